This design comes from an exercise in tuning for small area on the open sky130 flow, not from production work. Where RTL was checked, it was by simulation tests only, not by an equivalence proof against the original. The runs stand in the order in which they began. Some may have run side by side, so a run need not build on the results above it, and the first need not be the original design. The series may have gaps, and a smaller design here may also do less where the tests do not look. For runs 1 to 3, 9 and 21, only the layout was checked, not whether the RTL still works. Power is estimated from default activity; no workload was simulated.

==> design/flow/design.v <==
`timescale 1ns / 1ps
module FourBitCPU(rst, clk, opcode, address, myinput, myoutput, HLT, s_flag, z_flag, c_flag);
parameter n=4;
localparam DEPTH = 2**n;
input rst, clk;
input [3:0] opcode;
input [n-1:0] address;
input [7:0] myinput;
output reg [7:0] myoutput;
output reg HLT, s_flag, z_flag, c_flag;
reg [n-1:0] stackPoint;
reg [7:0] stackReg [0:DEPTH-1];
reg [7:0] mem [0:DEPTH-1];
reg [4:0] progCount;
integer i;
wire [n-1:0] addrNext = address + 1'b1;
wire [n-1:0] spDec    = stackPoint - 1'b1;
wire [7:0] memA   = mem[address];
wire [7:0] memA1  = mem[addrNext];
wire [7:0] mem0   = mem[0];
wire [7:0] stkTop = stackReg[stackPoint];
wire [8:0] sum    = {1'b0, memA} + {1'b0, myinput};
wire       borrow = (memA < myinput);
wire [7:0] andRes = memA & myinput;
wire [7:0] orRes  = memA | myinput;
wire [7:0] xorRes = memA ^ myinput;
always @(posedge clk)
begin
if (rst)
begin
  for (i=0; i<DEPTH; i=i+1)
    begin
      mem[i] <= i;
      stackReg[i] <= i;
    end
  c_flag <= 0;
  z_flag <= 0;
  s_flag <= 0;
  myoutput <= 0;
  HLT <= 0;
  progCount <= 0;
  stackPoint <= 4'b1110;
end
else if (progCount < 16 && !HLT)
begin
progCount <= progCount + 1;
case(opcode)
4'b0000:       
begin
  {c_flag, myoutput} <= sum;
  if (memA == 0) z_flag <= 1;
  s_flag <= 1'b0;
end
4'b0001:       
begin
  s_flag <= borrow;
  c_flag <= borrow;
  z_flag <= (memA == 0);
  myoutput <= memA;
end
4'b0010:       
begin
  mem[address] <= memA1;
  mem[addrNext] <= memA;
  myoutput <= memA1;
end
4'b0011:       
begin
  mem[address] <= mem0;
  if (mem0 == 0) z_flag <= 1;
  myoutput <= mem0;
end
4'b0100:       
begin
  myoutput <= memA >> 1;
end
4'b0101:       
begin
  mem[address] <= myinput;
  myoutput <= myinput;
  z_flag <= (myinput == 0);
end
4'b0110:       
begin
  myoutput <= memA;
  z_flag <= (memA == 0);
end
4'b0111:       
begin
  mem[address] <= andRes;
  myoutput <= andRes;
  if (andRes == 0) z_flag <= 1;
end
4'b1000:       
begin
  c_flag <= 0;
  z_flag <= 0;
  s_flag <= 0;
  myoutput <= memA;
end
4'b1001:       
begin
  mem[address] <= orRes;
  myoutput <= orRes;
  z_flag <= (orRes == 0);
  c_flag <= 1'b0;
  s_flag <= 1'b0;
end
4'b1010:       
begin
  mem[address] <= xorRes;
  myoutput <= xorRes;
  z_flag <= (xorRes == 0);
  c_flag <= 1'b0;
  s_flag <= 1'b0;
end
4'b1011:       
begin
  stackPoint <= spDec;
  stackReg[spDec] <= memA;
  myoutput <= memA;
end
4'b1100:       
begin
  mem[address] <= stkTop;
  stackPoint <= stackPoint + 1'b1;
  myoutput <= stkTop;
end
4'b1101:       
begin
  myoutput <= memA << 1;
  z_flag <= (memA == 0);
end
4'b1110:       
begin
  mem[address] <= ~memA;
  myoutput <= ~memA;
end
4'b1111:       
begin
  HLT <= 1'b1;
end
default: myoutput <= 0;
endcase
end
end
endmodule
==> design/flow/run.sh <==
#!/bin/bash
# synth_recipe.tcl (not shown) runs the flow's synth.tcl, then flattens the netlist and writes it again
# the make line also repeats each setting of config.mk as NAME=value (left out here)
make -C /OpenROAD-flow-scripts/flow DESIGN_CONFIG=/design/flow/config.mk WORK_HOME=/design/flow/orfs CLKGATE_MAP_FILE= SYNTH_SCRIPT=/design/flow/synth_recipe.tcl finish
==> design/flow/config.mk <==
export PLATFORM = sky130hd
export DESIGN_NAME = FourBitCPU
export DESIGN_NICKNAME = FourBitCPU
export VERILOG_FILES = /design/flow/design.v
export SDC_FILE = /design/flow/constraint.sdc
export NUM_CORES = 4
export LEC_CHECK = 0
export CAP_MARGIN = 20
export CORE_MARGIN = 2
export CORE_UTILIZATION = 40
export SLEW_MARGIN = 20
==> design/flow/constraint.sdc <==
create_clock -name core_clock -period 8.0 [get_ports {clk}]
set_input_delay 1.6000 -clock core_clock [delete_from_list [all_inputs] [get_ports {clk}]]
set_output_delay 1.6000 -clock core_clock [all_outputs]
set_load 0.01 [all_outputs]
==> impl_metrics.csv, run 1 <==
group,metric,value,unit
status,status,"finished clean",
clocking,cts_max_level,1,
grt,antenna_found_initial,0,
yosys,yosys-top-cells-count,"edfxtp_1, nor2_1, nand2_1",
grt,overflow,0,
timing,drv_slew,0,
floorplanning,fp.coreArea,40900,µm²
place,dp_cells,1894,
critical_path,crit_start,"address[2]",
worst_hold_path,hold_start,"myoutput[5]",
critical_path,crit_arrival,5.88,ns
floorplanning,io_pins,30,
critical_path,critPathRequiredTime,8.27,ns
power_and_ir_drop,p_int,0.00279,W
drt,dr_total_vias,12920,
clocking,cts_root_buf,"clkbuf_16",
critical_path,reg2reg_to,"mem[11][0]",
final_layout,layout.cells.non_filler,1952,
critical_path,cp-end-kind,"flop",
power_and_ir_drop,seqPwrFrac,43.0,%
drt,wl_per_cell,27.7,µm
clocking,cts_tree,"done",
yosys,ys_seq_elements,281,
yosys,avgSynthCellArea,11.7,µm²
grt,grt_pass1_vias,12526,
place,gp_congestion,1.05,
timing,rsz0062_at_grt,"no",
timing,fin_worst_skew,0.0119,ns
grt,grt_max_degree,41,
yosys,ys.flop_type,"edfxtp_1",
final_layout,antennaDiodeCount,0,
power_and_ir_drop,p_per_area,212,nW/µm²
floorplanning,initial_utilization,40.6,%
clocking,ctsResizeCount,0,
drt,drt-total-wl,54100,µm
timing,period_minus_slack,5.61,ns
power_and_ir_drop,p_leak,6.00,nW
power_and_ir_drop,ir_drop,165,µV
clocking,clkSlewWorstSetupHoldPaths,0.06,ns
run,maxCapViolations,0,
grt,track_usage,24.7,%
clocking,post_cts_buffers,0,
final_layout,drive_above_1_share,15.6,%
clocking,ctsHoldBuffers,0,
clocking,cts_buffers,31,
yosys,yosysSeqAreaShare,49.3,%
drt,viasPerCell,6.62,
yosys,syn_nets,1476,
power_and_ir_drop,power_switching,0.00112,W
timing,setup_ws,2.39,ns
timing,tns,0,ns
drt,drc_errors,0,
yosys,syn-instance-count,1421,
critical_path,critPathKind,"input port to flop",
drt,first_iter_violations,1866,
place,dp_hpwl,36600,µm
drt,ant_nets,0,
critical_path,r2r-start,"mem[0][0]",
power_and_ir_drop,switching_share,28.6,%
critical_path,regToRegSetupSlack,3.68,ns
floorplanning,dieArea,43200,µm²
clocking,clock-sinks,281,
yosys,synth_most_common_cell,"edfxtp_1",
critical_path,crit_fanout,39,
worst_hold_path,whs_endpoint,"myoutput[5]",
timing,final-hold-violation-count,0,
place,io_buffers,29,
yosys,netlist-cell-type-count,71,
power_and_ir_drop,clkPwrFrac,38.9,%
final_layout,syn2layout_area_growth,10.8,%
timing,holdWs,0.460,ns
yosys,yosys_warnings,1,
power_and_ir_drop,finalPower,0.00390,W
drt,drt-pass1-iter-count,6,
clocking,clockBufferDepth,3,
floorplanning,die_w,208,µm
floorplanning,rows,74,
timing,worstMarginPinSlew,1.06,ns
place,pre_cts_slack,1.88,ns
critical_path,rr_worst_depth,9,
timing,setup_viol,0,
yosys,syn_area,16600,µm²
yosys,synth_edf_count,256,
final_layout,nNetsFinal,1450,
yosys,synthArstFlopShare,0,%
worst_hold_path,min_delay_path_depth,2,
yosys,synth_top_area_share,46.3,%
timing,timing.slew.headroom,29.3,%
grt,grt_pass1_wl,81400,µm
yosys,synth.area.top_cells,"edfxtp_1, mux4_2, o22ai_1",
worst_hold_path,holdCritPathClass,"flop to flop",
critical_path,cp-start-kind,"input port",
timing,period_share,70.1,%
timing,max_freq,0.178,GHz
clocking,clk_latency,0.59,ns
power_and_ir_drop,power_frac_comb,18.2,%
yosys,synth_top_cell_by_area,"edfxtp_1",
floorplanning,fp.dieH,208,µm
final_layout,fill_cells,3769,
critical path, stage by stage:
cell             delay (ns)
clkdlybuf4s50_1        0.88
nor2b_2                0.87
a221oi_4               0.12
buf_4                  0.36
ha_1                   0.48
a2bb2oi_1              0.31
a21oi_1                0.16
a221oi_4               0.78
a22oi_1                0.26
worst max-delay path by stage:
stage                       end  cells past startpoint
finish               mem[11][0]                      9
global route          mem[7][5]                     12
CTS                  mem[11][0]                     10
detailed placement   mem[11][0]                     10
global placement     mem[15][0]                     10
floorplan           myoutput[7]                     17
kinds of logic after synthesis:
logic type	after synthesis	synth area share, %
simple gates	464	12.2
fa+ha+maj	37	2.83
xor+xnor	15	0.836
flops	281	49.3
buf+inv	157	4.43
mux	124	15.7
compound gates	343	14.7
power by group through the flow:
| stage | Clock [W] | Sequential (W) | Combinational (W) |
|---|---|---|---|
| after global placement | 0 | 0.00170 | 0.000690 |
| after detailed placement | 0 | 0.00171 | 0.000690 |
| after global routing | 0.00159 | 0.00168 | 0.000743 |
| after floorplan | 0 | 0.00170 | 0.000455 |
| final | 0.00152 | 0.00168 | 0.000709 |
| after CTS | 0.00153 | 0.00168 | 0.000694 |
layout by cell type, fill, tap and decap left out, types with 24 or more instances in the layout:
master           count
o22ai_1            117
buf_4               31
edfxtp_1           256
clkbuf_16           31
nand3_1             33
ha_1                35
inv_1               36
nor3_1              26
nand2_1            133
mux4_2             100
nor2_1             188
clkdlybuf4s50_1     26
o21ai_0             27
a21oi_1             48
a22oi_1             41
dfxtp_1             24
per-stage QoR:
stage	cell area, µm²	utilization (%)
2_1_floorplan	16600	-
3_3_place_gp	17300	42.3
3_5_place_dp	17300	42.4
4_1_cts	18400	45.0
5_1_grt	18400	45.0
6_report	18400	45.0
metal layers:
layer  wire length, µm  track usage [%]
met1             21400             33.9
met2             25100             39.1
met3              5290             4.37
met5                 0                0
met4              2340             9.93
registers in the layout, indices dropped and copies added, names as in the netlist, named ones only:
name        count
stackPoint      4
s_flag          1
c_flag          1
mem           128
z_flag          1
progCount       5
stackReg      128
HLT             1
myoutput        8
layout make-up:
cell class	instances	area [µm²]	share of cell area, %
clock buffers	32	779	4.23
clock inverters	26	298	1.62
inverters	37	139	0.754
multi-input cells	983	7800	42.4
flip-flops and latches	281	8190	44.5
well taps	532	666	3.61
repair buffers	61	543	2.95
==> inputs of run 2 (changes only) <==
==> design/flow/design.v (replaced) <==
`timescale 1ns / 1ps
module FourBitCPU(rst, clk, opcode, address, myinput, myoutput, HLT, s_flag, z_flag, c_flag);
input rst, clk;
input [3:0] opcode;
input [3:0] address;
input [7:0] myinput;
output reg [7:0] myoutput;
output reg HLT, s_flag, z_flag, c_flag;
reg [7:0] memE [0:7];
reg [7:0] memO [0:7];
reg [7:0] stk  [0:7];
reg [3:0] stackPoint;
reg [3:0] stkCnt;
reg [4:0] progCount;
integer i;
wire run = !progCount[4] && !HLT;
wire [2:0] oIdx = address[3:1];
wire [2:0] eIdx = address[3:1] + address[0];
wire [7:0] eVal = memE[eIdx];
wire [7:0] oVal = memO[oIdx];
wire [7:0] memA  = address[0] ? oVal : eVal;
wire [7:0] memA1 = address[0] ? eVal : oVal;
wire [7:0] mem0  = memE[0];
wire [3:0] spDec = stackPoint - 1'b1;
wire       stkEmpty = (stkCnt == 4'd0);
wire [7:0] stkTop = stkEmpty ? {4'b0, stackPoint} : stk[stackPoint[2:0]];
wire [8:0] sum    = {1'b0, memA} + {1'b0, myinput};
wire       borrow = (memA < myinput);
reg [7:0] res;
always @*
  case (opcode)
    4'd0:  res = sum[7:0];
    4'd2:  res = memA1;
    4'd3:  res = mem0;
    4'd4:  res = memA >> 1;
    4'd5:  res = myinput;
    4'd7:  res = memA & myinput;
    4'd9:  res = memA | myinput;
    4'd10: res = memA ^ myinput;
    4'd12: res = stkTop;
    4'd13: res = memA << 1;
    4'd14: res = ~memA;
    default: res = memA;
  endcase
wire resZero = (res == 8'd0);
wire memZero = (memA == 8'd0);
wire isXchg = (opcode == 4'd2);
wire isPush = (opcode == 4'd11);
wire isPop  = (opcode == 4'd12);
wire wrA    = (opcode == 4'd3) || (opcode == 4'd5) || (opcode == 4'd7) || (opcode == 4'd9) ||
              (opcode == 4'd10) || (opcode == 4'd12) || (opcode == 4'd14);
wire weE = run && (isXchg || (wrA && !address[0]));
wire weO = run && (isXchg || (wrA && address[0]));
wire [7:0] dE = isXchg ? oVal : res;
wire [7:0] dO = isXchg ? eVal : res;
always @(posedge clk)
begin
  for (i=0; i<8; i=i+1)
  begin
    if (rst) memE[i] <= 2*i;
    else if (weE && eIdx == i) memE[i] <= dE;
    if (rst) memO[i] <= 2*i+1;
    else if (weO && oIdx == i) memO[i] <= dO;
  end
  if (!rst && run && isPush)
    stk[spDec[2:0]] <= memA;
end
always @(posedge clk)
begin
if (rst)
begin
  c_flag <= 0;
  z_flag <= 0;
  s_flag <= 0;
  myoutput <= 0;
  HLT <= 0;
  progCount <= 0;
  stackPoint <= 4'b1110;
  stkCnt <= 0;
end
else if (run)
begin
  progCount <= progCount + 1'b1;
  if (opcode != 4'd15) myoutput <= res;
  case (opcode)
  4'd0: begin c_flag <= sum[8]; s_flag <= 1'b0; if (memZero) z_flag <= 1'b1; end
  4'd1: begin c_flag <= borrow; s_flag <= borrow; z_flag <= memZero; end
  4'd3, 4'd7: if (resZero) z_flag <= 1'b1;
  4'd5, 4'd6: z_flag <= resZero;
  4'd8: begin c_flag <= 1'b0; s_flag <= 1'b0; z_flag <= 1'b0; end
  4'd9, 4'd10: begin c_flag <= 1'b0; s_flag <= 1'b0; z_flag <= resZero; end
  4'd11: begin stackPoint <= spDec; stkCnt <= stkCnt + 1'b1; end
  4'd12: begin stackPoint <= stackPoint + 1'b1; if (!stkEmpty) stkCnt <= stkCnt - 1'b1; end
  4'd13: z_flag <= memZero;
  4'd15: HLT <= 1'b1;
  default: ;
  endcase
end
end
endmodule
==> impl_metrics.csv, run 2 <==
group,metric,value,unit
clocking,post_cts_buffers,0,
yosys,syn-instance-count,1276,
final_layout,layout_common_cells,"nor2_1, dfxtp_1, a211oi_1",
clocking,clk_latency,0.54,ns
run,maxCapViolations,0,
yosys,synth_edf_count,64,
drt,first_iter_violations,1005,
critical_path,crit_arrival,7.45,ns
place,gp_congestion,0.958,
grt,antenna_found_initial,0,
yosys,synth_most_common_cell,"nor2_1",
critical_path,cp-end-kind,"flop",
critical_path,crit_fanout,12,
clocking,ctsHoldBuffers,0,
drt,top_layer_used,"met4",
critical_path,r2r-start,"memO[3][6]",
yosys,avgSynthCellArea,9.22,µm²
floorplanning,dieArea,30800,µm²
yosys,synth.area.top_cells,"dfxtp_1, edfxtp_1, nor2_1",
floorplanning,fp.dieH,175,µm
power_and_ir_drop,p_leak,4.78,nW
place,dp_hpwl,25100,µm
yosys,synth_top_area_share,26.5,%
yosys,synth_top_cell_by_area,"dfxtp_1",
drt,drt-pass1-iter-count,6,
critical_path,crit_top_cell,"ha_1",
timing,max_freq,0.142,GHz
timing,rsz0062_at_grt,"no",
critical_path,rr_worst_depth,16,
timing,worstMarginPinSlew,1.12,ns
clocking,cts_root_buf,"clkbuf_16",
worst_hold_path,holdCritPathClass,"flop to flop",
yosys,yosys-top-cells-count,"nor2_1, dfxtp_1, a211oi_1",
critical_path,cp-start-kind,"input port",
drt,wl_met3,1950,µm
worst_hold_path,whs_endpoint,"memO[1][1]",
yosys,yosysSeqAreaShare,42.9,%
yosys,netlist-cell-type-count,83,
grt,grt_max_degree,85,
grt,grt_pass1_wl,54700,µm
final_layout,layout.cells.non_filler,1696,
drt,viasPerCell,5.90,
place,dp_cells,1648,
grt,grt_pass1_vias,9260,
worst_hold_path,hold_start,"memO[1][1]",
drt,dr_total_vias,9998,
status,status,"finished clean",
drt,wl_per_cell,20.7,µm
critical_path,path_cells,"clkdlybuf4s50_1, ha_1, ha_1, nor2b_1, a221oi_1, o2bb2ai_1, nor3_1, or2_2, inv_1, ha_1, inv_1, fa_1, xnor2_1, o211a_1, a221oi_1, o211ai_1, a2111o_1, o22ai_1, nand2b_1, or4_1, a221o_1",
grt,track_usage,22.6,%
critical_path,timing.critical_path.buf_inv,3,
timing,final-hold-violation-count,0,
drt,dr_wl_met2,15500,µm
yosys,ys_seq_elements,220,
floorplanning,fp.coreArea,28900,µm²
critical_path,regToRegSetupSlack,3.10,ns
critical_path,critical_path.slowest_cell,"ha_1",
timing,timing.slew.headroom,24.4,%
clocking,ctsResizeCount,0,
timing,period_minus_slack,7.02,ns
critical_path,max_stage_delay,0.52,ns
clocking,cts_max_level,1,
timing,fin_worst_skew,0.0250,ns
timing,period_share,87.7,%
worst_hold_path,min_delay_path_depth,1,
timing,drv_slew,0,
yosys,ys.flop_type,"dfxtp_1",
final_layout,antennaDiodeCount,0,
timing,tns,0,ns
floorplanning,rows,62,
yosys,syn_area,11800,µm²
power_and_ir_drop,ir_drop,143,µV
critical_path,critPathRequiredTime,8.43,ns
drt,m1WireLength,16800,µm
clocking,cts_tree,"done",
timing,setup_ws,0.981,ns
final_layout,mostFrequentLayoutCell,"nor2_1",
grt,overflow,0,
final_layout,drive_above_1_share,10.7,%
yosys,syn_nets,1330,
clocking,clockBufferDepth,3,
yosys,yosys_warnings,3,
clocking,cts_buffers,26,
critical_path,cpLargestDelayFamily,"compound AO/OA/AOI/OAI gates",
clocking,clock-sinks,220,
critical_path,reg2reg_to,"z_flag",
drt,ant_nets,0,
clocking,clkSlewWorstSetupHoldPaths,0.06,ns
critical_path,critPathKind,"input port to flop",
place,io_buffers,29,
final_layout,syn2layout_area_growth,13.3,%
floorplanning,die_w,175,µm
floorplanning,initial_utilization,40.8,%
final_layout,nNetsFinal,1346,
power_and_ir_drop,p_per_area,214,nW/µm²
yosys,synthArstFlopShare,0,%
place,pre_cts_slack,0.457,ns
drt,drc_errors,0,
timing,setup_viol,0,
floorplanning,io_pins,30,
drt,drt-total-wl,35100,µm
[run 2: final cells by class]
class	instances	area [µm²]
Clock buffer	39	772
Clock inverter	9	47.5
Fill cell	2783	15500
Inverter	37	140
Multi-Input combinational cell	933	6220
Sequential cell	220	5040
Tap cell	384	480
Timing Repair Buffer	74	626
[run 2: how the worst max path moves through the flow]
stage	from	cells after the start	slack, ns	end
after floorplan	address[0]	19	1.61	z_flag
after global placement	address[0]	19	0.56	z_flag
after detailed placement	address[0]	21	0.46	z_flag
after CTS	address[0]	21	1.02	z_flag
after global routing	address[0]	21	0.58	z_flag
final	address[0]	21	0.98	z_flag
[run 2: cell families after synthesis]
kind of cell	count (synthesis)	share of synthesized area, %
AOI/OAI and AO/OA	362	22.0
xor gates and xnor gates	18	1.47
adders and majority gates	37	4.04
buffers and inverters	123	4.39
DFF	220	42.9
muxes	58	6.84
and+or+nand+nor	458	18.4
[run 2: power by group]
group          total [W]  internal [W]  switching (W)  leakage, nW
Combinational   0.000526      0.000188       0.000338         2.54
Sequential       0.00121       0.00119      0.0000221         1.85
Clock            0.00112      0.000664       0.000458        0.392
Total            0.00286       0.00204       0.000818         4.78
[run 2: per-layer routing]
metal | global-route usage [%] | vias up
met4 | 5.96 | 0
met3 | 3.70 | 65
met1 | 33.2 | 4848
li1 | - | 4779
met2 | 34.4 | 306
met5 | 0 | -
[run 2: per-stage QoR]
step	power (W)	instance area (µm²)	hold WS [ns]	utilization, %
2_1_floorplan	0.00157	11800	0.426	-
3_3_place_gp	0.00175	12500	0.447	43.3
3_5_place_dp	0.00175	12500	0.452	43.3
4_1_cts	0.00287	13300	0.463	46.2
5_1_grt	0.00298	13300	0.484	46.2
6_report	0.00286	13300	0.461	46.2
[run 2: worst register-to-register path: cells and delay by family (launching register included)]
| kind | cells | cell delay (ns) |
|---|---|---|
| compound gates | 9 | 2.89 |
| flops | 1 | 0.31 |
| buf+inv | 2 | 0.45 |
| simple gates | 3 | 0.65 |
| mux | 1 | 0.26 |
| fa+ha+maj | 1 | 0.23 |
==> inputs of run 3 (changes only) <==
==> design/flow/design.v (replaced) <==
`timescale 1ns / 1ps
module FourBitCPU(rst, clk, opcode, address, myinput, myoutput, HLT, s_flag, z_flag, c_flag);
input rst, clk;
input [3:0] opcode;
input [3:0] address;
input [7:0] myinput;
output reg [7:0] myoutput;
output reg HLT, s_flag, z_flag, c_flag;
reg [7:0] memE [0:7];
reg [7:0] memO [0:7];
reg [7:0] stk  [0:7];
reg [3:0] stackPoint;
reg [3:0] stkCnt;
reg [4:0] progCount;
wire run = !progCount[4] && !HLT;
wire [7:0] oSel = 8'd1 << address[3:1];
wire [7:0] eSel = address[0] ? {oSel[6:0], oSel[7]} : oSel;
wire [2:0] eIdx = address[3:1] + address[0];
wire [7:0] eVal = memE[eIdx];
wire [7:0] oVal = memO[address[3:1]];
wire [7:0] stkRd = stk[stackPoint[2:0]];
integer i;
wire [7:0] memA  = address[0] ? oVal : eVal;
wire [7:0] memA1 = address[0] ? eVal : oVal;
wire [7:0] mem0  = memE[0];
wire [7:0] spSel = 8'd1 << stackPoint[2:0];
wire       stkEmpty = (stkCnt == 4'd0);
wire [7:0] stkTop = stkEmpty ? {4'b0, stackPoint} : stkRd;
wire       isSub = (opcode == 4'd1);
wire [7:0] addB  = myinput ^ {8{isSub}};
reg [8:0] cy;
reg [7:0] sum;
integer k;
always @*
begin
  cy[0] = isSub;
  for (k=0; k<8; k=k+1)
  begin
    sum[k] = memA[k] ^ addB[k] ^ cy[k];
    cy[k+1] = (memA[k] & addB[k]) | (cy[k] & (memA[k] ^ addB[k]));
  end
end
wire borrow = !cy[8];
reg [7:0] res;
always @*
  case (opcode)
    4'd0:  res = sum;
    4'd2:  res = memA1;
    4'd3:  res = mem0;
    4'd4:  res = memA >> 1;
    4'd5:  res = myinput;
    4'd7:  res = memA & myinput;
    4'd9:  res = memA | myinput;
    4'd10: res = memA ^ myinput;
    4'd12: res = stkTop;
    4'd13: res = memA << 1;
    4'd14: res = ~memA;
    default: res = memA;
  endcase
wire resZero = (res == 8'd0);
wire memZero = (memA == 8'd0);
wire isXchg = (opcode == 4'd2);
wire isPush = (opcode == 4'd11);
wire wrA    = (opcode == 4'd3) || (opcode == 4'd5) || (opcode == 4'd7) || (opcode == 4'd9) ||
              (opcode == 4'd10) || (opcode == 4'd12) || (opcode == 4'd14);
wire weE = run && (isXchg || (wrA && !address[0]));
wire weO = run && (isXchg || (wrA && address[0]));
wire [7:0] dE = isXchg ? oVal : res;
wire [7:0] dO = isXchg ? eVal : res;
wire [7:0] dE0 = dE & {8{!rst}};
wire [7:0] dE1 = dE | {8{rst}};
wire [7:0] dO0 = dO & {8{!rst}};
wire [7:0] dO1 = dO | {8{rst}};
wire stkWe = !rst && run && isPush;
genvar g;
generate
  for (g=0; g<8; g=g+1)
  begin : bank
    wire enE = rst || (weE && eSel[g]);
    wire enO = rst || (weO && oSel[g]);
    wire [7:0] nE = {dE0[7:4], g[2] ? dE1[3] : dE0[3], g[1] ? dE1[2] : dE0[2],
                     g[0] ? dE1[1] : dE0[1], dE0[0]};
    wire [7:0] nO = {dO0[7:4], g[2] ? dO1[3] : dO0[3], g[1] ? dO1[2] : dO0[2],
                     g[0] ? dO1[1] : dO0[1], dO1[0]};
    wire enS = stkWe && spSel[(g+1)%8];
    always @(posedge clk)
    begin
      if (enE) memE[g] <= nE;
      if (enO) memO[g] <= nO;
      if (enS) stk[g] <= memA;
    end
  end
endgenerate
always @(posedge clk)
begin
if (rst)
begin
  c_flag <= 0;
  z_flag <= 0;
  s_flag <= 0;
  myoutput <= 0;
  HLT <= 0;
  progCount <= 0;
  stackPoint <= 4'b1110;
  stkCnt <= 0;
end
else if (run)
begin
  progCount <= progCount + 1'b1;
  if (opcode != 4'd15) myoutput <= res;
  case (opcode)
  4'd0: begin c_flag <= cy[8]; s_flag <= 1'b0; if (memZero) z_flag <= 1'b1; end
  4'd1: begin c_flag <= borrow; s_flag <= borrow; z_flag <= memZero; end
  4'd3, 4'd7: if (resZero) z_flag <= 1'b1;
  4'd5, 4'd6: z_flag <= resZero;
  4'd8: begin c_flag <= 1'b0; s_flag <= 1'b0; z_flag <= 1'b0; end
  4'd9, 4'd10: begin c_flag <= 1'b0; s_flag <= 1'b0; z_flag <= resZero; end
  4'd11: begin stackPoint <= stackPoint - 1'b1; stkCnt <= stkCnt + 1'b1; end
  4'd12: begin stackPoint <= stackPoint + 1'b1; if (!stkEmpty) stkCnt <= stkCnt - 1'b1; end
  4'd13: z_flag <= memZero;
  4'd15: HLT <= 1'b1;
  default: ;
  endcase
end
end
endmodule
==> design/flow/flow/run.sh (new file) <==
#!/bin/bash
# Own flow: the standard layout (standard.sh), with the synthesis script
# swapped for flow/synth.tcl (same as synth_recipe.tcl but a different ABC
# mapping script). Every tool's output goes to a log file in this folder.
set -euo pipefail
HERE=$(pwd)
export FLOW_ABC_SCRIPT=$HERE/flow/abc_map.script
# check that synth_recipe.tcl is the script we modified
diff <(grep -v '^proc synth' synth_recipe.tcl) <(grep -v '^#\|^proc\|^  \|^}' flow/synth.tcl) > synth_diff.log 2>&1 || true
sed "s#SYNTH_SCRIPT=[^ ]*#SYNTH_SCRIPT=$HERE/flow/synth.tcl#" standard.sh > my_standard.sh
if [[ -f flow/cts_args ]]; then export CTS_ARGS="$(cat flow/cts_args)"; fi
bash my_standard.sh > flow_run.log 2>&1
==> design/flow/flow/abc_map.script (new file) <==
strash
dch -f
amap
topo
==> design/flow/flow/synth.tcl (new file) <==
# The standard flow's synthesis script (synth_recipe.tcl) with one change: the combinational
# logic is mapped by ABC with flow/abc_map.script (area-oriented amap) instead of
# ORFS's abc_speed/abc_area script. Registers are untouched by ABC.
proc synth {args} { yosys synth -nofsm -noshare {*}$args }
proc abc {args} {
  set i [lsearch -exact $args -script]
  if {$i >= 0} { lset args [expr {$i + 1}] $::env(FLOW_ABC_SCRIPT) }
  yosys abc {*}$args
}
source $::env(SCRIPTS_DIR)/synth.tcl
# left out here: clear keep_hierarchy, flatten, clean up, hide names made inside functions, write 1_2_yosys.v
==> design/flow/standard.sh (new file) <==
#!/bin/bash
# synth_recipe.tcl (not shown) runs the flow's synth.tcl, then flattens the netlist and writes it again
# the make line also repeats each setting of config.mk as NAME=value (left out here)
make -C /OpenROAD-flow-scripts/flow DESIGN_CONFIG=/design/flow/config.mk WORK_HOME=/design/flow/orfs CLKGATE_MAP_FILE= SYNTH_SCRIPT=/design/flow/synth_recipe.tcl "${@:-finish}"
removed: design/flow/run.sh
==> impl_metrics.csv, run 3 <==
group,metric,value,unit
yosys,synth_compound_area_share,18.9,%
timing,fin_worst_skew,0.00914,ns
drt,drc_errors,0,
yosys,synth_simple_gate_area_share,8.56,%
yosys,synth_edf_count,192,
yosys,yosys-top-cells-count,"edfxtp_1, nor2_1, clkinv_1",
floorplanning,fp.coreArea,23500,µm²
clocking,cts_root_buf,"clkbuf_16",
yosys,synth_adder_area_share,4.86,%
timing,timing.slew.headroom,29.3,%
power_and_ir_drop,ir_drop,197,µV
grt,overflow,0,
clocking,clock-sinks,217,
final_layout,nNetsFinal,979,
yosys,synth.area.mux_share,0,%
yosys,synth.area.top_cells,"edfxtp_1, dfxtp_1, nor2_1",
yosys,yosys_warnings,4,
place,gp_congestion,0.967,
clocking,ctsHoldBuffers,0,
drt,dr_wl_met2,12900,µm
yosys,synth_top_cell_by_area,"edfxtp_1",
drt,m1WireLength,11200,µm
clocking,cts_buffers,24,
clocking,clk_latency,0.50,ns
drt,wl_met3,2170,µm
place,io_buffers,29,
yosys,synth_top_area_share,59.8,%
drt,drt-pass1-iter-count,5,
clocking,clockBufferDepth,3,
critical_path,crit_top_cell,"fa_2",
yosys,synthArstFlopShare,0,%
yosys,ys_seq_elements,217,
yosys,ys.flop_type,"edfxtp_1",
final_layout,drive_above_1_share,18.1,%
floorplanning,fp.dieH,159,µm
yosys,syn-instance-count,765,
critical_path,cp-end-kind,"flop",
floorplanning,dieArea,25300,µm²
critical_path,critical_path.slowest_cell,"fa_1",
timing,final-hold-violation-count,0,
status,status,"finished clean",
timing,max_freq,0.130,GHz
grt,grt_pass1_wl,41500,µm
power_and_ir_drop,p_per_area,248,nW/µm²
yosys,netlist-cell-type-count,37,
timing,period_minus_slack,7.71,ns
power_and_ir_drop,finalPower,0.00300,W
critical_path,cp-start-kind,"input port",
drt,drt-total-wl,27000,µm
yosys,syn_nets,815,
critical_path,critPathRequiredTime,8.38,ns
clocking,cts_max_level,1,
timing,period_share,96.3,%
floorplanning,die_w,159,µm
critical_path,crit_fanout,5,
clocking,cts_tree,"done",
drt,top_layer_used,"met4",
run,maxCapViolations,0,
timing,worstMarginPinSlew,1.05,ns
place,dp_hpwl,19600,µm
final_layout,antennaDiodeCount,0,
drt,viasPerCell,5.89,
critical_path,max_stage_delay,0.49,ns
timing,drv_slew,0,
yosys,syn_area,9630,µm²
drt,wl_per_cell,21.4,µm
critical_path,regToRegSetupSlack,1.75,ns
floorplanning,rows,56,
yosys,synth_top_family_by_area,"compound AO/OA/AOI/OAI gates",
yosys,synth_xor_area_share,0,%
critical_path,critPathKind,"input port to flop",
final_layout,syn2layout_area_growth,25.5,%
drt,dr_total_vias,7446,
yosys,synth_most_common_cell,"edfxtp_1",
timing,setup_viol,0,
final_layout,layout_common_cells,"edfxtp_1, buf_4, nor2_1",
critical_path,crit_arrival,8.09,ns
floorplanning,io_pins,30,
grt,grt_max_degree,31,
final_layout,mostFrequentLayoutCell,"edfxtp_1",
drt,ant_nets,0,
timing,holdWs,0.460,ns
worst_hold_path,holdCritPathClass,"flop to flop",
grt,track_usage,21.0,%
yosys,yosysSeqAreaShare,65.0,%
power_and_ir_drop,p_leak,4.23,nW
grt,grt_pass1_vias,7161,
drt,first_iter_violations,657,
yosys,avgSynthCellArea,12.6,µm²
clocking,clkSlewWorstSetupHoldPaths,0.06,ns
grt,antenna_found_initial,0,
floorplanning,initial_utilization,40.9,%
[run 3: cell types whose count changed after synthesis, moves of 21 or more]
cell	delta
a21oi_1	-26
mux2i_1	-32
a211oi_1	-90
edfxtp_1	+128
nand2_1	-32
nand2b_1	-22
clkinv_1	+67
inv_1	-34
dfxtp_1	-131
a222oi_1	+29
nor2_1	-126
o211ai_1	-21
clkbuf_1	-57
a22oi_1	+26
[run 3: per-stage QoR]
stage	instances	util (%)	TNS (ns)	worst slack, ns	area (µm²)
final	1265	51.4	0	0.293	12100
after global routing	1265	51.4	-0.0201	-0.0201	12100
after CTS	1263	51.1	0	0.00871	12000
after detailed placement	1216	47.4	-8.70	-0.842	11200
after global placement	1216	47.4	-5.92	-0.684	11200
after floorplan	765	-	0	0.00428	9690
[run 3: cell families after synthesis]
group / after synthesis
adder cells (fa/ha/maj): 32
flip-flops: 217
AND/OR/NAND/NOR: 189
AO/OA/AOI/OAI: 258
buffers and inverters: 69
[run 3: critical path: cells and delay by family]
kind / cells / cell delay (ns)
AND/OR/NAND/NOR: 8 / 1.39
AO/OA/AOI/OAI: 10 / 2.02
adder cells (fa/ha/maj): 9 / 2.79
buffers and inverters: 4 / 0.29
[run 3: cell type report]
type / count / area, µm²
clock buffer: 29 / 641
inverter: 69 / 268
tap: 319 / 399
timing repair buffer: 138 / 1100
multi-input combinational: 479 / 3250
sequential: 217 / 6270
clock inverter: 14 / 164
fill: 2095 / 11400
[run 3: repair_timing]
item                                    in CTS  in global routing
endpoints found under the setup margin       1                  1
setup buffers                                4                  2
gates resized for setup                     14                 14
pin swaps                                   17                 21
gates cloned                                 0                  0
[run 3: power by group]
group | switching (W) | total, W | internal, W
sequential | 0.0000319 | 0.00139 | 0.00136
combinational | 0.000306 | 0.000490 | 0.000184
clock | 0.000419 | 0.00111 | 0.000695
total | 0.000757 | 0.00300 | 0.00224
[run 3: per-layer routing]
layer  track usage (%)  vias up
met4              5.99        0
li1                  -     3443
met1              28.7     3610
met3              3.44       59
met5                 0        -
met2              34.8      334
[run 3: worst paths after layout]
kind / from / endpoint / cells after the start
max: address[1] / z_flag / 31
min: progCount[3] / progCount[3] / 2
max reg2reg: memO[3][0] / z_flag / 25
min reg2reg: progCount[3] / progCount[3] / 2
==> inputs of run 4 (changes only) <==
--- a/design/flow/design.v
+++ b/design/flow/design.v
@@ -10,7 +10,6 @@
 reg [7:0] memO [0:7];
 reg [7:0] stk  [0:7];
 reg [3:0] stackPoint;
-reg [3:0] stkCnt;
 reg [4:0] progCount;
 wire run = !progCount[4] && !HLT;
 wire [7:0] oSel = 8'd1 << address[3:1];
@@ -18,14 +17,11 @@
 wire [2:0] eIdx = address[3:1] + address[0];
 wire [7:0] eVal = memE[eIdx];
 wire [7:0] oVal = memO[address[3:1]];
-wire [7:0] stkRd = stk[stackPoint[2:0]];
-integer i;
 wire [7:0] memA  = address[0] ? oVal : eVal;
 wire [7:0] memA1 = address[0] ? eVal : oVal;
 wire [7:0] mem0  = memE[0];
-wire [7:0] spSel = 8'd1 << stackPoint[2:0];
-wire       stkEmpty = (stkCnt == 4'd0);
-wire [7:0] stkTop = stkEmpty ? {4'b0, stackPoint} : stkRd;
+wire [7:0] spSel  = 8'd1 << stackPoint[2:0];
+wire [7:0] stkTop = stk[stackPoint[2:0]];
 wire       isSub = (opcode == 4'd1);
 wire [7:0] addB  = myinput ^ {8{isSub}};
 reg [8:0] cy;
@@ -41,26 +37,32 @@
   end
 end
 wire borrow = !cy[8];
+reg [7:0] lres;
+always @*
+  case (opcode)
+    4'd3:  lres = mem0;
+    4'd5:  lres = myinput;
+    4'd7:  lres = memA & myinput;
+    4'd9:  lres = memA | myinput;
+    4'd10: lres = memA ^ myinput;
+    default: lres = memA;
+  endcase
 reg [7:0] res;
 always @*
   case (opcode)
     4'd0:  res = sum;
     4'd2:  res = memA1;
-    4'd3:  res = mem0;
     4'd4:  res = memA >> 1;
-    4'd5:  res = myinput;
-    4'd7:  res = memA & myinput;
-    4'd9:  res = memA | myinput;
-    4'd10: res = memA ^ myinput;
     4'd12: res = stkTop;
     4'd13: res = memA << 1;
     4'd14: res = ~memA;
-    default: res = memA;
+    default: res = lres;
   endcase
-wire resZero = (res == 8'd0);
+wire resZero = (lres == 8'd0);
 wire memZero = (memA == 8'd0);
 wire isXchg = (opcode == 4'd2);
 wire isPush = (opcode == 4'd11);
+wire isPop  = (opcode == 4'd12);
 wire wrA    = (opcode == 4'd3) || (opcode == 4'd5) || (opcode == 4'd7) || (opcode == 4'd9) ||
               (opcode == 4'd10) || (opcode == 4'd12) || (opcode == 4'd14);
 wire weE = run && (isXchg || (wrA && !address[0]));
@@ -71,7 +73,12 @@
 wire [7:0] dE1 = dE | {8{rst}};
 wire [7:0] dO0 = dO & {8{!rst}};
 wire [7:0] dO1 = dO | {8{rst}};
-wire stkWe = !rst && run && isPush;
+wire stkWe = run && (isPush || isPop);
+wire stkK  = rst || isPop;
+wire [7:0] dS0 = memA & {8{!stkK}};
+wire [7:0] dS1 = memA | {8{stkK}};
+wire       dS3a = rst ? 1'b0 : isPop ? !stackPoint[3] : memA[3];
+wire       dS3b = rst ? 1'b1 : isPop ? !stackPoint[3] : memA[3];
 genvar g;
 generate
   for (g=0; g<8; g=g+1)
@@ -82,12 +89,14 @@
                      g[0] ? dE1[1] : dE0[1], dE0[0]};
     wire [7:0] nO = {dO0[7:4], g[2] ? dO1[3] : dO0[3], g[1] ? dO1[2] : dO0[2],
                      g[0] ? dO1[1] : dO0[1], dO1[0]};
-    wire enS = stkWe && spSel[(g+1)%8];
+    wire enS = rst || (stkWe && (isPush ? spSel[(g+1)%8] : spSel[g]));
+    wire [7:0] nS = {dS0[7:4], (g >= 6) ? dS3b : dS3a, g[2] ? dS1[2] : dS0[2],
+                     g[1] ? dS1[1] : dS0[1], g[0] ? dS1[0] : dS0[0]};
     always @(posedge clk)
     begin
       if (enE) memE[g] <= nE;
       if (enO) memO[g] <= nO;
-      if (enS) stk[g] <= memA;
+      if (enS) stk[g] <= nS;
     end
   end
 endgenerate
@@ -102,7 +111,6 @@
   HLT <= 0;
   progCount <= 0;
   stackPoint <= 4'b1110;
-  stkCnt <= 0;
 end
 else if (run)
 begin
@@ -115,8 +123,8 @@
   4'd5, 4'd6: z_flag <= resZero;
   4'd8: begin c_flag <= 1'b0; s_flag <= 1'b0; z_flag <= 1'b0; end
   4'd9, 4'd10: begin c_flag <= 1'b0; s_flag <= 1'b0; z_flag <= resZero; end
-  4'd11: begin stackPoint <= stackPoint - 1'b1; stkCnt <= stkCnt + 1'b1; end
-  4'd12: begin stackPoint <= stackPoint + 1'b1; if (!stkEmpty) stkCnt <= stkCnt - 1'b1; end
+  4'd11: stackPoint <= stackPoint - 1'b1;
+  4'd12: stackPoint <= stackPoint + 1'b1;
   4'd13: z_flag <= memZero;
   4'd15: HLT <= 1'b1;
   default: ;
--- a/design/flow/flow/run.sh
+++ b/design/flow/flow/run.sh
@@ -9,4 +9,5 @@
 diff <(grep -v '^proc synth' synth_recipe.tcl) <(grep -v '^#\|^proc\|^  \|^}' flow/synth.tcl) > synth_diff.log 2>&1 || true
 sed "s#SYNTH_SCRIPT=[^ ]*#SYNTH_SCRIPT=$HERE/flow/synth.tcl#" standard.sh > my_standard.sh
 if [[ -f flow/cts_args ]]; then export CTS_ARGS="$(cat flow/cts_args)"; fi
+if [[ -f flow/buffer_ports_args ]]; then export BUFFER_PORTS_ARGS="$(cat flow/buffer_ports_args)"; fi
 bash my_standard.sh > flow_run.log 2>&1
==> design/flow/flow/abc_map.script (replaced) <==
strash
dch -f
amap
mfs -a
strash
dch -f
amap
topo
==> design/flow/flow/buffer_ports_args (new file) <==
-buffer_cell sky130_fd_sc_hd__buf_1
==> design/flow/flow/cts_args (new file) <==
-sink_clustering_enable -repair_clock_nets -dont_use_dummy_load -buf_list {sky130_fd_sc_hd__clkbuf_8} -sink_clustering_size 16 -sink_clustering_max_diameter 80
--- a/design/flow/flow/synth.tcl
+++ b/design/flow/flow/synth.tcl
@@ -1,5 +1,5 @@
 # The standard flow's synthesis script (synth_recipe.tcl) with one change: the combinational
-# logic is mapped by ABC with flow/abc_map.script (area-oriented amap) instead of
+# logic is mapped by ABC with flow/abc_map.script (area-oriented amap and mfs) instead of
 # ORFS's abc_speed/abc_area script. Registers are untouched by ABC.
 proc synth {args} { yosys synth -nofsm -noshare {*}$args }
 proc abc {args} {
--- a/design/flow/config.mk
+++ b/design/flow/config.mk
@@ -7,5 +7,6 @@
 export LEC_CHECK = 0
 export CAP_MARGIN = 20
 export CORE_MARGIN = 2
-export CORE_UTILIZATION = 40
+export CORE_UTILIZATION = 60
+export GPL_TIMING_DRIVEN = 0
 export SLEW_MARGIN = 20
==> impl_metrics.csv, run 4 <==
group,metric,value,unit
final_layout,syn2layout_area_growth,10.3,%
drt,drt-total-wl,25700,µm
critical_path,crit_top_cell,"fa_1",
critical_path,timing.critical_path.buf_inv,7,
clocking,cts_tree,"done",
critical_path,cp-start-kind,"input port",
place,gp_congestion,0.914,
critical_path,cp-end-kind,"flop",
power_and_ir_drop,p_leak,3.50,nW
final_layout,fill_cells,1187,
grt,grt_max_degree,38,
yosys,synthArstFlopShare,0,%
yosys,synth_edf_count,192,
yosys,syn_nets,798,
grt,antenna_found_initial,0,
grt,track_usage,30.7,%
drt,m1WireLength,10500,µm
floorplanning,rows,46,
yosys,yosys-top-cells-count,"edfxtp_1, clkinv_1, nor2_1",
timing,period_minus_slack,7.72,ns
drt,dr_wl_met2,12100,µm
drt,viasPerCell,6.86,
timing,worstMarginPinSlew,1.07,ns
floorplanning,fp.dieH,130,µm
grt,overflow,0,
yosys,ys.flop_type,"edfxtp_1",
timing,drv_slew,0,
yosys,synth_top_cell_by_area,"edfxtp_1",
yosys,synth_top_area_share,60.4,%
clocking,cts_max_level,1,
power_and_ir_drop,p_per_area,225,nW/µm²
clocking,ctsHoldBuffers,0,
timing,timing.slew.headroom,28.2,%
yosys,ys_seq_elements,213,
drt,top_layer_used,"met4",
floorplanning,fp.coreArea,15700,µm²
final_layout,drive_above_1_share,9.52,%
grt,grt_pass1_vias,6789,
place,io_buffers,29,
timing,fin_worst_skew,0.0378,ns
place,dp_hpwl,18200,µm
timing,final-hold-violation-count,0,
final_layout,nNetsFinal,868,
yosys,syn-instance-count,751,
critical_path,cpLargestDelayFamily,"adder cells",
power_and_ir_drop,ir_drop,162,µV
floorplanning,io_pins,30,
critical_path,critPathRequiredTime,8.22,ns
critical_path,crit_arrival,7.95,ns
floorplanning,dieArea,16900,µm²
clocking,clkSlewWorstSetupHoldPaths,0.08,ns
critical_path,critPathKind,"input port to flop",
drt,first_iter_violations,1146,
drt,ant_nets,0,
yosys,netlist-cell-type-count,40,
status,status,"finished clean",
clocking,clock-sinks,213,
worst_hold_path,holdCritPathClass,"flop to flop",
timing,max_freq,0.130,GHz
clocking,cts_root_buf,"clkbuf_8",
yosys,avgSynthCellArea,12.7,µm²
grt,grt_pass1_wl,38500,µm
drt,wl_per_cell,24.8,µm
yosys,syn_area,9540,µm²
clocking,clockBufferDepth,3,
drt,drt-pass1-iter-count,6,
yosys,yosysSeqAreaShare,64.8,%
yosys,synth.area.top_cells,"edfxtp_1, dfxtp_1, clkinv_1",
final_layout,mostFrequentLayoutCell,"edfxtp_1",
critical_path,critical_path.slowest_cell,"fa_1",
floorplanning,die_w,130,µm
timing,tns,0,ns
final_layout,antennaDiodeCount,0,
clocking,clk_latency,0.51,ns
clocking,cts_buffers,17,
timing,setup_viol,0,
floorplanning,initial_utilization,60.7,%
critical_path,crit_fanout,27,
critical_path,max_stage_delay,0.49,ns
run,maxCapViolations,0,
drt,wl_met3,2330,µm
final_layout,layout_common_cells,"edfxtp_1, nor2_1, clkinv_1",
yosys,yosys_warnings,4,
power_and_ir_drop,finalPower,0.00237,W
drt,dr_total_vias,7098,
drt,drc_errors,0,
yosys,synth_most_common_cell,"edfxtp_1",
timing,period_share,96.5,%
[run 4: cell count changes after synthesis, sizes merged, moves of 7 or more]
cell	delta
nor2	-12
nor4	-8
a211oi	+10
a21oi	-18
o221ai	+7
a22oi	-8
a221oi	+12
[run 4: kinds of logic after synthesis]
logic type / Yosys count / synth area share, %
AND/OR/NAND/NOR: 184 / 8.50
AO/OA/AOI/OAI: 251 / 19.3
flip-flops: 213 / 64.8
adder cells (fa/ha/maj): 29 / 4.43
buffers and inverters: 74 / 2.91
[run 4: where the power goes]
part | switching [W] | internal [W] | leakage [nW]
clock network | 0.000314 | 0.000192 | 0.122
registers | 0.0000441 | 0.00137 | 2.10
logic | 0.000309 | 0.000139 | 1.28
total | 0.000667 | 0.00170 | 3.50
[run 4: stage by stage]
stage          utilization [%]  hold slack [ns]  setup slack, ns  cells  instance area, µm²
6_report                  67.0            0.498            0.280   1035               10500
3_5_place_dp              64.2            0.478            -2.33   1008               10100
2_1_floorplan                -            0.434            0.280    751                9540
4_1_cts                   66.4            0.501          0.00325   1029               10400
5_1_grt                   67.0            0.516          -0.0194   1035               10500
3_3_place_gp              63.1            0.451            -2.10    996                9920
[run 4: worst paths after layout]
kind	from	endpoint	slack, ns	cells after the start
min reg2reg	progCount[3]	progCount[3]	0.50	2
max reg2reg	memE[2][0]	memO[7][7]	2.24	20
min	progCount[3]	progCount[3]	0.50	2
max	address[0]	memO[7][7]	0.28	27
[run 4: cell type report]
class	instances	area [µm²]	share of cell area [%]
repair buffers	51	303	2.88
multi-input cells	464	3250	30.9
flip-flops and latches	213	6190	58.8
inverters	74	279	2.65
clock buffers	17	234	2.22
well taps	216	270	2.57
[run 4: worst register-to-register path, delay by kind of cell, from the launching register on]
kind / cells / cell delay [ns]
AOI/OAI and AO/OA: 7 / 1.73
adders and majority gates: 7 / 2.71
buffers and inverters: 5 / 0.58
DFF: 1 / 0.37
and+or+nand+nor: 1 / 0.10
[run 4: what timing repair did]
item	in CTS	in global routing
resized for setup	18	11
buffers inserted	4	4
setup endpoints to repair	69	49
pin swaps	6	3
[run 4: metal layers]
layer,global-route usage [%],up-vias
met3,5.74,54
met4,9.11,0
met2,48.8,385
met1,43.8,3499
li1,-,3160
met5,0,-
==> inputs of run 5 (changes only) <==
--- a/design/flow/design.v
+++ b/design/flow/design.v
@@ -11,7 +11,8 @@
 reg [7:0] stk  [0:7];
 reg [3:0] stackPoint;
 reg [4:0] progCount;
-wire run = !progCount[4] && !HLT;
+wire pcDone = (progCount[2:0] == 3'b000);
+wire run = !pcDone && !HLT;
 wire [7:0] oSel = 8'd1 << address[3:1];
 wire [7:0] eSel = address[0] ? {oSel[6:0], oSel[7]} : oSel;
 wire [2:0] eIdx = address[3:1] + address[0];
@@ -37,16 +38,22 @@
   end
 end
 wire borrow = !cy[8];
-reg [7:0] lres;
+reg [3:0] lut;    
 always @*
   case (opcode)
-    4'd3:  lres = mem0;
-    4'd5:  lres = myinput;
-    4'd7:  lres = memA & myinput;
-    4'd9:  lres = memA | myinput;
-    4'd10: lres = memA ^ myinput;
-    default: lres = memA;
+    4'd3:  lut = 4'b1100;    
+    4'd5:  lut = 4'b1010;    
+    4'd7:  lut = 4'b1000;    
+    4'd9:  lut = 4'b1110;    
+    4'd10: lut = 4'b0110;    
+    4'd14: lut = 4'b0011;    
+    default: lut = 4'b1100;  
   endcase
+reg [7:0] lres;
+integer j;
+always @*
+  for (j=0; j<8; j=j+1)
+    lres[j] = (opcode == 4'd3) ? mem0[j] : lut[{memA[j], myinput[j]}];
 reg [7:0] res;
 always @*
   case (opcode)
@@ -55,7 +62,6 @@
     4'd4:  res = memA >> 1;
     4'd12: res = stkTop;
     4'd13: res = memA << 1;
-    4'd14: res = ~memA;
     default: res = lres;
   endcase
 wire resZero = (lres == 8'd0);
@@ -109,12 +115,12 @@
   s_flag <= 0;
   myoutput <= 0;
   HLT <= 0;
-  progCount <= 0;
+  progCount <= 5'b00001;
   stackPoint <= 4'b1110;
 end
 else if (run)
 begin
-  progCount <= progCount + 1'b1;
+  progCount <= {progCount[3:0], progCount[4] ^ progCount[2]};
   if (opcode != 4'd15) myoutput <= res;
   case (opcode)
   4'd0: begin c_flag <= cy[8]; s_flag <= 1'b0; if (memZero) z_flag <= 1'b1; end
--- a/design/flow/config.mk
+++ b/design/flow/config.mk
@@ -5,8 +5,8 @@
 export SDC_FILE = /design/flow/constraint.sdc
 export NUM_CORES = 4
 export LEC_CHECK = 0
-export CAP_MARGIN = 20
+export CAP_MARGIN = 0
 export CORE_MARGIN = 2
 export CORE_UTILIZATION = 60
 export GPL_TIMING_DRIVEN = 0
-export SLEW_MARGIN = 20
+export SLEW_MARGIN = 0
==> impl_metrics.csv, run 5 <==
group,metric,value,unit
yosys,syn-instance-count,716,
yosys,synth_top_cell_by_area,"edfxtp_1",
final_layout,antennaDiodeCount,0,
yosys,synth.area.top_cells,"edfxtp_1, dfxtp_1, nor2_1",
timing,period_share,95.2,%
status,status,"failed layout checks",
yosys,ys_seq_elements,213,
floorplanning,rows,45,
critical_path,r2r-start,"memO[4][0]",
timing,fin_worst_skew,0.0495,ns
status,violatedChecks,"max-capacitance violations, max-slew violations",
drt,wl_met3,2170,µm
yosys,synth_edf_count,192,
timing,drv_slew,11,
clocking,clkSlewWorstSetupHoldPaths,0.09,ns
yosys,yosys-top-cells-count,"edfxtp_1, nor2_1, clkinv_1",
clocking,cts_max_level,1,
yosys,syn_nets,746,
clocking,clock-sinks,213,
floorplanning,initial_utilization,61.0,%
drt,dr_wl_met2,11400,µm
power_and_ir_drop,p_leak,3.32,nW
yosys,synth_most_common_cell,"edfxtp_1",
drt,m1WireLength,10000,µm
timing,rsz0062_at_grt,"no",
final_layout,fill_cells,1124,
critical_path,critPathRequiredTime,8.22,ns
grt,overflow,0,
critical_path,crit_start,"address[0]",
timing,setup_viol,0,
clocking,clockBufferDepth,3,
timing,timing.slew.headroom,-2.09,%
grt,track_usage,30.2,%
clocking,cts_root_buf,"clkbuf_8",
timing,holdWs,0.474,ns
place,io_buffers,29,
yosys,syn_area,9250,µm²
timing,max_freq,0.131,GHz
drt,viasPerCell,6.96,
critical_path,crit_arrival,7.83,ns
drt,first_iter_violations,895,
yosys,yosysSeqAreaShare,66.9,%
grt,antenna_found_initial,0,
critical_path,regToRegSetupSlack,2.29,ns
final_layout,drive_above_1_share,8.08,%
critical_path,cp-start-kind,"input port",
grt,grt_pass1_wl,37000,µm
drt,dr_total_vias,6741,
timing,worstMarginPinSlew,1.52,ns
place,dp_cells,939,
drt,top_layer_used,"met4",
yosys,ys.flop_type,"edfxtp_1",
clocking,ctsHoldBuffers,0,
critical_path,cp-end-kind,"flop",
clocking,cts_buffers,17,
place,gp_congestion,1.03,
final_layout,syn2layout_area_growth,9.62,%
critical_path,crit_fanout,27,
yosys,synthArstFlopShare,0,%
yosys,synth_top_area_share,62.4,%
final_layout,layout.cells.non_filler,968,
grt,grt_max_degree,38,
final_layout,nNetsFinal,812,
drt,drt-total-wl,24300,µm
drt,ant_nets,0,
floorplanning,fp.dieH,128,µm
grt,grt_pass1_vias,6275,
run,maxCapViolations,1,
timing,final-hold-violation-count,0,
floorplanning,fp.coreArea,15100,µm²
power_and_ir_drop,finalPower,0.00234,W
clocking,cts_tree,"done",
final_layout,layout_common_cells,"edfxtp_1, nor2_1, clkinv_1",
power_and_ir_drop,p_per_area,231,nW/µm²
timing,period_minus_slack,7.61,ns
worst_hold_path,min_delay_path_depth,2,
worst_hold_path,hold_start,"progCount[4]",
yosys,avgSynthCellArea,12.9,µm²
critical_path,critPathKind,"input port to flop",
yosys,yosys_warnings,4,
floorplanning,io_pins,30,
critical_path,rr_worst_depth,22,
power_and_ir_drop,ir_drop,178,µV
final_layout,mostFrequentLayoutCell,"edfxtp_1",
place,dp_hpwl,16400,µm
yosys,netlist-cell-type-count,37,
drt,drt-pass1-iter-count,7,
drt,drc_errors,0,
floorplanning,dieArea,16400,µm²
worst_hold_path,holdCritPathClass,"flop to flop",
timing,tns,0,ns
floorplanning,die_w,128,µm
drt,wl_per_cell,25.1,µm
clocking,clk_latency,0.52,ns
## run 5: cell types whose count changed after synthesis, sizes merged, moves of 5 or more
cell,delta
a22o,+10
o21a,+6
a221oi,-8
clkinv,-10
ha,-17
nand3,-6
o221ai,+5
nor2,+11
o21ai,-11
## run 5: area by class of cell
cell class | count | area [µm²] | area share [%]
Clock buffer | 17 | 234 | 2.31
Inverter | 64 | 244 | 2.41
Multi-Input combinational cell | 439 | 2990 | 29.5
Sequential cell | 213 | 6190 | 61.0
Tap cell | 188 | 235 | 2.32
Timing Repair Buffer | 47 | 241 | 2.38
## run 5: metal layers
layer,track usage (%),up-vias
met4,10.1,0
met2,47.8,357
met1,43.2,3294
li1,-,3040
met3,5.13,50
met5,0,-
## run 5: critical path, cell delays in order
cell,delay [ns]
buf_4,0.25
ha_2,0.22
ha_1,0.21
nor2_1,0.10
a21oi_4,0.28
buf_4,0.18
nor3_4,0.04
buf_4,0.18
a22o_1,0.23
nor4_1,0.53
o22ai_1,0.26
fa_1,0.45
fa_1,0.43
clkinv_1,0.08
fa_1,0.20
fa_1,0.20
clkinv_1,0.09
fa_1,0.43
clkinv_1,0.08
fa_1,0.19
clkinv_1,0.09
fa_1,0.53
a221oi_4,0.30
o221ai_2,0.18
nor2_1,0.16
nor2_1,0.08
o21a_1,0.23
## run 5: metrics by stage
step / worst slack, ns / utilization [%] / instance area (µm²)
final: 0.388 / 66.9 / 10100
after CTS: 0.0377 / 66.3 / 10000
after detailed placement: -1.86 / 63.7 / 9640
after global placement: -1.88 / 63.3 / 9590
after floorplan: 0.672 / - / 9250
after global routing: 0.0440 / 66.9 / 10100
## run 5: timing repair
action	CTS	global route
endpoints found under the setup margin	69	17
buffers inserted	6	2
cloned	0	0
pin swaps	6	0
gates resized for setup	29	7
## run 5: logic make-up after synthesis
| logic type | Yosys count | synth area share, % |
|---|---|---|
| compound gates | 241 | 19.6 |
| fa+ha+maj | 12 | 2.27 |
| buf+inv | 64 | 2.60 |
| flops | 213 | 66.9 |
| simple gates | 186 | 8.61 |
## run 5: path summary, 6_finish.rpt
kind / end
worst max-delay path: memE[2][7]
worst min-delay path: progCount[4]
worst max register to register: memE[2][7]
worst min register to register: progCount[4]
## run 5: report_power, final
part,internal (W),switching (W)
combinational,0.000125,0.000296
sequential,0.00137,0.0000399
clock,0.000192,0.000318
total,0.00168,0.000654
==> inputs of run 6 (changes only) <==
--- a/design/flow/config.mk
+++ b/design/flow/config.mk
@@ -5,8 +5,8 @@
 export SDC_FILE = /design/flow/constraint.sdc
 export NUM_CORES = 4
 export LEC_CHECK = 0
-export CAP_MARGIN = 0
+export CAP_MARGIN = 20
 export CORE_MARGIN = 2
 export CORE_UTILIZATION = 60
 export GPL_TIMING_DRIVEN = 0
-export SLEW_MARGIN = 0
+export SLEW_MARGIN = 20
==> impl_metrics.csv, run 6 <==
group,metric,value,unit
floorplanning,die_w,128,µm
clocking,cts_root_buf,"clkbuf_8",
floorplanning,initial_utilization,61.0,%
place,dp_cells,943,
final_layout,fin_util,66.8,%
yosys,yosys-top-cells-count,"edfxtp_1, nor2_1, clkinv_1",
final_layout,layout_common_cells,"edfxtp_1, nor2_1, clkinv_1",
grt,grt_pass1_wl,37100,µm
worst_hold_path,holdCritPathClass,"flop to flop",
yosys,synth_top_area_share,62.4,%
yosys,synth_top_cell_by_area,"edfxtp_1",
floorplanning,io_pins,30,
critical_path,max_stage_delay,0.46,ns
place,io_buffers,29,
yosys,ys.flop_type,"edfxtp_1",
timing,tns,0,ns
clocking,cts_tree,"done",
critical_path,critical_path.slowest_cell,"fa_1",
yosys,synth_edf_count,192,
clocking,ctsHoldBuffers,0,
grt,grt_pass1_vias,6426,
drt,drt-total-wl,24300,µm
final_layout,antennaDiodeCount,0,
timing,drv_slew,0,
floorplanning,dieArea,16400,µm²
drt,dr_total_vias,6764,
run,maxCapViolations,0,
clocking,cts_buffers,17,
timing,worstMarginPinSlew,1.07,ns
timing,max_freq,0.129,GHz
final_layout,seq_area,6190,µm²
power_and_ir_drop,p_leak,3.30,nW
power_and_ir_drop,p_per_area,231,nW/µm²
yosys,synth_most_common_cell,"edfxtp_1",
clocking,cts_max_level,1,
floorplanning,fp.coreArea,15100,µm²
timing,timing.slew.headroom,27.8,%
grt,track_usage,30.4,%
grt,antenna_found_initial,0,
power_and_ir_drop,finalPower,0.00234,W
timing,holdWs,0.472,ns
critical_path,cp-start-kind,"input port",
clocking,clock-sinks,213,
final_layout,mostFrequentLayoutCell,"edfxtp_1",
drt,first_iter_violations,929,
place,gp_congestion,1.03,
grt,grt_max_degree,38,
final_layout,multi_input_area,3010,µm²
final_layout,fill_cells,1091,
yosys,ys_seq_elements,213,
power_and_ir_drop,ir_drop,251,µV
yosys,syn_area,9250,µm²
yosys,synthArstFlopShare,0,%
timing,setup_viol,0,
timing,fin_worst_skew,0.0446,ns
clocking,clkSlewWorstSetupHoldPaths,0.09,ns
critical_path,crit_top_cell,"fa_1",
yosys,avgSynthCellArea,12.9,µm²
critical_path,crit_fanout,8,
final_layout,syn2layout_area_growth,9.49,%
floorplanning,fp.dieH,128,µm
critical_path,crit_arrival,7.94,ns
final_layout,drive_above_1_share,8.27,%
yosys,syn-instance-count,716,
drt,viasPerCell,7.03,
place,dp_hpwl,16700,µm
clocking,clk_latency,0.52,ns
yosys,yosys_warnings,4,
drt,wl_per_cell,25.3,µm
final_layout,nNetsFinal,806,
yosys,yosysSeqAreaShare,66.9,%
critical_path,critPathKind,"input port to flop",
final_layout,layout.cells.non_filler,962,
critical_path,cp-end-kind,"flop",
drt,drc_errors,0,
yosys,netlist-cell-type-count,37,
status,status,"finished clean",
timing,period_share,97.2,%
timing,final-hold-violation-count,0,
grt,overflow,0,
critical_path,critPathRequiredTime,8.17,ns
floorplanning,rows,45,
drt,ant_nets,0,
yosys,synth.area.top_cells,"edfxtp_1, dfxtp_1, nor2_1",
drt,drt-pass1-iter-count,6,
clocking,clockBufferDepth,3,
yosys,syn_nets,746,
timing,period_minus_slack,7.77,ns
-- run 6: cell counts after synthesis --
Identical to the previous run, type by type.
-- run 6: path summary, 6_finish.rpt --
kind	from	to	slack (ns)	cells after the start
max	address[1]	memO[6][7]	0.23	30
min	progCount[4]	progCount[4]	0.47	2
max reg2reg	memO[4][0]	memO[6][7]	2.13	22
min reg2reg	progCount[4]	progCount[4]	0.47	2
-- run 6: metrics by stage --
stage | area, µm² | setup slack (ns)
floorplan | 9250 | 0.672
CTS | 10100 | 0.0134
global route | 10100 | -0.0199
detailed placement | 9750 | -1.69
finish | 10100 | 0.228
global placement | 9590 | -1.88
-- run 6: logic make-up (layout without fill, tap and decap cells) --
| kind of cell | Yosys count | in the layout | synth area share, % |
|---|---|---|---|
| flip-flops | 213 | 213 | 66.9 |
| adder cells (fa/ha/maj) | 12 | 12 | 2.27 |
| AO/OA/AOI/OAI | 241 | 241 | 19.6 |
| AND/OR/NAND/NOR | 186 | 186 | 8.61 |
| buffers and inverters | 64 | 122 | 2.60 |
-- run 6: where the power goes --
part | switching (W) | internal, W
logic | 0.000296 | 0.000126
clock network | 0.000323 | 0.000192
registers | 0.0000410 | 0.00137
total | 0.000659 | 0.00168
-- run 6: timing repair --
item                                    4_1_cts  5_1_grt
resized for setup                            24        5
endpoints found under the setup margin       63       17
setup buffers                                 0        2
-- run 6: area by class of cell --
cell class	instances	area share, %
clock buffer	17	2.31
timing repair buffer	41	1.97
inverter	64	2.57
sequential	213	61.1
multi-input combinational	439	29.7
tap	188	2.32
-- run 6: worst max-delay path, delay by kind of cell --
| family | cells | cell delay [ns] |
|---|---|---|
| and+or+nand+nor | 5 | 0.63 |
| buffers and inverters | 8 | 1.25 |
| AOI/OAI and AO/OA | 8 | 1.64 |
| adders and majority gates | 9 | 2.81 |
-- run 6: layer usage --
metal / up-vias / GRT usage (%) / wire length, µm
met3: 58 / 3.92 / 2010
met2: 363 / 48.1 / 11600
met1: 3313 / 43.4 / 9850
met4: 0 / 12.2 / 899
li1: 3030 / - / -
met5: - / 0 / 0
==> inputs of run 7 (changes only) <==
--- a/design/flow/config.mk
+++ b/design/flow/config.mk
@@ -5,8 +5,8 @@
 export SDC_FILE = /design/flow/constraint.sdc
 export NUM_CORES = 4
 export LEC_CHECK = 0
-export CAP_MARGIN = 20
+export CAP_MARGIN = 10
 export CORE_MARGIN = 2
 export CORE_UTILIZATION = 60
 export GPL_TIMING_DRIVEN = 0
-export SLEW_MARGIN = 20
+export SLEW_MARGIN = 10
==> impl_metrics.csv, run 7 <==
group,metric,value,unit
critical_path,reg2reg_to,"memO[6][7]",
yosys,yosysSeqAreaShare,66.9,%
drt,drt-total-wl,24900,µm
critical_path,critPathRequiredTime,8.18,ns
yosys,synthArstFlopShare,0,%
floorplanning,die_w,128,µm
yosys,avgSynthCellArea,12.9,µm²
drt,ant_nets,0,
critical_path,crit_fanout,11,
yosys,synth_top_area_share,62.4,%
yosys,yosys-top-cells-count,"edfxtp_1, nor2_1, clkinv_1",
grt,track_usage,30.5,%
timing,setup_viol,0,
grt,grt_pass1_vias,6526,
worst_hold_path,min_delay_path_depth,2,
clocking,clkSlewWorstSetupHoldPaths,0.09,ns
timing,max_freq,0.129,GHz
yosys,synth_top_cell_by_area,"edfxtp_1",
final_layout,layout_common_cells,"edfxtp_1, nor2_1, clkinv_1",
critical_path,critPathKind,"input port to flop",
worst_hold_path,hold_start,"progCount[4]",
yosys,synth_top_family_by_area,"compound AO/OA/AOI/OAI gates",
clocking,clockBufferDepth,3,
final_layout,seq_area,6190,µm²
final_layout,layout.cells.non_filler,966,
timing,period_share,96.9,%
floorplanning,io_pins,30,
clocking,cts_buffers,17,
grt,antenna_found_initial,0,
critical_path,r2r-start,"memO[4][0]",
drt,drc_errors,0,
grt,grt_pass1_wl,37500,µm
final_layout,fin_util,67.1,%
timing,period_minus_slack,7.75,ns
critical_path,rr_worst_depth,22,
drt,drt-pass1-iter-count,7,
yosys,synth_simple_gate_area_share,8.61,%
status,status,"finished clean",
clocking,clock-sinks,213,
power_and_ir_drop,ir_drop,223,µV
yosys,syn-instance-count,716,
place,dp_hpwl,16500,µm
floorplanning,dieArea,16400,µm²
final_layout,mostFrequentLayoutCell,"edfxtp_1",
place,io_buffers,29,
clocking,clk_latency,0.51,ns
drt,first_iter_violations,909,
yosys,synth_edf_count,192,
floorplanning,fp.coreArea,15100,µm²
critical_path,cp-end-kind,"flop",
timing,worstMarginPinSlew,1.09,ns
drt,dr_total_vias,6845,
worst_hold_path,holdCritPathClass,"flop to flop",
critical_path,crit_arrival,7.93,ns
drt,wl_per_cell,25.7,µm
final_layout,stdcell_area,10200,µm²
clocking,ctsHoldBuffers,0,
grt,use_met2,47.9,%
critical_path,regToRegSetupSlack,2.16,ns
yosys,synth_xor_area_share,0,%
clocking,cts_tree,"done",
yosys,synth.area.mux_share,0,%
yosys,ys.flop_type,"edfxtp_1",
final_layout,multi_input_area,3030,µm²
place,dp_cells,940,
floorplanning,rows,45,
drt,viasPerCell,7.09,
final_layout,fill_cells,1111,
power_and_ir_drop,p_per_area,231,nW/µm²
place,postPlaceCellArea,9710,µm²
final_layout,antennaDiodeCount,0,
timing,timing.slew.headroom,26.6,%
grt,grt_busiest_layer,"met2",
timing,final-hold-violation-count,0,
yosys,yosys_warnings,4,
timing,fin_worst_skew,0.0424,ns
grt,overflow,0,
critical_path,cp-start-kind,"input port",
yosys,synth_compound_area_share,19.6,%
yosys,synth_adder_area_share,2.27,%
clocking,cts_max_level,1,
final_layout,syn2layout_area_growth,9.91,%
yosys,ys_seq_elements,213,
floorplanning,initial_utilization,61.0,%
timing,drv_slew,0,
yosys,netlist-cell-type-count,37,
grt,grt_max_degree,38,
power_and_ir_drop,p_leak,3.31,nW
floorplanning,fp.dieH,128,µm
worst_hold_path,whs_endpoint,"progCount[4]",
yosys,syn_area,9250,µm²
grt,grtUsageMet3,4.01,%
yosys,synth.area.top_cells,"edfxtp_1, dfxtp_1, nor2_1",
final_layout,nNetsFinal,810,
run,maxCapViolations,0,
yosys,synth_most_common_cell,"edfxtp_1",
grt,met1_usage,43.5,%
yosys,syn_nets,746,
clocking,cts_root_buf,"clkbuf_8",
final_layout,drive_above_1_share,8.87,%
place,gp_congestion,1.03,
-- run 7: cell counts after synthesis --
Identical to the previous run, type by type.
-- run 7: stage by stage --
stage	setup TNS, ns	worst slack, ns	hold WS, ns	power (W)
floorplan	0	0.672	0.435	0.00167
global placement	-83.99	-1.88	0.442	0.00181
detailed placement	-88.77	-1.90	0.459	0.00182
CTS	0	0.129	0.473	0.00233
global route	-0.256	-0.0557	0.496	0.00243
finish	0	0.250	0.477	0.00235
-- run 7: cell families after synthesis --
family,Yosys count
adders and majority gates,12
and+or+nand+nor,186
buffers and inverters,64
DFF,213
AOI/OAI and AO/OA,241
-- run 7: cell type report --
type                       instances  share of cell area [%]
multi-input combinational        439                    29.8
timing repair buffer              45                    2.25
clock buffer                      17                    2.30
inverter                          64                    2.40
sequential                       213                    60.9
tap                              188                    2.31
-- run 7: worst max path at each step --
stage / slack (ns) / from / to
2_1_floorplan: 0.67 / address[0] / memE[0][7]
3_3_place_gp: -1.88 / address[0] / memO[6][7]
3_5_place_dp: -1.90 / address[0] / memO[0][7]
4_1_cts: 0.13 / address[1] / memO[5][7]
5_1_grt: -0.06 / address[2] / memO[7][7]
6_report: 0.25 / address[2] / memO[6][7]
-- run 7: timing repair --
action | 4_1_cts | 5_1_grt
resized for setup | 28 | 6
setup buffers | 5 | 2
setup endpoints to repair | 69 | 16
pin swaps | 5 | 1
-- run 7: critical path, cell delays in order --
cell and delay (ns):
buf_1 0.32, clkinv_1 0.35, nor3_2 0.86, a222oi_1 0.20
nand2_1 0.11, nor2_1 0.13, o22ai_2 0.18, clkinv_2 0.22
o22ai_2 0.23, fa_1 0.26, fa_1 0.18, clkinv_1 0.09
fa_1 0.46, fa_1 0.45, clkinv_1 0.08, fa_1 0.18
clkinv_1 0.09, fa_1 0.43, clkinv_1 0.07, fa_1 0.39
a221oi_2 0.30, o221ai_1 0.27, nor2_1 0.15, nor2_1 0.07
o21a_1 0.26
-- run 7: where the power goes --
part           internal (W)  switching (W)  total [W]
sequential          0.00137      0.0000408    0.00141
clock              0.000192       0.000324   0.000516
combinational      0.000125       0.000301   0.000426
-- run 7: routing by layer --
metal / wire [µm] / share of wire [%]
met2: 11500 / 46
met3: 2270 / 9.1
met5: 0 / 0
met4: 1020 / 4.1
met1: 10000 / 40
==> inputs of run 8 (changes only) <==
==> design/flow/flow/cts_args (replaced) <==
-sink_clustering_enable -repair_clock_nets -dont_use_dummy_load -buf_list {sky130_fd_sc_hd__clkbuf_16} -sink_clustering_size 32 -sink_clustering_max_diameter 100
--- a/design/flow/config.mk
+++ b/design/flow/config.mk
@@ -5,8 +5,8 @@
 export SDC_FILE = /design/flow/constraint.sdc
 export NUM_CORES = 4
 export LEC_CHECK = 0
-export CAP_MARGIN = 10
+export CAP_MARGIN = 20
 export CORE_MARGIN = 2
 export CORE_UTILIZATION = 60
 export GPL_TIMING_DRIVEN = 0
-export SLEW_MARGIN = 10
+export SLEW_MARGIN = 20
==> impl_metrics.csv, run 8 <==
group,metric,value,unit
status,status,"finished clean",
yosys,synthArstFlopShare,0,%
critical_path,crit_start,"address[1]",
critical_path,cp-start-kind,"input port",
critical_path,r2r-start,"memO[4][0]",
place,gp_congestion,1.03,
floorplanning,die_w,128,µm
yosys,syn_area,9250,µm²
timing,fin_worst_skew,0.0546,ns
drt,drt-total-wl,24500,µm
yosys,yosysSeqAreaShare,66.9,%
grt,grt_max_degree,38,
critical_path,cp.depth,30,
timing,period_share,97.0,%
yosys,synth_top_cell_by_area,"edfxtp_1",
place,io_buffers,29,
final_layout,multi_input_area,3010,µm²
critical_path,timing.critical_path.buf_inv,8,
final_layout,nNetsFinal,801,
final_layout,layout_common_cells,"edfxtp_1, nor2_1, clkinv_1",
drt,first_iter_violations,833,
timing,holdWs,0.468,ns
drt,dr_total_vias,6717,
place,dp_hpwl,16700,µm
critical_path,cp-end-kind,"flop",
yosys,yosys_warnings,4,
timing,period_minus_slack,7.76,ns
clocking,cts_root_buf,"clkbuf_16",
power_and_ir_drop,finalPower,0.00240,W
yosys,avgSynthCellArea,12.9,µm²
critical_path,cp-endpoint,"memO[4][7]",
final_layout,syn2layout_area_growth,10.0,%
clocking,cts_tree,"done",
yosys,syn-instance-count,716,
drt,viasPerCell,7.02,
critical_path,crit_arrival,7.93,ns
final_layout,seq_area,6190,µm²
drt,drc_errors,0,
drt,ant_nets,0,
yosys,ys.flop_type,"edfxtp_1",
critical_path,crit_fanout,8,
yosys,synth_most_common_cell,"edfxtp_1",
timing,max_freq,0.129,GHz
floorplanning,fp.coreArea,15100,µm²
timing,drv_slew,0,
clocking,clock-sinks,213,
run,maxCapViolations,0,
critical_path,critPathKind,"input port to flop",
critical_path,critical_path.slowest_cell,"fa_1",
yosys,ys_seq_elements,213,
power_and_ir_drop,ir_drop,236,µV
floorplanning,io_pins,30,
power_and_ir_drop,p_leak,3.32,nW
clocking,cts_buffers,11,
critical_path,regToRegSetupSlack,2.24,ns
place,dp_cells,943,
timing,worstMarginPinSlew,1.13,ns
critical_path,reg2reg_to,"memO[4][7]",
clocking,cts_max_level,1,
power_and_ir_drop,p_per_area,236,nW/µm²
final_layout,layout.cells.non_filler,957,
timing,tns,0,ns
yosys,syn_nets,746,
timing,timing.slew.headroom,24.2,%
critical_path,crit_top_cell,"fa_1",
critical_path,rr_worst_depth,22,
worst_hold_path,holdCritPathClass,"flop to flop",
final_layout,mostFrequentLayoutCell,"edfxtp_1",
floorplanning,fp.dieH,128,µm
timing,setup_viol,0,
clocking,clk_latency,0.48,ns
floorplanning,initial_utilization,61.0,%
yosys,yosys-top-cells-count,"edfxtp_1, nor2_1, clkinv_1",
drt,drt-pass1-iter-count,8,
grt,grt_pass1_wl,37100,µm
grt,track_usage,30.2,%
yosys,netlist-cell-type-count,37,
clocking,ctsHoldBuffers,0,
grt,antenna_found_initial,0,
final_layout,fill_cells,1082,
timing,final-hold-violation-count,0,
yosys,synth_edf_count,192,
clocking,clockBufferDepth,3,
drt,wl_per_cell,25.6,µm
critical_path,cpLargestDelayFamily,"adder cells",
final_layout,drive_above_1_share,7.67,%
critical_path,max_stage_delay,0.46,ns
yosys,synth_top_area_share,62.4,%
clocking,clkSlewWorstSetupHoldPaths,0.07,ns
floorplanning,dieArea,16400,µm²
final_layout,antennaDiodeCount,0,
critical_path,critPathRequiredTime,8.17,ns
floorplanning,rows,45,
grt,grt_pass1_vias,6377,
yosys,synth.area.top_cells,"edfxtp_1, dfxtp_1, nor2_1",
grt,overflow,0,
[run 8: cell counts after synthesis]
Identical to the previous run, type by type.
[run 8: final cells by class]
| class | count | share of cell area, % |
|---|---|---|
| inverter | 64 | 2.56 |
| tap | 188 | 2.31 |
| sequential | 213 | 60.8 |
| clock buffer | 11 | 2.71 |
| multi-input combinational | 439 | 29.6 |
| timing repair buffer | 42 | 2.03 |
[run 8: report_power, final]
group | internal (W) | total [W] | switching (W)
Clock | 0.000249 | 0.000570 | 0.000321
Combinational | 0.000126 | 0.000424 | 0.000297
Sequential | 0.00137 | 0.00141 | 0.0000411
Total | 0.00174 | 0.00240 | 0.000659
[run 8: cell families after synthesis]
family	Yosys count	share of synthesized area, %
buffers and inverters	64	2.60
AOI/OAI and AO/OA	241	19.6
DFF	213	66.9
adders and majority gates	12	2.27
and+or+nand+nor	186	8.61
[run 8: per-layer routing]
layer | track usage (%) | vias to the layer above | wire, µm
met4 | 12.4 | 0 | 1020
met2 | 48.2 | 372 | 11500
met3 | 4.47 | 53 | 2130
met1 | 42.2 | 3273 | 9810
met5 | 0 | - | 0
li1 | - | 3019 | -
[run 8: worst min-delay path by stage]
stage / start / endpoint / slack, ns / cells after the start
2_1_floorplan: progCount[4] / progCount[4] / 0.43 / 2
3_3_place_gp: progCount[4] / progCount[4] / 0.44 / 2
3_5_place_dp: progCount[4] / progCount[4] / 0.46 / 2
4_1_cts: progCount[4] / progCount[4] / 0.47 / 2
5_1_grt: progCount[4] / progCount[4] / 0.49 / 2
6_report: progCount[4] / progCount[4] / 0.47 / 2
[run 8: repair_timing]
action	CTS	global route
endpoints found under the setup margin	69	17
gates resized for setup	24	5
setup buffers	0	3
[run 8: per-stage QoR]
stage | cell area [µm²] | worst slack, ns | util [%]
floorplan | 9250 | 0.672 | -
global placement | 9590 | -1.88 | 63.3
detailed placement | 9750 | -1.69 | 64.3
CTS | 10100 | 0.0307 | 66.8
global route | 10200 | -0.0375 | 67.1
finish | 10200 | 0.242 | 67.1
[run 8: worst register-to-register path, cell delays in order (launching register included)]
cell      delay [ns]
edfxtp_1        0.38
a22o_1          0.21
a221o_1         0.26
nor2_1          0.39
o22ai_1         0.17
bufinv_8        0.26
o22ai_2         0.10
fa_1            0.47
fa_1            0.43
clkinv_1        0.08
fa_1            0.20
fa_1            0.20
clkinv_1        0.09
fa_1            0.43
clkinv_1        0.07
fa_1            0.17
clkinv_1        0.09
fa_1            0.48
a221oi_2        0.34
o221ai_2        0.20
nor2_1          0.12
nor2_1          0.07
o21a_2          0.24
==> inputs of run 9 (changes only) <==
--- a/design/flow/design.v
+++ b/design/flow/design.v
@@ -18,8 +18,8 @@
 wire [2:0] eIdx = address[3:1] + address[0];
 wire [7:0] eVal = memE[eIdx];
 wire [7:0] oVal = memO[address[3:1]];
-wire [7:0] memA  = address[0] ? oVal : eVal;
-wire [7:0] memA1 = address[0] ? eVal : oVal;
+wire       isXchg = (opcode == 4'd2);
+wire [7:0] memA  = (address[0] ^ isXchg) ? oVal : eVal;
 wire [7:0] mem0  = memE[0];
 wire [7:0] spSel  = 8'd1 << stackPoint[2:0];
 wire [7:0] stkTop = stk[stackPoint[2:0]];
@@ -58,15 +58,13 @@
 always @*
   case (opcode)
     4'd0:  res = sum;
-    4'd2:  res = memA1;
     4'd4:  res = memA >> 1;
     4'd12: res = stkTop;
     4'd13: res = memA << 1;
     default: res = lres;
   endcase
 wire resZero = (lres == 8'd0);
-wire memZero = (memA == 8'd0);
-wire isXchg = (opcode == 4'd2);
+wire memZero = resZero;
 wire isPush = (opcode == 4'd11);
 wire isPop  = (opcode == 4'd12);
 wire wrA    = (opcode == 4'd3) || (opcode == 4'd5) || (opcode == 4'd7) || (opcode == 4'd9) ||
==> design/flow/flow/cts_args (replaced) <==
-sink_clustering_enable -repair_clock_nets -dont_use_dummy_load -buf_list {sky130_fd_sc_hd__clkbuf_8} -sink_clustering_size 16 -sink_clustering_max_diameter 80
==> impl_metrics.csv, run 9 <==
group,metric,value,unit
status,status,"finished clean",
final_layout,syn2layout_area_growth,9.22,%
run,maxCapViolations,0,
drt,dr_total_vias,6631,
critical_path,max_stage_delay,0.52,ns
clocking,cts_root_buf,"clkbuf_8",
clocking,ctsHoldBuffers,0,
yosys,synth_most_common_cell,"edfxtp_1",
yosys,syn-instance-count,693,
critical_path,cpLargestDelayFamily,"adder cells",
clocking,cts_max_level,1,
grt,antenna_found_initial,0,
clocking,clock-sinks,213,
yosys,ys.flop_type,"edfxtp_1",
final_layout,drive_above_1_share,8.48,%
timing,period_minus_slack,7.82,ns
critical_path,regToRegSetupSlack,2.06,ns
critical_path,critPathKind,"input port to flop",
timing,period_share,97.8,%
grt,use_met2,51.1,%
critical_path,crit_fanout,21,
clocking,clkSlewWorstSetupHoldPaths,0.10,ns
worst_hold_path,hold_start,"progCount[4]",
clocking,cts_buffers,17,
critical_path,path_cells,"buf_1, clkinv_1, nand2_1, nor2_2, clkinv_2, o22ai_4, o22ai_1, clkinv_1, o22ai_1, fa_1, fa_1, clkinv_1, fa_1, clkinv_1, fa_1, fa_1, fa_1, fa_1, a21oi_1, o221ai_1, nor2_1, nor2_1, o21a_2",
grt,grt_busiest_layer,"met2",
timing,fin_worst_skew,0.0526,ns
timing,timing.slew.headroom,25.1,%
floorplanning,io_pins,30,
floorplanning,rows,45,
power_and_ir_drop,p_leak,3.23,nW
timing,tns,0,ns
critical_path,cp-endpoint,"memE[6][7]",
yosys,syn_nets,723,
critical_path,cp-start-kind,"input port",
drt,drt-total-wl,24400,µm
floorplanning,die_w,127,µm
clocking,post_cts_buffers,0,
critical_path,critical_path.slowest_cell,"nor2_2",
timing,worstMarginPinSlew,1.10,ns
grt,grt_max_degree,41,
yosys,yosysSeqAreaShare,67.7,%
place,io_buffers,29,
final_layout,layout_common_cells,"edfxtp_1, nor2_1, clkinv_1",
critical_path,crit_arrival,8.00,ns
worst_hold_path,holdCritPathClass,"flop to flop",
clocking,clk_latency,0.51,ns
drt,drc_errors,0,
yosys,ys_seq_elements,213,
grt,overflow,0,
drt,first_iter_violations,794,
place,dp_hpwl,17200,µm
yosys,syn_area,9130,µm²
place,postPlaceCellArea,9690,µm²
timing,setup_viol,0,
final_layout,mostFrequentLayoutCell,"edfxtp_1",
grt,grt_pass1_wl,37700,µm
power_and_ir_drop,ir_drop,165,µV
yosys,yosys_warnings,4,
drt,drt-pass1-iter-count,6,
drt,viasPerCell,7.03,
grt,grt_pass1_vias,6569,
timing,rsz0062_at_grt,"no",
final_layout,stdcell_area,9970,µm²
place,gp_congestion,0.928,
timing,drv_slew,0,
critical_path,timing.critical_path.buf_inv,6,
timing,final-hold-violation-count,0,
critical_path,cp.depth,23,
yosys,avgSynthCellArea,13.2,µm²
critical_path,cp-end-kind,"flop",
drt,wl_per_cell,25.9,µm
grt,grtUsageMet3,5.40,%
floorplanning,dieArea,16200,µm²
critical_path,reg2reg_to,"memE[6][7]",
critical_path,critPathRequiredTime,8.18,ns
clocking,cts_tree,"done",
floorplanning,fp.coreArea,15000,µm²
yosys,synth.area.top_cells,"edfxtp_1, dfxtp_1, nor2_1",
yosys,synth_edf_count,192,
critical_path,crit_start,"opcode[3]",
yosys,synth_top_cell_by_area,"edfxtp_1",
yosys,yosys-top-cells-count,"edfxtp_1, nor2_1, clkinv_1",
yosys,netlist-cell-type-count,37,
critical_path,crit_top_cell,"fa_1",
timing,max_freq,0.128,GHz
grt,track_usage,30.9,%
critical_path,r2r-start,"memO[3][0]",
final_layout,nNetsFinal,787,
final_layout,antennaDiodeCount,0,
drt,ant_nets,0,
floorplanning,initial_utilization,60.7,%
clocking,clockBufferDepth,3,
critical_path,rr_worst_depth,20,
power_and_ir_drop,p_per_area,234,nW/µm²
yosys,synth_top_area_share,63.1,%
grt,met1_usage,41.7,%
yosys,synthArstFlopShare,0,%
floorplanning,fp.dieH,127,µm
==> run 9: changes by cell type after synthesis, moves of 3 or more <==
cell / before / now
nand2_1: 46 / 37
and3_1: 0 / 3
nor4_1: 3 / 0
o22ai_1: 35 / 28
a22o_1: 18 / 13
o21a_1: 8 / 14
nor2_1: 84 / 72
nor3_1: 26 / 30
==> run 9: how the worst min path moves through the flow <==
stage,endpoint,slack [ns],cells after the start
floorplan,progCount[4],0.43,2
global placement,progCount[4],0.44,2
detailed placement,progCount[4],0.46,2
CTS,progCount[4],0.47,2
global route,progCount[4],0.51,2
finish,progCount[4],0.47,2
==> run 9: what timing repair did <==
item	4_1_cts	5_1_grt
setup endpoints to repair	49	41
pin swaps	0	0
resized for setup	7	5
==> run 9: cell families (layout without fill, tap and decap cells) <==
kind of cell             Yosys count  count (layout)  synth area share [%]
AO/OA/AOI/OAI                    232             232                  19.1
adder cells (fa/ha/maj)           12              12                  2.30
buffers and inverters             65             127                  2.67
flip-flops                       213             213                  67.7
AND/OR/NAND/NOR                  171             171                  8.19
==> run 9: final cells by class <==
cell class | instances | area, µm²
Sequential cell | 213 | 6190
Fill cell | 1106 | 5060
Multi-Input combinational cell | 415 | 2830
Inverter | 65 | 245
Timing Repair Buffer | 45 | 240
Tap cell | 188 | 235
Clock buffer | 17 | 234
==> run 9: worst register-to-register path: stages (launching register included) <==
cell	delay [ns]
edfxtp_1	0.37
a222oi_1	0.32
nand4_1	0.15
a21oi_1	0.22
o22ai_1	0.17
clkinv_1	0.15
o22ai_1	0.12
fa_1	0.48
fa_1	0.45
clkinv_1	0.08
fa_1	0.19
clkinv_1	0.10
fa_1	0.47
fa_1	0.47
fa_1	0.46
fa_1	0.48
a21oi_1	0.19
o221ai_1	0.26
nor2_1	0.18
nor2_1	0.10
o21a_2	0.23
==> run 9: where the power goes <==
group          switching [W]  internal (W)  leakage [nW]  total, W
Clock               0.000317      0.000192         0.122  0.000509
Combinational       0.000283      0.000123          1.02  0.000406
Sequential         0.0000450       0.00137          2.10   0.00142
==> run 9: per-layer routing <==
layer / up-vias / share of wire, %
met1: 3289 / 39
met4: 0 / 3.2
li1: 2929 / -
met5: - / 0
met3: 53 / 8.8
met2: 360 / 49
==> run 9: stage by stage <==
stage / std cells / util [%] / worst slack (ns) / hold WS (ns) / total power [W]
floorplan: 693 / - / 0.751 / 0.435 / 0.00168
global placement: 910 / 63.0 / -1.01 / 0.443 / 0.00181
detailed placement: 926 / 64.5 / -1.11 / 0.458 / 0.00184
CTS: 943 / 66.2 / 0.0854 / 0.472 / 0.00233
global route: 943 / 66.3 / 0.0283 / 0.511 / 0.00243
finish: 943 / 66.3 / 0.179 / 0.471 / 0.00233
==> inputs of run 10 (changes only) <==
--- a/design/flow/design.v
+++ b/design/flow/design.v
@@ -54,14 +54,14 @@
 always @*
   for (j=0; j<8; j=j+1)
     lres[j] = (opcode == 4'd3) ? mem0[j] : lut[{memA[j], myinput[j]}];
+wire [7:0] wres = (opcode == 4'd12) ? stkTop : lres;
 reg [7:0] res;
 always @*
   case (opcode)
     4'd0:  res = sum;
     4'd4:  res = memA >> 1;
-    4'd12: res = stkTop;
     4'd13: res = memA << 1;
-    default: res = lres;
+    default: res = wres;
   endcase
 wire resZero = (lres == 8'd0);
 wire memZero = resZero;
@@ -71,8 +71,8 @@
               (opcode == 4'd10) || (opcode == 4'd12) || (opcode == 4'd14);
 wire weE = run && (isXchg || (wrA && !address[0]));
 wire weO = run && (isXchg || (wrA && address[0]));
-wire [7:0] dE = isXchg ? oVal : res;
-wire [7:0] dO = isXchg ? eVal : res;
+wire [7:0] dE = isXchg ? oVal : wres;
+wire [7:0] dO = isXchg ? eVal : wres;
 wire [7:0] dE0 = dE & {8{!rst}};
 wire [7:0] dE1 = dE | {8{rst}};
 wire [7:0] dO0 = dO & {8{!rst}};
==> impl_metrics.csv, run 10 <==
group,metric,value,unit
place,dp_cells,941,
yosys,synth_simple_gate_area_share,8.81,%
drt,dr_total_vias,6639,
floorplanning,fp.dieH,128,µm
floorplanning,initial_utilization,60.9,%
yosys,synth.area.top_cells,"edfxtp_1, dfxtp_1, a222oi_1",
yosys,ys.flop_type,"edfxtp_1",
power_and_ir_drop,clkPwrFrac,22.0,%
yosys,synth_adder_area_share,2.29,%
grt,overflow,0,
timing,max_freq,0.134,GHz
power_and_ir_drop,power_frac_comb,17.3,%
clocking,post_cts_buffers,0,
clocking,ctsHoldBuffers,0,
drt,first_iter_violations,828,
grt,grt_max_degree,37,
yosys,syn_nets,742,
yosys,ys_seq_elements,213,
final_layout,mostFrequentLayoutCell,"edfxtp_1",
yosys,syn_area,9160,µm²
power_and_ir_drop,seqPwrFrac,60.7,%
power_and_ir_drop,switching_share,27.7,%
grt,track_usage,29.0,%
yosys,synth_edf_count,192,
clocking,clock-sinks,213,
critical_path,cp-end-kind,"flop",
drt,drt-total-wl,23400,µm
clocking,cts_root_buf,"clkbuf_8",
power_and_ir_drop,power_switching,0.000645,W
yosys,synth_compound_area_share,18.5,%
clocking,clockBufferDepth,3,
place,io_buffers,29,
power_and_ir_drop,p_per_area,234,nW/µm²
critical_path,crit_fanout,12,
floorplanning,die_w,128,µm
timing,period_minus_slack,7.48,ns
clocking,clk_latency,0.52,ns
timing,fin_worst_skew,0.0570,ns
drt,drc_errors,0,
drt,drt-pass1-iter-count,6,
status,status,"finished clean",
yosys,syn-instance-count,712,
yosys,avgSynthCellArea,12.9,µm²
yosys,synth_xor_area_share,0,%
timing,setup_viol,0,
yosys,synthArstFlopShare,0,%
final_layout,nNetsFinal,802,
floorplanning,io_pins,30,
yosys,synth_top_area_share,62.9,%
place,gp_congestion,0.948,
yosys,yosysSeqAreaShare,67.5,%
yosys,yosys_warnings,4,
clocking,cts_tree,"done",
final_layout,drive_above_1_share,7.01,%
clocking,ctsResizeCount,0,
timing,timing.slew.headroom,30.1,%
floorplanning,rows,45,
yosys,yosys-top-cells-count,"edfxtp_1, nor2_1, clkinv_1",
floorplanning,fp.coreArea,15000,µm²
grt,antenna_found_initial,0,
final_layout,fill_cells,1133,
timing,final-hold-violation-count,0,
run,maxCapViolations,0,
yosys,synth_most_common_cell,"edfxtp_1",
floorplanning,dieArea,16300,µm²
critical_path,max_stage_delay,0.48,ns
yosys,synth_top_cell_by_area,"edfxtp_1",
clocking,clkSlewWorstSetupHoldPaths,0.10,ns
critical_path,crit_top_cell,"fa_1",
final_layout,stdcell_area,9950,µm²
power_and_ir_drop,p_leak,3.24,nW
grt,grt_pass1_vias,6250,
grt,grt_pass1_wl,35600,µm
yosys,netlist-cell-type-count,39,
timing,period_share,93.5,%
drt,ant_nets,0,
critical_path,crit_arrival,7.92,ns
critical_path,critical_path.slowest_cell,"fa_1",
place,dp_hpwl,16300,µm
final_layout,antennaDiodeCount,0,
yosys,synth.area.mux_share,0,%
worst_hold_path,holdCritPathClass,"flop to flop",
clocking,cts_buffers,17,
final_layout,layout_common_cells,"edfxtp_1, nor2_1, clkinv_1",
power_and_ir_drop,ir_drop,173,µV
timing,rsz0062_at_grt,"no",
clocking,cts_max_level,1,
yosys,synth_top_family_by_area,"compound AO/OA/AOI/OAI gates",
timing,drv_slew,0,
power_and_ir_drop,p_int,0.00168,W
drt,wl_per_cell,24.4,µm
critical_path,critPathRequiredTime,8.44,ns
timing,worstMarginPinSlew,1.04,ns
final_layout,syn2layout_area_growth,8.60,%
final_layout,layout.cells.non_filler,958,
place,postPlaceCellArea,9690,µm²
critical_path,cp-start-kind,"input port",
drt,viasPerCell,6.93,
critical_path,critPathKind,"input port to flop",
==> run 10: changes by cell type after synthesis, moves of 5 or more <==
cell	change
a222oi_1	+5
nand2_1	+5
a221oi_1	-5
a22o_1	-8
a21oi_1	+8
o22ai_1	+10
o21ai_0	+7
==> run 10: power by group through the flow <==
stage | logic, W | registers, W | clock network (W)
floorplan | 0.000246 | 0.00143 | 0
global placement | 0.000374 | 0.00143 | 0
detailed placement | 0.000391 | 0.00144 | 0
CTS | 0.000393 | 0.00141 | 0.000516
global route | 0.000437 | 0.00142 | 0.000555
finish | 0.000403 | 0.00141 | 0.000512
==> run 10: layer usage <==
layer / global-route usage (%) / vias to the layer above / share of wire [%] / wire [µm]
li1: - / 2978 / - / -
met1: 43.3 / 3232 / 43 / 10100
met2: 45.1 / 372 / 46 / 10700
met3: 3.73 / 57 / 8.4 / 1960
met4: 9.18 / 0 / 2.9 / 678
met5: 0 / - / 0 / 0
==> run 10: kinds of logic (layout without fill, tap and decap cells) <==
family,after synthesis,count (layout)
AND/OR/NAND/NOR,183,183
buffers and inverters,69,127
adder cells (fa/ha/maj),12,12
AO/OA/AOI/OAI,235,235
flip-flops,213,213
==> run 10: area by class of cell <==
| type | instances | area (µm²) | area share, % |
|---|---|---|---|
| clock buffers | 17 | 234 | 2.35 |
| flip-flops and latches | 213 | 6190 | 62.2 |
| repair buffers | 41 | 205 | 2.06 |
| well taps | 188 | 235 | 2.36 |
| inverters | 69 | 263 | 2.64 |
| multi-input cells | 430 | 2830 | 28.4 |
==> run 10: final timing paths <==
check	from	end	slack (ns)	depth (start not counted)
worst max-delay path	address[0]	c_flag	0.52	28
worst min-delay path	progCount[4]	progCount[4]	0.47	2
worst max register to register	memE[3][1]	c_flag	2.96	21
worst min register to register	progCount[4]	progCount[4]	0.47	2
==> run 10: stage by stage <==
| step | worst slack, ns | total power [W] | setup TNS, ns | hold WS, ns | utilization, % |
|---|---|---|---|---|---|
| 3_5_place_dp | -0.309 | 0.00183 | -0.592 | 0.466 | 64.4 |
| 6_report | 0.519 | 0.00233 | 0 | 0.474 | 66.2 |
| 2_1_floorplan | 1.19 | 0.00167 | 0 | 0.435 | - |
| 5_1_grt | 0.101 | 0.00241 | 0 | 0.500 | 66.2 |
| 4_1_cts | 0.161 | 0.00232 | 0 | 0.480 | 66.0 |
| 3_3_place_gp | -0.411 | 0.00181 | -1.07 | 0.443 | 63.2 |
==> run 10: worst max-delay path, delay by kind of cell <==
| kind | cells | cell delay [ns] |
|---|---|---|
| AO/OA/AOI/OAI | 8 | 1.98 |
| adder cells (fa/ha/maj) | 9 | 2.71 |
| buffers and inverters | 7 | 0.93 |
| AND/OR/NAND/NOR | 4 | 0.69 |
==> inputs of run 11 (changes only) <==
--- a/design/flow/config.mk
+++ b/design/flow/config.mk
@@ -7,6 +7,6 @@
 export LEC_CHECK = 0
 export CAP_MARGIN = 20
 export CORE_MARGIN = 2
-export CORE_UTILIZATION = 60
+export CORE_UTILIZATION = 70
 export GPL_TIMING_DRIVEN = 0
 export SLEW_MARGIN = 20
==> impl_metrics.csv, run 11 <==
group,metric,value,unit
status,status,"finished clean",
timing,setup_viol,0,
timing,worstMarginPinSlew,1.13,ns
yosys,syn_nets,742,
final_layout,syn2layout_area_growth,7.80,%
yosys,synth_top_cell_by_area,"edfxtp_1",
place,gp_congestion,0.921,
grt,antenna_found_initial,0,
power_and_ir_drop,p_per_area,238,nW/µm²
worst_hold_path,min_delay_path_depth,2,
place,dp_hpwl,16200,µm
critical_path,r2r-start,"memE[3][1]",
final_layout,nNetsFinal,797,
floorplanning,die_w,118,µm
critical_path,crit_start,"opcode[2]",
drt,drc_errors,0,
critical_path,crit_fanout,20,
drt,drt-total-wl,24400,µm
timing,max_freq,0.131,GHz
grt,grt_pass1_wl,37000,µm
yosys,synth_top_area_share,62.9,%
drt,ant_nets,0,
floorplanning,dieArea,14000,µm²
drt,dr_total_vias,6895,
yosys,yosys-top-cells-count,"edfxtp_1, nor2_1, clkinv_1",
yosys,synthArstFlopShare,0,%
yosys,synth.area.top_cells,"edfxtp_1, dfxtp_1, a222oi_1",
yosys,netlist-cell-type-count,39,
yosys,yosysSeqAreaShare,67.5,%
timing,final-hold-violation-count,0,
drt,viasPerCell,7.36,
yosys,avgSynthCellArea,12.9,µm²
clocking,clockBufferDepth,3,
grt,grt_max_degree,37,
timing,period_minus_slack,7.63,ns
critical_path,rr_worst_depth,21,
worst_hold_path,holdCritPathClass,"flop to flop",
timing,fin_worst_skew,0.0605,ns
drt,wl_per_cell,26.0,µm
critical_path,critPathKind,"input port to flop",
clocking,clkSlewWorstSetupHoldPaths,0.09,ns
clocking,cts_max_level,1,
grt,overflow,0,
final_layout,stdcell_area,9880,µm²
yosys,syn_area,9160,µm²
timing,period_share,95.3,%
yosys,ys_seq_elements,213,
final_layout,fill_cells,777,
grt,track_usage,35.0,%
final_layout,drive_above_1_share,6.27,%
timing,drv_slew,0,
power_and_ir_drop,p_leak,3.21,nW
final_layout,layout_common_cells,"edfxtp_1, nor2_1, clkinv_1",
worst_hold_path,hold_start,"progCount[4]",
power_and_ir_drop,ir_drop,242,µV
clocking,cts_buffers,17,
yosys,syn-instance-count,712,
final_layout,antennaDiodeCount,0,
floorplanning,io_pins,30,
floorplanning,rows,41,
critical_path,critPathRequiredTime,8.35,ns
floorplanning,fp.coreArea,12700,µm²
clocking,ctsHoldBuffers,0,
clocking,clk_latency,0.53,ns
final_layout,layout.cells.non_filler,937,
critical_path,cp-start-kind,"input port",
critical_path,crit_arrival,7.98,ns
final_layout,mostFrequentLayoutCell,"edfxtp_1",
run,maxCapViolations,0,
critical_path,cp-end-kind,"flop",
place,io_buffers,29,
yosys,synth_edf_count,192,
yosys,synth_most_common_cell,"edfxtp_1",
timing,timing.slew.headroom,24.0,%
clocking,cts_root_buf,"clkbuf_8",
final_layout,seq_area,6190,µm²
place,postPlaceCellArea,9610,µm²
clocking,cts_tree,"done",
place,dp_cells,920,
clocking,clock-sinks,213,
floorplanning,fp.dieH,118,µm
drt,first_iter_violations,1125,
clocking,post_cts_buffers,0,
timing,rsz0062_at_grt,"no",
floorplanning,initial_utilization,72.0,%
grt,grt_pass1_vias,6462,
final_layout,multi_input_area,2820,µm²
timing,holdWs,0.465,ns
yosys,ys.flop_type,"edfxtp_1",
drt,drt-pass1-iter-count,5,
yosys,yosys_warnings,4,
run 11: area by class of cell:
class                           instances  area share (%)
Tap cell                              172            2.18
Clock buffer                           17            2.37
Multi-Input combinational cell        430            28.5
Inverter                               69            2.66
Timing Repair Buffer                   36            1.63
Sequential cell                       213            62.6
run 11: where the power goes:
part / leakage (nW) / switching [W] / internal (W)
clock network: 0.122 / 0.000327 / 0.000192
registers: 2.10 / 0.0000474 / 0.00137
logic: 0.984 / 0.000289 / 0.000119
total: 3.21 / 0.000664 / 0.00168
run 11: worst max-delay path, cell delays in order:
cell	delay [ns]
buf_1	0.12
clkinv_1	0.11
nand2_1	0.10
nor2_1	0.68
clkinvlp_4	0.60
o22ai_2	0.47
clkinv_1	0.36
o22ai_1	0.38
clkinv_1	0.28
o22ai_1	0.32
fa_1	0.27
fa_1	0.18
clkinv_1	0.08
fa_1	0.45
fa_1	0.43
clkinv_1	0.07
fa_1	0.17
clkinv_1	0.09
fa_1	0.42
clkinv_1	0.08
fa_1	0.39
nand2_1	0.09
o2111a_1	0.18
nor3_1	0.05
run 11: what timing repair did:
action	4_1_cts	5_1_grt
resized for setup	0	5
endpoints found under the hold margin	0	0
setup endpoints to repair	0	4
run 11: layer usage:
metal / track usage, % / wire length (µm)
met3: 5.98 / 3160
met4: 10.4 / 746
met1: 51.3 / 9110
met5: 0 / 0
met2: 55.0 / 11300
run 11: kinds of logic after synthesis:
group / count (synthesis) / synth area share, %
simple gates: 183 / 8.81
buf+inv: 69 / 2.83
flops: 213 / 67.5
fa+ha+maj: 12 / 2.29
compound gates: 235 / 18.5
run 11: final timing paths:
path | end | slack, ns
hold reg to reg | progCount[4] | 0.47
hold / removal | progCount[4] | 0.47
setup reg to reg | c_flag | 2.82
setup / recovery | myoutput[7] | 0.37
run 11: stage by stage:
step	TNS (ns)	utilization, %	worst slack (ns)	power, W
floorplan	0	-	1.19	0.00167
global placement	-0.303	74.6	-0.219	0.00180
detailed placement	-0.982	75.6	-0.389	0.00183
CTS	0	77.4	0.112	0.00232
global route	0	77.6	0.0395	0.00242
finish	0	77.6	0.372	0.00235
==> inputs of run 12 (changes only) <==
==> design/flow/flow/cts_args (replaced) <==
-sink_clustering_enable -repair_clock_nets -dont_use_dummy_load -buf_list {sky130_fd_sc_hd__clkbuf_8} -sink_clustering_size 20 -sink_clustering_max_diameter 50
==> impl_metrics.csv, run 12 <==
group,metric,value,unit
timing,drv_slew,0,
final_layout,layout.cells.non_filler,936,
grt,grt_pass1_vias,6441,
floorplanning,initial_utilization,72.0,%
floorplanning,rows,41,
drt,first_iter_violations,949,
grt,antenna_found_initial,0,
place,gp_congestion,0.921,
floorplanning,dieArea,14000,µm²
final_layout,stdcell_area,9860,µm²
final_layout,mostFrequentLayoutCell,"edfxtp_1",
clocking,cts_max_level,1,
yosys,syn-instance-count,712,
drt,ant_nets,0,
place,dp_hpwl,16200,µm
critical_path,max_stage_delay,0.64,ns
timing,tns,0,ns
place,io_buffers,29,
timing,setup_viol,0,
clocking,clock-sinks,213,
floorplanning,fp.dieH,118,µm
yosys,netlist-cell-type-count,39,
grt,track_usage,33.7,%
timing,period_share,95.0,%
timing,max_freq,0.132,GHz
timing,period_minus_slack,7.60,ns
floorplanning,io_pins,30,
power_and_ir_drop,p_per_area,234,nW/µm²
floorplanning,fp.coreArea,12700,µm²
clocking,cts_buffers,16,
clocking,clk_latency,0.50,ns
timing,fin_worst_skew,0.0495,ns
timing,setup_ws,0.397,ns
clocking,post_cts_buffers,0,
power_and_ir_drop,p_leak,3.20,nW
status,status,"finished clean",
drt,drt-pass1-iter-count,6,
place,postPlaceCellArea,9610,µm²
critical_path,crit_arrival,7.92,ns
yosys,synth_top_cell_by_area,"edfxtp_1",
yosys,synth_most_common_cell,"edfxtp_1",
drt,wl_per_cell,25.1,µm
drt,drc_errors,0,
clocking,cts_root_buf,"clkbuf_8",
grt,grt_pass1_wl,35900,µm
timing,final-hold-violation-count,0,
critical_path,regToRegSetupSlack,2.81,ns
final_layout,nNetsFinal,796,
place,pre_cts_slack,-0.389,ns
yosys,syn_nets,742,
floorplanning,die_w,118,µm
final_layout,fill_cells,775,
yosys,yosys-top-cells-count,"edfxtp_1, nor2_1, clkinv_1",
yosys,synth.area.top_cells,"edfxtp_1, dfxtp_1, a222oi_1",
timing,timing.slew.headroom,24.2,%
final_layout,layout_common_cells,"edfxtp_1, nor2_1, clkinv_1",
grt,overflow,0,
drt,viasPerCell,7.28,
critical_path,cp-end-kind,"flop",
clocking,clockBufferDepth,3,
run,maxCapViolations,0,
critical_path,critical_path.slowest_cell,"nor2_1",
yosys,synth_top_area_share,62.9,%
drt,drt-total-wl,23500,µm
power_and_ir_drop,ir_drop,199,µV
yosys,ys_seq_elements,213,
critical_path,critPathRequiredTime,8.31,ns
drt,dr_total_vias,6812,
critical_path,cp-start-kind,"input port",
final_layout,fin_util,77.5,%
critical_path,critPathKind,"input port to flop",
yosys,synth_edf_count,192,
critical_path,path_cells,"buf_1, clkinv_1, nand2_1, nor2_1, clkinvlp_4, o22ai_2, clkinv_1, o22ai_1, clkinv_1, o22ai_1, fa_1, fa_1, clkinv_1, fa_1, fa_1, clkinv_1, fa_1, clkinv_1, fa_1, clkinv_1, fa_1, nand2_1, o2111a_1, nor3_1",
final_layout,syn2layout_area_growth,7.65,%
clocking,clkSlewWorstSetupHoldPaths,0.07,ns
grt,grt_max_degree,37,
clocking,ctsResizeCount,0,
final_layout,drive_above_1_share,6.15,%
yosys,yosysSeqAreaShare,67.5,%
clocking,cts_tree,"done",
worst_hold_path,holdCritPathClass,"flop to flop",
clocking,ctsHoldBuffers,0,
yosys,ys.flop_type,"edfxtp_1",
timing,worstMarginPinSlew,1.12,ns
critical_path,crit_fanout,20,
place,dp_cells,920,
yosys,synthArstFlopShare,0,%
final_layout,antennaDiodeCount,0,
yosys,syn_area,9160,µm²
yosys,avgSynthCellArea,12.9,µm²
yosys,yosys_warnings,4,
timing,rsz0062_at_grt,"no",
run 12: cell count changes in the layout (fill, tap and decap cells not counted), sizes merged:
cell,previous run,this run
clkbuf,18,17
run 12: final timing paths:
check                from      endpoint  cells after the start
max             opcode[2]   myoutput[7]                     24
min          progCount[4]  progCount[4]                      2
min reg2reg  progCount[4]  progCount[4]                      2
max reg2reg    memE[3][1]        c_flag                     21
run 12: worst max-delay path, delay by kind of cell:
family | cells | cell delay, ns
AO/OA/AOI/OAI | 4 | 1.34
AND/OR/NAND/NOR | 4 | 0.88
adder cells (fa/ha/maj) | 7 | 2.31
buffers and inverters | 9 | 1.74
run 12: cell type report:
class | instances | area (µm²) | area share (%)
multi-input cells | 430 | 2820 | 28.6
flip-flops and latches | 213 | 6190 | 62.7
clock buffers | 16 | 220 | 2.23
repair buffers | 36 | 161 | 1.64
inverters | 69 | 263 | 2.66
well taps | 172 | 215 | 2.18
run 12: power by group:
group | switching, W | leakage [nW] | internal, W
sequential | 0.0000451 | 2.10 | 0.00137
clock | 0.000307 | 0.115 | 0.000181
combinational | 0.000284 | 0.984 | 0.000119
run 12: routing by layer:
layer | part of all wire, % | vias to the layer above | global-route usage (%) | wire length, µm
met5 | 0 | - | 0 | 0
li1 | - | 2966 | - | -
met3 | 11 | 64 | 6.08 | 2670
met4 | 2.6 | 0 | 8.18 | 620
met2 | 47 | 516 | 53.8 | 11000
met1 | 39 | 3266 | 49.3 | 9130
run 12: cells by family (layout without fill, tap and decap cells):
group	Yosys count	count (layout)	share of synthesized area, %
compound gates	235	235	18.5
buf+inv	69	121	2.83
simple gates	183	183	8.81
flops	213	213	67.5
fa+ha+maj	12	12	2.29
run 12: metrics by stage:
stage          hold slack, ns  total power, W
2_1_floorplan           0.435         0.00167
3_3_place_gp            0.441         0.00180
3_5_place_dp            0.455         0.00183
4_1_cts                 0.466         0.00229
5_1_grt                 0.496         0.00239
6_report                0.459         0.00231
==> inputs of run 13 (changes only) <==
==> design/flow/flow/cts_args (replaced) <==
-sink_clustering_enable -repair_clock_nets -dont_use_dummy_load -buf_list {sky130_fd_sc_hd__clkbuf_4} -sink_clustering_size 10 -sink_clustering_max_diameter 40
==> impl_metrics.csv, run 13 <==
group,metric,value,unit
yosys,netlist-cell-type-count,39,
timing,fin_worst_skew,0.0821,ns
floorplanning,rows,41,
final_layout,layout_common_cells,"edfxtp_1, nor2_1, clkinv_1",
yosys,ys_seq_elements,213,
drt,dr_total_vias,6866,
drt,drc_errors,0,
critical_path,crit_fanout,20,
power_and_ir_drop,ir_drop,166,µV
yosys,syn_area,9160,µm²
worst_hold_path,holdCritPathClass,"flop to flop",
critical_path,cp-start-kind,"input port",
place,io_buffers,29,
clocking,cts_tree,"done",
final_layout,nNetsFinal,807,
grt,overflow,0,
clocking,clkSlewWorstSetupHoldPaths,0.10,ns
clocking,cts_buffers,27,
timing,max_freq,0.132,GHz
critical_path,crit_start,"opcode[2]",
final_layout,mostFrequentLayoutCell,"edfxtp_1",
drt,drt-pass1-iter-count,6,
timing,holdWs,0.468,ns
yosys,synth.area.top_cells,"edfxtp_1, dfxtp_1, a222oi_1",
power_and_ir_drop,power_switching,0.000646,W
drt,drt-total-wl,23500,µm
final_layout,fill_cells,785,
timing,period_minus_slack,7.56,ns
clocking,clockBufferDepth,3,
power_and_ir_drop,p_per_area,233,nW/µm²
clocking,post_cts_buffers,0,
final_layout,syn2layout_area_growth,7.37,%
yosys,yosys_warnings,4,
critical_path,critical_path.slowest_cell,"clkinv_1",
yosys,synth_top_area_share,62.9,%
grt,grt_pass1_vias,6458,
yosys,syn_nets,742,
drt,viasPerCell,7.25,
place,dp_hpwl,16200,µm
clocking,clock-sinks,213,
timing,period_share,94.5,%
power_and_ir_drop,switching_share,28.2,%
timing,worstMarginPinSlew,1.15,ns
grt,grt_pass1_wl,36000,µm
yosys,synthArstFlopShare,0,%
timing,setup_viol,0,
clocking,ctsResizeCount,0,
power_and_ir_drop,finalPower,0.00229,W
clocking,cts_root_buf,"clkbuf_4",
critical_path,crit_arrival,7.99,ns
floorplanning,io_pins,30,
yosys,synth_top_cell_by_area,"edfxtp_1",
power_and_ir_drop,power_frac_comb,17.6,%
grt,antenna_found_initial,0,
grt,grt_max_degree,37,
critical_path,cpLargestDelayFamily,"adder cells",
floorplanning,initial_utilization,72.0,%
clocking,clk_latency,0.65,ns
critical_path,max_stage_delay,0.66,ns
timing,timing.slew.headroom,22.4,%
timing,tns,0,ns
yosys,synth_most_common_cell,"edfxtp_1",
power_and_ir_drop,clkPwrFrac,20.6,%
floorplanning,fp.coreArea,12700,µm²
power_and_ir_drop,seqPwrFrac,61.8,%
yosys,yosys-top-cells-count,"edfxtp_1, nor2_1, clkinv_1",
critical_path,r2r-start,"memE[3][1]",
critical_path,path_cells,"buf_1, clkinv_1, nand2_1, nor2_1, clkinv_1, o22ai_2, clkinv_1, o22ai_1, clkinv_1, o22ai_1, fa_1, fa_1, clkinv_1, fa_1, fa_1, clkinv_1, fa_1, clkinv_1, fa_1, clkinv_1, fa_1, nand2_1, o2111a_1, nor3_1",
yosys,ys.flop_type,"edfxtp_1",
clocking,ctsHoldBuffers,0,
grt,track_usage,33.8,%
timing,final-hold-violation-count,0,
run,maxCapViolations,0,
critical_path,timing.critical_path.buf_inv,9,
yosys,yosysSeqAreaShare,67.5,%
place,dp_cells,920,
critical_path,critPathKind,"input port to flop",
final_layout,stdcell_area,9840,µm²
floorplanning,fp.dieH,118,µm
yosys,synth_edf_count,192,
critical_path,critPathRequiredTime,8.42,ns
critical_path,cp-end-kind,"flop",
yosys,syn-instance-count,712,
place,gp_congestion,0.921,
final_layout,layout.cells.non_filler,947,
floorplanning,die_w,118,µm
clocking,cts_max_level,1,
drt,wl_per_cell,24.8,µm
power_and_ir_drop,p_leak,3.21,nW
yosys,avgSynthCellArea,12.9,µm²
final_layout,drive_above_1_share,7.23,%
critical_path,crit_top_cell,"clkinv_1",
worst_hold_path,hold_start,"progCount[4]",
place,postPlaceCellArea,9610,µm²
power_and_ir_drop,p_int,0.00165,W
status,status,"finished clean",
drt,first_iter_violations,970,
drt,ant_nets,0,
timing,drv_slew,0,
floorplanning,dieArea,14000,µm²
final_layout,antennaDiodeCount,0,
==> run 13: path summary, 6_finish.rpt <==
path | to | slack (ns) | depth (start not counted)
worst max-delay path | myoutput[7] | 0.44 | 24
worst min-delay path | progCount[4] | 0.47 | 2
worst max register to register | c_flag | 2.83 | 21
worst min register to register | progCount[4] | 0.47 | 2
==> run 13: final cells by class <==
cell class / count / area, µm² / area share, %
flip-flops and latches: 213 / 6190 / 62.9
multi-input cells: 430 / 2810 / 28.6
inverters: 69 / 259 / 2.63
well taps: 172 / 215 / 2.19
clock buffers: 27 / 203 / 2.06
repair buffers: 36 / 161 / 1.64
==> run 13: power groups by stage <==
stage	sequential (W)	clock (W)	combinational [W]
3_5_place_dp	0.00144	0	0.000388
3_3_place_gp	0.00143	0	0.000370
2_1_floorplan	0.00143	0	0.000246
4_1_cts	0.00142	0.000466	0.000391
5_1_grt	0.00143	0.000513	0.000435
6_report	0.00142	0.000471	0.000404
==> run 13: per-layer routing <==
| metal | vias up | track usage, % | wire [µm] | share of wire, % |
|---|---|---|---|---|
| li1 | 2995 | - | - | - |
| met1 | 3251 | 49.2 | 8980 | 38 |
| met2 | 558 | 52.9 | 10900 | 47 |
| met3 | 62 | 6.81 | 2970 | 13 |
| met4 | 0 | 9.75 | 586 | 2.5 |
| met5 | - | 0 | 0 | 0 |
==> run 13: logic make-up after synthesis <==
| group | synth area share (%) |
|---|---|
| adders and majority gates | 2.29 |
| DFF | 67.5 |
| AOI/OAI and AO/OA | 18.5 |
| and+or+nand+nor | 8.81 |
| buffers and inverters | 2.83 |
==> run 13: per-stage QoR <==
stage               worst slack, ns  utilization [%]
CTS                           0.189             77.1
finish                        0.437             77.3
global placement             -0.219             74.6
global route                -0.0421             77.3
detailed placement           -0.389             75.6
floorplan                      1.19                -
==> run 13: worst min-delay path, cell delays in order, from the launching register on <==
cell      delay (ns)
dfxtp_1         0.33
clkinv_1        0.05
a21oi_1         0.05
==> inputs of run 14 (changes only) <==
--- a/design/flow/config.mk
+++ b/design/flow/config.mk
@@ -7,6 +7,6 @@
 export LEC_CHECK = 0
 export CAP_MARGIN = 20
 export CORE_MARGIN = 2
-export CORE_UTILIZATION = 70
+export CORE_UTILIZATION = 75
 export GPL_TIMING_DRIVEN = 0
 export SLEW_MARGIN = 20
==> impl_metrics.csv, run 14 <==
group,metric,value,unit
status,status,"finished clean",
drt,viasPerCell,7.60,
drt,top_layer_used,"met4",
clocking,clock-sinks,213,
worst_hold_path,min_delay_path_depth,2,
timing,final-hold-violation-count,0,
final_layout,multi_input_area,2820,µm²
power_and_ir_drop,ir_drop,178,µV
clocking,cts_root_buf,"clkbuf_4",
drt,dr_total_vias,6980,
final_layout,seq_area,6190,µm²
final_layout,nNetsFinal,802,
timing,tns,0,ns
drt,ant_nets,0,
yosys,synth_top_area_share,62.9,%
timing,period_share,92.4,%
yosys,syn-instance-count,712,
final_layout,layout_common_cells,"edfxtp_1, nor2_1, clkinv_1",
timing,worstMarginPinSlew,1.13,ns
timing,timing.slew.headroom,23.7,%
floorplanning,initial_utilization,76.6,%
timing,rsz0062_at_grt,"no",
final_layout,layout.cells.non_filler,918,
critical_path,critPathKind,"input port to flop",
place,io_buffers,29,
yosys,yosys_warnings,4,
place,gp_congestion,0.988,
yosys,ys.flop_type,"edfxtp_1",
timing,drv_slew,0,
timing,period_minus_slack,7.39,ns
drt,wl_met3,3160,µm
grt,grt_max_degree,37,
drt,dr_wl_met2,10400,µm
yosys,synth_edf_count,192,
grt,grt_pass1_wl,35100,µm
grt,antenna_found_initial,0,
final_layout,syn2layout_area_growth,6.79,%
timing,max_freq,0.135,GHz
drt,first_iter_violations,1195,
timing,setup_viol,0,
clocking,post_cts_buffers,0,
timing,fin_worst_skew,0.0835,ns
critical_path,cp-start-kind,"input port",
floorplanning,fp.coreArea,12000,µm²
yosys,syn_nets,742,
critical_path,crit_arrival,7.81,ns
worst_hold_path,holdCritPathClass,"flop to flop",
final_layout,fin_util,81.8,%
yosys,netlist-cell-type-count,39,
drt,drc_errors,0,
floorplanning,fp.dieH,115,µm
place,dp_cells,890,
clocking,clk_latency,0.66,ns
power_and_ir_drop,finalPower,0.00229,W
critical_path,rr_worst_depth,20,
floorplanning,die_w,115,µm
clocking,ctsHoldBuffers,0,
yosys,synth_top_cell_by_area,"edfxtp_1",
power_and_ir_drop,p_per_area,234,nW/µm²
critical_path,crit_fanout,12,
drt,drt-total-wl,23100,µm
drt,drt-pass1-iter-count,7,
clocking,clockBufferDepth,3,
power_and_ir_drop,p_leak,3.19,nW
yosys,synth.area.top_cells,"edfxtp_1, dfxtp_1, a222oi_1",
grt,track_usage,35.7,%
clocking,cts_buffers,27,
yosys,syn_area,9160,µm²
yosys,synthArstFlopShare,0,%
drt,m1WireLength,8600,µm
run,maxCapViolations,0,
clocking,cts_tree,"done",
clocking,clkSlewWorstSetupHoldPaths,0.09,ns
critical_path,cp-end-kind,"flop",
yosys,yosysSeqAreaShare,67.5,%
critical_path,critPathRequiredTime,8.42,ns
yosys,ys_seq_elements,213,
place,dp_hpwl,15600,µm
grt,overflow,0,
yosys,avgSynthCellArea,12.9,µm²
final_layout,fill_cells,671,
clocking,cts_max_level,1,
final_layout,drive_above_1_share,7.01,%
grt,grt_pass1_vias,6476,
floorplanning,rows,40,
final_layout,mostFrequentLayoutCell,"edfxtp_1",
floorplanning,io_pins,30,
yosys,synth_most_common_cell,"edfxtp_1",
yosys,yosys-top-cells-count,"edfxtp_1, nor2_1, clkinv_1",
floorplanning,dieArea,13100,µm²
drt,wl_per_cell,25.2,µm
## run 14: per-stage QoR
step | area [µm²] | hold slack, ns | worst slack, ns
6_report | 9780 | 0.482 | 0.608
5_1_grt | 9780 | 0.509 | 0.184
3_3_place_gp | 9450 | 0.442 | -0.332
2_1_floorplan | 9160 | 0.435 | 1.19
3_5_place_dp | 9550 | 0.466 | -0.626
4_1_cts | 9750 | 0.480 | 0.119
## run 14: path summary, 6_finish.rpt
kind,from,end,slack (ns)
setup / recovery,address[0],myoutput[7],0.61
hold / removal,progCount[4],progCount[4],0.48
setup reg to reg,memO[3][0],myoutput[7],2.78
hold reg to reg,progCount[4],progCount[4],0.48
## run 14: worst max-delay path, stage by stage
cell and delay [ns]:
clkbuf_2 0.19, ha_1 0.24, ha_1 0.40, nor3_1 0.87, a222oi_1 0.17, and3_1 0.29, o22ai_1 0.37, clkinv_1 0.35
o22ai_1 0.27, fa_1 0.25, fa_1 0.18, clkinv_1 0.08, fa_1 0.45, fa_1 0.45, clkinv_1 0.08, fa_1 0.17
clkinv_1 0.09, fa_1 0.42, clkinv_1 0.07, fa_1 0.40, nand2_1 0.10, o2111a_1 0.22, nor3_1 0.07
## run 14: timing repair
action / 4_1_cts / 5_1_grt
resized for setup: 1 / 6
endpoints found under the setup margin: 1 / 4
gates cloned: 0 / 0
## run 14: cell type report
cell class	count	area share, %
Sequential cell	213	63.2
Multi-Input combinational cell	430	28.8
Timing Repair Buffer	31	1.29
Antenna cell	1	0.0256
Tap cell	147	1.88
Inverter	69	2.69
Clock buffer	27	2.07
## run 14: power breakdown
group	internal, W	leakage [nW]	switching [W]
Sequential	0.00137	2.10	0.0000447
Combinational	0.000118	0.961	0.000286
Clock	0.000155	0.124	0.000313
Total	0.00164	3.19	0.000644
## run 14: layer usage
| metal | GRT usage (%) | vias to the layer above |
|---|---|---|
| li1 | - | 2997 |
| met1 | 50.8 | 3247 |
| met2 | 55.6 | 632 |
| met3 | 7.46 | 104 |
| met4 | 13.4 | 0 |
| met5 | 0 | - |
## run 14: cell families (layout without fill, tap and decap cells)
logic type               after synthesis  after routing  share of synthesized area [%]
buffers and inverters                 69            127                           2.83
other                                  0              1                              0
AND/OR/NAND/NOR                      183            183                           8.81
flip-flops                           213            213                           67.5
adder cells (fa/ha/maj)               12             12                           2.29
AO/OA/AOI/OAI                        235            235                           18.5
==> inputs of run 15 (changes only) <==
==> design/flow/flow/run.sh (replaced) <==
#!/bin/bash
# Own flow: the standard layout (standard.sh), with the synthesis script
# swapped for flow/synth.tcl (same as synth_recipe.tcl but a different ABC
# mapping script) and no separate adder mapping. Every tool's output goes to a log file in this folder.
set -euo pipefail
HERE=$(pwd)
export FLOW_ABC_SCRIPT=$HERE/flow/abc_map.script
# check that synth_recipe.tcl is the script we modified
diff <(grep -v '^proc synth' synth_recipe.tcl) <(grep -v '^#\|^proc\|^  \|^}' flow/synth.tcl) > synth_diff.log 2>&1 || true
# Also leave ADDER_MAP_FILE empty, so that ORFS skips its extract_fa/adder
# mapping step and ABC maps the adder logic with everything else.
sed "s#SYNTH_SCRIPT=[^ ]*#SYNTH_SCRIPT=$HERE/flow/synth.tcl ADDER_MAP_FILE=#" standard.sh > my_standard.sh
if [[ -f flow/cts_args ]]; then export CTS_ARGS="$(cat flow/cts_args)"; fi
if [[ -f flow/buffer_ports_args ]]; then export BUFFER_PORTS_ARGS="$(cat flow/buffer_ports_args)"; fi
bash my_standard.sh > flow_run.log 2>&1
==> impl_metrics.csv, run 15 <==
group,metric,value,unit
status,status,"finished clean",
yosys,synth_edf_count,192,
yosys,synth_top_area_share,64.0,%
floorplanning,fp.coreArea,11900,µm²
final_layout,drive_above_1_share,5.65,%
final_layout,stdcell_area,9600,µm²
clocking,clock-sinks,213,
yosys,synth.area.top_cells,"edfxtp_1, dfxtp_1, nor2_1",
clocking,ctsHoldBuffers,0,
clocking,cts_buffers,28,
critical_path,critPathKind,"input port to flop",
drt,drc_errors,0,
floorplanning,io_pins,30,
drt,first_iter_violations,1372,
floorplanning,fp.dieH,114,µm
critical_path,crit_start,"opcode[2]",
floorplanning,die_w,114,µm
yosys,yosys-top-cells-count,"edfxtp_1, nor2_1, o21ai_0",
timing,fin_worst_skew,0.114,ns
timing,setup_viol,0,
final_layout,mostFrequentLayoutCell,"edfxtp_1",
timing,worstMarginPinSlew,1.18,ns
final_layout,syn2layout_area_growth,6.57,%
yosys,ys.flop_type,"edfxtp_1",
critical_path,r2r-start,"memO[7][0]",
final_layout,nNetsFinal,799,
drt,ant_nets,0,
yosys,synth_most_common_cell,"edfxtp_1",
place,gp_congestion,1.05,
critical_path,critical_path.slowest_cell,"o22ai_1",
critical_path,regToRegSetupSlack,4.05,ns
place,dp_cells,898,
critical_path,max_stage_delay,0.75,ns
final_layout,antennaDiodeCount,0,
final_layout,layout_common_cells,"edfxtp_1, nor2_1, clkinv_1",
yosys,syn_nets,733,
timing,rsz0062_at_grt,"no",
yosys,synth_top_cell_by_area,"edfxtp_1",
timing,final-hold-violation-count,0,
timing,drv_slew,0,
floorplanning,initial_utilization,75.9,%
critical_path,rr_worst_depth,21,
yosys,syn_area,9010,µm²
grt,antenna_found_initial,0,
clocking,clkSlewWorstSetupHoldPaths,0.10,ns
timing,timing.slew.headroom,21.0,%
worst_hold_path,holdCritPathClass,"flop to flop",
timing,tns,0,ns
critical_path,reg2reg_to,"c_flag",
clocking,ctsResizeCount,0,
critical_path,timing.critical_path.buf_inv,5,
floorplanning,dieArea,12900,µm²
power_and_ir_drop,p_per_area,233,nW/µm²
critical_path,cpLargestDelayFamily,"compound AO/OA/AOI/OAI gates",
drt,viasPerCell,7.47,
power_and_ir_drop,ir_drop,218,µV
drt,wl_per_cell,25.0,µm
power_and_ir_drop,p_leak,3.13,nW
clocking,cts_max_level,1,
grt,grt_max_degree,37,
clocking,cts_root_buf,"clkbuf_4",
yosys,syn-instance-count,715,
grt,track_usage,35.7,%
clocking,clockBufferDepth,3,
yosys,synthArstFlopShare,0,%
place,io_buffers,29,
critical_path,cp.depth,25,
yosys,yosysSeqAreaShare,68.7,%
critical_path,cp-end-kind,"flop",
timing,period_minus_slack,6.89,ns
yosys,ys_seq_elements,213,
timing,max_freq,0.145,GHz
drt,dr_total_vias,6916,
yosys,netlist-cell-type-count,34,
final_layout,layout.cells.non_filler,926,
grt,grt_pass1_vias,6367,
drt,drt-total-wl,23100,µm
critical_path,crit_fanout,18,
critical_path,cp-start-kind,"input port",
yosys,avgSynthCellArea,12.6,µm²
place,dp_hpwl,15600,µm
place,postPlaceCellArea,9380,µm²
yosys,yosys_warnings,4,
drt,drt-pass1-iter-count,7,
run,maxCapViolations,0,
clocking,clk_latency,0.70,ns
clocking,post_cts_buffers,0,
critical_path,cp-endpoint,"c_flag",
floorplanning,rows,40,
critical_path,crit_arrival,7.38,ns
timing,period_share,86.2,%
clocking,cts_tree,"done",
critical_path,crit_top_cell,"nor2_1",
grt,grt_pass1_wl,34600,µm
grt,overflow,0,
critical_path,critPathRequiredTime,8.48,ns
==> run 15: cell count changes after synthesis, moves of 4 or more <==
cell / change
a211oi_1: -5
a21oi_1: +9
a221oi_1: +5
clkinv_1: -13
fa_1: -8
ha_1: -4
nand2_1: -10
nor2_1: +20
nor3_1: +4
o21ai_0: +17
o221ai_1: -7
o22ai_1: -6
==> run 15: layout make-up <==
class	instances	area [µm²]
clock buffer	28	210
inverter	56	210
tap	147	184
timing repair buffer	36	163
sequential	213	6190
multi-input combinational	446	2650
fill	697	2260
==> run 15: worst min path at each step <==
| stage | from | endpoint | cells past startpoint |
|---|---|---|---|
| 2_1_floorplan | progCount[4] | progCount[4] | 2 |
| 3_3_place_gp | progCount[4] | progCount[4] | 2 |
| 3_5_place_dp | progCount[4] | progCount[4] | 2 |
| 4_1_cts | progCount[4] | progCount[4] | 2 |
| 5_1_grt | progCount[4] | progCount[4] | 2 |
| 6_report | progCount[4] | progCount[4] | 2 |
==> run 15: per-layer routing <==
layer	track usage (%)	vias to the layer above	share of wire, %
met5	0	-	0
met4	15.1	0	3.3
met3	7.60	78	14
met2	53.9	618	46
met1	51.8	3208	37
li1	-	3012	-
==> run 15: metrics by stage <==
stage | hold slack [ns] | total power [W] | setup slack [ns] | utilization (%)
after CTS | 0.467 | 0.00222 | 1.36 | 80.8
after global routing | 0.496 | 0.00230 | 0.653 | 80.9
after floorplan | 0.435 | 0.00163 | 2.13 | -
after global placement | 0.445 | 0.00174 | 0.530 | 78.4
after detailed placement | 0.453 | 0.00176 | 0.737 | 79.1
final | 0.471 | 0.00224 | 1.11 | 80.9
==> run 15: cells by family after synthesis <==
kind of cell	after synthesis	synth area share, %
flops	213	68.7
simple gates	201	9.91
compound gates	245	19.1
buf+inv	56	2.33
==> run 15: worst reg2reg max path: stages (launching register included) <==
cell      delay, ns
edfxtp_1       0.37
a22o_1         0.19
a221oi_1       0.23
nand2_1        0.14
a21oi_1        0.19
o22ai_1        0.24
nor2_1         0.22
a21oi_1        0.08
and2_0         0.21
o21a_1         0.21
o21a_1         0.21
o21a_1         0.20
o21a_1         0.20
o21a_1         0.19
nor2_1         0.12
nor2_1         0.09
nor2_1         0.13
a21oi_1        0.07
a22oi_1        0.20
nor2_1         0.06
a21oi_1        0.12
nor2_1         0.05
==> run 15: where the power goes <==
group | internal (W) | switching (W)
sequential | 0.00136 | 0.0000411
clock | 0.000160 | 0.000320
combinational | 0.000103 | 0.000254
total | 0.00162 | 0.000615
==> inputs of run 16 (changes only) <==
--- a/design/flow/config.mk
+++ b/design/flow/config.mk
@@ -7,6 +7,6 @@
 export LEC_CHECK = 0
 export CAP_MARGIN = 20
 export CORE_MARGIN = 2
-export CORE_UTILIZATION = 75
+export CORE_UTILIZATION = 82
 export GPL_TIMING_DRIVEN = 0
 export SLEW_MARGIN = 20
==> impl_metrics.csv, run 16 <==
group,metric,value,unit
floorplanning,rows,38,
clocking,ctsHoldBuffers,0,
yosys,ys.flop_type,"edfxtp_1",
final_layout,nNetsFinal,793,
grt,grt_busiest_layer,"met2",
clocking,cts_root_buf,"clkbuf_4",
yosys,avgSynthCellArea,12.6,µm²
yosys,netlist-cell-type-count,34,
grt,grt_pass1_vias,6901,
timing,holdWs,0.456,ns
timing,rsz0062_at_grt,"no",
critical_path,cp-start-kind,"input port",
grt,grt_max_degree,37,
grt,grtUsageMet3,13.0,%
drt,drt-pass1-iter-count,8,
grt,antenna_found_initial,0,
run,maxCapViolations,0,
yosys,yosys-top-cells-count,"edfxtp_1, nor2_1, o21ai_0",
worst_hold_path,min_delay_path_depth,2,
place,postPlaceCellArea,9340,µm²
drt,drc_errors,0,
clocking,cts_tree,"done",
floorplanning,fp.coreArea,10800,µm²
critical_path,cpLargestDelayFamily,"compound AO/OA/AOI/OAI gates",
place,dp_hpwl,16700,µm
timing,fin_worst_skew,0.122,ns
yosys,syn_nets,733,
floorplanning,io_pins,30,
place,gp_congestion,0.951,
yosys,synth_top_cell_by_area,"edfxtp_1",
critical_path,crit_arrival,7.85,ns
power_and_ir_drop,p_per_area,237,nW/µm²
critical_path,rr_worst_depth,21,
critical_path,timing.critical_path.buf_inv,5,
floorplanning,die_w,109,µm
yosys,yosys_warnings,4,
clocking,clockBufferDepth,3,
worst_hold_path,holdCritPathClass,"flop to flop",
grt,use_met2,69.7,%
yosys,synth_most_common_cell,"edfxtp_1",
drt,first_iter_violations,2153,
timing,tns,0,ns
yosys,ys_seq_elements,213,
final_layout,drive_above_1_share,5.05,%
drt,drt-total-wl,26100,µm
timing,worstMarginPinSlew,1.10,ns
final_layout,stdcell_area,9550,µm²
drt,viasPerCell,8.09,
power_and_ir_drop,ir_drop,225,µV
grt,track_usage,45.3,%
final_layout,mostFrequentLayoutCell,"edfxtp_1",
worst_hold_path,hold_start,"progCount[4]",
final_layout,multi_input_area,2650,µm²
critical_path,max_stage_delay,0.84,ns
drt,ant_nets,0,
clocking,clk_latency,0.71,ns
critical_path,critical_path.slowest_cell,"o22ai_1",
critical_path,crit_top_cell,"nor2_1",
floorplanning,initial_utilization,83.4,%
clocking,clkSlewWorstSetupHoldPaths,0.07,ns
drt,dr_total_vias,7382,
floorplanning,dieArea,11800,µm²
critical_path,regToRegSetupSlack,3.84,ns
timing,drv_slew,0,
critical_path,reg2reg_to,"c_flag",
clocking,clock-sinks,213,
place,io_buffers,29,
grt,grt_pass1_wl,38800,µm
yosys,synth_edf_count,192,
yosys,syn-instance-count,715,
final_layout,antennaDiodeCount,0,
yosys,syn_area,9010,µm²
grt,overflow,0,
power_and_ir_drop,p_leak,3.10,nW
critical_path,critPathRequiredTime,8.45,ns
status,status,"finished clean",
critical_path,crit_fanout,18,
timing,max_freq,0.135,GHz
critical_path,crit_start,"opcode[2]",
timing,period_share,92.5,%
power_and_ir_drop,finalPower,0.00226,W
clocking,ctsResizeCount,0,
critical_path,r2r-start,"memO[1][1]",
clocking,post_cts_buffers,0,
timing,period_minus_slack,7.40,ns
yosys,yosysSeqAreaShare,68.7,%
floorplanning,fp.dieH,109,µm
grt,met1_usage,61.1,%
critical_path,critPathKind,"input port to flop",
yosys,synth_top_area_share,64.0,%
clocking,cts_max_level,1,
drt,wl_per_cell,28.5,µm
clocking,cts_buffers,26,
timing,setup_viol,0,
final_layout,syn2layout_area_growth,6.03,%
final_layout,fill_cells,428,
critical_path,cp-end-kind,"flop",
timing,final-hold-violation-count,0,
final_layout,fin_util,88.5,%
yosys,synthArstFlopShare,0,%
final_layout,layout_common_cells,"edfxtp_1, nor2_1, clkinv_1",
final_layout,seq_area,6190,µm²
worst_hold_path,whs_endpoint,"progCount[4]",
timing,timing.slew.headroom,26.5,%
yosys,synth.area.top_cells,"edfxtp_1, dfxtp_1, nor2_1",
[run 16: cell families (layout without fill, tap and decap cells)]
| kind of cell | after synthesis | in the layout | synth area share [%] |
|---|---|---|---|
| flops | 213 | 213 | 68.7 |
| simple gates | 201 | 201 | 9.91 |
| compound gates | 245 | 245 | 19.1 |
| buf+inv | 56 | 114 | 2.33 |
[run 16: worst max path at each step]
stage	cells past startpoint	slack, ns	to
after global routing	25	0.28	c_flag
final	25	0.60	c_flag
after floorplan	24	2.13	c_flag
after detailed placement	25	0.45	c_flag
after CTS	26	0.85	c_flag
after global placement	26	0.62	c_flag
[run 16: cell type report]
| type | instances | area share, % |
|---|---|---|
| multi-input cells | 446 | 27.8 |
| well taps | 140 | 1.83 |
| flip-flops and latches | 213 | 64.8 |
| clock buffers | 26 | 2.04 |
| repair buffers | 32 | 1.39 |
| inverters | 56 | 2.20 |
[run 16: report_power, final]
part / total (W) / internal, W / switching, W
sequential: 0.00141 / 0.00136 / 0.0000490
combinational: 0.000370 / 0.000101 / 0.000268
clock: 0.000482 / 0.000149 / 0.000333
total: 0.00226 / 0.00161 / 0.000650
[run 16: through the flow]
step / worst slack (ns) / cells
2_1_floorplan: 2.13 / 715
3_3_place_gp: 0.617 / 884
3_5_place_dp: 0.453 / 887
4_1_cts: 0.849 / 913
5_1_grt: 0.276 / 913
6_report: 0.599 / 913
[run 16: worst reg2reg max path, cell delays in order (launching register included)]
cell,delay (ns)
edfxtp_1,0.37
a222oi_1,0.12
nand3_1,0.14
o21ai_0,0.19
o22ai_1,0.36
clkinv_1,0.36
nor2_1,0.27
a21oi_1,0.08
and2_0,0.18
o21a_1,0.21
o21a_1,0.20
o21a_1,0.20
o21a_1,0.20
o21a_1,0.19
nor2_1,0.14
nor2_1,0.09
nor2_1,0.13
a21oi_1,0.05
a22oi_1,0.22
nor2_1,0.06
a21oi_1,0.12
nor2_1,0.05
[run 16: per-layer routing]
layer | routed length (µm) | vias up
met5 | 0 | -
met4 | 1630 | 0
met3 | 4430 | 196
met2 | 11800 | 867
met1 | 8160 | 3306
li1 | - | 3013
==> inputs of run 17 (changes only) <==
--- a/design/flow/config.mk
+++ b/design/flow/config.mk
@@ -7,6 +7,6 @@
 export LEC_CHECK = 0
 export CAP_MARGIN = 20
 export CORE_MARGIN = 2
-export CORE_UTILIZATION = 82
+export CORE_UTILIZATION = 70
 export GPL_TIMING_DRIVEN = 0
 export SLEW_MARGIN = 20
==> impl_metrics.csv, run 17 <==
group,metric,value,unit
drt,ant_nets,0,
worst_hold_path,whs_endpoint,"progCount[4]",
yosys,syn_area,9010,µm²
floorplanning,dieArea,13800,µm²
clocking,clk_latency,0.64,ns
place,dp_hpwl,15800,µm
floorplanning,die_w,117,µm
place,gp_congestion,0.921,
critical_path,max_stage_delay,0.70,ns
yosys,synthArstFlopShare,0,%
yosys,avgSynthCellArea,12.6,µm²
timing,rsz0062_at_grt,"no",
yosys,yosys-top-cells-count,"edfxtp_1, nor2_1, o21ai_0",
timing,timing.slew.headroom,29.7,%
critical_path,regToRegSetupSlack,4.11,ns
timing,drv_slew,0,
timing,final-hold-violation-count,0,
drt,drt-pass1-iter-count,6,
drt,drc_errors,0,
yosys,synth_most_common_cell,"edfxtp_1",
yosys,syn-instance-count,715,
power_and_ir_drop,clkPwrFrac,20.9,%
floorplanning,fp.dieH,117,µm
grt,track_usage,33.4,%
timing,tns,0,ns
final_layout,nNetsFinal,798,
floorplanning,rows,41,
clocking,clock-sinks,213,
clocking,clkSlewWorstSetupHoldPaths,0.11,ns
timing,period_share,84.8,%
run,maxCapViolations,0,
timing,worstMarginPinSlew,1.05,ns
power_and_ir_drop,p_leak,3.13,nW
yosys,netlist-cell-type-count,34,
worst_hold_path,min_delay_path_depth,2,
grt,grt_pass1_vias,6507,
timing,period_minus_slack,6.78,ns
drt,first_iter_violations,1209,
clocking,cts_root_buf,"clkbuf_4",
timing,max_freq,0.147,GHz
power_and_ir_drop,p_per_area,231,nW/µm²
clocking,cts_tree,"done",
yosys,synth_edf_count,192,
critical_path,critPathRequiredTime,8.49,ns
yosys,yosys_warnings,4,
critical_path,crit_top_cell,"nor2_1",
power_and_ir_drop,power_switching,0.000610,W
grt,antenna_found_initial,1,
critical_path,rr_worst_depth,21,
clocking,ctsHoldBuffers,0,
worst_hold_path,hold_start,"progCount[4]",
drt,viasPerCell,7.19,
drt,drt-total-wl,23100,µm
power_and_ir_drop,seqPwrFrac,63.0,%
final_layout,syn2layout_area_growth,6.84,%
yosys,synth.area.top_cells,"edfxtp_1, dfxtp_1, nor2_1",
yosys,yosysSeqAreaShare,68.7,%
yosys,synth_top_area_share,64.0,%
clocking,ctsResizeCount,0,
status,status,"finished clean",
yosys,syn_nets,733,
critical_path,crit_arrival,7.27,ns
clocking,post_cts_buffers,0,
timing,fin_worst_skew,0.0590,ns
yosys,ys.flop_type,"edfxtp_1",
critical_path,timing.critical_path.buf_inv,5,
drt,wl_per_cell,24.3,µm
critical_path,reg2reg_to,"c_flag",
yosys,ys_seq_elements,213,
grt,grt_pass1_wl,35300,µm
critical_path,critPathKind,"input port to flop",
floorplanning,io_pins,30,
clocking,clockBufferDepth,3,
timing,setup_viol,0,
final_layout,drive_above_1_share,5.53,%
yosys,synth_top_cell_by_area,"edfxtp_1",
drt,dr_total_vias,6836,
floorplanning,initial_utilization,71.7,%
power_and_ir_drop,ir_drop,198,µV
grt,overflow,0,
clocking,cts_max_level,1,
power_and_ir_drop,switching_share,27.5,%
critical_path,critical_path.slowest_cell,"o22ai_1",
final_layout,mostFrequentLayoutCell,"edfxtp_1",
critical_path,cp-start-kind,"input port",
critical_path,cpLargestDelayFamily,"compound AO/OA/AOI/OAI gates",
place,io_buffers,29,
power_and_ir_drop,power_frac_comb,16.1,%
floorplanning,fp.coreArea,12600,µm²
grt,grt_max_degree,37,
critical_path,cp-end-kind,"flop",
timing,holdWs,0.468,ns
critical_path,r2r-start,"memE[3][1]",
critical_path,crit_fanout,18,
clocking,cts_buffers,26,
worst_hold_path,holdCritPathClass,"flop to flop",
power_and_ir_drop,p_int,0.00161,W
final_layout,layout_common_cells,"edfxtp_1, nor2_1, clkinv_1",
run 17: cell types whose count changed in the layout (fill, tap and decap cells not counted), sizes merged:
| cell | change |
|---|---|
| buf | +5 |
| diode | +1 |
run 17: metrics by stage:
step	utilization, %	setup WS, ns	cell area (µm²)	total power, W	std cells
2_1_floorplan	-	2.13	9010	0.00163	715
3_3_place_gp	74.2	0.571	9330	0.00174	916
3_5_place_dp	74.9	0.717	9420	0.00177	924
4_1_cts	76.5	1.38	9610	0.00221	950
5_1_grt	76.5	0.706	9620	0.00230	950
6_report	76.6	1.22	9620	0.00222	951
run 17: layout make-up:
type | count | area [µm²]
clock buffer | 26 | 195
timing repair buffer | 37 | 168
antenna | 1 | 2.50
tap | 172 | 215
fill | 824 | 2950
multi-input combinational | 446 | 2650
inverter | 56 | 210
sequential | 213 | 6190
run 17: worst max path at each step:
stage	from	cells after the start	slack [ns]	endpoint
6_report	opcode[2]	25	1.22	c_flag
5_1_grt	opcode[2]	25	0.71	c_flag
4_1_cts	opcode[2]	25	1.38	c_flag
3_3_place_gp	address[1]	26	0.57	c_flag
2_1_floorplan	opcode[0]	24	2.13	c_flag
3_5_place_dp	opcode[2]	25	0.72	c_flag
run 17: layer usage:
metal  part of all wire [%]  GRT usage (%)  vias up
li1                       -              -     3027
met1                     38           48.0     3219
met2                     46           50.1      519
met3                     13           7.88       71
met4                    3.2           13.9        0
met5                      0              0        -
run 17: power groups by stage:
stage | clock (W) | combinational (W) | sequential, W
2_1_floorplan | 0 | 0.000220 | 0.00141
3_3_place_gp | 0 | 0.000328 | 0.00142
3_5_place_dp | 0 | 0.000347 | 0.00142
4_1_cts | 0.000466 | 0.000349 | 0.00140
5_1_grt | 0.000500 | 0.000387 | 0.00141
6_report | 0.000465 | 0.000358 | 0.00140
run 17: cells by family after synthesis:
family	share of synthesized area (%)
AO/OA/AOI/OAI	19.1
buffers and inverters	2.33
flip-flops	68.7
AND/OR/NAND/NOR	9.91
run 17: worst register-to-register path: stages (launching register included):
cell and delay, ns:
edfxtp_1 0.34, a222oi_1 0.10, nand3_1 0.14, o21ai_0 0.18
o22ai_1 0.34, clkinv_1 0.32, nor2_1 0.26, a21oi_1 0.07
and2_0 0.18, o21a_1 0.20, o21a_1 0.20, o21a_1 0.21
o21a_1 0.21, o21a_1 0.19, nor2_1 0.12, nor2_1 0.08
nor2_1 0.13, a21oi_1 0.06, a22oi_1 0.20, nor2_1 0.06
a21oi_1 0.12, nor2_1 0.05
==> inputs of run 18 (changes only) <==
--- a/design/flow/config.mk
+++ b/design/flow/config.mk
@@ -5,8 +5,8 @@
 export SDC_FILE = /design/flow/constraint.sdc
 export NUM_CORES = 4
 export LEC_CHECK = 0
-export CAP_MARGIN = 20
+export CAP_MARGIN = 10
 export CORE_MARGIN = 2
 export CORE_UTILIZATION = 70
 export GPL_TIMING_DRIVEN = 0
-export SLEW_MARGIN = 20
+export SLEW_MARGIN = 10
==> impl_metrics.csv, run 18 <==
group,metric,value,unit
critical_path,timing.critical_path.buf_inv,4,
yosys,synth_simple_gate_area_share,9.91,%
critical_path,critPathRequiredTime,8.46,ns
final_layout,layout_common_cells,"edfxtp_1, nor2_1, clkinv_1",
yosys,yosys_warnings,4,
timing,period_share,90.4,%
floorplanning,rows,41,
clocking,ctsHoldBuffers,0,
power_and_ir_drop,p_leak,3.12,nW
timing,fin_worst_skew,0.0466,ns
final_layout,fill_cells,835,
yosys,synth_edf_count,192,
grt,track_usage,33.4,%
timing,tns,0,ns
floorplanning,initial_utilization,71.7,%
drt,drt-pass1-iter-count,7,
timing,period_minus_slack,7.23,ns
clocking,cts_buffers,26,
yosys,ys_seq_elements,213,
timing,timing.slew.headroom,17.0,%
clocking,clock-sinks,213,
drt,ant_nets,0,
critical_path,cp-end-kind,"flop",
final_layout,seq_area,6190,µm²
clocking,cts_max_level,1,
clocking,clockBufferDepth,3,
status,status,"finished clean",
yosys,netlist-cell-type-count,34,
yosys,syn_area,9010,µm²
drt,drc_errors,0,
place,postPlaceCellArea,9410,µm²
timing,worstMarginPinSlew,1.24,ns
grt,grt_max_degree,37,
floorplanning,io_pins,30,
grt,grt_pass1_wl,35300,µm
timing,final-hold-violation-count,0,
floorplanning,die_w,117,µm
place,gp_congestion,0.921,
yosys,synth_adder_area_share,0,%
timing,max_freq,0.138,GHz
run,maxCapViolations,0,
yosys,synth_top_cell_by_area,"edfxtp_1",
timing,drv_slew,0,
final_layout,syn2layout_area_growth,6.70,%
critical_path,crit_fanout,11,
yosys,syn_nets,733,
floorplanning,dieArea,13800,µm²
critical_path,critPathKind,"input port to flop",
clocking,post_cts_buffers,0,
floorplanning,fp.dieH,117,µm
drt,dr_total_vias,6825,
final_layout,drive_above_1_share,5.01,%
grt,antenna_found_initial,1,
place,dp_hpwl,15800,µm
grt,grt_busiest_layer,"met2",
yosys,synth.area.top_cells,"edfxtp_1, dfxtp_1, nor2_1",
critical_path,cp-start-kind,"input port",
final_layout,multi_input_area,2630,µm²
critical_path,crit_top_cell,"nor2_1",
yosys,synth_most_common_cell,"edfxtp_1",
yosys,ys.flop_type,"edfxtp_1",
timing,setup_viol,0,
drt,viasPerCell,7.17,
critical_path,critical_path.slowest_cell,"nor3_1",
power_and_ir_drop,ir_drop,172,µV
worst_hold_path,holdCritPathClass,"flop to flop",
yosys,synth_compound_area_share,19.1,%
grt,grt_pass1_vias,6477,
grt,met1_usage,48.9,%
critical_path,max_stage_delay,1.02,ns
clocking,cts_tree,"done",
yosys,synth_top_area_share,64.0,%
clocking,clkSlewWorstSetupHoldPaths,0.07,ns
clocking,clk_latency,0.64,ns
yosys,avgSynthCellArea,12.6,µm²
yosys,synth_top_family_by_area,"compound AO/OA/AOI/OAI gates",
critical_path,cpLargestDelayFamily,"compound AO/OA/AOI/OAI gates",
drt,wl_per_cell,24.2,µm
grt,overflow,0,
final_layout,nNetsFinal,799,
timing,rsz0062_at_grt,"no",
yosys,synth.area.mux_share,0,%
grt,grtUsageMet3,7.64,%
yosys,synthArstFlopShare,0,%
final_layout,mostFrequentLayoutCell,"edfxtp_1",
clocking,ctsResizeCount,0,
yosys,synth_xor_area_share,0,%
clocking,cts_root_buf,"clkbuf_4",
drt,first_iter_violations,1211,
floorplanning,fp.coreArea,12600,µm²
grt,use_met2,50.4,%
power_and_ir_drop,p_per_area,231,nW/µm²
final_layout,stdcell_area,9610,µm²
yosys,syn-instance-count,715,
yosys,yosys-top-cells-count,"edfxtp_1, nor2_1, o21ai_0",
yosys,yosysSeqAreaShare,68.7,%
place,io_buffers,29,
critical_path,crit_arrival,7.69,ns
drt,drt-total-wl,23100,µm
-- run 18: cell counts after synthesis --
Identical to the previous run, type by type.
-- run 18: where the power goes --
group	switching, W	internal (W)
Sequential	0.0000389	0.00136
Clock	0.000315	0.000149
Combinational	0.000255	0.000103
Total	0.000609	0.00161
-- run 18: worst register-to-register path: cells and delay by family, from the launching register on --
kind	cells	cell delay [ns]
simple gates	8	0.99
flops	1	0.36
compound gates	13	2.48
-- run 18: cell families (layout without fill, tap and decap cells) --
kind of cell | count (synthesis) | after routing
buffers and inverters | 56 | 120
DFF | 213 | 213
other | 0 | 1
AOI/OAI and AO/OA | 245 | 245
and+or+nand+nor | 201 | 201
-- run 18: worst paths after layout --
kind / start / depth (start not counted) / endpoint / slack, ns
setup / recovery: address[1] / 26 / c_flag / 0.77
hold / removal: progCount[4] / 2 / progCount[4] / 0.49
setup reg to reg: memO[5][0] / 21 / c_flag / 4.02
hold reg to reg: progCount[4] / 2 / progCount[4] / 0.49
-- run 18: per-layer routing --
metal	wire (µm)	part of all wire (%)	vias up
li1	-	-	3025
met1	8770	38	3222
met2	10700	46	519
met3	3000	13	59
met4	574	2.5	0
met5	0	0	-
-- run 18: layout make-up --
cell class / count / share of cell area, %
diodes: 1 / 0.0260
well taps: 172 / 2.24
inverters: 56 / 2.19
clock buffers: 26 / 2.03
multi-input cells: 446 / 27.3
flip-flops and latches: 213 / 64.4
repair buffers: 38 / 1.82
-- run 18: through the flow --
| stage | util (%) | total power (W) | worst slack (ns) | cells | hold slack, ns |
|---|---|---|---|---|---|
| 6_report | 76.5 | 0.00222 | 0.768 | 952 | 0.486 |
| 5_1_grt | 76.4 | 0.00230 | 0.344 | 951 | 0.507 |
| 4_1_cts | 76.4 | 0.00221 | 0.966 | 951 | 0.480 |
| 3_5_place_dp | 74.8 | 0.00177 | 0.362 | 925 | 0.470 |
| 3_3_place_gp | 74.2 | 0.00174 | 0.571 | 916 | 0.444 |
| 2_1_floorplan | - | 0.00163 | 2.13 | 715 | 0.435 |
==> inputs of run 19 (changes only) <==
--- a/design/flow/config.mk
+++ b/design/flow/config.mk
@@ -7,6 +7,6 @@
 export LEC_CHECK = 0
 export CAP_MARGIN = 10
 export CORE_MARGIN = 2
-export CORE_UTILIZATION = 70
+export CORE_UTILIZATION = 82
 export GPL_TIMING_DRIVEN = 0
 export SLEW_MARGIN = 10
==> impl_metrics.csv, run 19 <==
group,metric,value,unit
drt,drc_errors,0,
drt,dr_total_vias,7440,
yosys,yosys-top-cells-count,"edfxtp_1, nor2_1, o21ai_0",
yosys,syn_area,9010,µm²
worst_hold_path,holdCritPathClass,"flop to flop",
power_and_ir_drop,ir_drop,197,µV
yosys,synth_top_cell_by_area,"edfxtp_1",
clocking,clkSlewWorstSetupHoldPaths,0.10,ns
yosys,ys_seq_elements,213,
power_and_ir_drop,switching_share,28.7,%
place,io_buffers,29,
power_and_ir_drop,p_leak,3.11,nW
place,pre_cts_slack,0.317,ns
grt,grt_pass1_wl,38400,µm
power_and_ir_drop,power_frac_comb,16.3,%
status,status,"finished clean",
yosys,synth_edf_count,192,
timing,period_share,94.7,%
clocking,cts_max_level,1,
final_layout,syn2layout_area_growth,6.08,%
critical_path,crit_arrival,8.03,ns
yosys,syn-instance-count,715,
yosys,avgSynthCellArea,12.6,µm²
power_and_ir_drop,clkPwrFrac,21.7,%
grt,track_usage,44.9,%
power_and_ir_drop,p_per_area,238,nW/µm²
timing,final-hold-violation-count,0,
critical_path,crit_fanout,18,
critical_path,critPathRequiredTime,8.45,ns
floorplanning,die_w,109,µm
place,dp_hpwl,16800,µm
critical_path,critPathKind,"input port to flop",
final_layout,mostFrequentLayoutCell,"edfxtp_1",
drt,wl_per_cell,28.5,µm
timing,worstMarginPinSlew,1.26,ns
grt,antenna_found_initial,0,
floorplanning,fp.dieH,109,µm
yosys,ys.flop_type,"edfxtp_1",
critical_path,critical_path.slowest_cell,"o22ai_1",
critical_path,crit_start,"opcode[2]",
timing,drv_slew,0,
yosys,yosysSeqAreaShare,68.7,%
critical_path,timing.critical_path.buf_inv,5,
clocking,cts_tree,"done",
drt,drt-total-wl,26000,µm
critical_path,crit_top_cell,"nor2_1",
power_and_ir_drop,seqPwrFrac,61.9,%
floorplanning,io_pins,30,
critical_path,cp-end-kind,"flop",
timing,max_freq,0.132,GHz
critical_path,max_stage_delay,0.94,ns
place,postPlaceCellArea,9330,µm²
power_and_ir_drop,finalPower,0.00228,W
timing,fin_worst_skew,0.112,ns
yosys,synth_most_common_cell,"edfxtp_1",
clocking,cts_buffers,28,
timing,period_minus_slack,7.57,ns
grt,grt_max_degree,37,
critical_path,cpLargestDelayFamily,"compound AO/OA/AOI/OAI gates",
floorplanning,initial_utilization,83.4,%
timing,holdWs,0.461,ns
critical_path,regToRegSetupSlack,3.77,ns
power_and_ir_drop,power_switching,0.000653,W
drt,drt-pass1-iter-count,13,
timing,tns,0,ns
floorplanning,dieArea,11800,µm²
run,maxCapViolations,0,
final_layout,layout_common_cells,"edfxtp_1, nor2_1, clkinv_1",
yosys,synth.area.top_cells,"edfxtp_1, dfxtp_1, nor2_1",
grt,grt_pass1_vias,6892,
clocking,clock-sinks,213,
critical_path,r2r-start,"memO[1][1]",
final_layout,drive_above_1_share,4.90,%
final_layout,stdcell_area,9550,µm²
drt,viasPerCell,8.13,
clocking,clk_latency,0.70,ns
drt,first_iter_violations,1894,
yosys,syn_nets,733,
yosys,netlist-cell-type-count,34,
timing,setup_viol,0,
place,gp_congestion,0.951,
clocking,ctsResizeCount,0,
clocking,clockBufferDepth,3,
grt,overflow,0,
worst_hold_path,hold_start,"progCount[4]",
timing,timing.slew.headroom,15.4,%
floorplanning,rows,38,
timing,rsz0062_at_grt,"no",
clocking,cts_root_buf,"clkbuf_4",
floorplanning,fp.coreArea,10800,µm²
timing,setup_ws,0.428,ns
yosys,synth_top_area_share,64.0,%
final_layout,nNetsFinal,795,
power_and_ir_drop,p_int,0.00162,W
clocking,ctsHoldBuffers,0,
critical_path,cp-start-kind,"input port",
final_layout,antennaDiodeCount,0,
yosys,yosys_warnings,4,
clocking,post_cts_buffers,0,
drt,ant_nets,0,
yosys,synthArstFlopShare,0,%
-- run 19: cell counts after synthesis --
Identical to the previous run, type by type.
-- run 19: cell type report --
class	count	area, µm²
well taps	140	175
clock buffers	28	210
repair buffers	32	133
flip-flops and latches	213	6190
inverters	56	210
fillers	430	1240
multi-input cells	446	2640
-- run 19: logic make-up (layout without fill, tap and decap cells) --
group,Yosys count,count (layout),share of synthesized area (%)
flip-flops,213,213,68.7
AO/OA/AOI/OAI,245,245,19.1
AND/OR/NAND/NOR,201,201,9.91
buffers and inverters,56,116,2.33
-- run 19: power by group through the flow --
stage	logic (W)	registers, W	clock network, W
2_1_floorplan	0.000220	0.00141	0
3_3_place_gp	0.000321	0.00142	0
3_5_place_dp	0.000344	0.00143	0
4_1_cts	0.000350	0.00140	0.000479
5_1_grt	0.000388	0.00142	0.000515
6_report	0.000372	0.00141	0.000495
-- run 19: worst register-to-register path, cell delays in order, from the launching register on --
cell	delay (ns)
edfxtp_1	0.36
a222oi_1	0.11
nand3_1	0.16
o21ai_0	0.23
o22ai_1	0.34
clkinv_1	0.36
nor2_1	0.29
a21oi_1	0.08
and2_0	0.18
o21a_1	0.21
o21a_1	0.20
o21a_1	0.20
o21a_1	0.20
o21a_1	0.19
nor2_1	0.14
nor2_1	0.09
nor2_1	0.14
a21oi_1	0.06
a22oi_1	0.21
nor2_1	0.06
a21oi_1	0.13
nor2_1	0.05
-- run 19: per-layer routing --
layer	wire (µm)	track usage, %	vias to the layer above
li1	-	-	3007
met1	8030	61.4	3342
met2	11800	69.5	920
met3	4790	12.3	171
met4	1410	18.5	0
met5	0	0	-
-- run 19: path summary, 6_finish.rpt --
| check | cells after the start | to |
|---|---|---|
| setup / recovery | 25 | c_flag |
| hold / removal | 2 | progCount[4] |
| setup reg to reg | 21 | c_flag |
| hold reg to reg | 2 | progCount[4] |
-- run 19: metrics by stage --
stage                     utilization (%)  cells
final                                88.5    915
after global routing                 88.5    915
after CTS                            88.4    915
after detailed placement             86.4    887
after global placement               86.1    884
after floorplan                         -    715
==> inputs of run 20 (changes only) <==
--- a/design/flow/config.mk
+++ b/design/flow/config.mk
@@ -7,6 +7,6 @@
 export LEC_CHECK = 0
 export CAP_MARGIN = 10
 export CORE_MARGIN = 2
-export CORE_UTILIZATION = 82
+export CORE_UTILIZATION = 78
 export GPL_TIMING_DRIVEN = 0
 export SLEW_MARGIN = 10
==> impl_metrics.csv, run 20 <==
group,metric,value,unit
timing,worstMarginPinSlew,1.32,ns
final_layout,antennaDiodeCount,0,
clocking,clockBufferDepth,3,
timing,tns,0,ns
power_and_ir_drop,ir_drop,202,µV
clocking,cts_buffers,27,
clocking,post_cts_buffers,0,
grt,grt_max_degree,37,
critical_path,r2r-start,"memO[5][0]",
critical_path,critical_path.slowest_cell,"o22ai_1",
critical_path,reg2reg_to,"c_flag",
clocking,ctsResizeCount,0,
yosys,yosys_warnings,4,
worst_hold_path,holdCritPathClass,"flop to flop",
timing,timing.slew.headroom,11.4,%
final_layout,drive_above_1_share,4.77,%
clocking,ctsHoldBuffers,0,
worst_hold_path,min_delay_path_depth,2,
critical_path,regToRegSetupSlack,3.99,ns
grt,antenna_found_initial,0,
final_layout,mostFrequentLayoutCell,"edfxtp_1",
timing,final-hold-violation-count,0,
drt,drc_errors,0,
clocking,cts_tree,"done",
yosys,avgSynthCellArea,12.6,µm²
clocking,cts_max_level,1,
place,io_buffers,29,
place,gp_congestion,0.985,
yosys,synth_top_cell_by_area,"edfxtp_1",
yosys,yosys-top-cells-count,"edfxtp_1, nor2_1, o21ai_0",
drt,drt-total-wl,23900,µm
run,maxCapViolations,0,
final_layout,syn2layout_area_growth,5.99,%
drt,viasPerCell,7.70,
yosys,syn-instance-count,715,
final_layout,layout_common_cells,"edfxtp_1, nor2_1, clkinv_1",
clocking,cts_root_buf,"clkbuf_4",
timing,holdWs,0.481,ns
timing,fin_worst_skew,0.0873,ns
drt,ant_nets,0,
grt,grt_pass1_vias,6659,
place,dp_hpwl,15900,µm
clocking,clk_latency,0.67,ns
yosys,synth_most_common_cell,"edfxtp_1",
timing,period_share,87.3,%
yosys,synth.area.top_cells,"edfxtp_1, dfxtp_1, nor2_1",
timing,setup_viol,0,
yosys,ys_seq_elements,213,
critical_path,max_stage_delay,0.75,ns
drt,first_iter_violations,1412,
clocking,clkSlewWorstSetupHoldPaths,0.10,ns
yosys,synth_top_area_share,64.0,%
critical_path,crit_top_cell,"nor2_1",
timing,period_minus_slack,6.99,ns
floorplanning,fp.coreArea,11300,µm²
critical_path,critPathRequiredTime,8.45,ns
drt,dr_total_vias,7073,
timing,setup_ws,1.01,ns
floorplanning,io_pins,30,
critical_path,critPathKind,"input port to flop",
place,pre_cts_slack,0.274,ns
grt,overflow,0,
critical_path,cp-start-kind,"input port",
power_and_ir_drop,p_per_area,235,nW/µm²
floorplanning,fp.dieH,111,µm
yosys,yosysSeqAreaShare,68.7,%
status,status,"finished clean",
timing,drv_slew,0,
final_layout,fill_cells,603,
grt,grt_pass1_wl,36100,µm
timing,max_freq,0.143,GHz
floorplanning,dieArea,12400,µm²
drt,drt-pass1-iter-count,8,
critical_path,crit_fanout,18,
yosys,ys.flop_type,"edfxtp_1",
yosys,synthArstFlopShare,0,%
timing,rsz0062_at_grt,"no",
power_and_ir_drop,p_leak,3.11,nW
drt,wl_per_cell,26.0,µm
critical_path,rr_worst_depth,21,
yosys,synth_edf_count,192,
yosys,syn_area,9010,µm²
worst_hold_path,hold_start,"progCount[4]",
critical_path,crit_arrival,7.43,ns
floorplanning,initial_utilization,79.6,%
grt,track_usage,38.2,%
final_layout,nNetsFinal,795,
yosys,syn_nets,733,
yosys,netlist-cell-type-count,34,
floorplanning,rows,39,
floorplanning,die_w,111,µm
worst_hold_path,whs_endpoint,"progCount[4]",
clocking,clock-sinks,213,
critical_path,cp-end-kind,"flop",
-- run 20: cell count changes in the layout (fill, tap and decap cells not counted) --
cell / delta
o21ai_1: -4
buf_4: -2
buf_2: +3
clkbuf_4: -1
o21ai_0: +4
nor3_2: -1
nor3_1: +1
-- run 20: area by class of cell --
cell class                 instances  area, µm²  share of cell area (%)
timing repair buffer              33        133                    1.39
sequential                       213       6190                    64.8
inverter                          56        210                    2.20
tap                              143        179                    1.87
clock buffer                      27        203                    2.12
multi-input combinational        446       2640                    27.6
-- run 20: cell families (layout without fill, tap and decap cells) --
family                 after synthesis  count (layout)  share of synthesized area [%]
buffers and inverters               56             116                           2.33
flip-flops                         213             213                           68.7
AND/OR/NAND/NOR                    201             201                           9.91
AO/OA/AOI/OAI                      245             245                           19.1
-- run 20: power breakdown --
part	internal (W)	total, W	switching (W)
combinational	0.000101	0.000358	0.000257
clock	0.000155	0.000481	0.000326
sequential	0.00136	0.00141	0.0000443
total	0.00162	0.00224	0.000627
-- run 20: stage by stage --
step	total power, W	area, µm²	instances	util [%]
4_1_cts	0.00221	9530	917	84.1
5_1_grt	0.00230	9550	918	84.3
3_3_place_gp	0.00174	9290	887	82.1
6_report	0.00224	9550	918	84.3
2_1_floorplan	0.00163	9010	715	-
3_5_place_dp	0.00177	9320	890	82.3
-- run 20: worst max-delay path, delay by kind of cell --
family                 cells  cell delay [ns]
buffers and inverters      5             1.64
and+or+nand+nor            9             1.61
AOI/OAI and AO/OA         11             2.55
-- run 20: worst max-delay path by stage --
stage | start | end | slack [ns] | depth (start not counted)
after CTS | address[1] | c_flag | 0.85 | 26
after floorplan | opcode[0] | c_flag | 2.13 | 24
after detailed placement | address[1] | c_flag | 0.27 | 26
final | opcode[3] | c_flag | 1.01 | 25
after global routing | opcode[2] | c_flag | 0.51 | 25
after global placement | address[1] | c_flag | 0.62 | 26
-- run 20: per-layer routing --
metal / up-vias / share of wire, % / global-route usage, % / routed length [µm]
met5: - / 0 / 0 / 0
met4: 0 / 4.9 / 17.2 / 1170
met3: 116 / 16 / 9.80 / 3710
met2: 742 / 46 / 58.8 / 10900
met1: 3207 / 34 / 52.7 / 8100
li1: 3008 / - / - / -
==> inputs of run 21 (changes only) <==
--- a/design/flow/design.v
+++ b/design/flow/design.v
@@ -69,8 +69,8 @@
 wire isPop  = (opcode == 4'd12);
 wire wrA    = (opcode == 4'd3) || (opcode == 4'd5) || (opcode == 4'd7) || (opcode == 4'd9) ||
               (opcode == 4'd10) || (opcode == 4'd12) || (opcode == 4'd14);
-wire weE = run && (isXchg || (wrA && !address[0]));
-wire weO = run && (isXchg || (wrA && address[0]));
+wire weE = isXchg || (wrA && !address[0]);
+wire weO = isXchg || (wrA && address[0]);
 wire [7:0] dE = isXchg ? oVal : wres;
 wire [7:0] dO = isXchg ? eVal : wres;
 wire [7:0] dE0 = dE & {8{!rst}};
==> impl_metrics.csv, run 21 <==
group,metric,value,unit
drt,drt-total-wl,24100,µm
yosys,yosysSeqAreaShare,68.8,%
status,status,"finished clean",
grt,grt_max_degree,37,
grt,grt_pass1_wl,37300,µm
yosys,syn_area,9000,µm²
grt,grtUsageMet3,8.55,%
yosys,syn_nets,731,
power_and_ir_drop,ir_drop,191,µV
critical_path,crit_fanout,17,
grt,use_met2,60.2,%
timing,period_minus_slack,7.34,ns
clocking,cts_max_level,1,
timing,setup_ws,0.657,ns
timing,setup_viol,0,
floorplanning,fp.dieH,111,µm
place,io_buffers,29,
critical_path,max_stage_delay,0.80,ns
clocking,cts_root_buf,"clkbuf_4",
critical_path,critPathRequiredTime,8.45,ns
grt,overflow,0,
final_layout,syn2layout_area_growth,6.08,%
yosys,synth_top_area_share,64.1,%
worst_hold_path,holdCritPathClass,"flop to flop",
yosys,synth_top_cell_by_area,"edfxtp_1",
yosys,synth_most_common_cell,"edfxtp_1",
place,gp_congestion,1.03,
grt,met1_usage,55.1,%
run,maxCapViolations,0,
drt,drc_errors,0,
drt,dr_total_vias,7144,
drt,ant_nets,0,
floorplanning,initial_utilization,79.5,%
timing,worstMarginPinSlew,1.26,ns
drt,first_iter_violations,1473,
clocking,post_cts_buffers,0,
place,pre_cts_slack,0.394,ns
drt,viasPerCell,7.80,
timing,max_freq,0.136,GHz
final_layout,mostFrequentLayoutCell,"edfxtp_1",
timing,final-hold-violation-count,0,
yosys,avgSynthCellArea,12.6,µm²
grt,grt_pass1_vias,6790,
yosys,netlist-cell-type-count,36,
timing,rsz0062_at_grt,"no",
clocking,cts_buffers,26,
critical_path,crit_arrival,7.79,ns
clocking,clkSlewWorstSetupHoldPaths,0.08,ns
timing,period_share,91.8,%
power_and_ir_drop,p_leak,3.10,nW
critical_path,cp-end-kind,"flop",
power_and_ir_drop,p_per_area,234,nW/µm²
yosys,yosys-top-cells-count,"edfxtp_1, nor2_1, clkinv_1",
critical_path,critPathKind,"input port to flop",
timing,tns,0,ns
yosys,synthArstFlopShare,0,%
floorplanning,io_pins,30,
final_layout,nNetsFinal,793,
critical_path,cpLargestDelayFamily,"compound AO/OA/AOI/OAI gates",
clocking,clock-sinks,213,
clocking,ctsResizeCount,0,
yosys,ys_seq_elements,213,
drt,drt-pass1-iter-count,7,
final_layout,fill_cells,600,
timing,drv_slew,0,
final_layout,layout_common_cells,"edfxtp_1, nor2_1, clkinv_1",
drt,wl_per_cell,26.3,µm
yosys,synth_edf_count,192,
grt,grt_busiest_layer,"met2",
critical_path,timing.critical_path.buf_inv,5,
clocking,ctsHoldBuffers,0,
yosys,yosys_warnings,4,
timing,timing.slew.headroom,15.1,%
clocking,cts_tree,"done",
final_layout,fin_util,84.3,%
floorplanning,fp.coreArea,11300,µm²
critical_path,critical_path.slowest_cell,"o22ai_1",
final_layout,antennaDiodeCount,0,
floorplanning,die_w,111,µm
grt,track_usage,39.5,%
yosys,synth.area.top_cells,"edfxtp_1, dfxtp_1, a222oi_1",
yosys,ys.flop_type,"edfxtp_1",
critical_path,crit_top_cell,"nor2_1",
grt,antenna_found_initial,0,
place,dp_hpwl,16000,µm
critical_path,cp-start-kind,"input port",
floorplanning,dieArea,12400,µm²
timing,fin_worst_skew,0.0746,ns
clocking,clockBufferDepth,3,
yosys,syn-instance-count,713,
floorplanning,rows,39,
final_layout,drive_above_1_share,4.79,%
clocking,clk_latency,0.65,ns
==> run 21: cell types whose count changed after synthesis, moves of 2 or more <==
cell / previous run / this run
a221oi_1: 19 / 17
o32ai_1: 1 / 4
a22oi_1: 23 / 17
nand2_1: 32 / 38
o21ai_0: 57 / 53
a22o_1: 3 / 5
clkinv_1: 56 / 54
nor2_1: 91 / 89
o22ai_1: 32 / 35
a21boi_0: 4 / 8
a2111oi_0: 0 / 2
a221o_1: 0 / 2
o21a_1: 14 / 9
==> run 21: logic make-up (layout without fill, tap and decap cells) <==
group | count (synthesis) | in the layout | synth area share (%)
DFF | 213 | 213 | 68.8
buffers and inverters | 54 | 114 | 2.25
and+or+nand+nor | 204 | 204 | 10.0
AOI/OAI and AO/OA | 242 | 242 | 19.0
==> run 21: cell type report <==
class	instances	area (µm²)	area share, %
Clock buffer	26	195	2.05
Inverter	54	203	2.12
Multi-Input combinational cell	446	2630	27.6
Sequential cell	213	6190	64.8
Tap cell	143	179	1.87
Timing Repair Buffer	34	148	1.55
==> run 21: path summary, 6_finish.rpt <==
path              slack, ns  cells past startpoint         start            to
setup / recovery       0.66                     25     opcode[2]        c_flag
hold reg to reg        0.46                      2  progCount[4]  progCount[4]
setup reg to reg       3.02                     21    memO[2][0]        c_flag
hold / removal         0.46                      2  progCount[4]  progCount[4]
==> run 21: through the flow <==
stage          hold slack (ns)  instance area [µm²]  power [W]  cells
2_1_floorplan            0.435                 9000    0.00163    713
3_3_place_gp             0.443                 9290    0.00173    885
3_5_place_dp             0.449                 9330    0.00176    890
4_1_cts                  0.461                 9520    0.00220    916
5_1_grt                  0.479                 9540    0.00229    916
6_report                 0.465                 9540    0.00223    916
==> run 21: worst min-delay path, delay by kind of cell, from the launching register on <==
kind            cells  cell delay [ns]
buf+inv             1             0.06
compound gates      1             0.05
flops               1             0.32
==> run 21: per-layer routing <==
layer	up-vias	share of wire, %
met5	-	0
met4	0	5.0
met3	139	15
met2	722	46
met1	3275	33
li1	3008	-
==> run 21: power by group <==
| group | total (W) | internal [W] | switching, W |
|---|---|---|---|
| clock network | 0.000466 | 0.000150 | 0.000316 |
| logic | 0.000357 | 0.000101 | 0.000257 |
| registers | 0.00141 | 0.00136 | 0.0000443 |
| total | 0.00223 | 0.00161 | 0.000618 |
==> inputs of run 22 (changes only) <==
--- a/design/flow/design.v
+++ b/design/flow/design.v
@@ -69,8 +69,8 @@
 wire isPop  = (opcode == 4'd12);
 wire wrA    = (opcode == 4'd3) || (opcode == 4'd5) || (opcode == 4'd7) || (opcode == 4'd9) ||
               (opcode == 4'd10) || (opcode == 4'd12) || (opcode == 4'd14);
-wire weE = isXchg || (wrA && !address[0]);
-wire weO = isXchg || (wrA && address[0]);
+wire weE = run && (isXchg || (wrA && !address[0]));
+wire weO = run && (isXchg || (wrA && address[0]));
 wire [7:0] dE = isXchg ? oVal : wres;
 wire [7:0] dO = isXchg ? eVal : wres;
 wire [7:0] dE0 = dE & {8{!rst}};
==> design/flow/flow/cts_args (replaced) <==
-sink_clustering_enable -repair_clock_nets -dont_use_dummy_load -buf_list {sky130_fd_sc_hd__clkbuf_4} -sink_clustering_size 9 -sink_clustering_max_diameter 40
==> impl_metrics.csv, run 22 <==
group,metric,value,unit
status,status,"finished clean",
floorplanning,fp.dieH,111,µm
yosys,synth_top_area_share,64.0,%
drt,dr_total_vias,7006,
final_layout,mostFrequentLayoutCell,"edfxtp_1",
clocking,clk_latency,0.66,ns
timing,setup_viol,0,
final_layout,nNetsFinal,796,
clocking,post_cts_buffers,0,
timing,drv_slew,0,
grt,overflow,0,
clocking,cts_buffers,28,
final_layout,drive_above_1_share,5.15,%
critical_path,crit_arrival,7.46,ns
final_layout,fin_util,84.5,%
floorplanning,rows,39,
yosys,synth_most_common_cell,"edfxtp_1",
yosys,synth_top_cell_by_area,"edfxtp_1",
critical_path,cp-end-kind,"flop",
place,gp_congestion,0.985,
power_and_ir_drop,p_leak,3.11,nW
yosys,yosysSeqAreaShare,68.7,%
clocking,cts_root_buf,"clkbuf_4",
floorplanning,dieArea,12400,µm²
final_layout,layout_common_cells,"edfxtp_1, nor2_1, clkinv_1",
yosys,ys.flop_type,"edfxtp_1",
drt,drt-total-wl,23600,µm
timing,timing.slew.headroom,10.8,%
yosys,syn_nets,733,
drt,wl_per_cell,25.6,µm
clocking,cts_tree,"done",
grt,grt_pass1_wl,35900,µm
yosys,synth_simple_gate_area_share,9.91,%
yosys,yosys_warnings,4,
floorplanning,initial_utilization,79.6,%
timing,period_minus_slack,7.02,ns
yosys,synth_xor_area_share,0,%
drt,ant_nets,0,
power_and_ir_drop,ir_drop,192,µV
final_layout,syn2layout_area_growth,6.18,%
drt,viasPerCell,7.62,
run,maxCapViolations,0,
clocking,clock-sinks,213,
worst_hold_path,holdCritPathClass,"flop to flop",
yosys,synth_adder_area_share,0,%
clocking,clkSlewWorstSetupHoldPaths,0.07,ns
floorplanning,die_w,111,µm
timing,final-hold-violation-count,0,
timing,rsz0062_at_grt,"no",
yosys,avgSynthCellArea,12.6,µm²
yosys,synth_edf_count,192,
yosys,synth.area.mux_share,0,%
drt,first_iter_violations,1409,
drt,drt-pass1-iter-count,7,
grt,antenna_found_initial,0,
grt,grt_pass1_vias,6640,
yosys,ys_seq_elements,213,
floorplanning,io_pins,30,
final_layout,fill_cells,597,
yosys,yosys-top-cells-count,"edfxtp_1, nor2_1, o21ai_0",
timing,tns,0,ns
timing,fin_worst_skew,0.0849,ns
final_layout,antennaDiodeCount,0,
floorplanning,fp.coreArea,11300,µm²
place,io_buffers,29,
yosys,netlist-cell-type-count,34,
critical_path,crit_fanout,18,
clocking,clockBufferDepth,3,
yosys,synthArstFlopShare,0,%
critical_path,cp-start-kind,"input port",
critical_path,critPathKind,"input port to flop",
timing,period_share,87.7,%
yosys,synth_top_family_by_area,"compound AO/OA/AOI/OAI gates",
timing,max_freq,0.142,GHz
timing,worstMarginPinSlew,1.32,ns
critical_path,critPathRequiredTime,8.44,ns
drt,drc_errors,0,
clocking,cts_max_level,1,
power_and_ir_drop,p_per_area,234,nW/µm²
clocking,ctsResizeCount,0,
grt,track_usage,37.9,%
yosys,syn-instance-count,715,
clocking,ctsHoldBuffers,0,
place,dp_hpwl,15900,µm
yosys,synth_compound_area_share,19.1,%
grt,grt_max_degree,37,
yosys,syn_area,9010,µm²
yosys,synth.area.top_cells,"edfxtp_1, dfxtp_1, nor2_1",
==> run 22: cell types whose count changed after synthesis, sizes merged, moves of 3 or more <==
cell	before	now
a22oi	17	23
nand2	38	32
o21a	9	14
a21boi	8	4
o21ai	53	57
o22ai	35	32
o32ai	4	1
==> run 22: worst max-delay path: stages <==
cell and delay [ns]:
buf_1 0.13, clkinv_1 0.10, nand2_1 0.08, nor2_1 0.64, clkinv_1 0.64, o22ai_1 0.75
clkinv_1 0.45, o22ai_1 0.33, clkinv_1 0.31, nor2_1 0.26, a21oi_1 0.08, and2_0 0.19
o21a_1 0.22, o21a_1 0.21, o21a_1 0.21, o21a_1 0.20, o21a_1 0.18, nor2_1 0.12
nor2_1 0.09, nor2_1 0.14, a21oi_1 0.07, a22oi_1 0.19, nor2_1 0.06, a21oi_1 0.13
nor2_1 0.05
==> run 22: worst paths after layout <==
path / slack (ns) / cells past startpoint / endpoint / start
max: 0.98 / 25 / c_flag / opcode[2]
min: 0.48 / 2 / progCount[1] / progCount[0]
max reg2reg: 3.93 / 21 / c_flag / memO[5][0]
min reg2reg: 0.48 / 2 / progCount[1] / progCount[0]
==> run 22: where the power goes <==
part	switching (W)	total [W]	leakage [nW]	internal, W
Sequential	0.0000434	0.00140	2.10	0.00136
Combinational	0.000257	0.000358	0.884	0.000101
Clock	0.000319	0.000479	0.129	0.000161
==> run 22: cell families (layout without fill, tap and decap cells) <==
| kind of cell | count (synthesis) | count (layout) |
|---|---|---|
| compound gates | 245 | 245 |
| flops | 213 | 213 |
| simple gates | 201 | 201 |
| buf+inv | 56 | 117 |
==> run 22: layout make-up <==
class / count / area (µm²) / area share, %
Timing Repair Buffer: 33 / 133 / 1.39
Inverter: 56 / 210 / 2.20
Clock buffer: 28 / 210 / 2.20
Multi-Input combinational cell: 446 / 2650 / 27.7
Sequential cell: 213 / 6190 / 64.7
Tap cell: 143 / 179 / 1.87
==> run 22: metal layers <==
| layer | up-vias | routed length, µm | track usage, % |
|---|---|---|---|
| met3 | 120 | 3390 | 9.69 |
| li1 | 3011 | - | - |
| met2 | 670 | 10900 | 58.2 |
| met1 | 3205 | 8180 | 52.7 |
| met5 | - | 0 | 0 |
| met4 | 0 | 1110 | 16.9 |
==> run 22: through the flow <==
| step | worst slack (ns) | power [W] | cells | area (µm²) | hold WS (ns) |
|---|---|---|---|---|---|
| after global routing | 0.482 | 0.00231 | 919 | 9560 | 0.504 |
| after CTS | 0.845 | 0.00222 | 918 | 9530 | 0.468 |
| final | 0.981 | 0.00224 | 919 | 9560 | 0.477 |
| after floorplan | 2.13 | 0.00163 | 715 | 9010 | 0.435 |
| after global placement | 0.624 | 0.00174 | 887 | 9290 | 0.444 |
| after detailed placement | 0.274 | 0.00177 | 890 | 9320 | 0.459 |
==> inputs of run 23 (changes only) <==
==> design/flow/flow/cts_args (replaced) <==
-sink_clustering_enable -repair_clock_nets -dont_use_dummy_load -buf_list {sky130_fd_sc_hd__clkbuf_4} -sink_clustering_size 10 -sink_clustering_max_diameter 40
--- a/design/flow/config.mk
+++ b/design/flow/config.mk
@@ -9,4 +9,5 @@
 export CORE_MARGIN = 2
 export CORE_UTILIZATION = 78
 export GPL_TIMING_DRIVEN = 0
+export PLACE_DENSITY = 0.8
 export SLEW_MARGIN = 10
==> impl_metrics.csv, run 23 <==
group,metric,value,unit
status,status,"finished clean",
critical_path,timing.critical_path.buf_inv,5,
yosys,synth_xor_area_share,0,%
yosys,synth.area.mux_share,0,%
clocking,ctsHoldBuffers,0,
grt,antenna_found_initial,0,
place,gp_congestion,0.985,
timing,drv_slew,0,
timing,period_minus_slack,6.99,ns
critical_path,max_stage_delay,0.75,ns
power_and_ir_drop,power_switching,0.000627,W
drt,drc_errors,0,
critical_path,crit_top_cell,"nor2_1",
critical_path,critPathRequiredTime,8.45,ns
floorplanning,dieArea,12400,µm²
floorplanning,die_w,111,µm
run,maxCapViolations,0,
timing,setup_viol,0,
timing,final-hold-violation-count,0,
drt,dr_total_vias,7073,
critical_path,regToRegSetupSlack,3.99,ns
worst_hold_path,hold_start,"progCount[4]",
floorplanning,fp.coreArea,11300,µm²
critical_path,reg2reg_to,"c_flag",
yosys,ys.flop_type,"edfxtp_1",
timing,fin_worst_skew,0.0873,ns
clocking,clock-sinks,213,
timing,setup_ws,1.01,ns
grt,grt_pass1_wl,36100,µm
power_and_ir_drop,ir_drop,202,µV
critical_path,critical_path.slowest_cell,"o22ai_1",
timing,period_share,87.3,%
final_layout,layout_common_cells,"edfxtp_1, nor2_1, clkinv_1",
drt,first_iter_violations,1412,
grt,overflow,0,
power_and_ir_drop,seqPwrFrac,62.6,%
timing,rsz0062_at_grt,"no",
clocking,cts_max_level,1,
final_layout,drive_above_1_share,4.77,%
yosys,yosys-top-cells-count,"edfxtp_1, nor2_1, o21ai_0",
clocking,cts_buffers,27,
clocking,post_cts_buffers,0,
clocking,clkSlewWorstSetupHoldPaths,0.10,ns
place,io_buffers,29,
power_and_ir_drop,p_int,0.00162,W
grt,grt_pass1_vias,6659,
yosys,syn_nets,733,
yosys,yosys_warnings,4,
grt,track_usage,38.2,%
yosys,syn-instance-count,715,
critical_path,cp-start-kind,"input port",
yosys,synth.area.top_cells,"edfxtp_1, dfxtp_1, nor2_1",
critical_path,critPathKind,"input port to flop",
yosys,ys_seq_elements,213,
clocking,cts_root_buf,"clkbuf_4",
final_layout,syn2layout_area_growth,5.99,%
drt,drt-total-wl,23900,µm
yosys,netlist-cell-type-count,34,
timing,worstMarginPinSlew,1.32,ns
floorplanning,fp.dieH,111,µm
critical_path,cpLargestDelayFamily,"compound AO/OA/AOI/OAI gates",
yosys,synth_edf_count,192,
yosys,synth_top_area_share,64.0,%
critical_path,cp.depth,25,
final_layout,fill_cells,603,
drt,viasPerCell,7.70,
yosys,yosysSeqAreaShare,68.7,%
yosys,avgSynthCellArea,12.6,µm²
critical_path,rr_worst_depth,21,
yosys,synth_simple_gate_area_share,9.91,%
yosys,synthArstFlopShare,0,%
timing,timing.slew.headroom,11.4,%
yosys,synth_top_cell_by_area,"edfxtp_1",
place,pre_cts_slack,0.274,ns
yosys,syn_area,9010,µm²
power_and_ir_drop,power_frac_comb,15.9,%
critical_path,cp-end-kind,"flop",
clocking,clockBufferDepth,3,
place,dp_hpwl,15900,µm
floorplanning,initial_utilization,79.6,%
power_and_ir_drop,p_per_area,235,nW/µm²
power_and_ir_drop,clkPwrFrac,21.5,%
clocking,cts_tree,"done",
power_and_ir_drop,switching_share,28.0,%
power_and_ir_drop,p_leak,3.11,nW
worst_hold_path,holdCritPathClass,"flop to flop",
critical_path,crit_start,"opcode[3]",
yosys,synth_adder_area_share,0,%
yosys,synth_compound_area_share,19.1,%
timing,tns,0,ns
drt,wl_per_cell,26.0,µm
yosys,synth_most_common_cell,"edfxtp_1",
critical_path,r2r-start,"memO[5][0]",
yosys,synth_top_family_by_area,"compound AO/OA/AOI/OAI gates",
timing,max_freq,0.143,GHz
drt,ant_nets,0,
final_layout,nNetsFinal,795,
floorplanning,rows,39,
critical_path,crit_arrival,7.43,ns
floorplanning,io_pins,30,
critical_path,cp-endpoint,"c_flag",
final_layout,multi_input_area,2640,µm²
clocking,ctsResizeCount,0,
power_and_ir_drop,finalPower,0.00224,W
final_layout,mostFrequentLayoutCell,"edfxtp_1",
grt,grt_max_degree,37,
drt,drt-pass1-iter-count,8,
final_layout,antennaDiodeCount,0,
clocking,clk_latency,0.67,ns
critical_path,crit_fanout,18,
final_layout,seq_area,6190,µm²
[run 23: cells by family (layout without fill, tap and decap cells)]
logic type | after synthesis | count (layout)
DFF | 213 | 213
and+or+nand+nor | 201 | 201
AOI/OAI and AO/OA | 245 | 245
buffers and inverters | 56 | 116
[run 23: worst min path at each step]
| stage | to | slack (ns) | cells after the start |
|---|---|---|---|
| floorplan | progCount[4] | 0.43 | 2 |
| global placement | progCount[4] | 0.44 | 2 |
| detailed placement | progCount[1] | 0.46 | 2 |
| CTS | progCount[4] | 0.48 | 2 |
| global route | progCount[4] | 0.50 | 2 |
| finish | progCount[4] | 0.48 | 2 |
[run 23: worst reg2reg max path, delay by kind of cell (launching register included)]
family / cells / cell delay (ns)
and+or+nand+nor: 8 / 1.01
AOI/OAI and AO/OA: 13 / 2.43
DFF: 1 / 0.37
[run 23: power groups by stage]
stage | Sequential [W] | Combinational, W | Clock [W]
floorplan | 0.00141 | 0.000220 | 0
global placement | 0.00142 | 0.000323 | 0
detailed placement | 0.00143 | 0.000340 | 0
CTS | 0.00140 | 0.000341 | 0.000471
global route | 0.00141 | 0.000381 | 0.000507
finish | 0.00141 | 0.000358 | 0.000481
[run 23: per-stage QoR]
stage | util, % | area, µm² | cells | hold WS [ns]
CTS | 84.1 | 9530 | 917 | 0.480
detailed placement | 82.3 | 9320 | 890 | 0.459
finish | 84.3 | 9550 | 918 | 0.481
floorplan | - | 9010 | 715 | 0.435
global route | 84.3 | 9550 | 918 | 0.504
global placement | 82.1 | 9290 | 887 | 0.444
[run 23: layout make-up]
type | count | area share (%)
repair buffers | 33 | 1.39
multi-input cells | 446 | 27.6
inverters | 56 | 2.20
flip-flops and latches | 213 | 64.8
clock buffers | 27 | 2.12
well taps | 143 | 1.87
[run 23: per-layer routing]
layer	up-vias	routed length (µm)	GRT usage [%]
met3	116	3710	9.80
li1	3008	-	-
met1	3207	8100	52.7
met4	0	1170	17.2
met5	-	0	0
met2	742	10900	58.8
==> inputs of run 24 (changes only) <==
--- a/design/flow/config.mk
+++ b/design/flow/config.mk
@@ -8,6 +8,6 @@
 export CAP_MARGIN = 10
 export CORE_MARGIN = 2
 export CORE_UTILIZATION = 78
+export GPL_ROUTABILITY_DRIVEN = 0
 export GPL_TIMING_DRIVEN = 0
-export PLACE_DENSITY = 0.8
 export SLEW_MARGIN = 10
==> impl_metrics.csv, run 24 <==
group,metric,value,unit
status,status,"finished clean",
power_and_ir_drop,power_frac_comb,16.0,%
critical_path,critPathRequiredTime,8.44,ns
clocking,clkSlewWorstSetupHoldPaths,0.08,ns
timing,period_minus_slack,7.26,ns
critical_path,regToRegSetupSlack,3.98,ns
drt,drc_errors,0,
place,dp_hpwl,15900,µm
yosys,synthArstFlopShare,0,%
drt,top_layer_used,"met4",
critical_path,crit_arrival,7.70,ns
clocking,clock-sinks,213,
clocking,post_cts_buffers,0,
yosys,syn-instance-count,715,
clocking,ctsHoldBuffers,0,
place,io_buffers,29,
floorplanning,rows,39,
power_and_ir_drop,switching_share,27.6,%
final_layout,nNetsFinal,795,
drt,drt-pass1-iter-count,9,
yosys,syn_nets,733,
yosys,synth_edf_count,192,
grt,grt_pass1_wl,35800,µm
power_and_ir_drop,ir_drop,192,µV
critical_path,crit_fanout,11,
drt,dr_wl_met2,10900,µm
timing,max_freq,0.138,GHz
yosys,yosys_warnings,4,
yosys,yosys-top-cells-count,"edfxtp_1, nor2_1, o21ai_0",
timing,timing.slew.headroom,17.2,%
drt,m1WireLength,8140,µm
grt,grt_max_degree,37,
power_and_ir_drop,power_switching,0.000616,W
place,pre_cts_slack,0.534,ns
run,maxCapViolations,0,
yosys,netlist-cell-type-count,34,
clocking,cts_root_buf,"clkbuf_4",
final_layout,layout_common_cells,"edfxtp_1, nor2_1, clkinv_1",
grt,track_usage,37.5,%
yosys,synth.area.top_cells,"edfxtp_1, dfxtp_1, nor2_1",
floorplanning,initial_utilization,79.6,%
timing,period_share,90.7,%
power_and_ir_drop,seqPwrFrac,63.0,%
worst_hold_path,holdCritPathClass,"flop to flop",
drt,wl_per_cell,25.6,µm
yosys,synth_most_common_cell,"edfxtp_1",
drt,ant_nets,0,
timing,tns,0,ns
drt,viasPerCell,7.77,
grt,overflow,0,
timing,setup_viol,0,
critical_path,cp-start-kind,"input port",
final_layout,syn2layout_area_growth,6.02,%
timing,rsz0062_at_grt,"no",
floorplanning,fp.dieH,111,µm
timing,worstMarginPinSlew,1.23,ns
power_and_ir_drop,p_int,0.00161,W
drt,wl_met3,3360,µm
final_layout,drive_above_1_share,4.77,%
final_layout,mostFrequentLayoutCell,"edfxtp_1",
timing,drv_slew,0,
clocking,clk_latency,0.65,ns
clocking,ctsResizeCount,0,
yosys,synth_top_cell_by_area,"edfxtp_1",
final_layout,antennaDiodeCount,0,
floorplanning,dieArea,12400,µm²
drt,first_iter_violations,1730,
place,postPlaceCellArea,9330,µm²
drt,drt-total-wl,23500,µm
clocking,cts_buffers,26,
final_layout,stdcell_area,9550,µm²
timing,final-hold-violation-count,0,
yosys,syn_area,9010,µm²
yosys,synth_top_area_share,64.0,%
yosys,ys.flop_type,"edfxtp_1",
power_and_ir_drop,clkPwrFrac,20.9,%
clocking,cts_tree,"done",
yosys,yosysSeqAreaShare,68.7,%
clocking,clockBufferDepth,3,
timing,fin_worst_skew,0.0867,ns
timing,setup_ws,0.744,ns
power_and_ir_drop,p_per_area,233,nW/µm²
floorplanning,io_pins,30,
yosys,avgSynthCellArea,12.6,µm²
critical_path,cp-end-kind,"flop",
floorplanning,die_w,111,µm
grt,grt_pass1_vias,6691,
yosys,ys_seq_elements,213,
floorplanning,fp.coreArea,11300,µm²
drt,dr_total_vias,7132,
power_and_ir_drop,p_leak,3.10,nW
grt,antenna_found_initial,0,
clocking,cts_max_level,1,
critical_path,critPathKind,"input port to flop",
==> run 24: cell counts after synthesis <==
No cell type changed its count.
==> run 24: cell families (layout without fill, tap and decap cells) <==
kind of cell           after synthesis  count (layout)  synth area share [%]
AO/OA/AOI/OAI                      245             245                  19.1
AND/OR/NAND/NOR                    201             201                  9.91
flip-flops                         213             213                  68.7
buffers and inverters               56             116                  2.33
==> run 24: critical path, stage by stage <==
cell and delay [ns]:
buf_1 0.38, clkinv_1 0.36, nor3_1 0.88, o21ai_0 0.68
clkinv_1 0.35, a221oi_1 0.08, nand3_1 0.13, o21ai_0 0.17
o22ai_1 0.32, clkinv_1 0.33, nor2_1 0.26, a21oi_1 0.07
and2_0 0.18, o21a_1 0.21, o21a_1 0.21, o21a_1 0.20
o21a_1 0.20, o21a_1 0.19, nor2_1 0.12, nor2_1 0.08
nor2_1 0.16, a21oi_1 0.07, a22oi_1 0.18, nor2_1 0.07
a21oi_1 0.14, nor2_1 0.05
==> run 24: layout make-up <==
type | instances | area [µm²]
Clock buffer | 26 | 195
Fill cell | 604 | 1770
Inverter | 56 | 210
Multi-Input combinational cell | 446 | 2640
Sequential cell | 213 | 6190
Tap cell | 143 | 179
Timing Repair Buffer | 34 | 143
==> run 24: path summary, 6_finish.rpt <==
path / cells past startpoint / start / end
setup / recovery: 26 / address[1] / c_flag
hold / removal: 2 / progCount[0] / progCount[1]
setup reg to reg: 21 / memO[5][0] / c_flag
hold reg to reg: 2 / progCount[0] / progCount[1]
==> run 24: through the flow <==
step | cells | power (W) | util (%) | hold WS (ns)
final | 918 | 0.00223 | 84.3 | 0.491
after global routing | 918 | 0.00229 | 84.3 | 0.500
after CTS | 917 | 0.00220 | 84.1 | 0.476
after detailed placement | 891 | 0.00176 | 82.4 | 0.459
after global placement | 887 | 0.00174 | 82.1 | 0.444
after floorplan | 715 | 0.00163 | - | 0.435
==> run 24: power by group through the flow <==
| stage | combinational [W] | clock, W | sequential, W |
|---|---|---|---|
| floorplan | 0.000220 | 0 | 0.00141 |
| global placement | 0.000321 | 0 | 0.00142 |
| detailed placement | 0.000339 | 0 | 0.00143 |
| CTS | 0.000341 | 0.000460 | 0.00140 |
| global route | 0.000382 | 0.000493 | 0.00141 |
| finish | 0.000357 | 0.000466 | 0.00140 |
==> run 24: metal layers <==
metal | vias to the layer above | global-route usage, %
met5 | - | 0
met1 | 3276 | 52.8
met4 | 0 | 15.3
met3 | 146 | 8.22
met2 | 706 | 58.6
li1 | 3004 | -

-- separate check: timing with driven ports --
Ports are ideal in the flow. The routed layouts listed here were re-timed in OpenROAD. Step 1, drivers: a clkbuf_16 drives clk and a buf_2 each remaining input, both assumed. Step 2, shift: input delay + t, output delay - t, t = (earliest + latest rising clock arrival at the registers) / 2. This alone moves slack from input paths to output paths. Slacks: ideal / step 1 / step 2; pairs: ideal / step 1.
run | t, ns | slack for setup (ns) | worst setup path at the end | worst slew at a driven data input, ns
run 1 | 0.637 | 2.388 / 2.422 / 1.785 | input to register | 0.03
run 2 | 0.573 | 0.981 / 1.006 / 0.434 | input to register | 0.04
run 3 | 0.545 | 0.293 / 0.317 / -0.228 | input to register | 0.04
run 4 | 0.528 | 0.280 / 0.252 / -0.276 | input to register | 0.07
run 5 | 0.537 | 0.388 / 0.383 / -0.154 | input to register | 0.04
run 6 | 0.534 | 0.228 / 0.231 / -0.303 | input to register | 0.04
run 7 | 0.534 | 0.250 / 0.264 / -0.271 | input to register | 0.04
run 8 | 0.498 | 0.242 / 0.262 / -0.236 | input to register | 0.04
run 9 | 0.520 | 0.179 / 0.198 / -0.322 | input to register | 0.04
run 10 | 0.524 | 0.519 / 0.532 / 0.007 | input to register | 0.03
run 11 | 0.538 | 0.372 / 0.388 / -0.150 | input to register | 0.04
run 12 | 0.512 | 0.397 / 0.410 / -0.102 | input to register | 0.03
run 13 | 0.646 | 0.437 / 0.451 / -0.196 | input to register | 0.03
run 14 | 0.650 | 0.608 / 0.620 / -0.030 | input to register | 0.03
run 15 | 0.678 | 1.107 / 1.122 / 0.444 | input to register | 0.03
run 16 | 0.681 | 0.599 / 0.614 / -0.068 | input to register | 0.04
run 17 | 0.645 | 1.218 / 1.230 / 0.585 | input to register | 0.04
run 18 | 0.651 | 0.768 / 0.777 / 0.125 | input to register | 0.04
run 19 | 0.680 | 0.428 / 0.441 / -0.239 | input to register | 0.04
run 20 | 0.658 | 1.013 / 1.028 / 0.370 | input to register | 0.03
run 21 | 0.651 | 0.657 / 0.673 / 0.021 | input to register | 0.04
run 22 | 0.649 | 0.981 / 0.997 / 0.348 | input to register | 0.03
run 23 | 0.658 | 1.013 / 1.028 / 0.370 | input to register | 0.03
run 24 | 0.646 | 0.744 / 0.757 / 0.111 | input to register | 0.03
